This is an optimization exercise on Yosys and OpenROAD, whose aim is small area and a short achievable clock period, not a production implementation.
Only simulation tests tie the RTL to the original design; equivalence was not proved.
Order is by start time. A run may have started before the one above it ended, and the first run may already hold edits.
Some runs may be left out. An edit can pass the tests and still lose a function that they never use.
Power and IR drop assume default switching activity.

===== run.sh =====
#!/bin/bash
# synth_recipe.tcl (not shown) runs the flow's synth.tcl, then flattens the netlist and writes it again
# the make line also repeats each setting of config.mk as NAME=value (left out here)
make -C /OpenROAD-flow-scripts/flow DESIGN_CONFIG=/design/flow/config.mk WORK_HOME=/design/flow/orfs CLKGATE_MAP_FILE= SYNTH_SCRIPT=/design/flow/synth_recipe.tcl finish

===== config.mk =====
export PLATFORM = sky130hd
export DESIGN_NAME = mycpu_top
export DESIGN_NICKNAME = mycpu_top
export VERILOG_FILES = /design/flow/design.v
export SDC_FILE = /design/flow/constraint.sdc
export NUM_CORES = 4
export LEC_CHECK = 0
export CAP_MARGIN = 20
export CORE_MARGIN = 2
export CORE_UTILIZATION = 35
export PLACE_DENSITY = 0.45
export SLEW_MARGIN = 20

===== constraint.sdc =====
create_clock -name core_clock -period 20.0 [get_ports {clk}]
set_input_delay 4.0000 -clock core_clock [delete_from_list [all_inputs] [get_ports {clk}]]
set_output_delay 4.0000 -clock core_clock [all_outputs]
set_load 0.01 [all_outputs]

===== design.v =====
module ALU_a(
    input [31:0] valA,
    input [31:0] valB ,
    input [2:0] aluOp,
    output [31:0] alu_out,
    output overflow
);
    assign alu_out = AluOut(valA, valB, aluOp);
    assign overflow=OverFlow(valA, valB, aluOp, alu_out);
    function [31:0] AluOut;
        input [31:0] valA;
        input [31:0] valB;
        input [2:0] aluOp;
        case (aluOp)
            0:AluOut = valA+valB; 
            1: AluOut = valA+valB;
            2:AluOut = valA-valB;
            3:AluOut = valA-valB;
            4:AluOut = valA & valB;
            5: AluOut = valA | valB;
            6:AluOut = valA ^ valB;
            7:AluOut = ~(valA | valB);
            default: AluOut = 0;
        endcase
    endfunction
    function OverFlow;
        input [31:0] valA;
        input [31:0] valB;
        input [2:0] aluOp;
        input [31:0] alu_out;
        case (aluOp)
            3'b000:OverFlow=(~(valA[31] ^ valB[31])) & (alu_out[31] ^ valA[31]);
            3'b010:OverFlow =(valA[31]^valB[31]) & (valA[31]^alu_out[31]) ;
            default: OverFlow = 0;
        endcase
    endfunction
endmodule  
module ALU_s(
    input[31:0] valA,  
    input[31:0] valB,  
    input [2:0] aluOp,
    output [31:0] alu_out
);
    assign alu_out = AluOut(valA, valB, aluOp);
    function [31:0] AluOut;
        input [31:0]valA;
        input [31:0] valB; 
        input [2:0] aluOp;
        case (aluOp)
            0:AluOut= valB << valA;
            2:AluOut = valB >> valA;
            3:AluOut = ($signed(valB)) >>> valA;
            4:AluOut = valB << valA;
            6:AluOut = valB >> valA;
            7:AluOut = ($signed(valB)) >>> valA;
            default: AluOut = 0;
        endcase
    endfunction
endmodule  
module ALU_c(
    input [31:0] valA,
    input [31:0] valB,
    input [2:0] aluOp,
    output [31:0] alu_out
);
    assign alu_out = AluOut(valA,valB, aluOp);
    function [31:0]AluOut;
        input [31:0] valA;
        input [31:0] valB;
        input [2:0] aluOp;
        case (aluOp)
            3'b010 : begin
                if(valA[31] == 1'b0 && valB[31] == 1'b0)
                    AluOut = valA < valB ? 1 : 0;
                else if(valA[31] == 1'b0 && valB[31] == 1'b1)
                    AluOut = 0;
                else if(valA[31] == 1'b1 && valB[31] == 1'b0)
                    AluOut = 1;
                else AluOut = valA < valB ? 1 : 0; 
            end 
            3'b011:begin
                AluOut = valA < valB ? 1 : 0;
            end
            default: AluOut = 0;
        endcase
    endfunction
endmodule  
module CP0(
    input clk,
    input rst_n,
    input [31:0] PC,
    input [31:0] Inst,
    input write_cp0reg,
    input [31:0] reg_data2,
    input trap,
    input IF_addr_fault,
    input ri_fault,
    input soft_int,
    input overflow,
    input load_addr_fault,
    input store_addr_fault,
    input delay_slot,
    input [31:0] data_sram_addr,
    output exception,
    output [31:0] epc,
    output [31:0] cause,
    output [31:0] badVAddr,
    output [31:0] status
);
    reg [31:0] Epc;
    reg [31:0] Cause;
    reg [31:0] BadVAddr;
    reg [31:0] Status;
    assign exception = trap | overflow | load_addr_fault | store_addr_fault | IF_addr_fault | ri_fault | soft_int;
    assign epc = Epc;
    assign cause = Cause;
    assign badVAddr = BadVAddr;
    assign status = Status;
    wire [6:0]tmp = {trap, overflow,load_addr_fault, store_addr_fault,
                    IF_addr_fault, ri_fault, soft_int};
    wire [31:0] exception_cause = ExceptionCause(trap, overflow, load_addr_fault, store_addr_fault,
            IF_addr_fault, ri_fault, soft_int, delay_slot, Inst);
    always @(posedge clk) begin
        if(!rst_n) begin
            Epc <= 0;
        end
        else if(exception || (write_cp0reg && Inst[15:11] == 14 && Inst[2:0] == 0))begin
            Epc <= EpcData(exception, trap, write_cp0reg, reg_data2, Inst, PC, delay_slot);
        end
    end
    always @(posedge clk) begin
        if(rst_n == 1'b0) Cause <= 0;
        else if(exception) Cause <= exception_cause; 
        else if(write_cp0reg && Inst[15:11] == 13 && Inst[2:0] == 0) begin
            Cause <= reg_data2;
        end 
    end
    always @(posedge clk) begin
        if(!rst_n) BadVAddr <= 0;
        else if (load_addr_fault | store_addr_fault) begin  
            BadVAddr <= data_sram_addr;
        end
        else if(IF_addr_fault) begin
            BadVAddr <= PC;
        end
        else if(write_cp0reg && Inst[15:11] == 8 && Inst[2:0] == 0)  
            BadVAddr <= reg_data2;
    end
    always @(posedge clk) begin
        if(!rst_n) Status <= 0;
        else if(exception) begin
            Status <= Status | 2;
        end 
        else if(write_cp0reg && Inst[15:11] == 12 && Inst[2:0] == 0) 
            Status <= reg_data2;
    end
    function [31:0] EpcData;
        input exception;
        input trap;
        input write_cp0reg;
        input [31:0] reg_data;
        input [31:0] Inst;
        input [31:0] PC;
        input delay_slot;
        if(exception) begin
            EpcData = delay_slot ? PC-4 : PC;
        end
        else if(write_cp0reg)   
            EpcData = reg_data;
        else EpcData = 0;
    endfunction
    function [31:0] ExceptionCause;
        input trap;
        input overflow;
        input load_addr_fault ;
        input store_addr_fault;
        input IF_addr_fault;
        input ri_fault;
        input soft_int;
        input delay_slot;
        input [31:0] Inst ;
        reg [31:0] ExceptionCause1;
        begin
            case ({trap, overflow,load_addr_fault, store_addr_fault,
                    IF_addr_fault, ri_fault, soft_int})
                7'b1000000: begin
                    case (Inst[5:0])
                        6'b001101:ExceptionCause1 = {25'b0, 5'b01001, 2'b0};
                        6'b001100:ExceptionCause1 = {25'b0, 5'b01000, 2'b0};
                        default: ExceptionCause1 = 0;
                    endcase
                end
                7'b0100000:ExceptionCause1  = {25'b0, 5'b01100, 2'b0};
                7'b0010000:ExceptionCause1 = {25'b0, 5'b00100, 2'b0};
                7'b0001000:ExceptionCause1 = {25'b0, 5'b00101, 2'b0}; 
                7'b0000100:ExceptionCause1 = {25'b0, 5'b00100, 2'b0};
                7'b0000010:ExceptionCause1 = {25'b0, 5'b01010, 2'b0};
                7'b0000001:ExceptionCause1 = 0;
                default: ExceptionCause1 = 0;
            endcase
            ExceptionCause = {delay_slot, 31'b0} | ExceptionCause1;
        end
    endfunction
endmodule  
module Control(
    input exception,
    input isbranch,
    input mult_div_run,
    input [31:0] EX_Inst,
    input [31:0] ID_Inst,
    input [31:0] MEM_Inst,
    input [4:0] EX_write_dst,
    input EX_write_reg,
    output reg IF_flush,
    output reg ID_flush,
    output reg EX_flush,
    output reg MEM_flush,
    output reg WB_flush,
    output reg IF_stall,
    output reg ID_stall,
    output reg EX_stall,
    output reg [1:0] PCSrc
);
    reg load_relate;
    reg ID_branch_reg_relate;
    wire EX_load = EXLoad(EX_Inst);
    wire MEM_store = MEMStore(MEM_Inst);
    wire load_store_hazard = EX_load & MEM_store;
    wire ID_eret = ID_Inst[31:26] == 6'b010000 && ID_Inst[5:0] == 6'b011000;
    reg ID_read_rs, ID_read_rt;
    wire [4:0] ID_rs = ID_Inst[25:21] ;
    wire [4:0] ID_rt = ID_Inst[20:16];
    always @(*) begin
        if(exception) begin
            IF_flush = 1;
            ID_flush = 1;
            EX_flush = 1;
            MEM_flush = 1;
            WB_flush = 1;
        end
        else if(ID_branch_reg_relate | load_relate) begin
            IF_flush = 0;
            ID_flush = 1;
            EX_flush = 0;
            MEM_flush = 0;
            WB_flush = 0;
        end
        else if(load_store_hazard | mult_div_run) begin
            IF_flush = 0;
            ID_flush = 0;
            EX_flush = 1;
            MEM_flush = 0;
            WB_flush = 0;
        end
        else if(ID_eret) begin
            IF_flush = 1;
            ID_flush = 0;
            EX_flush = 0;
            MEM_flush= 0;
            WB_flush = 0;
        end
        else begin
            IF_flush = 0;
            ID_flush = 0;
            EX_flush = 0;
            MEM_flush = 0;
            WB_flush = 0;
        end
    end
    always @(*) begin
        if( ID_branch_reg_relate | load_relate) begin
            IF_stall = 1 & (~exception);
            ID_stall = 1 & (~exception);
            EX_stall = 0 & (~exception);
        end
        else if(load_store_hazard | mult_div_run) begin
            IF_stall = 1 & (~exception);
            ID_stall = 1 & (~exception);
            EX_stall = 1 & (~exception);
        end
        else begin
            IF_stall = 0;
            ID_stall = 0;
            EX_stall = 0;
        end
    end
    always @(*) begin
        if(exception) begin
            PCSrc = 2'b10;
        end
        else if(isbranch) begin
            PCSrc = 2'b01;
        end
        else PCSrc = 0;
    end
    always @(*) begin
        if(ID_Inst[31:26] == 0)  begin 
            case (ID_Inst[5:3]) 
                3'b100:ID_read_rs = 1 ;
                3'b101:ID_read_rs = 1;
                3'b000: begin
                    case (ID_Inst[2:0])
                        3'b100:ID_read_rs = 1;
                        3'b111:ID_read_rs = 1;
                        3'b110:ID_read_rs = 1; 
                        default: ID_read_rs = 0;
                    endcase
                end
                3'b011:ID_read_rs = 1;
                3'b001:ID_read_rs = 0;  
                3'b010:ID_read_rs = 0;  
                default: ID_read_rs = 0;
            endcase
        end
        else begin
            case (ID_Inst[31:29])
                3'b001:ID_read_rs = 1; 
                3'b000:ID_read_rs = 0;  
                3'b100:ID_read_rs = 1;
                3'b101:ID_read_rs = 1;
                default: ID_read_rs = 0;
            endcase
        end
    end
    always @(*) begin
        if(ID_Inst[31:26] == 0) begin  
            case (ID_Inst[5:3]) 
                3'b100:ID_read_rt = 1 ;
                3'b101:ID_read_rt = 1;
                3'b000:ID_read_rt = 1;
                3'b011:ID_read_rt = 1;
                3'b001:ID_read_rt = 0;  
                3'b010:ID_read_rt = 0;  
                default: ID_read_rt = 0;
            endcase
        end
        else ID_read_rt = 0;
    end
    always @(*) begin
        if(ID_Inst[31:29] == 0) begin
            case (ID_Inst[28:26])
                3'b100: ID_branch_reg_relate = (( EX_write_dst == ID_Inst[25:21] ) || (EX_write_dst == ID_Inst[20:16])) && EX_write_dst != 0 && EX_write_reg;
                3'b101: ID_branch_reg_relate = (( EX_write_dst == ID_Inst[25:21] ) || (EX_write_dst == ID_Inst[20:16])) && EX_write_dst != 0 && EX_write_reg;
                3'b001: ID_branch_reg_relate = EX_write_reg &&  EX_write_dst != 0 && EX_write_dst == ID_Inst[25:21];
                3'b111: ID_branch_reg_relate = EX_write_reg && EX_write_dst != 0 && EX_write_dst == ID_Inst[25:21];
                3'b110: ID_branch_reg_relate = EX_write_reg && EX_write_dst != 0 && EX_write_dst == ID_Inst[25:21];
                3'b000: begin  
                    if((ID_Inst[5:0] == 6'b001000 || ID_Inst[5:0] == 6'b001001) && EX_write_dst != 0 && EX_write_reg && EX_write_dst == ID_Inst[25:21])
                        ID_branch_reg_relate = 1;
                    else ID_branch_reg_relate = 0;
                end
                default: ID_branch_reg_relate = 0;
            endcase
        end
        else begin
            ID_branch_reg_relate = 0;
        end
    end
    always @(*) begin
        if(EX_Inst[31:26] == 6'b100000 || EX_Inst[31:26] == 6'b100100 
        || EX_Inst[31:26] == 6'b100001 || EX_Inst[31:26] == 6'b100101
        || EX_Inst[31:26] == 6'b100011)  
        begin
            if(EX_write_dst == ID_rs && ID_read_rs && EX_write_dst != 0 && EX_write_reg
            || EX_write_dst == ID_rt && ID_read_rt && EX_write_dst != 0 && EX_write_reg) 
            begin
                load_relate = 1;
            end
            else load_relate = 0;
        end
        else begin
            load_relate = 0;
        end
    end
    function EXLoad;
        input [31:0] EX_Inst;
        if(EX_Inst[31:26] == 6'b100000 || EX_Inst[31:26] == 6'b100100 
        || EX_Inst[31:26] == 6'b100001 || EX_Inst[31:26] == 6'b100101
        || EX_Inst[31:26] == 6'b100011) 
        begin
            EXLoad = 1;
        end
        else begin
            EXLoad = 0;
        end
    endfunction
    function MEMStore;
        input [31:0] MEM_Inst;
        if(MEM_Inst[31:26] == 6'b101000 || MEM_Inst[31:26] == 6'b101001
        || MEM_Inst[31:26] == 6'b101011)
        begin
            MEMStore = 1;
        end
        else begin
            MEMStore = 0;
        end
    endfunction
endmodule  
module DM_Interface(
    input [3:0] data_sram_wen_in,  
    input [31:0] EX_data_sram_addr,
    input [31:0] MEM_data_sram_addr,
    input addrSrc,                      
    input [31:0] data_sram_wdata_in ,   
    input [31:0] data_sram_rdata_in,    
    output data_sram_en,                
    output [3:0] data_sram_wen_out,     
    output [31:0] data_sram_addr,       
    output [31:0] data_sram_wdata_out,  
    output [31:0] data_sram_rdata_out  
);
    assign data_sram_en = 1;
    assign data_sram_wen_out = data_sram_wen_in;
    wire [31:0] data_sram_addr_raw = addrSrc ? MEM_data_sram_addr : EX_data_sram_addr;
    assign data_sram_addr = ( data_sram_addr_raw[31:28] == 4'ha 
        || data_sram_addr_raw[31:28] == 4'hb ) ? data_sram_addr_raw - 32'ha0000000 : data_sram_addr_raw;
    assign data_sram_wdata_out = DataSramWdata(data_sram_wdata_in, data_sram_addr);
    assign data_sram_rdata_out = data_sram_rdata_in;
    function [31:0] DataSramWdata;
        input [31:0] data_sram_wdata_in;
        input [31:0] data_sram_addr;
        case (data_sram_addr[1:0])
            2'b00: DataSramWdata = data_sram_wdata_in;
            2'b01: DataSramWdata = {data_sram_wdata_in[23:0], 8'b0};
            2'b10: DataSramWdata = {data_sram_wdata_in[15:0], 16'b0};
            2'b11: DataSramWdata = {data_sram_wdata_in[7:0], 24'b0};
            default: DataSramWdata = data_sram_wdata_in;
        endcase
    endfunction
endmodule  
module EX(
    input clk,
    input rst_n,
    input [31:0] PC_in,
    input [31:0] PC4_in,
    input [4:0] write_dst_in,
    input write_reg_in,
    input write_cp0reg_in,
    input [31:0]  reg_data1_in,
    input [31:0] reg_data2_in,
    input [31:0] extImm,
    input [31:0] Inst_in,
    input [1:0] write_hilo_in,
    input trap_in,
    input [2:0] extOp_in,
    input [3:0] write_data_src_in,
    input [2:0] aluOp,
    input [4:0] sa,
    input flush,
    input [3:0] data_sram_wen_in,
    input IF_addr_fault_in,
    input delay_slot_in,
    input ri_fault_in,
    input soft_int_in,
    input [31:0] fwd_data1,
    input [31:0] fwd_data2,
    input [1:0] fwdSrc,
    output [31:0] PC_out,
    output [31:0] Inst_out,
    output [31:0] PC4_out,
    output[3:0]  data_sram_wen_out,
    output [31:0] data_sram_addr, 
    output [31:0] data_sram_wdata,
    output write_reg_out,
    output write_cp0reg_out,
    output [4:0] write_dst_out,
    output [31:0] reg_data1_out,
    output [31:0] reg_data2_out,
    output [1:0] write_hilo_out,
    output [2:0] extOp_out,
    output [3:0] write_data_src_out,
    output [31:0] alu_a_out,
    output [31:0] alu_s_out,
    output [31:0] alu_c_out,
    output trap_out,
    output IF_addr_fault_out,
    output ri_fault_out,
    output overflow_out,
    output soft_int_out,
    output delay_slot_out
);
    reg [31:0] reg_data1;
    reg [31:0] reg_data2;
    wire [31:0] valA_a = reg_data1;
    wire [31:0] valB_a = Inst_in[31:29] == 3'b000 ? reg_data2 : extImm;
    wire [31:0] valA_s = Inst_in[2] == 1'b1 ? reg_data1[4:0] : sa;
    wire [31:0] valB_s = reg_data2;
    wire [31:0] valA_c = valA_a;
    wire [31:0] valB_c = valB_a;
    wire overflow;
    wire alu_a_overflow;
    ALU_a ALU_a_U(valA_a, valB_a, aluOp, alu_a_out, alu_a_overflow);
    assign overflow = OverFlow(Inst_in, alu_a_overflow);
    ALU_s ALU_s_U(valA_s, valB_s, aluOp, alu_s_out);
    ALU_c ALU_c_U(valA_c, valB_c, aluOp, alu_c_out);
    assign data_sram_wen_out = data_sram_wen_in & {4{~flush}};
    assign PC_out = PC_in;
    assign Inst_out = Inst_in & {32{~flush}};
    assign PC4_out = PC4_in;
    assign data_sram_addr = alu_a_out;
    assign data_sram_wdata = reg_data2;
    assign write_reg_out = write_reg_in & (~flush);
    assign write_cp0reg_out = write_cp0reg_in & (~flush);
    assign write_dst_out = write_dst_in;
    assign reg_data1_out = reg_data1;
    assign reg_data2_out = reg_data2;
    assign write_hilo_out = write_hilo_in & {2{~flush}};
    assign extOp_out = extOp_in;
    assign write_data_src_out = write_data_src_in;
    assign trap_out = trap_in & (~flush);
    assign IF_addr_fault_out = IF_addr_fault_in & (~flush);
    assign ri_fault_out = ri_fault_in &  (~flush);
    assign overflow_out = overflow & (~flush);
    assign soft_int_out = soft_int_in & (~flush);
    assign delay_slot_out = delay_slot_in & (~flush);
    always @(*) begin
        if(fwdSrc[0]) reg_data1 = fwd_data1;
        else reg_data1 = reg_data1_in;
    end
    always @(*) begin
        if(fwdSrc[1]) reg_data2 = fwd_data2;
        else reg_data2 = reg_data2_in;
    end
    function OverFlow;
        input[31:0] Inst;
        input alu_a_overflow;
        if(Inst[31:26] == 0) begin  
            case (Inst[5:0])    
                6'b100000:OverFlow = alu_a_overflow;
                6'b100010:OverFlow = alu_a_overflow; 
                default: OverFlow = 0;
            endcase
        end
        else if(Inst[31:26] == 6'b001000)begin
            OverFlow = alu_a_overflow;
        end
        else OverFlow = 0;
    endfunction
endmodule 
module EX_MEM(
    input clk,
    input rst_n,
    input [31:0] PC_in,
    input [31:0] PC4_in,
    input [31:0] Inst_in,
    input [3:0] data_sram_wen_in,
    input [31:0] data_sram_addr_in,
    input [31:0] data_sram_wdata_in,
    input write_reg_in,
    input write_cp0reg_in,
    input [4:0] write_dst_in,
    input [31:0] reg_data1_in,
    input [31:0] reg_data2_in,
    input [1:0] write_hilo_in,
    input [63:0] hilo_in,  
    input [2:0] extOp_in,
    input [3:0] write_data_src_in,
    input [31:0] alu_a_in,
    input [31:0] alu_s_in,
    input [31:0] alu_c_in,
    input trap_in,
    input IF_addr_fault_in,
    input ri_fault_in,
    input overflow_in,
    input soft_int_in,
    input delay_slot_in,
    output [31:0] PC_out,
    output [31:0] PC4_out,
    output [31:0] Inst_out,
    output [3:0] data_sram_wen_out,
    output [31:0] data_sram_addr_out,
    output [31:0] data_sram_wdata_out,
    output write_reg_out,
    output write_cp0reg_out,
    output [4:0] write_dst_out,
    output [31:0] reg_data1_out,
    output [31:0] reg_data2_out,
    output [1:0] write_hilo_out,
    output [63:0] hilo_out,  
    output [2:0] extOp_out,
    output [3:0] write_data_src_out,
    output [31:0] alu_a_out,
    output [31:0] alu_s_out,
    output [31:0] alu_c_out,
    output trap_out ,
    output IF_addr_fault_out,
    output ri_fault_out,
    output overflow_out,
    output soft_int_out,
    output delay_slot_out
);
    reg [31:0] PC;
    reg [31:0] PC4;
    reg [31:0] Inst;
    reg [3:0] data_sram_wen;
    reg [31:0] data_sram_addr;
    reg [31:0] data_sram_wdata;
    reg write_reg;
    reg write_cp0reg;
    reg [4:0] write_dst;
    reg [31:0] reg_data1;
    reg [31:0] reg_data2;
    reg [1:0] write_hilo;
    reg [63:0] hilo;
    reg [2:0] extOp;
    reg [3:0] write_data_src;
    reg [31:0] alu_a;
    reg [31:0] alu_s;
    reg [31:0] alu_c;
    reg trap;
    reg IF_addr_fault;
    reg ri_fault;
    reg overflow;
    reg soft_int;
    reg delay_slot;
    assign PC_out = PC;
    assign PC4_out = PC4;
    assign Inst_out = Inst;
    assign data_sram_wen_out = data_sram_wen;
    assign data_sram_addr_out = data_sram_addr;
    assign data_sram_wdata_out = data_sram_wdata;
    assign write_reg_out = write_reg;
    assign write_cp0reg_out = write_cp0reg;
    assign write_dst_out = write_dst;
    assign reg_data1_out = reg_data1;
    assign reg_data2_out = reg_data2;
    assign write_hilo_out = write_hilo;
    assign hilo_out = hilo;
    assign extOp_out = extOp;
    assign write_data_src_out = write_data_src;
    assign alu_a_out = alu_a;
    assign alu_s_out = alu_s;
    assign alu_c_out = alu_c;
    assign trap_out  = trap;
    assign IF_addr_fault_out = IF_addr_fault;
    assign ri_fault_out = ri_fault;
    assign overflow_out = overflow;
    assign delay_slot_out = delay_slot;
    assign soft_int_out = soft_int;
    always @(posedge clk) begin
        if(!rst_n) begin 
            PC <= 0;
            PC4 <= 0;
            Inst <= 0;
            data_sram_wen <= 0;
            data_sram_addr <= 0;
            data_sram_wdata <= 0;
            write_reg <= 0;
            write_cp0reg <=0 ;
            write_dst <= 0;
            reg_data1 <= 0;
            reg_data2 <= 0;
            write_hilo <= 0;
            hilo <=0 ;
            extOp <= 0;
            write_data_src <= 0;
            alu_a <= 0;
            alu_s <= 0;
            alu_c <= 0;
            trap <= 0;
            IF_addr_fault <= 0;
            ri_fault <= 0;
            overflow <= 0;
            delay_slot <= 0;
            soft_int <= 0;
        end 
        else begin
            PC <= PC_in;
            PC4 <= PC4_in;
            Inst <= Inst_in;
            data_sram_wen <= data_sram_wen_in;
            data_sram_addr <= data_sram_addr_in;
            data_sram_wdata <= data_sram_wdata_in ;
            write_reg <= write_reg_in;
            write_cp0reg <= write_cp0reg_in;
            write_dst <= write_dst_in;
            reg_data1 <= reg_data1_in;
            reg_data2 <= reg_data2_in;
            write_hilo <= write_hilo_in;
            hilo <= hilo_in;
            extOp <= extOp_in;
            write_data_src <= write_data_src_in;
            alu_a <= alu_a_in;
            alu_s <= alu_s_in;
            alu_c <= alu_c_in;
            trap <= trap_in;
            IF_addr_fault <= IF_addr_fault_in;
            ri_fault <= ri_fault_in;
            overflow <= overflow_in;
            delay_slot <= delay_slot_in;
            soft_int <= soft_int_in;
        end
    end
endmodule  
module Exception(
    input trap,
    input overflow,
    input addrFault,
    input IF_addr_fault,
    input ri_fault,
    input soft_int,
    input [31:0] Inst,
    input delay_slot,
    output exception,
    output[31:0]  cause 
);
    assign exception = trap | overflow | addrFault | IF_addr_fault | ri_fault | soft_int;
    assign cause = Cause(trap, overflow, addrFault, IF_addr_fault, ri_fault,  Inst) | ({32{delay_slot}} & 32'h80000000);
    function [31:0] Cause;
        input trap;
        input overflow;
        input addrFault ;
        input IF_addr_fault;
        input ri_fault;
        input [31:0] Inst;
        if (trap) begin
            case (Inst[5:0]) 
                6'b001101:Cause = {25'b0, 5'b01001, 2'b0};
                6'b001100:Cause = {25'b0, 5'b01000, 2'b0};
                default: Cause = 0;
            endcase
        end
        else if (overflow) begin
            Cause = {25'b0, 5'b01100, 2'b0};
        end
        else if(addrFault) begin
            case (Inst[31:29])
                3'b100:Cause = {25'b0, 5'b00100, 2'b0};
                3'b101:Cause = {25'b0, 5'b00101, 2'b0}; 
                default: Cause = 0;
            endcase
        end
        else if(IF_addr_fault) begin
            Cause = {25'b0, 5'b00100, 2'b0};
        end
        else if(ri_fault) begin
            Cause = {25'b0, 5'b01010, 2'b0};
        end
        else Cause = 0;
    endfunction
endmodule  
module Forward(
    input [31:0] ID_Inst,
    input [31:0] EX_Inst,
    input [31:0] MEM_Inst ,
    input [31:0] WB_Inst,
    input [4:0] WB_write_dst,
    input [4:0] MEM_write_dst,
    input  WB_write_reg,
    input MEM_write_reg,
    input [3:0] WB_write_data_src,
    input [3:0] MEM_write_data_src,
    input [31:0] MEM_alu_a,
    input [31:0] MEM_alu_s,
    input [31:0] MEM_alu_c,
    input [31:0] MEM_data_sram_rdata,
    input [31:0] WB_alu_a, 
    input [31:0] WB_alu_s,
    input [31:0] WB_alu_c,
    input [31:0] WB_PC4,
    input [31:0] WB_data_sram_rdata,
    input [1:0] WB_write_hilo,
    input [63:0] WB_hilo,
    input [31:0] reg_hi,
    input [31:0] reg_lo,
    input [31:0] CP0_BadVAddr,
    input [31:0] CP0_Status,
    input [31:0] CP0_Cause,
    input [31:0] CP0_EPC,
    output reg [31:0] ID_fwd_data1,
    output reg [31:0] ID_fwd_data2,
    output reg [1:0] ID_fwdSrc,
    output reg [31:0] fwd_data1,
    output reg [31:0] fwd_data2,
    output reg [1:0] fwdSrc  
);
    wire [4:0] ID_rs = ID_Inst[25:21];
    wire [4:0] ID_rt = ID_Inst[20:16];
    wire [4:0] rs = EX_Inst[25:21];
    wire [4:0] rt = EX_Inst[20:16];
    wire EX_Rtype = EX_Inst[31:26] == 0 ? 1 : 0;
    always @(*) begin
        if(MEM_write_dst == rs && MEM_write_dst != 0 && MEM_write_reg) begin
            fwdSrc[0] = 1;
            case (MEM_write_data_src)
                0: fwd_data1 = MEM_alu_a;
                1: fwd_data1 = MEM_alu_c;
                2: fwd_data1 = MEM_alu_s;
                7: begin  
                    case (MEM_Inst[15:11])
                        8 :fwd_data1 = CP0_BadVAddr;
                        12:fwd_data1 = CP0_Status;
                        13:fwd_data1 = CP0_Cause;
                        14:fwd_data1 = CP0_EPC;
                        default: begin 
                            fwdSrc[0] = 0;
                            fwd_data1 = 0;
                        end
                    endcase
                end
                default: begin
                    fwd_data1 = 0;
                    fwdSrc[0] = 0;
                end
            endcase
        end
        else if(WB_write_dst == rs && WB_write_dst != 0 && WB_write_reg) begin
            fwdSrc[0] = 1;
            case (WB_write_data_src)
                0: fwd_data1 = WB_alu_a;
                1: fwd_data1 = WB_alu_c;
                2: fwd_data1 = WB_alu_s;
                3: fwd_data1 = WB_PC4 + 4;
                6: fwd_data1 = WB_data_sram_rdata;
                default: begin
                    fwd_data1 = 0;
                    fwdSrc[0] = 0;
                end
            endcase
        end
        else begin
            fwd_data1 = 0;
            fwdSrc[0] = 0;
        end
    end
    always @(*) begin
        if(MEM_write_dst == rt && MEM_write_dst != 0 && MEM_write_reg) begin
            fwdSrc[1] = 1;
            case (MEM_write_data_src)
                0: fwd_data2 = MEM_alu_a;
                1: fwd_data2 = MEM_alu_c;
                2: fwd_data2 = MEM_alu_s;
                7: begin  
                    case (MEM_Inst[15:11])
                        8 :fwd_data2 = CP0_BadVAddr;
                        12:fwd_data2 = CP0_Status;
                        13:fwd_data2 = CP0_Cause;
                        14:fwd_data2 = CP0_EPC;
                        default: begin 
                            fwdSrc[1] = 0;
                            fwd_data2 = 0;
                        end
                    endcase
                end
                default: begin
                    fwd_data2 = 0;
                    fwdSrc[1] = 0;
                end
            endcase
        end
        else if(WB_write_dst == rt && WB_write_dst != 0 && WB_write_reg) begin
            fwdSrc[1] = 1;
            case (WB_write_data_src)
                0: fwd_data2 = WB_alu_a;
                1: fwd_data2 = WB_alu_c;
                2: fwd_data2 = WB_alu_s;
                6: fwd_data2 = WB_data_sram_rdata;
                default: begin
                    fwd_data2 = 0;
                    fwdSrc[1] = 0;
                end
            endcase
        end
        else begin
            fwd_data2 = 0;
            fwdSrc[1] = 0;
        end
    end
    always @(*) begin
        if(MEM_write_dst == ID_rs && MEM_write_dst != 0 && MEM_write_reg) begin
            ID_fwdSrc[0] = 1;
            case (MEM_write_data_src)
                0: ID_fwd_data1 = MEM_alu_a;
                1: ID_fwd_data1 = MEM_alu_c;
                2: ID_fwd_data1 = MEM_alu_s;
                4: begin
                    if(MEM_Inst[1]) begin  
                        if(WB_write_hilo[0]) 
                            ID_fwd_data1 = WB_hilo[31:0];
                        else ID_fwd_data1 = reg_lo;    
                    end
                    else begin  
                        if(WB_write_hilo[1]) 
                            ID_fwd_data1 = WB_hilo[63:32];
                        else ID_fwd_data1 = reg_hi;
                    end
                end
                6: ID_fwd_data1 = MEM_data_sram_rdata;
                7: begin  
                    case (MEM_Inst[15:11])
                        8 :ID_fwd_data1 = CP0_BadVAddr;
                        12:ID_fwd_data1 = CP0_Status;
                        13:ID_fwd_data1 = CP0_Cause;
                        14:ID_fwd_data1 = CP0_EPC;
                        default: begin 
                            ID_fwdSrc[0] = 0;
                            ID_fwd_data1 = 0;
                        end
                    endcase
                end
                default: begin
                    ID_fwd_data1 = 0;
                    ID_fwdSrc[0] = 0;
                end
            endcase
        end
        else if(WB_write_dst == ID_rs && WB_write_dst != 0 && WB_write_reg) begin
            ID_fwdSrc[0] = 1;
            case (WB_write_data_src)
                0: ID_fwd_data1 = WB_alu_a;
                1: ID_fwd_data1 = WB_alu_c;
                2: ID_fwd_data1 = WB_alu_s;
                4: begin
                    if(WB_Inst[1]) begin
                        ID_fwd_data1 = reg_lo;
                    end
                    else ID_fwd_data1 = reg_hi;
                end
                6: ID_fwd_data1 = WB_data_sram_rdata;
                default: begin
                    ID_fwd_data1 = 0;
                    ID_fwdSrc[0] = 0;
                end
            endcase
        end
        else begin
            ID_fwd_data1 = 0;
            ID_fwdSrc[0] = 0;
        end
    end
    always @(*) begin
        if(MEM_write_dst == ID_rt && MEM_write_dst != 0 && MEM_write_reg) begin
            ID_fwdSrc[1] = 1;
            case (MEM_write_data_src)
                0: ID_fwd_data2 = MEM_alu_a;
                1: ID_fwd_data2 = MEM_alu_c;
                2: ID_fwd_data2 = MEM_alu_s;
                4: begin
                    if(MEM_Inst[1]) begin  
                        if(WB_write_hilo[0]) 
                            ID_fwd_data2 = WB_hilo[31:0];
                        else ID_fwd_data2 = reg_lo;    
                    end
                    else begin  
                        if(WB_write_hilo[1]) 
                            ID_fwd_data2 = WB_hilo[63:32];
                        else ID_fwd_data2 = reg_hi;
                    end
                end
                6: ID_fwd_data2 = MEM_data_sram_rdata;
                7: begin  
                    case (MEM_Inst[15:11])
                        8 :ID_fwd_data2 = CP0_BadVAddr;
                        12:ID_fwd_data2 = CP0_Status;
                        13:ID_fwd_data2 = CP0_Cause;
                        14:ID_fwd_data2 = CP0_EPC;
                        default: begin
                            ID_fwd_data2 = 0;
                            ID_fwdSrc[1] = 0;
                        end
                    endcase
                end
                default: begin
                    ID_fwd_data2 = 0;
                    ID_fwdSrc[1] = 0;
                end
            endcase
        end
        else if(WB_write_dst == ID_rt && WB_write_dst != 0 && WB_write_reg) begin
            ID_fwdSrc[1] = 1;
            case (WB_write_data_src)
                0: ID_fwd_data2 = WB_alu_a;
                1: ID_fwd_data2 = WB_alu_c;
                2: ID_fwd_data2 = WB_alu_s;
                4: begin
                    if(WB_Inst[1]) begin
                        ID_fwd_data2 = reg_lo;
                    end
                    else ID_fwd_data2 = reg_hi;
                end
                6: ID_fwd_data2 = WB_data_sram_rdata;
                default: begin
                    ID_fwd_data2 = 0;
                    ID_fwdSrc[1] = 0;
                end
            endcase
        end
        else begin
            ID_fwd_data2 = 0;
            ID_fwdSrc[1] = 0;
        end
    end
endmodule  
module ID(
    input clk,
    input rst_n,
    input [31:0] PC_in,
    input [31:0] PC4_in,
    input [31:0] Inst_raw, 
    input [4:0] write_dst_in,
    input  write_reg_in,   
    input[31:0] write_reg_data,
    input [31:0] epc,
    input flush,
    input IF_addr_fault_in,
    input [31:0] ID_fwd_data1,
    input [31:0] ID_fwd_data2,
    input [1:0] ID_fwdSrc,
    output [31:0] PC_out,
    output [31:0] PC4_out,
    output [31:0] Inst_out,
    output reg [4:0] write_dst_out,
    output reg write_reg_out, 
    output write_cp0reg_out,
    output reg  [31:0] nextPC,
    output[31:0] reg_data1,
    output[31:0] reg_data2,
    output [31:0] extImm,
    output [1:0] write_hilo,
    output trap,
    output [2:0] extOp,
    output[3:0] write_data_src ,
    output [2:0] aluOp,
    output [4:0] sa,
    output reg isbranch,
    output reg [3:0] data_sram_wen,
    output [31:0] data_sram_addr,
    output addrSrc,
    output IF_addr_fault_out,
    output delay_slot_out,
    output reg ri_fault,
    output soft_int
);
    reg [31:0] branch_inst_PC;
    wire [31:0] Inst_in = flush ? 0 : Inst_raw;
    wire [15:0] Imm;
    wire [4:0] rs, rt, rd;
    wire [25:0] target;
    wire [5:0] func, opcode;
    wire [5:0] opcode_fun;
    wire [31:0] valA_raw, valB_raw;
    wire [31:0] valA, valB;
    assign Imm = Inst_in[15:0];
    assign opcode = Inst_in[31:26];
    assign rs = Inst_in[25:21];
    assign rt = Inst_in[20:16];
    assign rd = Inst_in[15:11];
    assign target = Inst_in[25:0];
    assign func = Inst_in[5:0];
    assign Rtype = opcode == 6'b000000;
    assign PC4_out = PC4_in;
    assign PC_out = PC_in;
    assign write_cp0reg_out = (opcode == 6'b010000 && Inst_in[25:21] == 5'b00100 ? 1'b1 : 1'b0) & (~flush);
    assign extImm = ImmExt(Imm, opcode[3]&opcode[2], opcode);
    assign Inst_out = Inst_in;
    assign write_hilo = WriteHiLo(Rtype, func) & (~flush);
    assign write_mem = WriteMem(opcode) & (~flush);
    assign trap = Rtype && (func[5:1] == 5'b00110) ? 1 : 0;
    assign extOp = lwExtOp(opcode);
    assign write_data_src = WriteDataSrc(Inst_in, opcode,func, Rtype);
    assign aluOp = AluOp(opcode, func, Rtype);
    assign sa = Inst_in[10:6];
    assign IF_addr_fault_out = IF_addr_fault_in & (~flush);
    assign delay_slot_out = branch_inst_PC + 4 == PC_in;
    assign soft_int = isbranch && (nextPC == PC_in) && (~flush);
    RegFile RegFile_U(.clk(clk), .rst_n(rst_n), .readReg1(rs), .readReg2(rt), 
            .write_data(write_reg_data), .writeReg(write_dst_in), .write_en(write_reg_in),
            .read_data1(valA_raw), .read_data2(valB_raw));
    assign valA = ({32{ID_fwdSrc[0]}} & ID_fwd_data1) | ({32{~ID_fwdSrc[0]}} & valA_raw);
    assign valB = ({32{ID_fwdSrc[1]}} & ID_fwd_data2) | ({32{~ID_fwdSrc[1]}} & valB_raw);
    assign reg_data1 = valA;
    assign reg_data2 = valB;
    assign data_sram_addr = valA + extImm;
    assign addrSrc = Inst_in == 0 ? 1 : 0;
    always @(*) begin
        if (Rtype) begin
            case (func[5:3])
                3'b100: ri_fault = 0;
                3'b101: begin
                    if (func[2:0] == 3'b010 || func[2:0] == 3'b011)
                        ri_fault = 0;
                    else ri_fault = 1;
                end
                3'b000:begin
                    if(func[2:0] == 3'b001 || func[2:0] == 3'b101)
                        ri_fault = 1;
                    else ri_fault = 0;
                end
                3'b011: begin
                    if(func[2] == 1'b0) begin
                        ri_fault = 0;
                    end
                    else ri_fault = 1;
                end
                3'b001: begin
                    if(func[2:0] == 3'b000 || func[2:0] == 3'b001 || func[2:0] == 3'b101 || func[2:0] == 3'b100) 
                        ri_fault = 0;
                    else ri_fault = 1;
                end
                3'b010: begin
                    if(func[2] == 1'b0) 
                        ri_fault = 0;
                    else ri_fault = 1;
                end
                default: ri_fault = 1;
            endcase
        end
        else begin
            case (opcode[5:3])
                3'b001:  ri_fault = 0;
                3'b000:  ri_fault = 0;  
                3'b100:  begin 
                    case (opcode[2:0])
                        3'b000:ri_fault = 0;
                        3'b100:ri_fault = 0;
                        3'b001:ri_fault = 0;
                        3'b101:ri_fault = 0;
                        3'b011:ri_fault = 0; 
                        default: ri_fault = 1;
                    endcase
                end
                3'b101: begin
                    case (opcode[2:0])
                        3'b000:ri_fault = 0;
                        3'b001:ri_fault = 0;
                        3'b011:ri_fault = 0; 
                        default: ri_fault = 1;
                    endcase
                end
                3'b010: begin
                    if(opcode[2:0] == 3'b000) 
                        ri_fault = 0;
                    else ri_fault = 1;
                end
                default: ri_fault = 1;
            endcase
        end
    end
    always @(*) begin
        case (opcode)
            6'b101000: begin
                case (data_sram_addr[1:0]) 
                    2'b00: data_sram_wen = 4'b0001;
                    2'b01: data_sram_wen = 4'b0010;
                    2'b10: data_sram_wen = 4'b0100;
                    2'b11: data_sram_wen = 4'b1000; 
                    default: data_sram_wen = 0;
                endcase
            end 
            6'b101001: begin
                case (data_sram_addr[1:0])
                    2'b00: data_sram_wen = 4'b0011;
                    2'b10: data_sram_wen = 4'b1100; 
                    default: data_sram_wen = 0;
                endcase
            end
            6'b101011: begin
                case (data_sram_addr[1:0])
                    2'b00: data_sram_wen = 4'b1111; 
                    default: data_sram_wen = 0;
                endcase 
            end
            default: data_sram_wen = 0;
        endcase
    end
    wire  [31:0]  branchPC = BranchPC(opcode, PC4_in+{extImm[29:0],2'b00}, 
        {PC4_in[31:28],{target,2'b00}}, reg_data1);
    wire [1:0] PCSel;
    isBranch isBranch_U(.valA(valA), .valB(valB), .rt(rt), .opcode(opcode),
            .func(func), .Inst(Inst_in),.PCSel(PCSel));
    always @(posedge clk) begin
        if(rst_n == 1'b0) 
            branch_inst_PC <= 0;
        else begin
            case (opcode[5:3])
                3'b000: begin
                    case (opcode[2:0])
                        3'b100:branch_inst_PC <= PC_in;
                        3'b101:branch_inst_PC <= PC_in;
                        3'b001:branch_inst_PC <= PC_in;
                        3'b111:branch_inst_PC <= PC_in;
                        3'b110:branch_inst_PC <= PC_in;
                        3'b010:branch_inst_PC <= PC_in;
                        3'b011:branch_inst_PC <= PC_in;
                        3'b000:begin
                            if (func == 6'b001000 || func == 6'b001001) 
                                branch_inst_PC <= PC_in;
                        end
                        default: branch_inst_PC <= branch_inst_PC;
                    endcase
                end 
                default: branch_inst_PC <= branch_inst_PC;
            endcase
        end
    end
    always @(*) begin
        begin
            case (PCSel)
                2'b00:begin 
                     nextPC = PC4_in;
                     isbranch = 0;
                end
                2'b01: begin 
                    nextPC = branchPC;
                    isbranch = 1;
                end
                2'b10: begin
                    nextPC = epc;
                    isbranch = 1;
                end
                default: begin 
                    nextPC = PC4_in ;
                    isbranch = 0;
                end
            endcase
        end
    end
    always @(*) begin
        if(Inst_in == 0) begin
            write_reg_out = 0;
            write_dst_out = 0;
        end
        else if (Rtype) begin
            write_dst_out = rd;
            case (func[5:3])
                3'b100: write_reg_out = 1 & (~flush);
                3'b101: write_reg_out = (func[2:1] == 2'b01 ? 1 : 0) & (~flush);
                3'b000: write_reg_out = (func[2:0] == 3'b001 ? 0 : 1) & (~flush);
                3'b001: write_reg_out = (func[2:0] == 3'b001 ? 1 : 0) & (~flush);
                3'b010: write_reg_out = ((func[0] == 1'b0 && func[2] == 1'b0) ? 1: 0) & (~flush);
                default: write_reg_out = 0; 
            endcase
        end
        else begin
            case (opcode[5:3])
                3'b001: begin
                    write_dst_out = rt;
                    write_reg_out = 1 & (~flush);
                end 
                3'b000: begin
                    case (opcode[2:0])  
                        3'b001: begin
                            if (rt == 5'b10001 || rt == 5'b10000) begin
                                write_dst_out = 31;
                                write_reg_out = 1 & (~flush);
                            end
                            else begin
                                write_reg_out  = 0;
                                write_dst_out = 0;
                            end
                        end 
                        3'b011 : begin
                            write_dst_out = 31;
                            write_reg_out = 1 & (~flush);
                        end
                        default: begin 
                            write_reg_out = 0;
                            write_dst_out = 0;
                        end
                    endcase
                end
                3'b100: begin
                    if (opcode[2:1] == 2'b10 || opcode[2:1] == 2'b00 || opcode[2:0] == 3'b011)  begin
                        write_dst_out = rt;
                        write_reg_out = 1 & (~flush);
                    end
                    else begin 
                        write_reg_out = 0;
                        write_dst_out = 0;
                    end
                end
                3'b010:begin
                    if (opcode[2:0] == 3'b000 && Inst_in[25:21] == 0) begin
                        write_dst_out = rt;
                        write_reg_out = 1 & (~flush);
                    end 
                    else begin
                        write_reg_out = 0;
                        write_dst_out = 0;
                    end
                end
                default: begin
                    write_reg_out = 0;
                    write_dst_out = 0;
                end
            endcase
        end
    end
    function[31:0] ImmExt;
        input[15:0] Imm;
        input extOp;
        input [31:0] opcode;
        if(opcode == 6'b001111) ImmExt = ~{Imm,16'b0} ;
        else if(!extOp) ImmExt = {{16{Imm[15]}}, Imm};
        else ImmExt = {16'b0, Imm};
    endfunction
    function [1:0] WriteHiLo;
        input Rtype;
        input [5:0]func;
        if(Rtype) begin 
            if(func[5:2] == 4'b0110) WriteHiLo = 2'b11;
            else if(func == 6'b010001) WriteHiLo = 2'b10;
            else if(func == 6'b010011) WriteHiLo = 2'b01;
            else WriteHiLo = 0;
        end
        else WriteHiLo = 0;
    endfunction
    function WriteMem;
        input [5:0] opcode ;
        if (opcode == 6'b101000 ||  opcode == 6'b101001 || opcode == 6'b101011) 
            WriteMem = 1;
        else WriteMem = 0;
    endfunction
    function [2:0] lwExtOp;
        input [5:0] opcode;
        case (opcode[2:0])
            3'b000: lwExtOp = 3'b000;
            3'b100: lwExtOp = 3'b001;
            3'b001: lwExtOp = 3'b010;
            3'b101: lwExtOp = 3'b011;
            3'b011: lwExtOp = 3'b100;
            default: lwExtOp = 3'b000;
        endcase
    endfunction
    function [3:0] WriteDataSrc;
        input [31:0] Inst;
        input [5:0] opcode;
        input [5:0] func;
        input Rtype;
        if(Rtype) begin
            case (func[5:3])
                3'b100: WriteDataSrc = 0; 
                3'b101: WriteDataSrc = 1;
                3'b000: WriteDataSrc = 2;
                3'b001: WriteDataSrc = 3;
                3'b010: begin
                    if(func[2:0] == 3'b000 || func[2:0] == 3'b010 )
                        WriteDataSrc = 4;
                    else WriteDataSrc = 5;
                end
                default: WriteDataSrc = 0;
            endcase
        end
        else begin
            case (opcode[5:3])
                3'b001: begin
                    if (opcode[2:1] == 2'b01) begin
                        WriteDataSrc = 1;
                    end
                    else WriteDataSrc = 0;
                end 
                3'b000: WriteDataSrc = 3;
                3'b100: WriteDataSrc = 6;
                3'b010:begin
                    if(Inst[25:21] == 5'b00000) 
                        WriteDataSrc = 7;
                    else WriteDataSrc = 8;
                end
                default: WriteDataSrc = 0;
            endcase
        end
    endfunction 
    function [2:0] AluOp;
        input [5:0] opcode;
        input [5:0] func;
        input Rtype;
        if(Rtype) 
            AluOp = func[2:0];
        else begin
            AluOp = opcode[5:4] == 2'b10 ? 3'b000 : opcode[2:0];
        end
    endfunction
    function [31:0] BranchPC;
        input [5:0] opcode;
        input [31:0] extImm;
        input [31:0] target;
        input [31:0] reg_data1;
        case (opcode[2:0])
            3'b000: BranchPC = reg_data1;
            3'b010: BranchPC = target;
            3'b011: BranchPC = target;
            default: BranchPC = extImm;
        endcase
    endfunction
endmodule  
module ID_EX(
    input clk, 
    input rst_n,
    input [31:0] PC_in ,
    input [31:0] PC4_in,
    input [31:0] Inst_in,
    input [4:0] write_dst_in,
    input write_reg_in,
    input write_cp0reg_in,
    input [31:0] reg_data1_in,
    input [31:0] reg_data2_in,
    input [31:0] extImm_in,
    input [1:0] write_hilo_in,
    input trap_in,
    input [2:0] extOp_in,
    input [3:0] write_data_src_in,
    input [2:0] aluOp_in,
    input [4:0] sa_in,
    input [3:0] data_sram_wen_in,
    input IF_addr_fault_in,
    input delay_slot_in,
    input ri_fault_in,
    input soft_int_in,
    input stall,
    output [31:0] PC_out ,            
    output [31:0] PC4_out,          
    output [31:0] Inst_out,         
    output [4:0] write_dst_out,      
    output write_reg_out,           
    output write_cp0reg_out,       
    output [31:0] reg_data1_out,    
    output [31:0] reg_data2_out,      
    output [31:0] extImm_out,       
    output [1:0] write_hilo_out,      
    output trap_out,                
    output [2:0] extOp_out,         
    output [3:0] write_data_src_out,  
    output [2:0] aluOp_out,         
    output [4:0] sa_out,
    output [3:0] data_sram_wen_out,
    output IF_addr_fault_out,
    output delay_slot_out,
    output ri_fault_out,
    output soft_int_out
);
    reg [31:0] PC;
    reg [31:0] PC4;
    reg [4:0] write_dst;
    reg write_reg;
    reg write_cp0reg;
    reg [31:0] reg_data1, reg_data2,extImm, Inst;
    reg [1:0] write_hilo;
    reg trap;
    reg [2:0] aluOp;
    reg [3:0] write_data_src;
    reg [2:0] extOp;
    reg [4:0] sa;
    reg [3:0]  data_sram_wen;
    reg IF_addr_fault;
    reg delay_slot;
    reg ri_fault;
    reg soft_int;
    assign PC_out = PC;
    assign PC4_out = PC4;
    assign write_dst_out = write_dst;
    assign write_reg_out = write_reg;
    assign write_cp0reg_out = write_cp0reg;
    assign reg_data1_out = reg_data1;
    assign reg_data2_out = reg_data2;
    assign extImm_out = extImm;
    assign Inst_out = Inst;
    assign write_hilo_out = write_hilo;
    assign trap_out = trap;
    assign extOp_out = extOp;
    assign write_data_src_out = write_data_src;
    assign aluOp_out = aluOp;
    assign sa_out = sa;
    assign data_sram_wen_out = data_sram_wen;
    assign IF_addr_fault_out = IF_addr_fault;
    assign delay_slot_out = delay_slot;
    assign ri_fault_out = ri_fault;
    assign soft_int_out = soft_int;
    always @(posedge clk) begin
        if(rst_n == 1'b0) begin
            PC <= 0;
            PC4 <= 0;
            write_dst <= 0;
            write_reg <= 0;
            write_cp0reg <= 0;
            reg_data1 <= 0;
            reg_data2 <= 0;
            extImm <= 0;
            Inst <= 0;
            write_hilo <= 0;
            trap <= 0;
            aluOp <= 0;
            write_data_src <= 0;
            extOp <= 0;
            sa <= 0;
            data_sram_wen <= 0;
            IF_addr_fault <= 0;
            delay_slot <= 0;
            ri_fault <= 0;
            soft_int <= 0;
        end
        else if(!stall) begin
            PC <=  PC_in;
            PC4 <= PC4_in;
            write_dst <= write_dst_in;
            write_reg <= write_reg_in ;
            write_cp0reg <= write_cp0reg_in;
            reg_data1 <= reg_data1_in;
            reg_data2 <= reg_data2_in;
            extImm <= extImm_in;
            Inst <= Inst_in;    
            write_hilo <= write_hilo_in;
            trap <= trap_in;
            extOp <= extOp_in;
            write_data_src <=  write_data_src_in;
            aluOp <= aluOp_in;
            sa <= sa_in;
            data_sram_wen <= data_sram_wen_in;
            IF_addr_fault <= IF_addr_fault_in;
            delay_slot <= delay_slot_in;
            ri_fault <= ri_fault_in;
            soft_int <= soft_int_in;
        end
    end
endmodule  
module IF(
    input clk,
    input rst_n,
    input [1:0] PCSrc,
    input [31:0] nextPC,
    input [31:0] inst_sram_rdata,
    input stall,
    input flush,
    output [31:0] Inst,
    output [31:0] PC,
    output [31:0] PC4,
    output reg IF_addr_fault
);
    reg [31:0] PC_reg;
    reg start;
    assign PC = PC_reg;
    assign PC4 = PC_reg + 4;
    assign Inst = (inst_sram_rdata & {32{start}}) & {32{~flush}};
    always @(posedge clk) begin
        if(!rst_n)
            PC_reg <= 32'hbfc00000 - 4;
        else if(stall) begin
            PC_reg <= PC_reg;
        end
        else begin 
            case (PCSrc)
                2'b00: PC_reg <= PC_reg + 4;
                2'b01: PC_reg <= nextPC;
                2'b10: PC_reg <= 32'hBFC00380;
                default: PC_reg <= 0;
            endcase
        end
    end
    always @(posedge clk) begin
        if(!rst_n) begin
            start <= 0;
        end
        else start <= 1;
    end
    always @(*) begin
        case (PC[1:0])
            2'b00:IF_addr_fault = 0;
            2'b01:IF_addr_fault = 1 & (~flush);
            2'b10:IF_addr_fault = 1 & (~flush);
            2'b11:IF_addr_fault = 1 & (~flush);
            default: IF_addr_fault = 0;
        endcase
    end
endmodule  
module IF_ID(
    input clk,
    input rst_n,
    input [31:0] Inst_in,
    input [31:0] PC_in,
    input [31:0] PC4_in,
    input IF_addr_fault_in,
    input stall,
    output [31:0] Inst_out,
    output [31:0] PC_out,
    output [31:0] PC4_out,
    output IF_addr_fault_out
);
    reg [31:0] Inst;
    reg [31:0] PC;
    reg [31:0] PC4;
    reg IF_addr_fault;
    assign Inst_out = Inst;
    assign PC_out = PC; 
    assign PC4_out = PC4;
    assign IF_addr_fault_out =  IF_addr_fault;
    always @(posedge clk) begin
        if(!rst_n) begin
            Inst <= 0;
            PC <= 0;
            PC4 <= 0;
            IF_addr_fault <= 0;
        end
        else if(!stall)begin
            Inst <= Inst_in ;
            PC <= PC_in;
            PC4 <= PC4_in;
            IF_addr_fault <= IF_addr_fault_in;
        end
    end
endmodule  
module IM_Interface(
    input [1:0] PCSrc,
    input [31:0] PC4,
    input [31:0] nextPC,
    input [31:0] inst_sram_rdata,
    input stall,
    output inst_sram_en,
    output [3:0]  inst_sram_wen,
    output [31:0] inst_sram_addr,
    output [31:0] Inst
);
    assign Inst = inst_sram_rdata;
    assign inst_sram_en = 1;
    assign inst_sram_wen = 0;
    assign inst_sram_addr = (InstSramAddr(PCSrc, PC4, nextPC) & {32{~stall}})
                            | ({32{stall}} & (PC4-4));
    function [31:0] InstSramAddr;
        input [1:0] PCSrc;
        input [31:0] PC4;
        input [31:0] nextPC;
        case (PCSrc)
            2'b00: InstSramAddr = PC4;
            2'b01: InstSramAddr = nextPC;
            2'b10: InstSramAddr = 32'hBFC00380;
            default: InstSramAddr = PC4+4;
        endcase
    endfunction
endmodule  
module MEM(
    input clk,
    input rst_n,
    input [31:0] PC_in,
    input [31:0] PC4_in,
    input [31:0] Inst_in,
    input [3:0] data_sram_wen_in,
    input [31:0] data_sram_wdata_in,
    input [31:0] data_sram_rdata,
    input write_reg_in,
    input write_cp0reg_in,
    input [4:0] write_dst_in,
    input [31:0] reg_data1_in,
    input [31:0] reg_data2_in,
    input [1:0] write_hilo_in,
    input [63:0] hilo_in,
    input [2:0] extOp,
    input [3:0] write_data_src_in,
    input [31:0] alu_a_in,
    input [31:0] alu_s_in,
    input [31:0] alu_c_in,
    input trap_in,
    input IF_addr_fault_in,
    input ri_fault_in,
    input soft_int_in,
    input overflow_in,
    input delay_slot_in,
    input flush,
    output [31:0] PC_out,
    output [31:0] PC4_out,
    output [31:0] Inst_out,
    output [3:0] data_sram_wen_out,
    output [31:0] data_sram_wdata_out,
    output [31:0] data_sram_addr,
    output write_reg_out,
    output write_cp0reg_out,
    output [4:0] write_dst_out,
    output [31:0] reg_data1_out,
    output [31:0] reg_data2_out,
    output [1:0] write_hilo_out,
    output [63:0] hilo_out,
    output [3:0] write_data_src_out,
    output [31:0] alu_a_out,
    output [31:0] alu_s_out,
    output [31:0] alu_c_out,
    output [31:0] mem_ext_data,
    output trap_out,
    output IF_addr_fault_out,
    output ri_fault_out,
    output overflow_out,
    output soft_int_out,
    output reg load_addr_fault,
    output reg store_addr_fault,
    output delay_slot_out
);
    assign PC_out = PC_in;
    assign PC4_out = PC4_in;
    assign Inst_out = Inst_in & {32{~flush}};
    assign data_sram_wen_out = data_sram_wen_in & {4{~flush}};
    assign data_sram_wdata_out = data_sram_wdata_in;
    assign data_sram_addr = alu_a_in;
    assign write_reg_out = write_reg_in & (~flush);
    assign write_cp0reg_out = write_cp0reg_in & (~flush);
    assign write_dst_out = write_dst_in;
    assign reg_data1_out = reg_data1_in;
    assign reg_data2_out = reg_data2_in;
    assign write_hilo_out = write_hilo_in & {2{~flush}};
    assign hilo_out = hilo_in;
    assign write_data_src_out = write_data_src_in;
    assign alu_a_out = alu_a_in;
    assign alu_c_out = alu_c_in;
    assign alu_s_out = alu_s_in;
    assign mem_ext_data = MemDataExt(data_sram_rdata, extOp, data_sram_addr);
    assign trap_out = trap_in &(~flush);  
    assign IF_addr_fault_out = IF_addr_fault_in &(~flush);
    assign ri_fault_out = ri_fault_in &(~flush) ;
    assign soft_int_out = soft_int_in &(~flush) ;
    assign overflow_out = overflow_in &(~flush) ;
    assign delay_slot_out = delay_slot_in & (~flush);
    always @(*) begin
        case (Inst_in[31:26])
            6'b100001: begin
                load_addr_fault = alu_a_out[0];
                store_addr_fault = 0;
            end 
            6'b100101: begin
                load_addr_fault = alu_a_out[0];
                store_addr_fault = 0;
            end
            6'b100011: begin
                load_addr_fault = alu_a_out | alu_a_out[1];
                store_addr_fault = 0;
            end
            6'b101001:begin
                load_addr_fault = 0;
                store_addr_fault = alu_a_out[0];
            end
            6'b101011:begin
                load_addr_fault = 0;
                store_addr_fault = alu_a_out[0] | alu_a_out[1];
            end
            default: begin
                load_addr_fault = 0;
                store_addr_fault = 0;
            end
        endcase
    end
    function [31:0] MemDataExt;
        input[31:0] data_sram_rdata;
        input [2:0] extOp;
        input [31:0] data_sram_addr;
        reg [31:0] data_sram_rdata_real;
        begin
        case (data_sram_addr[1:0]) 
            2'b00: data_sram_rdata_real = data_sram_rdata;
            2'b01: data_sram_rdata_real = {8'b0, data_sram_rdata[31:8]} ;
            2'b10: data_sram_rdata_real = {16'b0, data_sram_rdata[31:16]};
            2'b11: data_sram_rdata_real = {24'b0, data_sram_rdata[31:24]};
            default: data_sram_rdata_real = data_sram_rdata;
        endcase
        case (extOp)
            3'b000:MemDataExt = {{24{data_sram_rdata_real[7]}} ,data_sram_rdata_real[7:0]};
            3'b001:MemDataExt = {24'b0, data_sram_rdata_real[7:0]};
            3'b010:MemDataExt = {{16{data_sram_rdata_real[15]}}, data_sram_rdata_real[15:0]};
            3'b011:MemDataExt = {16'b0, data_sram_rdata_real[15:0]};
            3'b100:MemDataExt = data_sram_rdata_real;
            default: MemDataExt = data_sram_rdata_real;
        endcase
        end
    endfunction
endmodule  
module MEM_WB(
    input clk,
    input rst_n,
    input [31:0] PC_in,
    input [31:0] PC4_in,
    input [31:0] Inst_in,
    input write_reg_in,
    input write_cp0reg_in,
    input [4:0] write_dst_in,
    input [31:0] reg_data1_in,
    input [31:0] reg_data2_in,
    input [1:0] write_hilo_in,
    input [63:0] hilo_in,
    input [3:0] write_data_src_in,
    input [31:0] alu_a_in,
    input [31:0] alu_s_in,
    input [31:0] alu_c_in,
    input [31:0] mem_ext_data_in,
    input trap_in,
    input IF_addr_fault_in,
    input ri_fault_in,
    input overflow_in,
    input soft_int_in,
    input load_addr_fault_in,
    input store_addr_fault_in,
    input delay_slot_in,
    output [31:0] PC_out,
    output [31:0] PC4_out,
    output [31:0] Inst_out,
    output write_reg_out,
    output write_cp0reg_out,
    output [4:0] write_dst_out,
    output [31:0] reg_data1_out,
    output [31:0] reg_data2_out,
    output [1:0] write_hilo_out,
    output [63:0] hilo_out,
    output [3:0] write_data_src_out,
    output [31:0] alu_a_out,
    output [31:0] alu_s_out,
    output [31:0] alu_c_out,
    output [31:0] mem_ext_data_out,
    output trap_out,
    output IF_addr_fault_out,
    output ri_fault_out,
    output overflow_out,
    output soft_int_out,
    output load_addr_fault_out,
    output store_addr_fault_out,
    output delay_slot_out
);
    reg [31:0] PC;
    reg [31:0] PC4;
    reg [31:0] Inst;
    reg write_reg;
    reg write_cp0reg;
    reg [4:0] write_dst;
    reg [31:0] reg_data1;
    reg [31:0] reg_data2;
    reg [1:0] write_hilo;
    reg [63:0] hilo;
    reg [3:0] write_data_src;
    reg [31:0] alu_a;
    reg [31:0] alu_s;
    reg [31:0] alu_c;
    reg [31:0] mem_ext_data;
    reg trap;
    reg IF_addr_fault;
    reg ri_fault;
    reg overflow;
    reg soft_int;
    reg load_addr_fault;
    reg store_addr_fault;
    reg delay_slot;
    assign PC_out = PC;
    assign PC4_out = PC4;
    assign Inst_out = Inst;
    assign write_reg_out = write_reg;
    assign write_cp0reg_out = write_cp0reg;
    assign write_dst_out = write_dst;
    assign reg_data1_out = reg_data1;
    assign reg_data2_out = reg_data2;
    assign write_hilo_out = write_hilo;
    assign hilo_out = hilo;
    assign write_data_src_out = write_data_src;
    assign alu_a_out = alu_a;
    assign alu_s_out = alu_s;
    assign alu_c_out = alu_c;
    assign mem_ext_data_out = mem_ext_data;
    assign trap_out = trap;
    assign IF_addr_fault_out = IF_addr_fault;
    assign ri_fault_out = ri_fault;
    assign overflow_out = overflow;
    assign soft_int_out = soft_int;
    assign load_addr_fault_out = load_addr_fault;
    assign store_addr_fault_out = store_addr_fault;
    assign delay_slot_out = delay_slot;
    always @(posedge clk) begin
        if(!rst_n) begin
            PC <= 0;
            PC4 <= 0;
            Inst <= 0;
            write_reg <= 0;
            write_dst <= 0;
            reg_data1 <= 0;
            reg_data2 <= 0;
            write_hilo <= 0;
            hilo <= 0;
            write_data_src <= 0;
            alu_a <= 0;
            alu_s <= 0;
            alu_c <= 0;
            mem_ext_data <= 0;
            trap <=0;
            IF_addr_fault <= 0;
            ri_fault <= 0;
            overflow <= 0;
            soft_int <= 0;
            load_addr_fault <= 0;
            store_addr_fault <= 0;
            delay_slot <= 0;
        end
        else begin
            PC <= PC_in;
            PC4 <= PC4_in;
            Inst <= Inst_in;
            write_reg <= write_reg_in;
            write_cp0reg <= write_cp0reg_in;
            write_dst  <= write_dst_in;
            reg_data1 <= reg_data1_in;
            reg_data2 <= reg_data2_in;
            write_hilo <= write_hilo_in;
            hilo <= hilo_in;
            write_data_src <= write_data_src_in;
            alu_a <= alu_a_in;
            alu_s <= alu_s_in;
            alu_c <= alu_c_in;
            mem_ext_data <= mem_ext_data_in;
            trap <= trap_in;
            IF_addr_fault <= IF_addr_fault_in;
            ri_fault <=  ri_fault_in;
            overflow <= overflow_in;
            soft_int <= soft_int_in;
            load_addr_fault <= load_addr_fault_in;
            store_addr_fault <= store_addr_fault_in;
            delay_slot <= delay_slot_in;
        end
    end
endmodule  
module MUL_DIV(
    input clk,
    input rst_n,
    input [31:0] ID_Inst,
    input [31:0] Inst,
    input [31:0] reg_data1,
    input [31:0] reg_data2,
    output running,
    output reg [31:0] hi,
    output reg [31:0] lo
);
    reg Running;
    reg [5:0] state;
    reg [31:0] valA;
    reg [31:0] valB;
    reg [63:0] divisor;
    reg [63:0] remainder;
    reg [31:0] quotient;
    wire div_en = DivEN(Inst);
    assign running = Running;
    reg [63:0] mul_res;
    always @(*) begin
        mul_res = 64'b0;
        case (Inst[1:0])
            2'b10: begin
                hi = (valA[31] ^ remainder[31]) ? -(remainder[31:0]) : remainder[31:0];
                lo = (valA[31] ^ valB[31]) ? -quotient :  quotient;
            end 
            2'b11:begin
                hi = remainder[31:0];
                lo = quotient;
            end 
            2'b00: begin
                mul_res = $signed(reg_data1) * $signed(reg_data2);
                hi = mul_res[63:32] ;
                lo = mul_res[31:0] ;
            end
            2'b01: begin
                mul_res = reg_data1 * reg_data2;
                hi = mul_res[63:32];
                lo = mul_res[31:0] ;
            end
            default: begin
                hi = 0;
                lo = 0;
            end
        endcase
    end
    wire [63:0] tmp_val = remainder - divisor;
    always @(posedge clk) begin
        if(!rst_n) begin
            valA <= 0;
            valB <= 0;
            state <= 0;
            divisor <= 0;
            remainder <= 0;
            quotient <= 0;
        end
        else if(div_en && state == 0 && Running) begin
            valA <= reg_data1;
            valB <= reg_data2;
            remainder <= {32'b0, (Inst[0]==1'b0 & reg_data1[31]) ? (~reg_data1)+1 : reg_data1};
            divisor <= {1'b0, (Inst[0]==1'b0 & reg_data2[31]) ? (~reg_data2)+1 : reg_data2, 31'b0 };
            quotient <= 0;
            state <= 32;
        end
        else if (state != 0) begin
            if(tmp_val[63] == 1'b1) begin
                quotient <= quotient << 1;
            end
            else begin
                remainder <= tmp_val;
                quotient <= (quotient << 1) | 1;
            end
            divisor <= divisor >> 1;
            state <= state - 1;
        end
    end
    wire ID_div = DivEN(ID_Inst);
    always @(posedge clk) begin
        if(!rst_n) begin
            Running <= 0;
        end
        else if(ID_div && !Running) begin
            Running <= 1;
        end
        else if(state == 1) begin
            Running <= 0;
        end
    end
    function DivEN;
        input [31:0] Inst;
        if (Inst[31:26] == 0 && (Inst[5:0] == 6'b011010 || Inst[5:0] == 6'b011011))
            DivEN = 1;
        else DivEN = 0;
    endfunction
endmodule  
module RegFile(
    input clk,
    input rst_n,
    input [4:0] readReg1,
    input [4:0] readReg2,
    input [31:0] write_data,
    input [4:0] writeReg,
    input write_en,
    output [31:0] read_data1,
    output [31:0] read_data2
);
    reg [31:0] Regs[0:31];
    parameter SIZE = 32;
    always @(posedge clk) begin
        if(rst_n == 1'b0) begin : reg_init
            integer i;
            for(i = 0; i < 32; i=i+1) begin
                Regs[i] <= 0;
            end
        end
        else if(write_en && writeReg != 0) begin
            Regs[writeReg] <= write_data;
        end
    end
    assign read_data1 = ReadReg(write_en, readReg1, Regs[readReg1], writeReg, write_data);
    assign read_data2 = ReadReg(write_en, readReg2, Regs[readReg2], writeReg, write_data);
    function [31:0] ReadReg;
        input write_en;
        input [4:0] reg_num;
        input [31:0] reg_val;
        input [4:0] write_reg;
        input [31:0] write_data;
        if(reg_num == 0)
            ReadReg = 0;
        else if(write_en && reg_num == writeReg) 
            ReadReg = write_data;
        else 
            ReadReg = reg_val;
    endfunction
endmodule  
module WB(
    input clk,
    input rst_n,
    input [31:0] PC_in,
    input [31:0] PC4,
    input [31:0] Inst,
    input write_reg_in,
    input write_cp0reg_in,
    input [4:0] write_dst_in,
    input [31:0] reg_data1,
    input [31:0] reg_data2,
    input [1:0] write_hilo,
    input [63:0] hilo,
    input [3:0] write_data_src,
    input [31:0] alu_a,
    inout [31:0] alu_s,
    input [31:0] alu_c,
    input [31:0] mem_ext_data,
    input flush,
    input [31:0] cause,
    input [31:0] status,
    input [31:0] badVaddr,
    input [31:0] epc  ,
    output [31:0] PC_out,
    output [31:0] Inst_out,
    output write_reg_out,
    output [4:0] write_dst_out,
    output [31:0] write_data,
    output write_cp0reg_out,
    output [31:0] reg_hi,
    output [31:0] reg_lo
);
    reg [31:0] Hi;
    reg [31:0] Lo;
    assign PC_out =  PC_in;
    assign Inst_out = Inst;
    assign write_reg_out = write_reg_in & (~flush);
    wire [31:0] hilo_data = Inst[1] ? Lo : Hi;
    reg  [31:0] cp0_reg_data;
    assign write_data = WriteData(write_data_src, alu_a, alu_c, alu_s,
            PC4, hilo_data, reg_data1, mem_ext_data, cp0_reg_data, reg_data2);
    assign write_cp0reg_out = write_cp0reg_in & (~flush);
    assign write_dst_out = write_dst_in;
    assign reg_hi = Hi;
    assign reg_lo = Lo;
    always @(*) begin
        if(Inst[2:0] == 0) begin
            case (Inst[15:11])
                8:  cp0_reg_data = badVaddr;
                12: cp0_reg_data = status;
                13: cp0_reg_data = cause;
                14: cp0_reg_data = epc; 
                default: cp0_reg_data = 0;
            endcase
        end
        else cp0_reg_data = 0;
    end
    always @(posedge clk) begin
        if(!rst_n) begin
            Hi <= 0;
            Lo <= 0;
        end
        else begin
           if(write_hilo == 2'b11 && flush == 1'b0) begin
                Hi <= hilo[63:32];
                Lo <= hilo[31:0];
            end
            else if(write_hilo == 2'b10 && flush == 1'b0) 
                Hi <= reg_data1;  
            else if(write_hilo == 2'b01 && flush == 1'b0)
                Lo <= reg_data1;
        end
    end
    function [31:0] WriteData;
        input [3:0] write_data_src;
        input [31:0] alu_a_out, alu_c_out, alu_s_out;
        input [31:0] PC4;
        input [31:0] hilo;
        input [31:0] reg_data1;
        input [31:0] mem_data_ext;
        input [31:0] cp0_reg;
        input [31:0] reg_data2;
        case (write_data_src)
            0 : WriteData = alu_a_out;
            1: WriteData = alu_c_out;
            2: WriteData = alu_s_out;
            3: WriteData = PC4+4;  
            4: WriteData = hilo;
            5: WriteData = reg_data1;
            6: WriteData = mem_data_ext;
            7: WriteData = cp0_reg;
            8: WriteData = reg_data2;
            default: WriteData = 0;
        endcase
    endfunction
endmodule  
module isBranch (
    input[31:0] valA,
    input [31:0] valB,
    input [4:0] rt,
    input [5:0] opcode,
    input [5:0] func,
    input [31:0] Inst,
    output reg [1:0] PCSel
);
    always @(*) begin
        case (opcode[5:3])
            3'b000:begin
                case (opcode[2:0])
                    3'b000: begin         
                        PCSel = func[5:1] == 5'b00100 ? 1 : 0;
                    end
                    3'b001:begin
                        case (rt)
                            5'b00001:PCSel= valA[31] == 1'b0 ?1 : 0;
                            5'b00000:PCSel = valA[31] == 1'b1 ? 1 : 0;
                            5'b10001:PCSel = valA[31] == 1'b0 ? 1 : 0;
                            5'b10000:PCSel = valA[31] == 1'b1 ? 1 : 0;
                            default: PCSel = 0;
                        endcase
                    end
                    3'b010:PCSel=1;
                    3'b011:PCSel=1;
                    3'b100:PCSel = valA == valB ? 1:0;
                    3'b101:PCSel = valA != valB ? 1:0;
                    3'b110:PCSel = ( valA[31] == 1'b1 || valA == 0 ) ? 1 : 0;
                    3'b111:PCSel = (valA > 0 && valA[31] != 1'b1) ? 1 : 0;
                    default PCSel = 0; 
                endcase 
            end
            3'b010:
                PCSel = (opcode[2:0] == 3'b000 && func==6'b011000) ? 2 : 0;      
            default:  
                PCSel = 0;
        endcase
    end
endmodule 
module mycpu_top(
    input clk, 
    input resetn,
    input ext_int,
    output inst_sram_en,
    output [3:0] inst_sram_wen,
    output [31:0] inst_sram_addr,
    output [31:0] inst_sram_wdata,
    input [31:0] inst_sram_rdata,
    output data_sram_en,
    output [3:0] data_sram_wen,
    output [31:0] data_sram_addr,
    output [31:0] data_sram_wdata,
    input [31:0] data_sram_rdata,
    output [31:0] debug_wb_pc,
    output [3:0] debug_wb_rf_wen,
    output [4:0] debug_wb_rf_wnum,
    output [31:0] debug_wb_rf_wdata
);
    wire [1:0] IF_PCSrc_in;
    wire [31:0] IF_nextPC_in;
    wire [31:0] IF_inst_sram_rdata_in;
    wire IF_stall_in;
    wire IF_flush_in;
    wire [31:0] IF_Inst_out;
    wire [31:0] IF_PC_out;
    wire [31:0] IF_PC4_out;
    wire IF_addr_fault_out;
    wire [1:0] IM_Interface_PCSrc_in;
    wire [31:0] IM_Interface_PC4_in ;
    wire [31:0] IM_Interface_nextPC_in;
    wire [31:0] IM_Interface_inst_sram_rdata_in = inst_sram_rdata;
    wire IM_Interface_inst_sram_en_out;
    wire [3:0] IM_Interface_inst_sram_wen_out;
    wire [31:0] IM_Interface_inst_sram_addr_out;
    wire [31:0] IM_Interface_Inst_out;
    assign inst_sram_en = IM_Interface_inst_sram_en_out;
    assign inst_sram_wen = IM_Interface_inst_sram_wen_out;
    assign inst_sram_wdata = 0;
    assign inst_sram_addr = IM_Interface_inst_sram_addr_out;
    IF IF_U(
        .clk(clk),
        .rst_n(resetn),
        .PCSrc(IF_PCSrc_in),
        .nextPC(IF_nextPC_in),
        .inst_sram_rdata(IF_inst_sram_rdata_in),
        .stall(IF_stall_in),
        .flush(IF_flush_in),
        .Inst(IF_Inst_out),
        .PC(IF_PC_out),
        .PC4(IF_PC4_out),
        .IF_addr_fault(IF_addr_fault_out)
    );
    wire IF_ID_stall;
    IM_Interface IM_Interface_U(
        .PCSrc(IM_Interface_PCSrc_in),
        .PC4(IM_Interface_PC4_in),
        .nextPC(IM_Interface_nextPC_in),
        .inst_sram_rdata(IM_Interface_inst_sram_rdata_in),
        .stall(IF_ID_stall),
        .inst_sram_en(IM_Interface_inst_sram_en_out),
        .inst_sram_wen(IM_Interface_inst_sram_wen_out),
        .inst_sram_addr(IM_Interface_inst_sram_addr_out),
        .Inst(IM_Interface_Inst_out)
    );
    wire [31:0] ID_PC_in;
    wire [31:0] ID_PC4_in;
    wire [31:0] ID_Inst_in;
    wire [4:0] ID_write_dst_in;
    wire ID_write_reg_in;
    wire [31:0] ID_write_reg_data_in;
    wire [31:0] ID_epc_in;
    wire ID_flush_in;
    wire ID_IF_addr_fault_in;
    wire [31:0] ID_PC_out;
    wire [31:0] ID_PC4_out;
    wire [31:0] ID_Inst_out;
    wire [4:0] ID_write_dst_out;
    wire ID_write_reg_out;
    wire ID_write_cp0reg_out;
    wire [31:0] ID_nextPC_out;
    wire [31:0] ID_reg_data1_out;
    wire [31:0] ID_reg_data2_out;
    wire [31:0] ID_extImm_out;
    wire [1:0] ID_write_hilo_out;
    wire ID_trap_out;
    wire [2:0] ID_extOp_out;
    wire [3:0] ID_write_data_src_out;
    wire [2:0] ID_aluOp_out;
    wire [4:0] ID_sa_out;
    wire ID_isbranch_out;
    wire [3:0] ID_data_sram_wen_out;
    wire [31:0] ID_data_sram_addr_out;
    wire ID_addrSrc_out;
    wire ID_IF_addr_fault_out;
    wire ID_delay_slot_out;
    wire ID_ri_fault_out;
    wire ID_soft_int_out;
    wire ID_stall_in;
    assign IF_ID_stall = ID_stall_in;
    IF_ID IF_ID_U(
        .clk(clk),
        .rst_n(resetn),
        .Inst_in(IF_Inst_out),
        .PC_in(IF_PC_out),
        .PC4_in(IF_PC4_out),
        .IF_addr_fault_in(IF_addr_fault_out),
        .stall(ID_stall_in),
        .Inst_out(ID_Inst_in),
        .PC_out(ID_PC_in),
        .PC4_out(ID_PC4_in),
        .IF_addr_fault_out(ID_IF_addr_fault_in)
    );
    wire [31:0] ID_fwd_data1;
    wire [31:0] ID_fwd_data2;
    wire [1:0] ID_fwdSrc;
    ID ID_U(
        .clk(clk),
        .rst_n(resetn),
        .PC_in(ID_PC_in),
        .PC4_in(ID_PC4_in),
        .Inst_raw(ID_Inst_in),
        .write_dst_in(ID_write_dst_in),
        .write_reg_in(ID_write_reg_in),
        .write_reg_data(ID_write_reg_data_in),
        .epc(ID_epc_in),
        .flush(ID_flush_in),
        .IF_addr_fault_in(ID_IF_addr_fault_in),
        .ID_fwd_data1(ID_fwd_data1),
        .ID_fwd_data2(ID_fwd_data2),
        .ID_fwdSrc(ID_fwdSrc),
        .PC_out(ID_PC_out),
        .PC4_out(ID_PC4_out),
        .Inst_out(ID_Inst_out),
        .write_dst_out(ID_write_dst_out),
        .write_reg_out(ID_write_reg_out),
        .write_cp0reg_out(ID_write_cp0reg_out),
        .nextPC(ID_nextPC_out),
        .reg_data1(ID_reg_data1_out),
        .reg_data2(ID_reg_data2_out),
        .extImm(ID_extImm_out),
        .write_hilo(ID_write_hilo_out),
        .trap(ID_trap_out),
        .extOp(ID_extOp_out),
        .write_data_src(ID_write_data_src_out),
        .aluOp(ID_aluOp_out),
        .sa(ID_sa_out),
        .isbranch(ID_isbranch_out),
        .data_sram_wen(ID_data_sram_wen_out),
        .data_sram_addr(ID_data_sram_addr_out),
        .addrSrc(ID_addrSrc_out),
        .IF_addr_fault_out(ID_IF_addr_fault_out),
        .delay_slot_out(ID_delay_slot_out),
        .ri_fault(ID_ri_fault_out),
        .soft_int(ID_soft_int_out)
    );
    assign IM_Interface_PC4_in = IF_PC4_out;
    assign IM_Interface_nextPC_in = ID_nextPC_out; 
    wire [31:0] EX_PC_in;
    wire [31:0] EX_PC4_in;
    wire [4:0] EX_write_dst_in;
    wire EX_write_reg_in;
    wire EX_write_cp0reg_in;
    wire [31:0] EX_reg_data1_in;
    wire [31:0] EX_reg_data2_in;
    wire [31:0] EX_extImm_in;
    wire [31:0] EX_Inst_in;
    wire [1:0] EX_write_hilo_in;
    wire EX_trap_in;
    wire [2:0] EX_extOp_in;
    wire [3:0] EX_write_data_src_in;
    wire [2:0] EX_aluOp_in;
    wire [4:0] EX_sa_in;
    wire EX_flush_in;
    wire [3:0] EX_data_sram_wen_in;
    wire EX_IF_addr_fault_in;
    wire EX_delay_slot_in;
    wire EX_ri_fault_in;
    wire EX_soft_int_in;
    wire [31:0] EX_PC_out;
    wire [31:0] EX_Inst_out;
    wire [31:0] EX_PC4_out;
    wire [3:0] EX_data_sram_wen_out;
    wire [31:0] EX_data_sram_addr_out;
    wire [31:0] EX_data_sram_wdata_out;
    wire EX_write_reg_out;
    wire EX_write_cp0reg_out;
    wire [4:0] EX_write_dst_out;
    wire [31:0] EX_reg_data1_out;
    wire [31:0] EX_reg_data2_out;
    wire [1:0] EX_write_hilo_out;
    wire [2:0] EX_extOp_out;
    wire [3:0] EX_write_data_src_out;
    wire [31:0] EX_alu_a_out;
    wire [31:0] EX_alu_s_out;
    wire [31:0] EX_alu_c_out;
    wire EX_trap_out;
    wire EX_IF_addr_fault_out;
    wire EX_ri_fault_out;
    wire EX_overflow_out;
    wire EX_soft_int_out;
    wire EX_delay_slot_out;
    wire EX_stall ;
    ID_EX ID_EX_U(
        .clk(clk),
        .rst_n(resetn),
        .PC_in(ID_PC_out),
        .PC4_in(ID_PC4_out),
        .Inst_in(ID_Inst_out),
        .write_dst_in(ID_write_dst_out),
        .write_reg_in(ID_write_reg_out),
        .write_cp0reg_in(ID_write_cp0reg_out),
        .reg_data1_in(ID_reg_data1_out),
        .reg_data2_in(ID_reg_data2_out),
        .extImm_in(ID_extImm_out),
        .write_hilo_in(ID_write_hilo_out),
        .trap_in(ID_trap_out),
        .extOp_in(ID_extOp_out),
        .write_data_src_in(ID_write_data_src_out),
        .aluOp_in(ID_aluOp_out),
        .sa_in(ID_sa_out),
        .data_sram_wen_in(ID_data_sram_wen_out),
        .IF_addr_fault_in(ID_IF_addr_fault_out),
        .delay_slot_in(ID_delay_slot_out),
        .ri_fault_in(ID_ri_fault_out),
        .soft_int_in(ID_soft_int_out),
        .stall(EX_stall),
        .PC_out(EX_PC_in),
        .PC4_out(EX_PC4_in),
        .Inst_out(EX_Inst_in),
        .write_dst_out(EX_write_dst_in),
        .write_reg_out(EX_write_reg_in),
        .write_cp0reg_out(EX_write_cp0reg_in),
        .reg_data1_out(EX_reg_data1_in),
        .reg_data2_out(EX_reg_data2_in),
        .extImm_out(EX_extImm_in),
        .write_hilo_out(EX_write_hilo_in),
        .trap_out(EX_trap_in),
        .extOp_out(EX_extOp_in),
        .write_data_src_out(EX_write_data_src_in),
        .aluOp_out(EX_aluOp_in),
        .sa_out(EX_sa_in),
        .data_sram_wen_out(EX_data_sram_wen_in),
        .IF_addr_fault_out(EX_IF_addr_fault_in),
        .delay_slot_out(EX_delay_slot_in),
        .ri_fault_out(EX_ri_fault_in),
        .soft_int_out(EX_soft_int_in)
    );
    wire [31:0] fwd_data1;
    wire [31:0] fwd_data2;
    wire [1:0] fwdSrc;
    EX EX_U(
        .clk(clk),
        .rst_n(resetn),
        .PC_in(EX_PC_in),
        .PC4_in(EX_PC4_in),
        .write_dst_in(EX_write_dst_in),
        .write_reg_in(EX_write_reg_in),
        .write_cp0reg_in(EX_write_cp0reg_in),
        .reg_data1_in(EX_reg_data1_in),
        .reg_data2_in(EX_reg_data2_in),
        .extImm(EX_extImm_in),
        .Inst_in(EX_Inst_in),
        .write_hilo_in(EX_write_hilo_in),
        .trap_in(EX_trap_in),
        .extOp_in(EX_extOp_in),
        .write_data_src_in(EX_write_data_src_in),
        .aluOp(EX_aluOp_in),
        .sa(EX_sa_in),
        .flush(EX_flush_in),
        .data_sram_wen_in(EX_data_sram_wen_in),
        .IF_addr_fault_in(EX_IF_addr_fault_in),
        .delay_slot_in(EX_delay_slot_in),
        .ri_fault_in(EX_ri_fault_in),
        .soft_int_in(EX_soft_int_in),
        .fwd_data1(fwd_data1),
        .fwd_data2(fwd_data2),
        .fwdSrc(fwdSrc),
        .PC_out(EX_PC_out),
        .Inst_out(EX_Inst_out),
        .PC4_out(EX_PC4_out),
        .data_sram_wen_out(EX_data_sram_wen_out),
        .data_sram_addr(EX_data_sram_addr_out),
        .data_sram_wdata(EX_data_sram_wdata_out),
        .write_reg_out(EX_write_reg_out),
        .write_cp0reg_out(EX_write_cp0reg_out),
        .write_dst_out(EX_write_dst_out),
        .reg_data1_out(EX_reg_data1_out),
        .reg_data2_out(EX_reg_data2_out),
        .write_hilo_out(EX_write_hilo_out),
        .extOp_out(EX_extOp_out),
        .write_data_src_out(EX_write_data_src_out),
        .alu_a_out(EX_alu_a_out),
        .alu_c_out(EX_alu_c_out),
        .alu_s_out(EX_alu_s_out),
        .trap_out(EX_trap_out),
        .IF_addr_fault_out(EX_IF_addr_fault_out),
        .ri_fault_out(EX_ri_fault_out),
        .overflow_out(EX_overflow_out),
        .soft_int_out(EX_soft_int_out),
        .delay_slot_out(EX_delay_slot_out)
    );
    wire MUL_DIV_running;
    wire [63:0] MUL_DIV_hilo;
    wire [31:0] MUL_DIV_hi;
    wire [31:0] MUL_DIV_lo;
    MUL_DIV MUL_DIV_U(
        .clk(clk),
        .rst_n(resetn),
        .reg_data1(EX_reg_data1_out),
        .reg_data2(EX_reg_data2_out),
        .ID_Inst(ID_Inst_out),
        .Inst(EX_Inst_in),
        .running(MUL_DIV_running),
        .hi(MUL_DIV_hi),
        .lo(MUL_DIV_lo)
    );
    assign MUL_DIV_hilo = {MUL_DIV_hi, MUL_DIV_lo};
    wire [31:0] MEM_PC_in;
    wire [31:0] MEM_PC4_in;
    wire [31:0] MEM_Inst_in;
    wire [3:0] MEM_data_sram_wen_in;
    wire [31:0] MEM_data_sram_wdata_in;
    wire [31:0] MEM_data_sram_rdata_in;
    wire MEM_write_reg_in;
    wire MEM_write_cp0reg_in;
    wire [4:0] MEM_write_dst_in;
    wire [31:0] MEM_reg_data1_in;
    wire [31:0] MEM_reg_data2_in;
    wire [1:0] MEM_write_hilo_in;
    wire [63:0] MEM_hilo_in;
    wire [2:0] MEM_extOp_in;
    wire [3:0] MEM_write_data_src_in;
    wire [31:0] MEM_alu_a_in;
    wire [31:0] MEM_alu_s_in;
    wire [31:0] MEM_alu_c_in;
    wire MEM_trap_in;
    wire MEM_IF_addr_fault_in;
    wire MEM_ri_fault_in;
    wire MEM_overflow_in;
    wire MEM_soft_int_in;
    wire MEM_delay_slot_in;
    wire MEM_flush_in;
    wire [31:0] MEM_PC_out;
    wire [31:0] MEM_PC4_out;
    wire [31:0] MEM_Inst_out;
    wire [3:0] MEM_data_sram_wen_out;
    wire [31:0] MEM_data_sram_wdata_out;
    wire [31:0] MEM_data_sram_addr_out;
    wire MEM_write_reg_out;
    wire MEM_write_cp0reg_out;
    wire [4:0] MEM_write_dst_out;
    wire [31:0] MEM_reg_data1_out;
    wire [31:0] MEM_reg_data2_out;
    wire [1:0] MEM_write_hilo_out;
    wire [63:0] MEM_hilo_out;
    wire [3:0] MEM_write_data_src_out;
    wire [31:0] MEM_alu_a_out;
    wire [31:0] MME_alu_s_out;
    wire [31:0] MEM_alu_c_out;
    wire [31:0] MEM_mem_ext_data_out;
    wire MEM_trap_out;
    wire MEM_IF_addr_fault_out;
    wire MEM_ri_fault_out;
    wire MEM_soft_int_out;
    wire MEM_overflow_out;
    wire MEM_load_addr_fault_out;
    wire MEM_store_addr_fault_out;
    wire MEM_delay_slot_out;
    EX_MEM EX_MEM_U(
        .clk(clk),
        .rst_n(resetn),
        .PC_in(EX_PC_out),
        .PC4_in(EX_PC4_out),
        .Inst_in(EX_Inst_out),
        .data_sram_wen_in(EX_data_sram_wen_out),
        .data_sram_addr_in(EX_data_sram_addr_out),
        .data_sram_wdata_in(EX_data_sram_wdata_out),
        .write_reg_in(EX_write_reg_out),
        .write_cp0reg_in(EX_write_cp0reg_out),
        .write_dst_in(EX_write_dst_out),
        .reg_data1_in(EX_reg_data1_out),
        .reg_data2_in(EX_reg_data2_out),
        .write_hilo_in(EX_write_hilo_out),
        .hilo_in(MUL_DIV_hilo),
        .extOp_in(EX_extOp_out),
        .write_data_src_in(EX_write_data_src_out),
        .alu_a_in(EX_alu_a_out),
        .alu_s_in(EX_alu_s_out),
        .alu_c_in(EX_alu_c_out),
        .trap_in(EX_trap_out),
        .IF_addr_fault_in(EX_IF_addr_fault_out),
        .ri_fault_in(EX_ri_fault_out),
        .overflow_in(EX_overflow_out),
        .soft_int_in(EX_soft_int_out),
        .delay_slot_in(EX_delay_slot_out),
        .PC_out(MEM_PC_in),
        .PC4_out(MEM_PC4_in),
        .Inst_out(MEM_Inst_in),
        .data_sram_wen_out(MEM_data_sram_wen_in),
        .data_sram_addr_out(),
        .data_sram_wdata_out(MEM_data_sram_wdata_in),
        .write_reg_out(MEM_write_reg_in),
        .write_cp0reg_out(MEM_write_cp0reg_in),
        .write_dst_out(MEM_write_dst_in),
        .reg_data1_out(MEM_reg_data1_in),
        .reg_data2_out(MEM_reg_data2_in),
        .write_hilo_out(MEM_write_hilo_in),
        .hilo_out(MEM_hilo_in),
        .extOp_out(MEM_extOp_in),
        .write_data_src_out(MEM_write_data_src_in),
        .alu_a_out(MEM_alu_a_in),
        .alu_s_out(MEM_alu_s_in),
        .alu_c_out(MEM_alu_c_in),
        .trap_out(MEM_trap_in),
        .IF_addr_fault_out(MEM_IF_addr_fault_in),
        .ri_fault_out(MEM_ri_fault_in),
        .overflow_out(MEM_overflow_in),
        .soft_int_out(MEM_soft_int_in),
        .delay_slot_out(MEM_delay_slot_in)
    );
    wire DM_Interface_addrSrc = DMInterfaceAddrSrc(EX_Inst_in, MEM_Inst_in);
    DM_Interface DM_Interface_U(
        .data_sram_wen_in(MEM_data_sram_wen_out),
        .EX_data_sram_addr(EX_data_sram_addr_out),
        .MEM_data_sram_addr(MEM_data_sram_addr_out),
        .addrSrc(DM_Interface_addrSrc),
        .data_sram_wdata_in(MEM_data_sram_wdata_out),
        .data_sram_rdata_in(data_sram_rdata),
        .data_sram_en(data_sram_en),
        .data_sram_wen_out(data_sram_wen),
        .data_sram_addr(data_sram_addr),
        .data_sram_wdata_out(data_sram_wdata),
        .data_sram_rdata_out(MEM_data_sram_rdata_in)
    );
    MEM MEM_U(
        .clk(clk),
        .rst_n(resetn),
        .PC_in(MEM_PC_in),
        .PC4_in(MEM_PC4_in),
        .Inst_in(MEM_Inst_in),
        .data_sram_wen_in(MEM_data_sram_wen_in),
        .data_sram_wdata_in(MEM_data_sram_wdata_in),
        .data_sram_rdata(MEM_data_sram_rdata_in),
        .write_reg_in(MEM_write_reg_in),
        .write_cp0reg_in(MEM_write_cp0reg_in),
        .write_dst_in(MEM_write_dst_in),
        .reg_data1_in(MEM_reg_data1_in),
        .reg_data2_in(MEM_reg_data2_in),
        .write_hilo_in(MEM_write_hilo_in),
        .hilo_in(MEM_hilo_in),
        .extOp(MEM_extOp_in),
        .write_data_src_in(MEM_write_data_src_in),
        .alu_a_in(MEM_alu_a_in),
        .alu_s_in(MEM_alu_s_in),
        .alu_c_in(MEM_alu_c_in),
        .trap_in(MEM_trap_in),
        .IF_addr_fault_in(MEM_IF_addr_fault_in),
        .ri_fault_in(MEM_ri_fault_in),
        .soft_int_in(MEM_soft_int_in),
        .overflow_in(MEM_overflow_in),
        .delay_slot_in(MEM_delay_slot_in),
        .flush(MEM_flush_in),
        .PC_out(MEM_PC_out),
        .PC4_out(MEM_PC4_out),
        .Inst_out(MEM_Inst_out),
        .data_sram_wen_out(MEM_data_sram_wen_out),
        .data_sram_wdata_out(MEM_data_sram_wdata_out),
        .data_sram_addr(MEM_data_sram_addr_out),
        .write_reg_out(MEM_write_reg_out),
        .write_cp0reg_out(MEM_write_cp0reg_out),
        .write_dst_out(MEM_write_dst_out),
        .reg_data1_out(MEM_reg_data1_out),
        .reg_data2_out(MEM_reg_data2_out),
        .write_hilo_out(MEM_write_hilo_out),
        .hilo_out(MEM_hilo_out),
        .write_data_src_out(MEM_write_data_src_out),
        .alu_a_out(MEM_alu_a_out),
        .alu_s_out(MME_alu_s_out),
        .alu_c_out(MEM_alu_c_out),
        .mem_ext_data(MEM_mem_ext_data_out),
        .trap_out(MEM_trap_out),
        .IF_addr_fault_out(MEM_IF_addr_fault_out),
        .ri_fault_out(MEM_ri_fault_out),
        .overflow_out(MEM_overflow_out),
        .soft_int_out(MEM_soft_int_out),
        .load_addr_fault(MEM_load_addr_fault_out),
        .store_addr_fault(MEM_store_addr_fault_out),
        .delay_slot_out(MEM_delay_slot_out)
    );
    wire [31:0] WB_PC_in;
    wire [31:0] WB_PC4_in;
    wire [31:0] WB_Inst_in;
    wire WB_write_reg_in;
    wire WB_write_cp0reg_in;
    wire [4:0] WB_write_dst_in;
    wire [31:0] WB_reg_data1_in;
    wire [31:0] WB_reg_data2_in;
    wire [1:0] WB_write_hilo_in;
    wire [63:0] WB_hilo_in;
    wire [3:0] WB_write_data_src_in;
    wire [31:0] WB_alu_a_in;
    wire [31:0] WB_alu_s_in;
    wire [31:0] WB_alu_c_in;
    wire [31:0] WB_mem_ext_data_in;
    wire WB_flush_in;
    wire [31:0] WB_cause_in;
    wire [31:0] WB_status_in;
    wire [31:0] WB_badVaddr_in;
    wire [31:0] WB_epc_in;
    wire [31:0] WB_PC_out;
    wire [31:0] WB_Inst_out;
    wire WB_write_reg_out;
    wire [31:0] WB_write_data_out;
    wire  WB_write_cp0reg_out;
    wire [4:0] WB_write_dst_out;
    wire CP0_trap_in;
    wire CP0_IF_addr_fault_in;
    wire CP0_ri_fault_in;
    wire CP0_soft_int_in;
    wire CP0_overflow_in;
    wire CP0_load_addr_fault_in;
    wire CP0_store_addr_fault_in;
    wire CP0_delay_slot_in;
    wire CP0_exception_out;
    MEM_WB MEM_WB_U(
        .clk(clk),
        .rst_n(resetn),
        .PC_in(MEM_PC_out),
        .PC4_in(MEM_PC4_out),
        .Inst_in(MEM_Inst_out),
        .write_reg_in(MEM_write_reg_out),
        .write_cp0reg_in(MEM_write_cp0reg_out),
        .write_dst_in(MEM_write_dst_out),
        .reg_data1_in(MEM_reg_data1_out),
        .reg_data2_in(MEM_reg_data2_out),
        .write_hilo_in(MEM_write_hilo_out),
        .hilo_in(MEM_hilo_out),
        .write_data_src_in(MEM_write_data_src_out),
        .alu_a_in(MEM_alu_a_out),
        .alu_s_in(MME_alu_s_out),
        .alu_c_in(MEM_alu_c_out),
        .mem_ext_data_in(MEM_mem_ext_data_out),
        .trap_in(MEM_trap_out),
        .IF_addr_fault_in(MEM_IF_addr_fault_out),
        .ri_fault_in(MEM_ri_fault_out),
        .overflow_in(MEM_overflow_out),
        .soft_int_in(MEM_soft_int_out),
        .load_addr_fault_in(MEM_load_addr_fault_out),
        .store_addr_fault_in(MEM_store_addr_fault_out),
        .delay_slot_in(MEM_delay_slot_out),
        .PC_out(WB_PC_in),
        .PC4_out(WB_PC4_in),
        .Inst_out(WB_Inst_in),
        .write_reg_out(WB_write_reg_in),
        .write_cp0reg_out(WB_write_cp0reg_in),
        .write_dst_out(WB_write_dst_in),
        .reg_data1_out(WB_reg_data1_in),
        .reg_data2_out(WB_reg_data2_in),
        .write_hilo_out(WB_write_hilo_in),
        .hilo_out(WB_hilo_in),
        .write_data_src_out(WB_write_data_src_in),
        .alu_a_out(WB_alu_a_in),
        .alu_s_out(WB_alu_s_in),
        .alu_c_out(WB_alu_c_in),
        .mem_ext_data_out(WB_mem_ext_data_in),
        .trap_out(CP0_trap_in),
        .IF_addr_fault_out(CP0_IF_addr_fault_in),
        .ri_fault_out(CP0_ri_fault_in),
        .overflow_out(CP0_overflow_in),
        .soft_int_out(CP0_soft_int_in),
        .load_addr_fault_out(CP0_load_addr_fault_in),
        .store_addr_fault_out(CP0_store_addr_fault_in),
        .delay_slot_out(CP0_delay_slot_in)
    );
    wire [31:0] reg_hi;
    wire [31:0] reg_lo;
    Forward Forward_U(
        .ID_Inst(ID_Inst_in),
        .EX_Inst(EX_Inst_in),
        .MEM_Inst(MEM_Inst_in),
        .WB_Inst(WB_Inst_in),
        .WB_write_dst(WB_write_dst_in),
        .MEM_write_dst(MEM_write_dst_in),
        .WB_write_reg(WB_write_reg_in),
        .MEM_write_reg(MEM_write_reg_in),
        .WB_write_data_src(WB_write_data_src_in),
        .MEM_write_data_src(MEM_write_data_src_in),
        .MEM_alu_a(MEM_alu_a_in),
        .MEM_alu_s(MEM_alu_s_in),
        .MEM_alu_c(MEM_alu_c_in),
        .MEM_data_sram_rdata(MEM_mem_ext_data_out),
        .WB_alu_a(WB_alu_a_in),
        .WB_alu_c(WB_alu_c_in),
        .WB_alu_s(WB_alu_s_in),
        .WB_PC4(WB_PC4_in),
        .WB_data_sram_rdata(WB_mem_ext_data_in),
        .WB_write_hilo(WB_write_hilo_in),
        .WB_hilo(WB_hilo_in),
        .reg_hi(reg_hi),
        .reg_lo(reg_lo),
        .CP0_BadVAddr(WB_badVaddr_in),
        .CP0_Status(WB_status_in),
        .CP0_Cause(WB_cause_in),
        .CP0_EPC(WB_epc_in),
        .ID_fwd_data1(ID_fwd_data1),
        .ID_fwd_data2(ID_fwd_data2),
        .ID_fwdSrc(ID_fwdSrc),
        .fwd_data1(fwd_data1),
        .fwd_data2(fwd_data2),
        .fwdSrc(fwdSrc)
    );
    WB WB_U(
        .clk(clk),
        .rst_n(resetn),
        .PC_in(WB_PC_in),
        .PC4(WB_PC4_in),
        .Inst(WB_Inst_in),
        .write_reg_in(WB_write_reg_in),
        .write_cp0reg_in(WB_write_cp0reg_in),
        .write_dst_in(WB_write_dst_in),
        .reg_data1(WB_reg_data1_in),
        .reg_data2(WB_reg_data2_in),
        .write_hilo(WB_write_hilo_in),
        .hilo(WB_hilo_in),
        .write_data_src(WB_write_data_src_in),
        .alu_a(WB_alu_a_in),
        .alu_s(WB_alu_s_in),
        .alu_c(WB_alu_c_in),
        .mem_ext_data(WB_mem_ext_data_in),
        .flush(WB_flush_in),
        .cause(WB_cause_in),
        .status(WB_status_in),
        .badVaddr(WB_badVaddr_in),
        .epc(WB_epc_in),
        .PC_out(WB_PC_out),
        .Inst_out(WB_Inst_out),
        .write_reg_out(WB_write_reg_out),   
        .write_dst_out(WB_write_dst_out),
        .write_data(WB_write_data_out),
        .write_cp0reg_out(WB_write_cp0reg_out),
        .reg_hi(reg_hi),
        .reg_lo(reg_lo)
    );
    assign ID_write_reg_in = WB_write_reg_out;
    assign ID_write_dst_in = WB_write_dst_out;
    assign ID_write_reg_data_in = WB_write_data_out;
    CP0 CP0_U(
        .clk(clk),
        .rst_n(resetn),
        .PC(WB_PC_out),
        .Inst(WB_Inst_in),
        .write_cp0reg(WB_write_cp0reg_out),
        .reg_data2(WB_reg_data2_in),
        .trap(CP0_trap_in),
        .IF_addr_fault(CP0_IF_addr_fault_in),
        .ri_fault(CP0_ri_fault_in),
        .soft_int(CP0_soft_int_in),
        .overflow(CP0_overflow_in),
        .load_addr_fault(CP0_load_addr_fault_in),
        .store_addr_fault(CP0_store_addr_fault_in),
        .delay_slot(CP0_delay_slot_in),
        .data_sram_addr(WB_alu_a_in),
        .exception(CP0_exception_out),
        .cause(WB_cause_in),
        .status(WB_status_in),
        .badVAddr(WB_badVaddr_in),
        .epc(WB_epc_in)
    );
    wire [1:0] Control_PCSrc;
    Control Control_U(
        .exception(CP0_exception_out),
        .isbranch(ID_isbranch_out),
        .mult_div_run(MUL_DIV_running),
        .EX_Inst(EX_Inst_in),
        .ID_Inst(ID_Inst_in),
        .MEM_Inst(MEM_Inst_in),
        .EX_write_dst(EX_write_dst_in),
        .EX_write_reg(EX_write_reg_in),
        .IF_flush(IF_flush_in),
        .ID_flush(ID_flush_in),
        .EX_flush(EX_flush_in),
        .MEM_flush(MEM_flush_in),
        .WB_flush(WB_flush_in),
        .IF_stall(IF_stall_in),
        .ID_stall(ID_stall_in),
        .EX_stall(EX_stall),
        .PCSrc(Control_PCSrc)
    );
    assign IF_PCSrc_in = Control_PCSrc;
    assign IF_nextPC_in = ID_nextPC_out;
    assign IF_inst_sram_rdata_in = IM_Interface_Inst_out;
    assign IM_Interface_PCSrc_in = Control_PCSrc;
    assign debug_wb_pc = WB_PC_in;
    assign debug_wb_rf_wen = {4{WB_write_reg_out}};
    assign debug_wb_rf_wnum = WB_write_dst_in;
    assign debug_wb_rf_wdata = WB_write_data_out;
    function DMInterfaceAddrSrc;
        input [31:0] EX_Inst;
        input [31:0] MEM_Inst;
        case (MEM_Inst[31:26])
            6'b101000:DMInterfaceAddrSrc = 1;
            6'b101001:DMInterfaceAddrSrc = 1;
            6'b101011:DMInterfaceAddrSrc = 1;
            default: DMInterfaceAddrSrc = 0;
        endcase
    endfunction
    reg [31:0] fwdEpc_data;
    reg  fwdEpc;
    always @(*) begin
        if(EX_write_cp0reg_in && EX_Inst_in[15:11] == 14 && EX_Inst_in[2:0] == 0) begin
            fwdEpc = 1;
            fwdEpc_data = EX_reg_data2_out;
        end
        else if(MEM_write_cp0reg_in && MEM_Inst_in[15:11] == 14 && MEM_Inst_in[2:0] == 0) begin
            fwdEpc = 1;
            fwdEpc_data = MEM_reg_data2_out;
        end
        else if(WB_write_cp0reg_in && WB_Inst_in[15:11] == 14 && WB_Inst_in[2:0] == 0) begin
            fwdEpc = 1;
            fwdEpc_data = WB_reg_data2_in;
        end
        else begin
            fwdEpc = 0;
            fwdEpc_data = 0;
        end
    end
     assign ID_epc_in = fwdEpc ? fwdEpc_data :  WB_epc_in;
endmodule  

==> impl_summary.txt, run 1 <==
----------------------------------------------------
[Critical path]
  Slowest library cell on the worst path ... a21oi_1
  Crit path arrival time ... 13820 ps
  Kind of capture point of the worst setup path ... output pin
  R2R Path Start ... EX_MEM_U.write_dst[4]
  Endpoint of the worst register-to-register path ... EX_MEM_U.hilo[46]
  R2R setup slack ... 5500 ps
  Critical path buffer and inverter count ... 5
  Top fanout value on the critical path ... 35
  WP data required ... 16000 ps
  Critical path start-end classification ... in -> out
  Cell family with most CP delay ... compound AO/OA/AOI/OAI gates
  Critical path startpoint category ... input port
  Largest stage delay on the critical path ... 860 ps
  Cell type with the highest occurrence count on the critical path ... o21ai_0
  Depth of the worst register-to-register path ... 39

[Pwr]
  Peak supply drop ... 0.0000895 V
  P_leak ... 83.6 nW
  Clock group share of total power ... 29.7%
  Cell Pwr Density ... 93.3 nW/µm²
  Switch Pwr ... 8.08 mW
  Pint ... 11.3 mW
  Combinational power share ... 39.9%
  Switching portion of total power ... 41.8%
  Portion of total power attributed to sequential cells ... 30.3%

[Final layout]
  Ratio of cells with drive above 1 in the final layout ... 9.32%
  Post-layout nets ... 22800
  Fin util ... 39.6%
  Area added between synthesis and finish ... 12.7%
  Most frequent cells in the layout ... nor2_1 (2891), nand2_1 (2120), inv_1 (1907)
  Top reg by flops ... ID_U.RegFile_U.Regs
  Commonest non-fill, non-tap cell in the layout ... nor2_1
  Registers with the highest flip-flop counts ... ID_U.RegFile_U.Regs x1024, EX_MEM_U.hilo x64, MEM_WB_U.hilo x64
  Non-Filler Instances ... 27900
  Max reg flops ... 1024

[Drt]
  Antenna Nets Post-Route ... 0
  DRC violation count after routing ... 0
  Total wire length after detailed routing ... 1010000 µm
  Via count ... 168000
  First DRT Iteration DRCs ... 23000
  Via-per-instance ratio ... 6.04
  Mean routed wirelength per cell ... 36.3 µm
  Number of iterations in the first detailed-routing pass ... 10

[Clocking]
  Post-CTS setup buffers ... 0
  Clock Root Buffer ... clkbuf_16
  Clock network latency to the later pin of the worst-skew pair ... 1030 ps
  CTS resizes ... 0
  Count of H-tree levels built during CTS ... 5
  TritonCTS clock tree ... done
  Buffer depth of the longest clock path ... 4
  Clock Sink Count ... 2378
  Number of buffers inserted by hold repair at cts ... 0
  Number of buffers created by CTS ... 300
  Clock slew seen by the registers of the worst setup and hold paths ... 60 ps

[STA]
  Pin slew with the least headroom to its limit ... 1390 ps
  Minimum setup slack in the final design ... 2180 ps
  Highest clock rate ... 0.0561 GHz
  Count of endpoints failing setup in the final report ... 0
  Ratio of final minimum period to clock period ... 89.1%
  Final Slew Violations ... 0
  Number of failing hold endpoints at the final stage ... 0
  Unrepaired setup endpoints after global routing ... no
  Relative slew margins ... 6.50%
  Worst clock skew on the final layout ... 126 ps
  Fin crit period ... 17820 ps
  Total negative setup slack ... 0 ps

[Synthesis]
  Count of mapped cells out of synthesis ... 20900
  FFs w/ async S/R, synth ... 0%
  Netlist area before placement ... 184000 µm²
  Flip-flop and latch count after synthesis ... 2378
  Count of flip-flops with a built-in enable after synthesis ... 1025
  Share of the yosys chip area belonging to registers ... 31.5%
  Synthesis warning total ... 23
  Leading register cell type out of synthesis ... dfxtp_1
  Count of different cell masters after synthesis ... 113
  Average cell area after synthesis ... 8.81 µm²

[Floorplanning]
  Die Y ... 729 µm
  Number of rows created at floorplan ... 266
  Core Footprint ... 524000 µm²
  Initial core utilization ... 35.1%
  Overall die area ... 531000 µm²
  I/O Pins ... 278
  Horizontal die dimension ... 729 µm

[Global routing]
  Pin count of the biggest net entering global routing ... 106
  Initial antenna violation count ... 128
  GRT Overall Usage ... 37.1%
  Via count of the first global-routing pass ... 160000
  Global-route wire length before repair ... 1370000 µm
  Gr ovfl total ... 0

[Flow run]
  Maximum Capacitance Violations ... 0

[Place]
  Placed wire-length estimate ... 737000 µm
  Total of buffers placed on input and output ports ... 238
  Post-Place Cells ... 27300
  Post-place setup slack ... 2700 ps
  Global placer's final weighted congestion ... 1.03

[Hold path]
  Worst Hold Class ... reg -> reg
  Hold path startpoint ... EX_MEM_U.reg_data1[4]
  Hold depth ... 1
  Terminating pin of the worst hold path ... MEM_WB_U.reg_data1[4]

[Outcome]
  Outcome ... timing/DRC/antenna clean

----------------------------------------------------
## per-stage QoR
step	instance area, µm²	hold slack, ps	total power [mW]
after floorplan	184000	411	10.2
after global placement	197000	413	13.5
after detailed placement	197000	417	13.5
after CTS	207000	405	19.2
after global routing	207000	442	20.1
final	207000	413	19.3
## worst max path at each step
stage | start | end | slack [ps] | depth (start not counted)
after global routing | data_sram_rdata[31] | inst_sram_addr[21] | 2490 | 26
final | data_sram_rdata[31] | inst_sram_addr[21] | 2180 | 26
after CTS | data_sram_rdata[31] | inst_sram_addr[21] | 2670 | 26
after detailed placement | data_sram_rdata[31] | inst_sram_addr[21] | 2700 | 26
after floorplan | data_sram_rdata[15] | inst_sram_addr[14] | 6050 | 24
after global placement | data_sram_rdata[31] | inst_sram_addr[21] | 2680 | 26
## synthesized netlist by cell type (all sizes together) (100+ instances only)
| cell | instances | area (µm²) |
|---|---|---|
| mux2i | 476 | 4760 |
| nand3 | 279 | 1400 |
| a311oi | 100 | 888 |
| and2 | 482 | 3020 |
| and3 | 131 | 820 |
| nor2 | 2910 | 10900 |
| dfxtp | 1353 | 27100 |
| o211ai | 151 | 1180 |
| o221ai | 129 | 1150 |
| fa | 1472 | 29500 |
| a22oi | 222 | 1670 |
| clkbuf | 1253 | 4700 |
| o21ai | 930 | 4670 |
| mux4 | 141 | 3180 |
| xor2 | 222 | 1940 |
| buf | 357 | 1700 |
| nor3 | 236 | 1200 |
| nand2 | 2163 | 8130 |
| edfxtp | 1025 | 30800 |
| o22ai | 164 | 1030 |
| nand2b | 153 | 957 |
| nor2b | 103 | 644 |
| ha | 595 | 7440 |
| xnor2 | 379 | 3320 |
| a31oi | 134 | 853 |
| inv | 1913 | 7180 |
| a21o | 170 | 1280 |
| a211oi | 388 | 2920 |
| a21oi | 1292 | 6470 |
| a221oi | 163 | 1430 |
| mux2 | 143 | 1610 |
## power groups by stage
stage / sequential (mW) / combinational (mW) / clock [mW]
after CTS: 5.85 / 7.60 / 5.78
final: 5.87 / 7.73 / 5.75
after floorplan: 5.69 / 4.49 / 0
after detailed placement: 5.95 / 7.54 / 0
after global routing: 5.89 / 8.21 / 5.95
after global placement: 5.95 / 7.55 / 0
## final cells by class
type | count | area, µm²
Clock buffer | 404 | 8390
Inverter | 1940 | 7300
Sequential cell | 2378 | 57900
Timing Repair Buffer | 1011 | 8380
Tap cell | 6968 | 8720
Multi-Input combinational cell | 15000 | 115000
Antenna cell | 57 | 143
Clock inverter | 139 | 1720
Fill cell | 53400 | 317000
## layer usage
metal  global-route usage [%]  up-vias  share of wire, %
met5                        0        -             0.067
met4                     24.8       62               8.2
met2                     54.3     9943                42
li1                         -    70800                 -
met3                     8.81     2456                10
met1                     48.6    85200                40
## cell families after synthesis
group           Yosys count  share of synthesized area, %
compound gates         4643                          16.7
fa+ha+maj              2068                          20.1
buf+inv                3550                          7.44
other cells               2                       0.00409
simple gates           6859                          16.3
mux                     760                          5.20
flops                  2378                          31.5
xor+xnor                601                          2.86
--- run 2: outline of the changes from run 1 ---
design.v: 2909 -> 4664 lines; modules unchanged: 16
  Forward: edited, 252 -> 255 lines
  ID: edited, 392 -> 396 lines
  IF: edited, 49 -> 41 lines
  MUL_DIV: edited, 97 -> 89 lines
  booth_mul33: new, 1756 lines, shown in part
  RegFile: edited, 40 -> 31 lines
  mycpu_top: edited, 729 -> 746 lines
==> module Forward, changes in run 2 <==
@@ -29,6 +29,7 @@
     output reg [31:0] ID_fwd_data1,
     output reg [31:0] ID_fwd_data2,
     output reg [1:0] ID_fwdSrc,
+    output [1:0] ID_fwd_ld,
     output reg [31:0] fwd_data1,
     output reg [31:0] fwd_data2,
     output reg [1:0] fwdSrc  
@@ -125,6 +126,8 @@
             fwdSrc[1] = 0;
         end
     end
+    assign ID_fwd_ld[0] = MEM_write_dst == ID_rs && MEM_write_dst != 0 && MEM_write_reg && MEM_write_data_src == 6;
+    assign ID_fwd_ld[1] = MEM_write_dst == ID_rt && MEM_write_dst != 0 && MEM_write_reg && MEM_write_data_src == 6;
     always @(*) begin
         if(MEM_write_dst == ID_rs && MEM_write_dst != 0 && MEM_write_reg) begin
             ID_fwdSrc[0] = 1;
@@ -144,7 +147,7 @@
                         else ID_fwd_data1 = reg_hi;
                     end
                 end
-                6: ID_fwd_data1 = MEM_data_sram_rdata;
+                6: ID_fwd_data1 = 0;  
                 7: begin  
                     case (MEM_Inst[15:11])
                         8 :ID_fwd_data1 = CP0_BadVAddr;
@@ -206,7 +209,7 @@
                         else ID_fwd_data2 = reg_hi;
                     end
                 end
-                6: ID_fwd_data2 = MEM_data_sram_rdata;
+                6: ID_fwd_data2 = 0;  
                 7: begin  
                     case (MEM_Inst[15:11])
                         8 :ID_fwd_data2 = CP0_BadVAddr;
==> module ID, changes in run 2 <==
@@ -13,6 +13,8 @@
     input [31:0] ID_fwd_data1,
     input [31:0] ID_fwd_data2,
     input [1:0] ID_fwdSrc,
+    input [1:0] ID_fwd_ld,
+    input [31:0] ld_data,
     output [31:0] PC_out,
     output [31:0] PC4_out,
     output [31:0] Inst_out,
@@ -36,7 +38,11 @@
     output IF_addr_fault_out,
     output delay_slot_out,
     output reg ri_fault,
-    output soft_int
+    output soft_int,
+    output br_isJR,
+    output br_early,
+    output br_cond,
+    output [31:0] br_target
 );
     reg [31:0] branch_inst_PC;
     wire [31:0] Inst_in = flush ? 0 : Inst_raw;
@@ -73,8 +79,10 @@
     RegFile RegFile_U(.clk(clk), .rst_n(rst_n), .readReg1(rs), .readReg2(rt), 
             .write_data(write_reg_data), .writeReg(write_dst_in), .write_en(write_reg_in),
             .read_data1(valA_raw), .read_data2(valB_raw));
-    assign valA = ({32{ID_fwdSrc[0]}} & ID_fwd_data1) | ({32{~ID_fwdSrc[0]}} & valA_raw);
-    assign valB = ({32{ID_fwdSrc[1]}} & ID_fwd_data2) | ({32{~ID_fwdSrc[1]}} & valB_raw);
+    wire [31:0] valA_e = ID_fwdSrc[0] ? ID_fwd_data1 : valA_raw;
+    wire [31:0] valB_e = ID_fwdSrc[1] ? ID_fwd_data2 : valB_raw;
+    assign valA = ID_fwd_ld[0] ? ld_data : valA_e;
+    assign valB = ID_fwd_ld[1] ? ld_data : valB_e;
     assign reg_data1 = valA;
     assign reg_data2 = valB;
     assign data_sram_addr = valA + extImm;
@@ -170,11 +178,25 @@
             default: data_sram_wen = 0;
         endcase
     end
-    wire  [31:0]  branchPC = BranchPC(opcode, PC4_in+{extImm[29:0],2'b00}, 
-        {PC4_in[31:28],{target,2'b00}}, reg_data1);
-    wire [1:0] PCSel;
-    isBranch isBranch_U(.valA(valA), .valB(valB), .rt(rt), .opcode(opcode),
-            .func(func), .Inst(Inst_in),.PCSel(PCSel));
+    wire isJR   = Rtype && func[5:1] == 5'b00100;
+    wire isJ    = opcode[5:1] == 5'b00001;
+    wire isERET = opcode == 6'b010000 && func == 6'b011000;
+    wire isBEQ  = opcode == 6'b000100;
+    wire isBNE  = opcode == 6'b000101;
+    wire isBLEZ = opcode == 6'b000110;
+    wire isBGTZ = opcode == 6'b000111;
+    wire isGEZ  = opcode == 6'b000001 && rt[3:1] == 3'b000 && rt[0] == 1'b1;
+    wire isLTZ  = opcode == 6'b000001 && rt[3:1] == 3'b000 && rt[0] == 1'b0;
+    wire eqAB  = valA == valB;
+    wire zeroA = valA == 32'b0;
+    assign br_cond = (isBEQ & eqAB) | (isBNE & ~eqAB)
+                   | (isBLEZ & (valA[31] | zeroA)) | (isBGTZ & ~valA[31] & ~zeroA)
+                   | (isGEZ & ~valA[31]) | (isLTZ & valA[31]);
+    assign br_isJR = isJR;
+    assign br_early = isJ | isERET;
+    wire [31:0] brt = PC4_in + {extImm[29:0], 2'b00};
+    wire [31:0] jt = {PC4_in[31:28], target, 2'b00};
+    assign br_target = isJ ? jt : (isERET ? epc : brt);
     always @(posedge clk) begin
         if(rst_n == 1'b0) 
             branch_inst_PC <= 0;
@@ -201,26 +223,8 @@
         end
     end
     always @(*) begin
-        begin
-            case (PCSel)
-                2'b00:begin 
-                     nextPC = PC4_in;
-                     isbranch = 0;
-                end
-                2'b01: begin 
-                    nextPC = branchPC;
-                    isbranch = 1;
-                end
-                2'b10: begin
-                    nextPC = epc;
-                    isbranch = 1;
-                end
-                default: begin 
-                    nextPC = PC4_in ;
-                    isbranch = 0;
-                end
-            endcase
-        end
+        isbranch = br_isJR | br_early | br_cond;
+        nextPC = br_isJR ? valA : br_target;
     end
     always @(*) begin
         if(Inst_in == 0) begin
==> module IF as of run 2 <==
module IF(
    input clk,
    input rst_n,
    input [1:0] PCSrc,
    input [31:0] nextPC,
    input [31:0] inst_sram_rdata,
    input stall,
    input flush,
    input [31:0] fetch_addr,
    output [31:0] Inst,
    output [31:0] PC,
    output [31:0] PC4,
    output reg IF_addr_fault
);
    reg [31:0] PC_reg;
    reg start;
    assign PC = PC_reg;
    assign PC4 = PC_reg + 4;
    assign Inst = (inst_sram_rdata & {32{start}}) & {32{~flush}};
    always @(posedge clk) begin
        if(!rst_n)
            PC_reg <= 32'hbfc00000 - 4;
        else
            PC_reg <= fetch_addr;
    end
    always @(posedge clk) begin
        if(!rst_n) begin
            start <= 0;
        end
        else start <= 1;
    end
    always @(*) begin
        case (PC[1:0])
            2'b00:IF_addr_fault = 0;
            2'b01:IF_addr_fault = 1 & (~flush);
            2'b10:IF_addr_fault = 1 & (~flush);
            2'b11:IF_addr_fault = 1 & (~flush);
            default: IF_addr_fault = 0;
        endcase
    end
endmodule  
==> module MUL_DIV as of run 2 <==
module MUL_DIV(
    input clk,
    input rst_n,
    input [31:0] ID_Inst,
    input [31:0] Inst,
    input [31:0] reg_data1,
    input [31:0] reg_data2,
    output running,
    output reg [31:0] hi,
    output reg [31:0] lo
);
    reg Running;
    reg [5:0] state;
    reg signA;
    reg signB;
    reg [31:0] divisor;
    reg [31:0] rem;
    reg [31:0] quo;
    wire div_en = DivEN(Inst);
    assign running = Running;
    wire mul_signed = ~Inst[0];
    wire [32:0] mul_a = {mul_signed & reg_data1[31], reg_data1};
    wire [32:0] mul_b = {mul_signed & reg_data2[31], reg_data2};
    wire [63:0] mul_res;
    booth_mul33 booth_mul33_U(.a(mul_a), .b(mul_b), .p(mul_res));
    always @(*) begin
        case (Inst[1:0])
            2'b10: begin
                hi = (signA ^ rem[31]) ? -rem : rem;
                lo = (signA ^ signB) ? -quo :  quo;
            end 
            2'b11:begin
                hi = rem;
                lo = quo;
            end 
            default: begin
                hi = mul_res[63:32];
                lo = mul_res[31:0];
            end
        endcase
    end
    wire [32:0] tmp_val = {rem, quo[31]} - {1'b0, divisor};
    always @(posedge clk) begin
        if(!rst_n) begin
            signA <= 0;
            signB <= 0;
            state <= 0;
            rem <= 0;
            quo <= 0;
        end
        else if(div_en && state == 0 && Running) begin
            signA <= reg_data1[31];
            signB <= reg_data2[31];
            rem <= 0;
            quo <= (Inst[0]==1'b0 & reg_data1[31]) ? (~reg_data1)+1 : reg_data1;
            divisor <= (Inst[0]==1'b0 & reg_data2[31]) ? (~reg_data2)+1 : reg_data2;
            state <= 32;
        end
        else if (state != 0) begin
            if(tmp_val[32] == 1'b1) begin
                rem <= {rem[30:0], quo[31]};
                quo <= {quo[30:0], 1'b0};
            end
            else begin
                rem <= tmp_val[31:0];
                quo <= {quo[30:0], 1'b1};
            end
            state <= state - 1;
        end
    end
    wire ID_div = DivEN(ID_Inst);
    always @(posedge clk) begin
        if(!rst_n) begin
            Running <= 0;
        end
        else if(ID_div && !Running) begin
            Running <= 1;
        end
        else if(state == 1) begin
            Running <= 0;
        end
    end
    function DivEN;
        input [31:0] Inst;
        if (Inst[31:26] == 0 && (Inst[5:0] == 6'b011010 || Inst[5:0] == 6'b011011))
            DivEN = 1;
        else DivEN = 0;
    endfunction
endmodule  
==> module booth_mul33 as of run 2, first 34 of 1756 lines <==
module booth_mul33(
    input [32:0] a,
    input [32:0] b,
    output [63:0] p
);
    wire one0 = b[0] ^ 1'b0;
    wire two0 = (b[1] & ~b[0] & ~1'b0) | (~b[1] & b[0] & 1'b0);
    wire neg0 = b[1] & ~(b[0] & 1'b0);
    wire [34:0] pp0;
    assign pp0[0] = ((one0 & a[0]) | (two0 & 1'b0)) ^ neg0;
    assign pp0[1] = ((one0 & a[1]) | (two0 & a[0])) ^ neg0;
    assign pp0[2] = ((one0 & a[2]) | (two0 & a[1])) ^ neg0;
    assign pp0[3] = ((one0 & a[3]) | (two0 & a[2])) ^ neg0;
    assign pp0[4] = ((one0 & a[4]) | (two0 & a[3])) ^ neg0;
    assign pp0[5] = ((one0 & a[5]) | (two0 & a[4])) ^ neg0;
    assign pp0[6] = ((one0 & a[6]) | (two0 & a[5])) ^ neg0;
    assign pp0[7] = ((one0 & a[7]) | (two0 & a[6])) ^ neg0;
    assign pp0[8] = ((one0 & a[8]) | (two0 & a[7])) ^ neg0;
    assign pp0[9] = ((one0 & a[9]) | (two0 & a[8])) ^ neg0;
    assign pp0[10] = ((one0 & a[10]) | (two0 & a[9])) ^ neg0;
    assign pp0[11] = ((one0 & a[11]) | (two0 & a[10])) ^ neg0;
    assign pp0[12] = ((one0 & a[12]) | (two0 & a[11])) ^ neg0;
    assign pp0[13] = ((one0 & a[13]) | (two0 & a[12])) ^ neg0;
    assign pp0[14] = ((one0 & a[14]) | (two0 & a[13])) ^ neg0;
    assign pp0[15] = ((one0 & a[15]) | (two0 & a[14])) ^ neg0;
    assign pp0[16] = ((one0 & a[16]) | (two0 & a[15])) ^ neg0;
    assign pp0[17] = ((one0 & a[17]) | (two0 & a[16])) ^ neg0;
    assign pp0[18] = ((one0 & a[18]) | (two0 & a[17])) ^ neg0;
    assign pp0[19] = ((one0 & a[19]) | (two0 & a[18])) ^ neg0;
    assign pp0[20] = ((one0 & a[20]) | (two0 & a[19])) ^ neg0;
    assign pp0[21] = ((one0 & a[21]) | (two0 & a[20])) ^ neg0;
    assign pp0[22] = ((one0 & a[22]) | (two0 & a[21])) ^ neg0;
    assign pp0[23] = ((one0 & a[23]) | (two0 & a[22])) ^ neg0;
    assign pp0[24] = ((one0 & a[24]) | (two0 & a[23])) ^ neg0;
==> module RegFile as of run 2 <==
module RegFile(
    input clk,
    input rst_n,
    input [4:0] readReg1,
    input [4:0] readReg2,
    input [31:0] write_data,
    input [4:0] writeReg,
    input write_en,
    output [31:0] read_data1,
    output [31:0] read_data2
);
    reg [31:0] Regs[1:31];
    reg [31:1] valid;
    always @(posedge clk) begin
        if (write_en && writeReg != 0)
            Regs[writeReg] <= write_data;
    end
    always @(posedge clk) begin
        if (rst_n == 1'b0)
            valid <= 0;
        else if (write_en && writeReg != 0)
            valid[writeReg] <= 1'b1;
    end
    wire [31:0] valid0 = {valid, 1'b0};
    wire [31:0] m1 = Regs[readReg1] & {32{valid0[readReg1]}};
    wire [31:0] m2 = Regs[readReg2] & {32{valid0[readReg2]}};
    wire byp1 = write_en && readReg1 == writeReg && readReg1 != 0;
    wire byp2 = write_en && readReg2 == writeReg && readReg2 != 0;
    assign read_data1 = byp1 ? write_data : m1;
    assign read_data2 = byp2 ? write_data : m2;
endmodule  
==> module mycpu_top, changes in run 2 <==
@@ -17,6 +17,7 @@
     output [4:0] debug_wb_rf_wnum,
     output [31:0] debug_wb_rf_wdata
 );
+    wire [31:0] fetch_addr;
     wire [1:0] IF_PCSrc_in;
     wire [31:0] IF_nextPC_in;
     wire [31:0] IF_inst_sram_rdata_in;
@@ -37,7 +38,7 @@
     assign inst_sram_en = IM_Interface_inst_sram_en_out;
     assign inst_sram_wen = IM_Interface_inst_sram_wen_out;
     assign inst_sram_wdata = 0;
-    assign inst_sram_addr = IM_Interface_inst_sram_addr_out;
+    assign inst_sram_addr = fetch_addr;
     IF IF_U(
         .clk(clk),
         .rst_n(resetn),
@@ -46,6 +47,7 @@
         .inst_sram_rdata(IF_inst_sram_rdata_in),
         .stall(IF_stall_in),
         .flush(IF_flush_in),
+        .fetch_addr(fetch_addr),
         .Inst(IF_Inst_out),
         .PC(IF_PC_out),
         .PC4(IF_PC4_out),
@@ -98,6 +100,8 @@
     wire ID_soft_int_out;
     wire ID_stall_in;
     assign IF_ID_stall = ID_stall_in;
+    wire ID_br_isJR, ID_br_early, ID_br_cond;
+    wire [31:0] ID_br_target;
     IF_ID IF_ID_U(
         .clk(clk),
         .rst_n(resetn),
@@ -114,6 +118,8 @@
     wire [31:0] ID_fwd_data1;
     wire [31:0] ID_fwd_data2;
     wire [1:0] ID_fwdSrc;
+    wire [1:0] ID_fwd_ld;
+    wire [31:0] MEM_mem_ext_data_out;
     ID ID_U(
         .clk(clk),
         .rst_n(resetn),
@@ -129,6 +135,8 @@
         .ID_fwd_data1(ID_fwd_data1),
         .ID_fwd_data2(ID_fwd_data2),
         .ID_fwdSrc(ID_fwdSrc),
+        .ID_fwd_ld(ID_fwd_ld),
+        .ld_data(MEM_mem_ext_data_out),
         .PC_out(ID_PC_out),
         .PC4_out(ID_PC4_out),
         .Inst_out(ID_Inst_out),
@@ -152,7 +160,11 @@
         .IF_addr_fault_out(ID_IF_addr_fault_out),
         .delay_slot_out(ID_delay_slot_out),
         .ri_fault(ID_ri_fault_out),
-        .soft_int(ID_soft_int_out)
+        .soft_int(ID_soft_int_out),
+        .br_isJR(ID_br_isJR),
+        .br_early(ID_br_early),
+        .br_cond(ID_br_cond),
+        .br_target(ID_br_target)
     );
     assign IM_Interface_PC4_in = IF_PC4_out;
     assign IM_Interface_nextPC_in = ID_nextPC_out; 
@@ -358,7 +370,6 @@
     wire [31:0] MEM_alu_a_out;
     wire [31:0] MME_alu_s_out;
     wire [31:0] MEM_alu_c_out;
-    wire [31:0] MEM_mem_ext_data_out;
     wire MEM_trap_out;
     wire MEM_IF_addr_fault_out;
     wire MEM_ri_fault_out;
@@ -606,6 +617,7 @@
         .ID_fwd_data1(ID_fwd_data1),
         .ID_fwd_data2(ID_fwd_data2),
         .ID_fwdSrc(ID_fwdSrc),
+        .ID_fwd_ld(ID_fwd_ld),
         .fwd_data1(fwd_data1),
         .fwd_data2(fwd_data2),
         .fwdSrc(fwdSrc)
@@ -726,4 +738,9 @@
         end
     end
      assign ID_epc_in = fwdEpc ? fwdEpc_data :  WB_epc_in;
+    wire [31:0] fetch_seq = IF_stall_in ? IF_PC_out :
+                            (CP0_exception_out ? 32'hBFC00380 : IF_PC4_out);
+    wire redirect_ok = ~IF_stall_in & ~CP0_exception_out;
+    assign fetch_addr = (redirect_ok & ID_br_isJR) ? ID_reg_data1_out :
+                        ((redirect_ok & (ID_br_early | ID_br_cond)) ? ID_br_target : fetch_seq);
 endmodule  
--- a/config.mk
+++ b/config.mk
@@ -7,6 +7,6 @@
 export LEC_CHECK = 0
 export CAP_MARGIN = 20
 export CORE_MARGIN = 2
-export CORE_UTILIZATION = 35
-export PLACE_DENSITY = 0.45
+export CORE_UTILIZATION = 50
+export PLACE_DENSITY = 0.6
 export SLEW_MARGIN = 20
==> run 2 against run 1 <==
Total power shrank 19%. Synthesized area shrank 18%. Routed wire length shrank 23%. Worst hold slack gained 2.3 ps. Flip-flop and latch count shrank 63. Non-clock buffer count shrank 173. Sequential share of layout area grew 6.0 points. Highest routed layer unchanged.
==> impl_summary.txt, run 2 <==
----------------------------------------------------
[Pwr]
  Cell Pwr Density ... 93.9 nW/µm²
  Peak supply drop ... 0.000106 V
  P_leak ... 61.5 nW
  Total Power ... 15.7 mW

[Place]
  Total of buffers placed on input and output ports ... 238
  Post-Place Cells ... 19800
  Post-place setup slack ... 4280 ps
  Global placer's final weighted congestion ... 1.08
  Placed wire-length estimate ... 542000 µm

[Critical path]
  R2R setup slack ... 6110 ps
  Depth of the worst register-to-register path ... 39
  Largest stage delay on the critical path ... 870 ps
  R2R Path Start ... EX_MEM_U.write_dst[1]
  WP data required ... 16000 ps
  Critical path start-end classification ... reg -> out
  Critical path startpoint category ... flop
  Endpoint of the worst register-to-register path ... EX_MEM_U.hilo[62]
  Top fanout value on the critical path ... 24
  Kind of capture point of the worst setup path ... output pin
  Slowest library cell on the worst path ... mux2i_4
  Crit path arrival time ... 12640 ps
  Cell type with the highest occurrence count on the critical path ... or4_1

[Synthesis]
  Flip-flop and latch count after synthesis ... 2315
  Count of flip-flops with a built-in enable after synthesis ... 1025
  Most common cell in the synthesized netlist ... nor2_1
  Count of different cell masters after synthesis ... 120
  Synthesis warning total ... 22
  Average cell area after synthesis ... 9.22 µm²
  Leading register cell type out of synthesis ... dfxtp_1
  Count of mapped cells out of synthesis ... 16300
  Share of the yosys chip area belonging to registers ... 37.6%
  Cell taking the most area after synthesis ... edfxtp_1
  Area share of the largest cell type after synthesis ... 20.5%
  FFs w/ async S/R, synth ... 0%
  Top area cells in the synthesized netlist ... edfxtp_1 (20%), dfxtp_1 (17%), fa_1 (6.2%), a21oi_1 (4.3%), xnor2_1 (3.9%)
  Netlist area before placement ... 150000 µm²
  Synth cell count leaders ... nor2_1 (1516), nand2_1 (1430), a21oi_1 (1305)

[Final layout]
  Top reg by flops ... ID_U.RegFile_U.Regs
  Post-layout nets ... 17000
  Register Area ... 56700 µm²
  Max reg flops ... 992
  Area occupied by multi-input gates ... 86600 µm²
  Fin util ... 55.8%
  Most frequent cells in the layout ... nor2_1 (1462), nand2_1 (1421), a21oi_1 (1298)
  Filler Cells Inserted ... 27500
  Ratio of cells with drive above 1 in the final layout ... 10.4%
  Commonest non-fill, non-tap cell in the layout ... nor2_1
  Registers with the highest flip-flop counts ... ID_U.RegFile_U.Regs x992, EX_MEM_U.hilo x64, MEM_WB_U.hilo x64
  Non-Filler Instances ... 20300
  Area added between synthesis and finish ... 11.1%

[Clocking]
  Clock Sink Count ... 2315
  Number of buffers created by CTS ... 268
  Clock network latency to the later pin of the worst-skew pair ... 960 ps
  Clock slew seen by the registers of the worst setup and hold paths ... 60 ps
  Number of buffers inserted by hold repair at cts ... 0
  Count of H-tree levels built during CTS ... 5
  Clock Root Buffer ... clkbuf_16
  Buffer depth of the longest clock path ... 4
  Post-CTS setup buffers ... 0
  CTS resizes ... 0
  TritonCTS clock tree ... done

[Global routing]
  Initial antenna violation count ... 101
  Via count of the first global-routing pass ... 128000
  GRT Overall Usage ... 49.0%
  Gr ovfl total ... 0
  Pin count of the biggest net entering global routing ... 134
  Global-route wire length before repair ... 1050000 µm

[Hold path]
  Hold depth ... 1
  Worst Hold Class ... reg -> reg
  Hold path startpoint ... EX_MEM_U.reg_data1[21]
  Terminating pin of the worst hold path ... MEM_WB_U.reg_data1[21]

[STA]
  Minimum setup slack in the final design ... 3360 ps
  Fin crit period ... 16640 ps
  Total negative setup slack ... 0 ps
  Relative slew margins ... 10.8%
  Highest clock rate ... 0.0601 GHz
  Worst clock skew on the final layout ... 73.4 ps
  Ratio of final minimum period to clock period ... 83.2%
  Final Slew Violations ... 0
  Number of failing hold endpoints at the final stage ... 0
  Count of endpoints failing setup in the final report ... 0
  Unrepaired setup endpoints after global routing ... no
  Pin slew with the least headroom to its limit ... 1330 ps

[Outcome]
  Outcome ... timing/DRC/antenna clean

[Floorplanning]
  Initial core utilization ... 50.2%
  I/O Pins ... 278
  Die Y ... 553 µm
  Core Footprint ... 300000 µm²
  Number of rows created at floorplan ... 201
  Overall die area ... 305000 µm²
  Horizontal die dimension ... 553 µm

[Drt]
  Total wire length after detailed routing ... 775000 µm
  Mean routed wirelength per cell ... 38.1 µm
  First DRT Iteration DRCs ... 24000
  Via-per-instance ratio ... 6.93
  DRC violation count after routing ... 0
  Via count ... 141000
  Number of iterations in the first detailed-routing pass ... 8
  Antenna Nets Post-Route ... 0

[Flow run]
  Maximum Capacitance Violations ... 0

----------------------------------------------------
## run 2: worst max-delay path: cells and delay by family (launching register included)
kind            cells  cell delay (ps)
compound gates     18             5520
xor+xnor            1              150
fa+ha+maj           3              920
buf+inv             5             1900
flops               1              390
mux                 1              870
simple gates        7             1860
## run 2: final cells by class
cell class              instances  share of cell area, %
flip-flops and latches       2315                   33.9
clock buffers                 362                   4.45
inverters                     820                   1.85
diodes                         63                 0.0943
well taps                    3958                   2.96
repair buffers                838                   4.17
multi-input cells           11800                   51.8
clock inverters               112                  0.787
## run 2: worst max path at each step
stage | startpoint | end | slack, ps
detailed placement | data_sram_rdata[31] | inst_sram_addr[30] | 4280
finish | EX_MEM_U.write_dst[1] | data_sram_addr[30] | 3360
floorplan | data_sram_rdata[31] | inst_sram_addr[3] | 7740
CTS | EX_MEM_U.write_dst[1] | data_sram_addr[30] | 3750
global route | EX_MEM_U.write_dst[1] | data_sram_addr[30] | 3060
global placement | data_sram_rdata[31] | inst_sram_addr[30] | 4350
## run 2: cells by family after synthesis
| kind of cell | Yosys count | share of synthesized area (%) |
|---|---|---|
| AND/OR/NAND/NOR | 4632 | 14.1 |
| AO/OA/AOI/OAI | 4400 | 19.2 |
| flip-flops | 2315 | 37.6 |
| buffers and inverters | 2191 | 5.84 |
| XOR/XNOR | 1089 | 6.34 |
| multiplexers | 882 | 7.84 |
| adder cells (fa/ha/maj) | 807 | 9.04 |
| other | 2 | 0.00499 |
## run 2: metrics by stage
step	hold WS, ps	area, µm²
2_1_floorplan	412	151000
3_3_place_gp	413	158000
3_5_place_dp	417	158000
4_1_cts	417	167000
5_1_grt	431	167000
6_report	415	167000
## run 2: metal layers
layer	track usage, %	part of all wire (%)	wire [µm]
met1	63.4	37	285000
met2	67.2	40	308000
met3	17.6	15	113000
met4	35.4	8.8	67900
met5	0.453	0.073	563
## run 2: power by group
part / switching, mW / internal (mW)
Combinational: 3.52 / 1.56
Clock: 2.18 / 2.86
Sequential: 0.380 / 5.20
==> inputs of run 3 (changes only) <==
--- a/design.v
+++ b/design.v
@@ -3,37 +3,31 @@
     input [31:0] valB ,
     input [2:0] aluOp,
     output [31:0] alu_out,
-    output overflow
+    output overflow,
+    output [31:0] slt_out,
+    output [31:0] sum_out
 );
-    assign alu_out = AluOut(valA, valB, aluOp);
-    assign overflow=OverFlow(valA, valB, aluOp, alu_out);
-    function [31:0] AluOut;
-        input [31:0] valA;
-        input [31:0] valB;
-        input [2:0] aluOp;
-        case (aluOp)
-            0:AluOut = valA+valB; 
-            1: AluOut = valA+valB;
-            2:AluOut = valA-valB;
-            3:AluOut = valA-valB;
-            4:AluOut = valA & valB;
-            5: AluOut = valA | valB;
-            6:AluOut = valA ^ valB;
-            7:AluOut = ~(valA | valB);
-            default: AluOut = 0;
-        endcase
-    endfunction
-    function OverFlow;
-        input [31:0] valA;
-        input [31:0] valB;
-        input [2:0] aluOp;
-        input [31:0] alu_out;
+    wire sub = aluOp[1] & ~aluOp[2];
+    wire [31:0] b_in = valB ^ {32{sub}};
+    wire [32:0] sum = {1'b0, valA} + {1'b0, b_in} + {32'b0, sub};
+    wire [31:0] addsub = sum[31:0];
+    assign sum_out = addsub;
+    reg [31:0] out;
+    always @(*) begin
         case (aluOp)
-            3'b000:OverFlow=(~(valA[31] ^ valB[31])) & (alu_out[31] ^ valA[31]);
-            3'b010:OverFlow =(valA[31]^valB[31]) & (valA[31]^alu_out[31]) ;
-            default: OverFlow = 0;
+            3'd4: out = valA & valB;
+            3'd5: out = valA | valB;
+            3'd6: out = valA ^ valB;
+            3'd7: out = ~(valA | valB);
+            default: out = addsub;
         endcase
-    endfunction
+    end
+    assign alu_out = out;
+    assign overflow = (aluOp == 3'b000) ? (~(valA[31] ^ valB[31]) & (addsub[31] ^ valA[31])) :
+                      (aluOp == 3'b010) ? ((valA[31] ^ valB[31]) & (valA[31] ^ addsub[31])) : 1'b0;
+    wire lt_u = ~sum[32];
+    wire lt_s = (valA[31] ^ valB[31]) ? valA[31] : addsub[31];
+    assign slt_out = {31'b0, (aluOp == 3'b010) ? lt_s : ((aluOp == 3'b011) ? lt_u : 1'b0)};
 endmodule  
 module ALU_s(
     input[31:0] valA,  
@@ -41,49 +35,18 @@
     input [2:0] aluOp,
     output [31:0] alu_out
 );
-    assign alu_out = AluOut(valA, valB, aluOp);
-    function [31:0] AluOut;
-        input [31:0]valA;
-        input [31:0] valB; 
-        input [2:0] aluOp;
-        case (aluOp)
-            0:AluOut= valB << valA;
-            2:AluOut = valB >> valA;
-            3:AluOut = ($signed(valB)) >>> valA;
-            4:AluOut = valB << valA;
-            6:AluOut = valB >> valA;
-            7:AluOut = ($signed(valB)) >>> valA;
-            default: AluOut = 0;
-        endcase
-    endfunction
-endmodule  
-module ALU_c(
-    input [31:0] valA,
-    input [31:0] valB,
-    input [2:0] aluOp,
-    output [31:0] alu_out
-);
-    assign alu_out = AluOut(valA,valB, aluOp);
-    function [31:0]AluOut;
-        input [31:0] valA;
-        input [31:0] valB;
-        input [2:0] aluOp;
-        case (aluOp)
-            3'b010 : begin
-                if(valA[31] == 1'b0 && valB[31] == 1'b0)
-                    AluOut = valA < valB ? 1 : 0;
-                else if(valA[31] == 1'b0 && valB[31] == 1'b1)
-                    AluOut = 0;
-                else if(valA[31] == 1'b1 && valB[31] == 1'b0)
-                    AluOut = 1;
-                else AluOut = valA < valB ? 1 : 0; 
-            end 
-            3'b011:begin
-                AluOut = valA < valB ? 1 : 0;
-            end
-            default: AluOut = 0;
-        endcase
+    wire left = ~aluOp[1] & ~aluOp[0];
+    wire zero = ~aluOp[1] & aluOp[0];
+    wire fill = aluOp[1] & aluOp[0] & valB[31];
+    function [31:0] rev;
+        input [31:0] x;
+        integer k;
+        for (k = 0; k < 32; k = k + 1) rev[k] = x[31-k];
     endfunction
+    wire [31:0] x = left ? rev(valB) : valB;
+    wire [63:0] y = {{32{fill}}, x} >> valA[4:0];
+    wire [31:0] r = left ? rev(y[31:0]) : y[31:0];
+    assign alu_out = zero ? 32'b0 : r;
 endmodule  
 module CP0(
     input clk,
@@ -412,9 +375,9 @@
     assign data_sram_en = 1;
     assign data_sram_wen_out = data_sram_wen_in;
     wire [31:0] data_sram_addr_raw = addrSrc ? MEM_data_sram_addr : EX_data_sram_addr;
-    assign data_sram_addr = ( data_sram_addr_raw[31:28] == 4'ha 
-        || data_sram_addr_raw[31:28] == 4'hb ) ? data_sram_addr_raw - 32'ha0000000 : data_sram_addr_raw;
-    assign data_sram_wdata_out = DataSramWdata(data_sram_wdata_in, data_sram_addr);
+    wire kseg1 = data_sram_addr_raw[31:29] == 3'b101;
+    assign data_sram_addr = {kseg1 ? 3'b000 : data_sram_addr_raw[31:29], data_sram_addr_raw[28:0]};
+    assign data_sram_wdata_out = DataSramWdata(data_sram_wdata_in, MEM_data_sram_addr);
     assign data_sram_rdata_out = data_sram_rdata_in;
     function [31:0] DataSramWdata;
         input [31:0] data_sram_wdata_in;
@@ -455,6 +418,12 @@
     input [31:0] fwd_data1,
     input [31:0] fwd_data2,
     input [1:0] fwdSrc,
+    input [31:0] mul_hi,
+    input [31:0] mul_lo,
+    input [31:0] mul_hi_b,
+    input mul_hi_c,
+    output [31:0] hib_out,
+    output hic_out,
     output [31:0] PC_out,
     output [31:0] Inst_out,
     output [31:0] PC4_out,
@@ -482,23 +451,37 @@
     reg [31:0] reg_data1;
     reg [31:0] reg_data2;
     wire [31:0] valA_a = reg_data1;
-    wire [31:0] valB_a = Inst_in[31:29] == 3'b000 ? reg_data2 : extImm;
+    wire [5:0] ex_opcode = Inst_in[31:26];
+    wire [31:0] extImm_c = (ex_opcode == 6'b001111) ? ~{Inst_in[15:0], 16'b0} :
+                           ((ex_opcode[3] & ex_opcode[2]) ? {16'b0, Inst_in[15:0]} :
+                                                            {{16{Inst_in[15]}}, Inst_in[15:0]});
+    wire [31:0] valB_a = Inst_in[31:29] == 3'b000 ? reg_data2 : extImm_c;
     wire [31:0] valA_s = Inst_in[2] == 1'b1 ? reg_data1[4:0] : sa;
     wire [31:0] valB_s = reg_data2;
     wire [31:0] valA_c = valA_a;
     wire [31:0] valB_c = valB_a;
     wire overflow;
     wire alu_a_overflow;
-    ALU_a ALU_a_U(valA_a, valB_a, aluOp, alu_a_out, alu_a_overflow);
+    wire [31:0] alu_a_raw, alu_c_raw, alu_s_raw;
+    wire [31:0] alu_sum;
+    ALU_a ALU_a_U(valA_a, valB_a, aluOp, alu_a_raw, alu_a_overflow, alu_c_raw, alu_sum);
     assign overflow = OverFlow(Inst_in, alu_a_overflow);
-    ALU_s ALU_s_U(valA_s, valB_s, aluOp, alu_s_out);
-    ALU_c ALU_c_U(valA_c, valB_c, aluOp, alu_c_out);
+    ALU_s ALU_s_U(valA_s, valB_s, aluOp, alu_s_raw);
+    assign alu_a_out = (write_hilo_in == 2'b11) ? mul_lo :
+                       (write_data_src_in == 4'd1) ? alu_c_raw :
+                       (write_data_src_in == 4'd2) ? alu_s_raw :
+                       (write_data_src_in == 4'd5) ? reg_data1 :
+                       (write_data_src_in == 4'd8) ? reg_data2 : alu_a_raw;
+    assign alu_s_out = 32'b0;
+    assign alu_c_out = 32'b0;
     assign data_sram_wen_out = data_sram_wen_in & {4{~flush}};
     assign PC_out = PC_in;
     assign Inst_out = Inst_in & {32{~flush}};
     assign PC4_out = PC4_in;
-    assign data_sram_addr = alu_a_out;
-    assign data_sram_wdata = reg_data2;
+    assign data_sram_addr = alu_sum;
+    assign data_sram_wdata = write_hilo_in[1] ? mul_hi : (write_hilo_in[0] ? mul_lo : reg_data2);
+    assign hib_out = write_hilo_in[1] ? mul_hi_b : 32'b0;
+    assign hic_out = write_hilo_in[1] & mul_hi_c;
     assign write_reg_out = write_reg_in & (~flush);
     assign write_cp0reg_out = write_cp0reg_in & (~flush);
     assign write_dst_out = write_dst_in;
@@ -538,6 +521,10 @@
     endfunction
 endmodule 
 module EX_MEM(
+    input [31:0] hib_in,
+    input hic_in,
+    output reg [31:0] hib_out,
+    output reg hic_out,
     input clk,
     input rst_n,
     input [31:0] PC_in,
@@ -639,6 +626,8 @@
     assign soft_int_out = soft_int;
     always @(posedge clk) begin
         if(!rst_n) begin 
+            hib_out <= 0;
+            hic_out <= 0;
             PC <= 0;
             PC4 <= 0;
             Inst <= 0;
@@ -665,6 +654,8 @@
             soft_int <= 0;
         end 
         else begin
+            hib_out <= hib_in;
+            hic_out <= hic_in;
             PC <= PC_in;
             PC4 <= PC4_in;
             Inst <= Inst_in;
@@ -740,259 +731,148 @@
     endfunction
 endmodule  
 module Forward(
-    input [31:0] ID_Inst,
-    input [31:0] EX_Inst,
-    input [31:0] MEM_Inst ,
-    input [31:0] WB_Inst,
-    input [4:0] WB_write_dst,
-    input [4:0] MEM_write_dst,
-    input  WB_write_reg,
-    input MEM_write_reg,
-    input [3:0] WB_write_data_src,
-    input [3:0] MEM_write_data_src,
-    input [31:0] MEM_alu_a,
-    input [31:0] MEM_alu_s,
-    input [31:0] MEM_alu_c,
+    input clk,
+    input rst_n,
+    input [31:0] nID_Inst,
+    input [31:0] nEX_Inst,
+    input [4:0] nMEM_write_dst,
+    input nMEM_write_reg,
+    input [3:0] nMEM_write_data_src,
+    input [31:0] nMEM_Inst,
+    input [4:0] nWB_write_dst,
+    input nWB_write_reg,
+    input [3:0] nWB_write_data_src,
+    input [31:0] nWB_Inst,
+    input [1:0] nWB_write_hilo,
+    input [31:0] MEM_R,
     input [31:0] MEM_data_sram_rdata,
-    input [31:0] WB_alu_a, 
-    input [31:0] WB_alu_s,
-    input [31:0] WB_alu_c,
+    input [31:0] WB_R,
+    input [31:0] WB_S,
     input [31:0] WB_PC4,
-    input [31:0] WB_data_sram_rdata,
-    input [1:0] WB_write_hilo,
-    input [63:0] WB_hilo,
     input [31:0] reg_hi,
     input [31:0] reg_lo,
     input [31:0] CP0_BadVAddr,
     input [31:0] CP0_Status,
     input [31:0] CP0_Cause,
     input [31:0] CP0_EPC,
-    output reg [31:0] ID_fwd_data1,
-    output reg [31:0] ID_fwd_data2,
-    output reg [1:0] ID_fwdSrc,
+    output [31:0] ID_fwd_data1,
+    output [31:0] ID_fwd_data2,
+    output [1:0] ID_fwdSrc,
     output [1:0] ID_fwd_ld,
-    output reg [31:0] fwd_data1,
-    output reg [31:0] fwd_data2,
-    output reg [1:0] fwdSrc  
+    output [31:0] fwd_data1,
+    output [31:0] fwd_data2,
+    output [1:0] fwdSrc
 );
-    wire [4:0] ID_rs = ID_Inst[25:21];
-    wire [4:0] ID_rt = ID_Inst[20:16];
-    wire [4:0] rs = EX_Inst[25:21];
-    wire [4:0] rt = EX_Inst[20:16];
-    wire EX_Rtype = EX_Inst[31:26] == 0 ? 1 : 0;
-    always @(*) begin
-        if(MEM_write_dst == rs && MEM_write_dst != 0 && MEM_write_reg) begin
-            fwdSrc[0] = 1;
-            case (MEM_write_data_src)
-                0: fwd_data1 = MEM_alu_a;
-                1: fwd_data1 = MEM_alu_c;
-                2: fwd_data1 = MEM_alu_s;
-                7: begin  
-                    case (MEM_Inst[15:11])
-                        8 :fwd_data1 = CP0_BadVAddr;
-                        12:fwd_data1 = CP0_Status;
-                        13:fwd_data1 = CP0_Cause;
-                        14:fwd_data1 = CP0_EPC;
-                        default: begin 
-                            fwdSrc[0] = 0;
-                            fwd_data1 = 0;
-                        end
-                    endcase
-                end
-                default: begin
-                    fwd_data1 = 0;
-                    fwdSrc[0] = 0;
-                end
-            endcase
-        end
-        else if(WB_write_dst == rs && WB_write_dst != 0 && WB_write_reg) begin
-            fwdSrc[0] = 1;
-            case (WB_write_data_src)
-                0: fwd_data1 = WB_alu_a;
-                1: fwd_data1 = WB_alu_c;
-                2: fwd_data1 = WB_alu_s;
-                3: fwd_data1 = WB_PC4 + 4;
-                6: fwd_data1 = WB_data_sram_rdata;
-                default: begin
-                    fwd_data1 = 0;
-                    fwdSrc[0] = 0;
-                end
-            endcase
-        end
-        else begin
-            fwd_data1 = 0;
-            fwdSrc[0] = 0;
-        end
-    end
-    always @(*) begin
-        if(MEM_write_dst == rt && MEM_write_dst != 0 && MEM_write_reg) begin
-            fwdSrc[1] = 1;
-            case (MEM_write_data_src)
-                0: fwd_data2 = MEM_alu_a;
-                1: fwd_data2 = MEM_alu_c;
-                2: fwd_data2 = MEM_alu_s;
-                7: begin  
-                    case (MEM_Inst[15:11])
-                        8 :fwd_data2 = CP0_BadVAddr;
-                        12:fwd_data2 = CP0_Status;
-                        13:fwd_data2 = CP0_Cause;
-                        14:fwd_data2 = CP0_EPC;
-                        default: begin 
-                            fwdSrc[1] = 0;
-                            fwd_data2 = 0;
-                        end
-                    endcase
-                end
-                default: begin
-                    fwd_data2 = 0;
-                    fwdSrc[1] = 0;
-                end
-            endcase
-        end
-        else if(WB_write_dst == rt && WB_write_dst != 0 && WB_write_reg) begin
-            fwdSrc[1] = 1;
-            case (WB_write_data_src)
-                0: fwd_data2 = WB_alu_a;
-                1: fwd_data2 = WB_alu_c;
-                2: fwd_data2 = WB_alu_s;
-                6: fwd_data2 = WB_data_sram_rdata;
-                default: begin
-                    fwd_data2 = 0;
-                    fwdSrc[1] = 0;
-                end
-            endcase
-        end
-        else begin
-            fwd_data2 = 0;
-            fwdSrc[1] = 0;
-        end
-    end
-    assign ID_fwd_ld[0] = MEM_write_dst == ID_rs && MEM_write_dst != 0 && MEM_write_reg && MEM_write_data_src == 6;
-    assign ID_fwd_ld[1] = MEM_write_dst == ID_rt && MEM_write_dst != 0 && MEM_write_reg && MEM_write_data_src == 6;
-    always @(*) begin
-        if(MEM_write_dst == ID_rs && MEM_write_dst != 0 && MEM_write_reg) begin
-            ID_fwdSrc[0] = 1;
-            case (MEM_write_data_src)
-                0: ID_fwd_data1 = MEM_alu_a;
-                1: ID_fwd_data1 = MEM_alu_c;
-                2: ID_fwd_data1 = MEM_alu_s;
-                4: begin
-                    if(MEM_Inst[1]) begin  
-                        if(WB_write_hilo[0]) 
-                            ID_fwd_data1 = WB_hilo[31:0];
-                        else ID_fwd_data1 = reg_lo;    
-                    end
-                    else begin  
-                        if(WB_write_hilo[1]) 
-                            ID_fwd_data1 = WB_hilo[63:32];
-                        else ID_fwd_data1 = reg_hi;
-                    end
-                end
-                6: ID_fwd_data1 = 0;  
-                7: begin  
-                    case (MEM_Inst[15:11])
-                        8 :ID_fwd_data1 = CP0_BadVAddr;
-                        12:ID_fwd_data1 = CP0_Status;
-                        13:ID_fwd_data1 = CP0_Cause;
-                        14:ID_fwd_data1 = CP0_EPC;
-                        default: begin 
-                            ID_fwdSrc[0] = 0;
-                            ID_fwd_data1 = 0;
-                        end
-                    endcase
-                end
-                default: begin
-                    ID_fwd_data1 = 0;
-                    ID_fwdSrc[0] = 0;
-                end
-            endcase
-        end
-        else if(WB_write_dst == ID_rs && WB_write_dst != 0 && WB_write_reg) begin
-            ID_fwdSrc[0] = 1;
-            case (WB_write_data_src)
-                0: ID_fwd_data1 = WB_alu_a;
-                1: ID_fwd_data1 = WB_alu_c;
-                2: ID_fwd_data1 = WB_alu_s;
-                4: begin
-                    if(WB_Inst[1]) begin
-                        ID_fwd_data1 = reg_lo;
-                    end
-                    else ID_fwd_data1 = reg_hi;
-                end
-                6: ID_fwd_data1 = WB_data_sram_rdata;
-                default: begin
-                    ID_fwd_data1 = 0;
-                    ID_fwdSrc[0] = 0;
-                end
-            endcase
-        end
-        else begin
-            ID_fwd_data1 = 0;
-            ID_fwdSrc[0] = 0;
+    localparam S_MEMR = 0, S_LD = 1, S_BAD = 2, S_STA = 3, S_CAU = 4, S_EPC = 5,
+               S_WBR = 6, S_WBS = 7, S_WBPC8 = 8, S_LO = 9, S_HI = 10, S_ZERO = 11;
+    function [10:0] cp0sel;
+        input [4:0] rd;
+        case (rd)
+            8:  cp0sel = 11'b1 << S_BAD;
+            12: cp0sel = 11'b1 << S_STA;
+            13: cp0sel = 11'b1 << S_CAU;
+            14: cp0sel = 11'b1 << S_EPC;
+            default: cp0sel = 11'b0;
+        endcase
+    endfunction
+    function [10:0] ExSel;
+        input [4:0] r;
+        input is_rs;
+        input [4:0] mdst; input mreg; input [3:0] msrc; input [31:0] minst;
+        input [4:0] wdst; input wreg; input [3:0] wsrc;
+        begin
+            ExSel = 11'b0;
+            if (mdst == r && mdst != 0 && mreg) begin
+                case (msrc)
+                    0, 1, 2: ExSel = 11'b1 << S_MEMR;
+                    7: ExSel = cp0sel(minst[15:11]);
+                    default: ExSel = 11'b0;
+                endcase
+            end
+            else if (wdst == r && wdst != 0 && wreg) begin
+                case (wsrc)
+                    0, 1, 2: ExSel = 11'b1 << S_WBR;
+                    3: ExSel = is_rs ? (11'b1 << S_WBPC8) : 11'b0;
+                    6: ExSel = 11'b1 << S_WBS;
+                    default: ExSel = 11'b0;
+                endcase
+            end
         end
-    end
-    always @(*) begin
-        if(MEM_write_dst == ID_rt && MEM_write_dst != 0 && MEM_write_reg) begin
-            ID_fwdSrc[1] = 1;
-            case (MEM_write_data_src)
-                0: ID_fwd_data2 = MEM_alu_a;
-                1: ID_fwd_data2 = MEM_alu_c;
-                2: ID_fwd_data2 = MEM_alu_s;
-                4: begin
-                    if(MEM_Inst[1]) begin  
-                        if(WB_write_hilo[0]) 
-                            ID_fwd_data2 = WB_hilo[31:0];
-                        else ID_fwd_data2 = reg_lo;    
+    endfunction
+    function [11:0] IdSel;
+        input [4:0] r;
+        input [4:0] mdst; input mreg; input [3:0] msrc; input [31:0] minst;
+        input [4:0] wdst; input wreg; input [3:0] wsrc; input [31:0] winst; input [1:0] whilo;
+        reg mfwd;
+        begin
+            IdSel = 12'b0;
+            mfwd = 1'b0;
+            if (mdst == r && mdst != 0 && mreg) begin
+                mfwd = 1'b1;
+                case (msrc)
+                    0, 1, 2: IdSel = 12'b1 << S_MEMR;
+                    4: begin
+                        if (minst[1])  
+                            IdSel = whilo[0] ? ((whilo == 2'b11) ? (12'b1 << S_WBR) : (12'b1 << S_WBS))
+                                             : (12'b1 << S_LO);
+                        else           
+                            IdSel = whilo[1] ? (12'b1 << S_WBS) : (12'b1 << S_HI);
                     end
-                    else begin  
-                        if(WB_write_hilo[1]) 
-                            ID_fwd_data2 = WB_hilo[63:32];
-                        else ID_fwd_data2 = reg_hi;
+                    6: IdSel = 12'b1 << S_LD;
+                    7: begin
+                        IdSel = {1'b0, cp0sel(minst[15:11])};
+                        mfwd = |IdSel;
                     end
-                end
-                6: ID_fwd_data2 = 0;  
-                7: begin  
-                    case (MEM_Inst[15:11])
-                        8 :ID_fwd_data2 = CP0_BadVAddr;
-                        12:ID_fwd_data2 = CP0_Status;
-                        13:ID_fwd_data2 = CP0_Cause;
-                        14:ID_fwd_data2 = CP0_EPC;
-                        default: begin
-                            ID_fwd_data2 = 0;
-                            ID_fwdSrc[1] = 0;
-                        end
-                    endcase
-                end
-                default: begin
-                    ID_fwd_data2 = 0;
-                    ID_fwdSrc[1] = 0;
-                end
-            endcase
+                    default: mfwd = 1'b0;
+                endcase
+            end
+            if (!mfwd && wdst == r && wdst != 0 && wreg) begin
+                case (wsrc)
+                    0, 1, 2, 5, 8: IdSel = 12'b1 << S_WBR;
+                    3: IdSel = 12'b1 << S_WBPC8;
+                    4: IdSel = winst[1] ? (12'b1 << S_LO) : (12'b1 << S_HI);
+                    6: IdSel = 12'b1 << S_WBS;
+                    7: IdSel = (winst[2:0] == 3'b000 && cp0sel(winst[15:11]) != 11'b0) ?
+                               {1'b0, cp0sel(winst[15:11])} : (12'b1 << S_ZERO);
+                    default: IdSel = 12'b1 << S_ZERO;
+                endcase
+            end
         end
-        else if(WB_write_dst == ID_rt && WB_write_dst != 0 && WB_write_reg) begin
-            ID_fwdSrc[1] = 1;
-            case (WB_write_data_src)
-                0: ID_fwd_data2 = WB_alu_a;
-                1: ID_fwd_data2 = WB_alu_c;
-                2: ID_fwd_data2 = WB_alu_s;
-                4: begin
-                    if(WB_Inst[1]) begin
-                        ID_fwd_data2 = reg_lo;
-                    end
-                    else ID_fwd_data2 = reg_hi;
-                end
-                6: ID_fwd_data2 = WB_data_sram_rdata;
-                default: begin
-                    ID_fwd_data2 = 0;
-                    ID_fwdSrc[1] = 0;
-                end
-            endcase
+    endfunction
+    wire [10:0] nE1 = ExSel(nEX_Inst[25:21], 1'b1, nMEM_write_dst, nMEM_write_reg, nMEM_write_data_src, nMEM_Inst,
+                            nWB_write_dst, nWB_write_reg, nWB_write_data_src);
+    wire [10:0] nE2 = ExSel(nEX_Inst[20:16], 1'b0, nMEM_write_dst, nMEM_write_reg, nMEM_write_data_src, nMEM_Inst,
+                            nWB_write_dst, nWB_write_reg, nWB_write_data_src);
+    wire [11:0] nI1 = IdSel(nID_Inst[25:21], nMEM_write_dst, nMEM_write_reg, nMEM_write_data_src, nMEM_Inst,
+                            nWB_write_dst, nWB_write_reg, nWB_write_data_src, nWB_Inst, nWB_write_hilo);
+    wire [11:0] nI2 = IdSel(nID_Inst[20:16], nMEM_write_dst, nMEM_write_reg, nMEM_write_data_src, nMEM_Inst,
+                            nWB_write_dst, nWB_write_reg, nWB_write_data_src, nWB_Inst, nWB_write_hilo);
+    reg [10:0] e1, e2;
+    reg [11:0] i1, i2;
+    always @(posedge clk) begin
+        if (!rst_n) begin
+            e1 <= 0; e2 <= 0; i1 <= 0; i2 <= 0;
         end
         else begin
-            ID_fwd_data2 = 0;
-            ID_fwdSrc[1] = 0;
+            e1 <= nE1; e2 <= nE2; i1 <= nI1; i2 <= nI2;
         end
     end
+    wire [31:0] WB_PC8 = WB_PC4 + 32'd4;
+    function [31:0] pick;
+        input [10:0] s;
+        input [31:0] memR, bad, sta, cau, epc, wbR, wbS, wbPC8, lo, hi;
+        pick = ({32{s[S_MEMR]}} & memR) | ({32{s[S_BAD]}} & bad) | ({32{s[S_STA]}} & sta) |
+               ({32{s[S_CAU]}} & cau) | ({32{s[S_EPC]}} & epc) | ({32{s[S_WBR]}} & wbR) |
+               ({32{s[S_WBS]}} & wbS) | ({32{s[S_WBPC8]}} & wbPC8) | ({32{s[S_LO]}} & lo) |
+               ({32{s[S_HI]}} & hi);
+    endfunction
+    assign fwd_data1 = pick(e1, MEM_R, CP0_BadVAddr, CP0_Status, CP0_Cause, CP0_EPC, WB_R, WB_S, WB_PC8, reg_lo, reg_hi);
+    assign fwd_data2 = pick(e2, MEM_R, CP0_BadVAddr, CP0_Status, CP0_Cause, CP0_EPC, WB_R, WB_S, WB_PC8, reg_lo, reg_hi);
+    assign fwdSrc = {|e2, |e1};
+    assign ID_fwd_data1 = pick(i1[10:0], MEM_R, CP0_BadVAddr, CP0_Status, CP0_Cause, CP0_EPC, WB_R, WB_S, WB_PC8, reg_lo, reg_hi);
+    assign ID_fwd_data2 = pick(i2[10:0], MEM_R, CP0_BadVAddr, CP0_Status, CP0_Cause, CP0_EPC, WB_R, WB_S, WB_PC8, reg_lo, reg_hi);
+    assign ID_fwdSrc = {|i2, |i1};
+    assign ID_fwd_ld = {i2[S_LD], i1[S_LD]};
 endmodule  
 module ID(
     input clk,
@@ -1011,6 +891,11 @@
     input [1:0] ID_fwdSrc,
     input [1:0] ID_fwd_ld,
     input [31:0] ld_data,
+    input [4:0] next_rs,
+    input [4:0] next_rt,
+    input [31:0] ld_raw,
+    input [1:0] ld_addr,
+    input [2:0] ld_extOp,
     output [31:0] PC_out,
     output [31:0] PC4_out,
     output [31:0] Inst_out,
@@ -1072,7 +957,7 @@
     assign IF_addr_fault_out = IF_addr_fault_in & (~flush);
     assign delay_slot_out = branch_inst_PC + 4 == PC_in;
     assign soft_int = isbranch && (nextPC == PC_in) && (~flush);
-    RegFile RegFile_U(.clk(clk), .rst_n(rst_n), .readReg1(rs), .readReg2(rt), 
+    RegFile RegFile_U(.clk(clk), .rst_n(rst_n), .readReg1(next_rs), .readReg2(next_rt), 
             .write_data(write_reg_data), .writeReg(write_dst_in), .write_en(write_reg_in),
             .read_data1(valA_raw), .read_data2(valB_raw));
     wire [31:0] valA_e = ID_fwdSrc[0] ? ID_fwd_data1 : valA_raw;
@@ -1183,15 +1068,36 @@
     wire isBGTZ = opcode == 6'b000111;
     wire isGEZ  = opcode == 6'b000001 && rt[3:1] == 3'b000 && rt[0] == 1'b1;
     wire isLTZ  = opcode == 6'b000001 && rt[3:1] == 3'b000 && rt[0] == 1'b0;
-    wire eqAB  = valA == valB;
-    wire zeroA = valA == 32'b0;
+    wire fa = ID_fwd_ld[0];
+    wire fb = ID_fwd_ld[1];
+    wire [31:0] X = fa ? valB_e : valA_e;
+    wire [4:0] lsh = {ld_addr, 3'b000};
+    wire ld_w8  = ld_extOp == 3'd0 || ld_extOp == 3'd1;
+    wire ld_w16 = ld_extOp == 3'd2 || ld_extOp == 3'd3;
+    wire ld_sgn = ld_extOp == 3'd0 || ld_extOp == 3'd2;
+    wire [31:0] wmask = ld_w8 ? 32'h000000ff : (ld_w16 ? 32'h0000ffff : 32'hffffffff);
+    wire [31:0] E = X << lsh;
+    wire [31:0] M = wmask << lsh;
+    wire [31:0] mask_hi = wmask & ~(32'hffffffff >> lsh);
+    wire xtop = ld_w8 ? X[7] : (ld_w16 ? X[15] : X[31]);
+    wire C1 = (X & mask_hi) == 32'b0;
+    wire C2 = ((X & ~wmask) == ({32{ld_sgn & xtop}} & ~wmask));
+    wire eq_ld = (&((ld_raw ~^ E) | ~M)) & C1 & C2;
+    wire zero_ld = &(~ld_raw | ~M);
+    wire [5:0] spos = (ld_w8 ? 6'd7 : (ld_w16 ? 6'd15 : 6'd31)) + {1'b0, lsh};
+    wire sbit = (spos < 6'd32) ? ld_raw[spos[4:0]] : 1'b0;
+    wire a31_ld = (ld_w8 | ld_w16) ? (ld_sgn & sbit) : ((ld_addr == 2'b00) & ld_raw[31]);
+    wire eqAB  = (fa | fb) ? ((fa & fb) | eq_ld) : (valA_e == valB_e);
+    wire zeroA = fa ? zero_ld : (valA_e == 32'b0);
+    wire signA = fa ? a31_ld : valA_e[31];
     assign br_cond = (isBEQ & eqAB) | (isBNE & ~eqAB)
-                   | (isBLEZ & (valA[31] | zeroA)) | (isBGTZ & ~valA[31] & ~zeroA)
-                   | (isGEZ & ~valA[31]) | (isLTZ & valA[31]);
+                   | (isBLEZ & (signA | zeroA)) | (isBGTZ & ~signA & ~zeroA)
+                   | (isGEZ & ~signA) | (isLTZ & signA);
     assign br_isJR = isJR;
     assign br_early = isJ | isERET;
-    wire [31:0] brt = PC4_in + {extImm[29:0], 2'b00};
-    wire [31:0] jt = {PC4_in[31:28], target, 2'b00};
+    wire [31:0] PC4_c = PC_in + 32'd4;
+    wire [31:0] brt = PC4_in;
+    wire [31:0] jt = {PC4_c[31:28], target, 2'b00};
     assign br_target = isJ ? jt : (isERET ? epc : brt);
     always @(posedge clk) begin
         if(rst_n == 1'b0) 
@@ -1912,7 +1818,9 @@
     input [31:0] reg_data2,
     output running,
     output reg [31:0] hi,
-    output reg [31:0] lo
+    output reg [31:0] lo,
+    output [31:0] hi_b,
+    output hi_c
 );
     reg Running;
     reg [5:0] state;
@@ -1926,8 +1834,12 @@
     wire mul_signed = ~Inst[0];
     wire [32:0] mul_a = {mul_signed & reg_data1[31], reg_data1};
     wire [32:0] mul_b = {mul_signed & reg_data2[31], reg_data2};
-    wire [63:0] mul_res;
-    booth_mul33 booth_mul33_U(.a(mul_a), .b(mul_b), .p(mul_res));
+    wire [31:0] mul_lo, mul_ha, mul_hb;
+    wire mul_c;
+    booth_mul33 booth_mul33_U(.a(mul_a), .b(mul_b), .p_lo(mul_lo), .p_c(mul_c), .p_ha(mul_ha), .p_hb(mul_hb));
+    wire is_div_op = Inst[1];
+    assign hi_b = is_div_op ? 32'b0 : mul_hb;
+    assign hi_c = is_div_op ? 1'b0 : mul_c;
     always @(*) begin
         case (Inst[1:0])
             2'b10: begin
@@ -1939,8 +1851,8 @@
                 lo = quo;
             end 
             default: begin
-                hi = mul_res[63:32];
-                lo = mul_res[31:0];
+                hi = mul_ha;
+                lo = mul_lo;
             end
         endcase
     end
@@ -1995,7 +1907,10 @@
 module booth_mul33(
     input [32:0] a,
     input [32:0] b,
-    output [63:0] p
+    output [31:0] p_lo,
+    output p_c,
+    output [31:0] p_ha,
+    output [31:0] p_hb
 );
     wire one0 = b[0] ^ 1'b0;
     wire two0 = (b[1] & ~b[0] & ~1'b0) | (~b[1] & b[0] & 1'b0);
@@ -3746,7 +3661,9 @@
     wire t1084 = (t959 & 1'b1) | (t959 & t958) | (1'b1 & t958);
     wire [63:0] ra = {t1083, t1081, t1079, t1077, t1075, t1073, t1071, t1069, t1067, t1065, t1063, t1061, t1059, t1057, t1055, t1053, t1051, t1049, t1047, t1045, t1043, t1041, t1039, t1037, t1035, t1033, t1031, t1029, t1027, t1025, t1023, t1021, t1019, t1017, t1015, t1013, t1011, t1009, t1007, t1005, t1003, t1001, t999, t997, t995, t993, t991, t989, t987, t985, t983, t981, t979, t977, t975, t973, t971, t969, t967, t965, t963, t961, pp0[1], pp0[0]};
     wire [63:0] rb = {t1082, t1080, t1078, t1076, t1074, t1072, t1070, t1068, t1066, t1064, t1062, t1060, t1058, t1056, t1054, t1052, t1050, t1048, t1046, t1044, t1042, t1040, t1038, t1036, t1034, t1032, t1030, t1028, t1026, t1024, t1022, t1020, t1018, t1016, t1014, t1012, t1010, t1008, t1006, t1004, t1002, t1000, t998, t996, t994, t992, t990, t988, t986, t984, t982, t980, t978, t976, t974, t972, t970, t968, t966, t964, t962, neg1, 1'b0, neg0};
-    assign p = ra + rb;
+    assign {p_c, p_lo} = {1'b0, ra[31:0]} + {1'b0, rb[31:0]};
+    assign p_ha = ra[63:32];
+    assign p_hb = rb[63:32];
 endmodule
 module RegFile(
     input clk,
@@ -3776,8 +3693,19 @@
     wire [31:0] m2 = Regs[readReg2] & {32{valid0[readReg2]}};
     wire byp1 = write_en && readReg1 == writeReg && readReg1 != 0;
     wire byp2 = write_en && readReg2 == writeReg && readReg2 != 0;
-    assign read_data1 = byp1 ? write_data : m1;
-    assign read_data2 = byp2 ? write_data : m2;
+    reg [31:0] rd1, rd2;
+    always @(posedge clk) begin
+        if (rst_n == 1'b0) begin
+            rd1 <= 0;
+            rd2 <= 0;
+        end
+        else begin
+            rd1 <= byp1 ? write_data : m1;
+            rd2 <= byp2 ? write_data : m2;
+        end
+    end
+    assign read_data1 = rd1;
+    assign read_data2 = rd2;
 endmodule  
 module WB(
     input clk,
@@ -3936,6 +3864,16 @@
     output [31:0] debug_wb_rf_wdata
 );
     wire [31:0] fetch_addr;
+    wire [31:0] nID_Inst;
+    wire [31:0] IF_brt;
+    wire [31:0] MEM_alu_a_in;
+    wire [2:0] MEM_extOp_in;
+    wire [31:0] WB_PC4_c;
+    wire [31:0] MEM_S_out;
+    wire [31:0] MUL_DIV_hi;
+    wire [31:0] MUL_DIV_lo;
+    wire [31:0] MUL_DIV_hi_b, EX_hib_out, MEM_hib;
+    wire MUL_DIV_hi_c, EX_hic_out, MEM_hic;
     wire [1:0] IF_PCSrc_in;
     wire [31:0] IF_nextPC_in;
     wire [31:0] IF_inst_sram_rdata_in;
@@ -4025,7 +3963,7 @@
         .rst_n(resetn),
         .Inst_in(IF_Inst_out),
         .PC_in(IF_PC_out),
-        .PC4_in(IF_PC4_out),
+        .PC4_in(IF_brt),
         .IF_addr_fault_in(IF_addr_fault_out),
         .stall(ID_stall_in),
         .Inst_out(ID_Inst_in),
@@ -4055,6 +3993,11 @@
         .ID_fwdSrc(ID_fwdSrc),
         .ID_fwd_ld(ID_fwd_ld),
         .ld_data(MEM_mem_ext_data_out),
+        .next_rs(nID_Inst[25:21]),
+        .next_rt(nID_Inst[20:16]),
+        .ld_raw(data_sram_rdata),
+        .ld_addr(MEM_alu_a_in[1:0]),
+        .ld_extOp(MEM_extOp_in),
         .PC_out(ID_PC_out),
         .PC4_out(ID_PC4_out),
         .Inst_out(ID_Inst_out),
@@ -4206,6 +4149,12 @@
         .fwd_data1(fwd_data1),
         .fwd_data2(fwd_data2),
         .fwdSrc(fwdSrc),
+        .mul_hi(MUL_DIV_hi),
+        .mul_lo(MUL_DIV_lo),
+        .mul_hi_b(MUL_DIV_hi_b),
+        .mul_hi_c(MUL_DIV_hi_c),
+        .hib_out(EX_hib_out),
+        .hic_out(EX_hic_out),
         .PC_out(EX_PC_out),
         .Inst_out(EX_Inst_out),
         .PC4_out(EX_PC4_out),
@@ -4232,8 +4181,6 @@
     );
     wire MUL_DIV_running;
     wire [63:0] MUL_DIV_hilo;
-    wire [31:0] MUL_DIV_hi;
-    wire [31:0] MUL_DIV_lo;
     MUL_DIV MUL_DIV_U(
         .clk(clk),
         .rst_n(resetn),
@@ -4243,7 +4190,9 @@
         .Inst(EX_Inst_in),
         .running(MUL_DIV_running),
         .hi(MUL_DIV_hi),
-        .lo(MUL_DIV_lo)
+        .lo(MUL_DIV_lo),
+        .hi_b(MUL_DIV_hi_b),
+        .hi_c(MUL_DIV_hi_c)
     );
     assign MUL_DIV_hilo = {MUL_DIV_hi, MUL_DIV_lo};
     wire [31:0] MEM_PC_in;
@@ -4259,9 +4208,7 @@
     wire [31:0] MEM_reg_data2_in;
     wire [1:0] MEM_write_hilo_in;
     wire [63:0] MEM_hilo_in;
-    wire [2:0] MEM_extOp_in;
     wire [3:0] MEM_write_data_src_in;
-    wire [31:0] MEM_alu_a_in;
     wire [31:0] MEM_alu_s_in;
     wire [31:0] MEM_alu_c_in;
     wire MEM_trap_in;
@@ -4297,6 +4244,10 @@
     wire MEM_store_addr_fault_out;
     wire MEM_delay_slot_out;
     EX_MEM EX_MEM_U(
+        .hib_in(EX_hib_out),
+        .hic_in(EX_hic_out),
+        .hib_out(MEM_hib),
+        .hic_out(MEM_hic),
         .clk(clk),
         .rst_n(resetn),
         .PC_in(EX_PC_out),
@@ -4308,10 +4259,10 @@
         .write_reg_in(EX_write_reg_out),
         .write_cp0reg_in(EX_write_cp0reg_out),
         .write_dst_in(EX_write_dst_out),
-        .reg_data1_in(EX_reg_data1_out),
-        .reg_data2_in(EX_reg_data2_out),
+        .reg_data1_in(32'b0),
+        .reg_data2_in(32'b0),
         .write_hilo_in(EX_write_hilo_out),
-        .hilo_in(MUL_DIV_hilo),
+        .hilo_in(64'b0),
         .extOp_in(EX_extOp_out),
         .write_data_src_in(EX_write_data_src_out),
         .alu_a_in(EX_alu_a_out),
@@ -4461,15 +4412,15 @@
         .write_reg_in(MEM_write_reg_out),
         .write_cp0reg_in(MEM_write_cp0reg_out),
         .write_dst_in(MEM_write_dst_out),
-        .reg_data1_in(MEM_reg_data1_out),
-        .reg_data2_in(MEM_reg_data2_out),
+        .reg_data1_in(32'b0),
+        .reg_data2_in(32'b0),
         .write_hilo_in(MEM_write_hilo_out),
-        .hilo_in(MEM_hilo_out),
+        .hilo_in(64'b0),
         .write_data_src_in(MEM_write_data_src_out),
         .alu_a_in(MEM_alu_a_out),
         .alu_s_in(MME_alu_s_out),
         .alu_c_in(MEM_alu_c_out),
-        .mem_ext_data_in(MEM_mem_ext_data_out),
+        .mem_ext_data_in(MEM_S_out),
         .trap_in(MEM_trap_out),
         .IF_addr_fault_in(MEM_IF_addr_fault_out),
         .ri_fault_in(MEM_ri_fault_out),
@@ -4505,27 +4456,24 @@
     wire [31:0] reg_hi;
     wire [31:0] reg_lo;
     Forward Forward_U(
-        .ID_Inst(ID_Inst_in),
-        .EX_Inst(EX_Inst_in),
-        .MEM_Inst(MEM_Inst_in),
-        .WB_Inst(WB_Inst_in),
-        .WB_write_dst(WB_write_dst_in),
-        .MEM_write_dst(MEM_write_dst_in),
-        .WB_write_reg(WB_write_reg_in),
-        .MEM_write_reg(MEM_write_reg_in),
-        .WB_write_data_src(WB_write_data_src_in),
-        .MEM_write_data_src(MEM_write_data_src_in),
-        .MEM_alu_a(MEM_alu_a_in),
-        .MEM_alu_s(MEM_alu_s_in),
-        .MEM_alu_c(MEM_alu_c_in),
+        .clk(clk),
+        .rst_n(resetn),
+        .nID_Inst(nID_Inst),
+        .nEX_Inst(EX_stall ? EX_Inst_in : ID_Inst_out),
+        .nMEM_write_dst(EX_write_dst_out),
+        .nMEM_write_reg(EX_write_reg_out),
+        .nMEM_write_data_src(EX_write_data_src_out),
+        .nMEM_Inst(EX_Inst_out),
+        .nWB_write_dst(MEM_write_dst_out),
+        .nWB_write_reg(MEM_write_reg_out),
+        .nWB_write_data_src(MEM_write_data_src_out),
+        .nWB_Inst(MEM_Inst_out),
+        .nWB_write_hilo(MEM_write_hilo_out),
+        .MEM_R(MEM_alu_a_in),
         .MEM_data_sram_rdata(MEM_mem_ext_data_out),
-        .WB_alu_a(WB_alu_a_in),
-        .WB_alu_c(WB_alu_c_in),
-        .WB_alu_s(WB_alu_s_in),
-        .WB_PC4(WB_PC4_in),
-        .WB_data_sram_rdata(WB_mem_ext_data_in),
-        .WB_write_hilo(WB_write_hilo_in),
-        .WB_hilo(WB_hilo_in),
+        .WB_R(WB_alu_a_in),
+        .WB_S(WB_mem_ext_data_in),
+        .WB_PC4(WB_PC4_c),
         .reg_hi(reg_hi),
         .reg_lo(reg_lo),
         .CP0_BadVAddr(WB_badVaddr_in),
@@ -4544,19 +4492,19 @@
         .clk(clk),
         .rst_n(resetn),
         .PC_in(WB_PC_in),
-        .PC4(WB_PC4_in),
+        .PC4(WB_PC4_c),
         .Inst(WB_Inst_in),
         .write_reg_in(WB_write_reg_in),
         .write_cp0reg_in(WB_write_cp0reg_in),
         .write_dst_in(WB_write_dst_in),
-        .reg_data1(WB_reg_data1_in),
-        .reg_data2(WB_reg_data2_in),
+        .reg_data1(WB_alu_a_in),
+        .reg_data2(WB_alu_a_in),
         .write_hilo(WB_write_hilo_in),
-        .hilo(WB_hilo_in),
+        .hilo({WB_mem_ext_data_in, WB_alu_a_in}),
         .write_data_src(WB_write_data_src_in),
         .alu_a(WB_alu_a_in),
-        .alu_s(WB_alu_s_in),
-        .alu_c(WB_alu_c_in),
+        .alu_s(WB_alu_a_in),
+        .alu_c(WB_alu_a_in),
         .mem_ext_data(WB_mem_ext_data_in),
         .flush(WB_flush_in),
         .cause(WB_cause_in),
@@ -4581,7 +4529,7 @@
         .PC(WB_PC_out),
         .Inst(WB_Inst_in),
         .write_cp0reg(WB_write_cp0reg_out),
-        .reg_data2(WB_reg_data2_in),
+        .reg_data2(WB_alu_a_in),
         .trap(CP0_trap_in),
         .IF_addr_fault(CP0_IF_addr_fault_in),
         .ri_fault(CP0_ri_fault_in),
@@ -4644,11 +4592,11 @@
         end
         else if(MEM_write_cp0reg_in && MEM_Inst_in[15:11] == 14 && MEM_Inst_in[2:0] == 0) begin
             fwdEpc = 1;
-            fwdEpc_data = MEM_reg_data2_out;
+            fwdEpc_data = MEM_alu_a_in;
         end
         else if(WB_write_cp0reg_in && WB_Inst_in[15:11] == 14 && WB_Inst_in[2:0] == 0) begin
             fwdEpc = 1;
-            fwdEpc_data = WB_reg_data2_in;
+            fwdEpc_data = WB_alu_a_in;
         end
         else begin
             fwdEpc = 0;
@@ -4661,4 +4609,8 @@
     wire redirect_ok = ~IF_stall_in & ~CP0_exception_out;
     assign fetch_addr = (redirect_ok & ID_br_isJR) ? ID_reg_data1_out :
                         ((redirect_ok & (ID_br_early | ID_br_cond)) ? ID_br_target : fetch_seq);
+    assign WB_PC4_c = WB_PC_in + 32'd4;
+    assign MEM_S_out = (MEM_write_data_src_in == 4'd6) ? MEM_mem_ext_data_out : (MEM_data_sram_wdata_in + MEM_hib + {31'b0, MEM_hic});
+    assign IF_brt = IF_PC4_out + {{14{inst_sram_rdata[15]}}, inst_sram_rdata[15:0], 2'b00};
+    assign nID_Inst = ID_stall_in ? ID_Inst_in : IF_Inst_out;
 endmodule  
--- a/config.mk
+++ b/config.mk
@@ -5,8 +5,8 @@
 export SDC_FILE = /design/flow/constraint.sdc
 export NUM_CORES = 4
 export LEC_CHECK = 0
-export CAP_MARGIN = 20
+export CAP_MARGIN = 60
 export CORE_MARGIN = 2
 export CORE_UTILIZATION = 50
 export PLACE_DENSITY = 0.6
-export SLEW_MARGIN = 20
+export SLEW_MARGIN = 60
==> run 3 against run 2 <==
Still clean on timing, DRC and antenna. Synthesized cell count rose by 4.7%. Total power down 9.8%. Worst hold slack worse by 11 ps. Cell count increased by 2.6%. Fmax up 24%. Sequential power fell by 14%. Flip-flop and latch count shrank 276. Cell area decreased by 1.4%. Critical path type unchanged. Critical endpoint is now data_sram_addr[31].
==> impl_summary.txt, run 3 <==
----------------------------------------------------
[Pwr]
  Peak supply drop ... 0.000121 V
  Cell Pwr Density ... 85.9 nW/µm²
  P_leak ... 61.2 nW

[Clocking]
  Number of buffers inserted by hold repair at cts ... 0
  Clock Root Buffer ... clkbuf_16
  Number of buffers created by CTS ... 235
  Clock slew seen by the registers of the worst setup and hold paths ... 70 ps
  TritonCTS clock tree ... done
  Post-CTS setup buffers ... 0
  Count of H-tree levels built during CTS ... 4
  Clock network latency to the later pin of the worst-skew pair ... 990 ps
  Buffer depth of the longest clock path ... 4
  Clock Sink Count ... 2039
  CTS resizes ... 0

[Floorplanning]
  Core Footprint ... 290000 µm²
  Number of rows created at floorplan ... 198
  Overall die area ... 296000 µm²
  I/O Pins ... 278
  Initial core utilization ... 50.2%
  Horizontal die dimension ... 544 µm
  Die Y ... 544 µm

[STA]
  Fin crit period ... 13450 ps
  Number of failing hold endpoints at the final stage ... 0
  Relative slew margins ... 51.4%
  Highest clock rate ... 0.0744 GHz
  Total negative setup slack ... 0 ps
  Count of endpoints failing setup in the final report ... 0
  Minimum setup slack in the final design ... 6550 ps
  Pin slew with the least headroom to its limit ... 728 ps
  Final Slew Violations ... 0
  Worst clock skew on the final layout ... 91.7 ps
  Worst hold slack ... 404 ps
  Unrepaired setup endpoints after global routing ... no
  Ratio of final minimum period to clock period ... 67.2%

[Synthesis]
  Leading register cell type out of synthesis ... edfxtp_1
  Cell taking the most area after synthesis ... edfxtp_1
  FFs w/ async S/R, synth ... 0%
  Area share of the largest cell type after synthesis ... 21.1%
  Count of flip-flops with a built-in enable after synthesis ... 1025
  Netlist area before placement ... 146000 µm²
  Count of different cell masters after synthesis ... 100
  Synthesis warning total ... 21
  Flip-flop and latch count after synthesis ... 2039
  Average cell area after synthesis ... 8.53 µm²
  Synth cell count leaders ... nand2_1 (2897), clkbuf_1 (1294), nor2_1 (1111)
  Count of mapped cells out of synthesis ... 17100
  Most common cell in the synthesized netlist ... nand2_1
  Share of the yosys chip area belonging to registers ... 35.1%
  Top area cells in the synthesized netlist ... edfxtp_1 (21%), dfxtp_1 (14%), nand2_1 (7.5%), fa_1 (6.6%), a22oi_1 (4.4%)

[Drt]
  DRC violation count after routing ... 0
  Via-per-instance ratio ... 6.99
  Antenna Nets Post-Route ... 0
  Mean routed wirelength per cell ... 36.2 µm
  Via count ... 146000
  Number of iterations in the first detailed-routing pass ... 14
  First DRT Iteration DRCs ... 24300
  Total wire length after detailed routing ... 754000 µm

[Place]
  Total of buffers placed on input and output ports ... 238
  Global placer's final weighted congestion ... 1.12
  Placed wire-length estimate ... 499000 µm
  Post-place setup slack ... 7440 ps

[Flow run]
  Maximum Capacitance Violations ... 0

[Critical path]
  WP data required ... 16000 ps
  Crit path arrival time ... 9450 ps
  Slowest library cell on the worst path ... clkdlybuf4s50_1
  Top fanout value on the critical path ... 18
  Critical path startpoint category ... flop
  Critical path start-end classification ... reg -> out
  Largest stage delay on the critical path ... 610 ps
  Kind of capture point of the worst setup path ... output pin
  Cell type with the highest occurrence count on the critical path ... buf_4

[Hold path]
  Worst Hold Class ... reg -> reg

[Final layout]
  Area added between synthesis and finish ... 13.1%
  Top reg by flops ... ID_U.RegFile_U.Regs
  Ratio of cells with drive above 1 in the final layout ... 10.6%
  Max reg flops ... 992
  Most frequent cells in the layout ... nand2_1 (2878), nor2_1 (1039), edfxtp_1 (1025)
  Post-layout nets ... 17600
  Commonest non-fill, non-tap cell in the layout ... nand2_1

[Global routing]
  GRT Overall Usage ... 49.2%
  Pin count of the biggest net entering global routing ... 109
  Global-route wire length before repair ... 1040000 µm
  Initial antenna violation count ... 67
  Via count of the first global-routing pass ... 133000
  Gr ovfl total ... 0

[Outcome]
  Outcome ... timing/DRC/antenna clean

----------------------------------------------------
-- run 3: cell count changes after synthesis, moves of 203 or more --
cell / before / now
dfxtp_1: 1290 / 1014
clkbuf_1: 984 / 1294
nor2_1: 1516 / 1111
a311oi_1: 61 / 358
a21oi_1: 1305 / 989
nand3_1: 274 / 830
and2_1: 458 / 255
nand2_1: 1430 / 2897
-- run 3: final cells by class --
type	instances	area (µm²)
inverters	735	2780
fillers	26500	126000
repair buffers	919	9090
clock buffers	315	6570
well taps	3900	4880
clock inverters	125	1430
multi-input cells	12800	88700
diodes	53	133
flip-flops and latches	2039	51200
-- run 3: worst paths after layout --
kind / from / end / slack, ps / depth (start not counted)
worst min-delay path: EX_MEM_U.PC[4] / MEM_WB_U.PC[4] / 400 / 1
worst max register to register: MEM_WB_U.PC[3] / EX_MEM_U.data_sram_wdata[29] / 9690 / 33
worst max-delay path: Forward_U.e2[0] / data_sram_addr[31] / 6550 / 26
worst min register to register: EX_MEM_U.PC[4] / MEM_WB_U.PC[4] / 400 / 1
-- run 3: cell families after synthesis --
group / share of synthesized area [%]
AO/OA/AOI/OAI: 20.1
AND/OR/NAND/NOR: 18.5
other: 0.00516
multiplexers: 4.10
XOR/XNOR: 6.79
flip-flops: 35.1
adder cells (fa/ha/maj): 9.39
buffers and inverters: 6.14
-- run 3: power breakdown --
| part | leakage [nW] | total, mW | switching (mW) | internal (mW) |
|---|---|---|---|---|
| Combinational | 39.5 | 4.75 | 3.12 | 1.63 |
| Clock | 3.93 | 4.59 | 1.96 | 2.63 |
| Sequential | 17.8 | 4.82 | 0.276 | 4.54 |
| Total | 61.2 | 14.2 | 5.35 | 8.81 |
-- run 3: worst max-delay path, delay by kind of cell (launching register included) --
family,cells,cell delay [ps]
AOI/OAI and AO/OA,14,4190
xor gates and xnor gates,2,750
adders and majority gates,1,270
buffers and inverters,6,2220
DFF,1,310
muxes,1,320
and+or+nand+nor,2,360
-- run 3: per-layer routing --
metal,track usage [%],vias up,wire length [µm]
li1,-,60300,-
met1,60.0,70800,270000
met2,68.6,11500,303000
met3,21.3,3103,113000
met4,35.8,52,66600
met5,1.77,-,1100
-- run 3: stage by stage --
stage	instances	total power [mW]	area, µm²	utilization [%]
final	20800	14.2	165000	56.7
after global routing	20800	14.5	165000	56.7
after CTS	20800	13.9	164000	56.4
after detailed placement	20300	9.42	156000	53.7
after global placement	20300	9.31	153000	52.7
after floorplan	17100	7.48	146000	-

[re-timing with driven ports]
How much do the figures lean on ideal ports? The routed layouts below were timed once more, with nothing changed but the port constraints. Step 1, drivers: a clkbuf_16 drives clk and a buf_2 each remaining input, both assumed. Step 2 adds t to the input delays and takes it off the output delays; t is the mean of the earliest and latest rising clock arrival at the registers after step 1. Input paths then give back, and output paths get back, about the clock's delay inside the block. Slacks: no drivers / after step 1 / after step 2; pairs: no drivers / after step 1.
run	t (ns)	setup WS [ns]	worst hold slack (ns)
run 1	1.073	2.176 / 2.151 / 2.151	0.413 / 0.413 / 0.413
run 2	1.048	3.364 / 3.241 / 3.624	0.415 / 0.415 / 0.415
run 3	1.066	6.553 / 6.433 / 7.015	0.404 / 0.404 / 0.404
After both steps setup and hold are still met in every run listed. The setup slack of run 1, which loses most, moves by -0.025 ns with the drivers and by -0.025 ns with both steps.
